From an optimization exercise on the open Yosys and OpenROAD flow, aimed at small area; shortcuts taken in it are not production practice. Where RTL was checked, it was by simulation tests only, not by an equivalence proof against the original. Order is by start time. A run may have started before the one above it ended, and the first run may already hold edits. Some runs may be left out. An edit can pass the tests and still lose a function that they never use. For runs 3 and 4, only the layout was checked, not whether the RTL still works. Power is estimated from default activity; no workload was simulated.

File: flow/design.v
`timescale 1ns/1ps
module sao_FSM #(
parameter luma_wait_cycle =35, 
parameter chroma_wait_cycle = 30,
parameter luma_BO_collect_cycle = 32,
parameter chroma_BO_collect_cycle = 16,
parameter SHIFT = 24,
parameter num_cycle_luma_st = 870+luma_wait_cycle,		 
parameter num_cycle_luma_dc = 64-SHIFT,		
parameter num_cycle_chroma_st = 210+chroma_wait_cycle,	 
parameter num_cycle_chroma_dc = 60-SHIFT,	   	 
parameter blk_22_X_len = 6,
parameter blk_22_Y_len = 6,
parameter cnt_st_len = 10,
parameter cut_x_len = 9,
parameter cut_y_len = 9,
parameter REFRESH_CYCLE = 22
)
(
	input 	logic				clk,arst_n,rst_n,en_i,en_o,
	input   logic	[2:0]		ctb_size_log2,
	input	logic 	[cut_x_len-1:0]					ctu_x,
	input	logic 	[cut_y_len-1:0]					ctu_y,
	input	logic [4:0] 							X_len,
	input	logic [4:0] 							Y_len,
	input 	logic									isWorking_deci,
	output	logic	[blk_22_X_len-1:0]				X,
	output	logic	[blk_22_Y_len-1:0]				Y,
	output 	logic									isWorking_stat,
	output  logic   								wait_forPre,
	output  logic   								is_bo_pre,
	output 	logic									not_end,
	output	logic   								isToRefresh,
	output	logic									not_end_pre_stage,
	output 	logic	[1:0]							cIdx,
	output	logic									end_of_luma_st,
	output	logic									end_of_chroma_st,
	output	logic									able_to_pass,
	output	logic									end_s,
	output  logic 	[cnt_st_len-1:0]				cnt_st
);
logic	[blk_22_X_len-1:0]					X_;
logic	[blk_22_Y_len-1:0]					Y_;
logic 	[cnt_st_len-1:0]					cnt_st_;
enum logic	{IDLE,WORK}						state_st,n_state_st;
assign	isToRefresh = (isWorking_stat && cnt_st == REFRESH_CYCLE);
assign  wait_forPre = (cIdx && cnt_st<chroma_wait_cycle) || (!cIdx && cnt_st<luma_wait_cycle);			 
assign 	is_bo_pre = (!cIdx && cnt_st<luma_BO_collect_cycle) || (cIdx && cnt_st<chroma_BO_collect_cycle);
logic										not_end_;
assign not_end =  not_end_ ; 
assign isWorking_stat = (state_st == WORK);
logic 								end_of_luma_st_;
assign end_of_luma_st_ = !cIdx && cnt_st == num_cycle_luma_st-1;
assign end_of_chroma_st_ = cIdx>0 && cnt_st < chroma_wait_cycle+12 && cnt_st > chroma_wait_cycle;
logic       n_initial;
assign able_to_pass = ((cnt_st > num_cycle_luma_st-6) || (cIdx && cnt_st> num_cycle_chroma_st-6)) ||  cnt_st<REFRESH_CYCLE-6;
always_ff @(posedge clk or negedge arst_n) 
	if(!arst_n)begin
		 state_st <= IDLE;
		 {cIdx,cnt_st,X,Y,end_s} <=0;
		 not_end_ <= 1;
		 n_initial <= 0;
		 not_end_pre_stage <= 1;
		 end_of_luma_st <= 0;
		 end_of_chroma_st <= 0;
	end
	else if(!rst_n)	begin
		 state_st <= IDLE;
		 {cIdx,cnt_st,X,Y,end_s} <=0;
		 not_end_ <= 1;
		 n_initial <= 0;
		 not_end_pre_stage <= 1;
		 end_of_luma_st <= 0;
		 end_of_chroma_st <= 0;
	end
	else	begin
		if( en_o)	begin
			 state_st <=  n_state_st;
			 cnt_st <= cnt_st_;
			 {X,Y}<={X_,Y_};
			 if(end_of_luma_st_)
				end_of_luma_st <= 1;
			else if(isWorking_deci)
				end_of_luma_st <= 0;
			if(end_of_chroma_st_)
				end_of_chroma_st <= 1;
			else if(isWorking_deci)
				end_of_chroma_st <= 0;
			if(end_of_luma_st_)	begin
				cIdx <= 1;
				end
			else if( cIdx==2'b01 &&  cnt_st == num_cycle_chroma_st-1)
				cIdx <= 2;
			else if( cIdx==2'b10 &&  cnt_st == num_cycle_chroma_st-1)
				cIdx <= 0;
			if(n_initial && cnt_st == 8)
				end_s <= 1;
			else if(isWorking_deci)
				end_s <= 0;
			not_end_ <= ((state_st == IDLE) || (!cIdx? (cnt_st!= num_cycle_luma_st-1) : (cnt_st!= num_cycle_chroma_st-1)));
			not_end_pre_stage <= ((!cIdx? (cnt_st!= luma_BO_collect_cycle-1) : (cnt_st!= chroma_BO_collect_cycle-1)));
			if(cnt_st>50)
				n_initial <= 1;
		end
	end
always_comb	begin
	n_state_st = IDLE;
	cnt_st_ =  cnt_st;
	X_ = X;
	Y_ = Y;
	case ( state_st)
		IDLE:	begin
			if(en_i)
				 n_state_st = WORK;
		end
		WORK:	begin			 
			if((!cIdx &&  cnt_st != num_cycle_luma_st-1) || 
				(|cIdx &&  cnt_st != num_cycle_chroma_st-1)) 
					cnt_st_ =  cnt_st+1;
				else
					cnt_st_ = 0;
			if(X<(X_len) && !wait_forPre)
				X_= X+1;
			else begin
				X_= 0;
				if(Y<(Y_len) && !wait_forPre)
					Y_=Y+1;
				else
					Y_=0; 
			end
			if(en_i)
				 n_state_st = WORK;
		end
		default: begin
		end
	endcase
end
endmodule
`timescale 1ns/1ps
module sao_stat_BO_classify #(
parameter bit_depth = 8
)
(
	input logic [bit_depth-1:0] 	rec,
	output logic  [4:0]	bo_catagory
);
	assign bo_catagory = rec[bit_depth-1:bit_depth-5];
endmodule
`timescale 1ns/1ps
module sao_stat_EO_classify #(
parameter bit_depth = 8
)
(
	input logic signed [1:0] 	sign_l,
	input logic signed [1:0] 	sign_r,
	output logic  [2:0]	eo_catagory
);
	logic [2:0] 	edgeIdx;
	assign edgeIdx=sign_l+sign_r+2;
	always_comb begin
		eo_catagory = 4;
		case (edgeIdx)
			3'd0:eo_catagory = 1;
			3'd1:eo_catagory = 2;
			3'd2:eo_catagory = 0;
			3'd3:eo_catagory = 3;
			default: eo_catagory = 4;
		endcase
	end
endmodule
`timescale 1ns/1ps
module sao_stat_accu #(
	parameter diff_clip_bit = 4,
	parameter num_pix_CTU_log2 = 5,
	parameter num_accu_len = num_pix_CTU_log2*2-1,
	parameter eo_cate_len = 3,
	parameter num_pix = 8,
	parameter num_pix_len = (num_pix>>1),
	parameter size_of_CTU = 64,
	parameter sum_th = (size_of_CTU>>1)*(size_of_CTU>>1)*16-8,
	parameter num_th = (1<<(num_accu_len+1))-4
	)
(
	input logic signed [diff_clip_bit+3:0]			s81,
	input logic signed [diff_clip_bit+3:0]			s71,
	input logic signed [diff_clip_bit+3:0]			s61,
	input logic signed [diff_clip_bit+3:0]			s51,
	input logic signed [diff_clip_bit+2:0]			s41,
	input logic signed [diff_clip_bit+2:0]			s31,
	input logic signed [diff_clip_bit+1:0]			s21,
	input logic signed [diff_clip_bit:0]			s11,
	input logic [num_pix-1:0]						sel,
	input logic   									not_end,		 
	input   logic 									wait_forPre,
	input   logic 									isToRefresh,
	output logic signed [num_accu_len+diff_clip_bit:0]						sum_blk_CTU,
	output logic 	[num_accu_len:0]		num_blk_CTU,
	input  logic  			clk,
	input  logic  			arst_n,
	input  logic  			rst_n,
	input  logic    		en_o
);
logic signed [diff_clip_bit+num_pix_len:0]			sum_blk;
logic signed [diff_clip_bit+num_pix_len:0]			sum_blk_;		 
logic [num_pix_len:0]								num_blk_;
logic [num_pix-1:0]									sel_;
logic 												not_end_;
parameter   num_blk_in_CTB_log2 = 10;
	logic    b_accu;
	logic    b_accu_;
assign b_accu = |sel;
assign num_blk_ = sel_[0]+sel_[1]+sel_[2]+sel_[3]+sel_[4]+sel_[5]+sel_[6]+sel_[7];
always_comb begin
	sum_blk = 0;
	casez(sel)
	8'b1???????: begin sum_blk = s81;	end
	8'b01??????: begin sum_blk = s71;	end
	8'b001?????: begin sum_blk = s61;	end
	8'b0001????: begin sum_blk = s51;	end
	8'b00001???: begin sum_blk = s41;	end
	8'b000001??: begin sum_blk = s31;	end
	8'b0000001?: begin sum_blk = s21;	end
	8'b00000001: begin sum_blk = s11;	end
	default: begin 		end
	endcase
end
always_ff @(posedge clk or negedge arst_n)
	if(!arst_n) begin
		{sum_blk_CTU,num_blk_CTU,sum_blk_,sel_,b_accu_} <= 0;
	end
	else if(!rst_n) begin
		{sum_blk_CTU,num_blk_CTU,sum_blk_,sel_,b_accu_} <= 0;
	end
	else begin
		if(en_o) begin
			b_accu_ <= b_accu && not_end && !wait_forPre;
			not_end_ <= not_end;
			sum_blk_ <= sum_blk;
			sel_ <= sel;
			if(isToRefresh)	begin
				{sum_blk_CTU,num_blk_CTU} <= 0; 
			end
			else  if(b_accu_) begin
				if(num_blk_CTU< num_th)	begin
					sum_blk_CTU <= sum_blk_+sum_blk_CTU;
					num_blk_CTU <= num_blk_ + num_blk_CTU;
				end
			end
		end
	end
endmodule
`timescale 1ns/1ps
module sao_stat_bo_reduce #(
parameter bit_depth = 8,
parameter n_pix = 4
)
(
	input	logic									clk,rst_n,arst_n,wait_forPre,en_o,
	input	logic									not_end_pre_stage,
	input	logic 	[1:0]							cIdx,
	input	logic 	[0:n_pix-1][bit_depth-1:0] 				n_rec_m,
	input	logic									is_bo_pre,
	input	logic									isWorking_stat,
	output 	logic	[0:2][4:0]    						cand_bo
);
logic	[bit_depth:0]				a,b;
logic	[bit_depth:0]				c,d;
logic	[bit_depth-1:0]				avg_22;
logic	[bit_depth+4:0]				sum;
logic	[bit_depth+4:0]				sum_16;
logic	[bit_depth+4:0]				sum_8;
logic								isWorking_stat_r1;
logic								isCollect,isAccu;
logic								isCollect_,isAccu_;
	always_comb begin
		sum_16 = sum+16;
		sum_8 = sum+8;
	end
	always_ff @(posedge clk or negedge arst_n)
		if(!arst_n) begin
			{cand_bo[0],cand_bo[1],cand_bo[2],sum,avg_22,isWorking_stat_r1,isCollect,isAccu} <= 0;
			{a,b}<=0;
			{c,d}<=0;
			{isCollect_,isAccu_}<=0;
		end
		else if (!rst_n) begin
			{cand_bo[0],cand_bo[1],cand_bo[2],sum,avg_22,isWorking_stat_r1,isCollect,isAccu} <= 0;
			{a,b}<=0;
			{c,d}<=0;
			{isCollect_,isAccu_}<=0;
		end
		else begin
			if(en_o)	begin
				isCollect_ <= isWorking_stat && !not_end_pre_stage;
				isAccu_ <= isWorking_stat && is_bo_pre;
				{isCollect,isAccu}<={isCollect_,isAccu_};
				a <= n_rec_m[0]+n_rec_m[1];
				b <= n_rec_m[2]+n_rec_m[3];
				c <= n_rec_m[4]+n_rec_m[5];
				d <= n_rec_m[6]+n_rec_m[7];
				avg_22 <= (a+b +c + d + 4 )>>3;
				if(isAccu)
					sum <= avg_22 + sum;
				else if(isCollect) begin
					sum <= 0;
					if(!cIdx)	begin
						cand_bo[0] <= sum_16>>8;		
					end
					else if(cIdx==1) begin
						cand_bo[1] <= sum_8>>7;
						end
					else begin
						cand_bo[2] <= sum_8>>7;
						end
				end
			end
		end
endmodule
`timescale 1ns/1ps
module sao_stat_boundary #(
	parameter pic_width_len = 13,
	parameter pic_height_len = 13,
	parameter cut_x_len = 9,
	parameter cut_y_len = 9,
	parameter blk_22_X_len = 6,
	parameter blk_22_Y_len = 6
)
(
	input	logic 	[pic_width_len-1:0]				pic_width,	
	input	logic 	[pic_height_len-1:0]			pic_height,
	input	logic 	[cut_x_len-1:0]					ctu_x,
	input	logic 	[cut_y_len-1:0]					ctu_y,
	input	logic	[blk_22_X_len-1:0]				X,
	input	logic	[blk_22_Y_len-1:0]				Y,
	input	logic	[1:0]							cIdx,
	input	logic	[2:0]							ctu_size,
	output	logic 									isAboveAvail,
	output	logic 									isLeftAvail,
	output	logic 									isLeftAboveAvail,
	output	logic									isLeftMergeAvail,
	output	logic									isUpperMergeAvail,
	output	logic [4:0] 							X_len,
	output	logic [4:0] 							Y_len
);
	logic	[5:0]		pic_height_mod_ctu_height;
	logic	[5:0]		pic_width_mod_ctu_width;
	logic	[8:0]		pic_height_div_ctu_height;
	logic	[8:0]		pic_width_div_ctu_width;
	logic   	[5:0]					mod_height;	
	logic   	[5:0]					mod_width;	
	logic       [8:0]					num_cur_ctu_X;	
	logic       [8:0]					num_cur_ctu_Y;	
	logic	b_w,b_h;	
assign pic_height_mod_ctu_height = 	pic_height%(1<<ctu_size);
assign pic_width_mod_ctu_width = 	pic_width%(1<<ctu_size);
assign	pic_height_div_ctu_height =	pic_height>>ctu_size;
assign	pic_width_div_ctu_width =	pic_width>>ctu_size;
logic	isChroma;
assign	isChroma = cIdx? 1:0;
assign mod_height = !cIdx? pic_height_mod_ctu_height: pic_height_mod_ctu_height>>1;
assign mod_width = !cIdx? pic_width_mod_ctu_width: pic_width_mod_ctu_width>>1;
assign num_cur_ctu_X = (ctu_x<<(isChroma))>>(ctu_size-4);
assign num_cur_ctu_Y = (ctu_y<<(isChroma))>>(ctu_size-4);
assign	b_w = !cIdx? mod_width>6 : mod_width>4;
assign	b_h = !cIdx? mod_height>4 : mod_height>2;
always_comb begin
		X_len = !cIdx? 5'd28:5'd13;
		Y_len = !cIdx? 5'd29:5'd14;
end
always_comb
	begin
		 isAboveAvail = 1;
		 isLeftAvail = 1;
		if(X==0 && ctu_x==0)
			 isLeftAvail = 0;
		if(Y==0 && ctu_y==0)
			  isAboveAvail = 0;
		 isLeftAboveAvail =  isLeftAvail &&  isAboveAvail;
		 isLeftMergeAvail =  !ctu_x? 0: 1;
		 isUpperMergeAvail = !ctu_y? 0: 1;
	end
endmodule
`timescale 1ns/1ps
module sao_stat_mask #(
parameter blk_22_X_len = 6,
parameter blk_22_Y_len = 6,
parameter n_pix = 4,
parameter n_eo_type = 4
)
(
	input	logic	[blk_22_X_len-1:0]				X,
	input	logic	[blk_22_Y_len-1:0]				Y,
	input	logic 									isAboveAvail,
	input	logic 									isLeftAvail,
	input	logic 									isLeftAboveAvail,
	output 	logic  	[0:n_eo_type-1][n_pix-1:0]						b_use
);
always_comb begin
	b_use[0] = {8'b11111111};
	b_use[1] = {8'b11111111};
	b_use[2] = {8'b11111111};
	b_use[3] = {8'b11111111};
	if(!isLeftAvail && X==0) begin
		b_use[0][0] = 0;
		b_use[0][2] = 0;
	end
	if(!isAboveAvail && Y==0) begin
		b_use[1][0] = 0;
		b_use[1][1] = 0;
		b_use[1][4] = 0;
		b_use[1][5] = 0;
	end
	if((!isAboveAvail && Y==0) ||(!isLeftAvail && X==0) || (!isLeftAboveAvail && !X && !Y))
		 b_use[2][0] = 0;
	if(! isAboveAvail && Y==0)  begin
		b_use[2][1] = 0;
		b_use[2][4] = 0;
		b_use[2][5] = 0;
	end
	if(!isLeftAvail && X==0) 
		b_use[2][2] = 0;	
	if((!isAboveAvail && Y==0) ||(!isLeftAvail && X==0) || (!isLeftAboveAvail && !X && !Y))
		b_use[3][0] = 0;
	if(! isAboveAvail && Y==0)  begin
		b_use[3][1] = 0;
		b_use[3][4] = 0;
		b_use[3][5] = 0;
	end
	if(!isLeftAvail && X==0) 
		b_use[3][2] = 0;
end		
endmodule 
`timescale 1ns/1ps
module sao_stat_n_add_s11
	#(
		parameter PIX2 = 2,
		parameter diff_clip_bit = 4,
		parameter n_bo_type = 5)
	(
		input 	logic 				[n_bo_type-1:0]								cate_target,		
		input 	logic 				[n_bo_type-1:0]								cate ,	
		input 	logic 	signed		[diff_clip_bit:0]					diff,
		output 	logic 	signed 		[diff_clip_bit:0]					s11
	);
	always_comb begin : proc_
		{s11} = 0;
		s11 = ( cate_target== cate)? diff:0;
	end	
	endmodule  
`timescale 1ns/1ps
module sao_stat_n_add_s21
	#(
		parameter PIX2 = 2,
		parameter diff_clip_bit = 4,
		parameter n_bo_type = 5)
	(
	input 	logic													clk,rst_n,arst_n,		
	input 	logic 				[n_bo_type-1:0]						cate_target,		
	input 	logic 				[0:PIX2-1][n_bo_type-1:0]						cate,	
	input 	logic 	signed		[0:PIX2-1][diff_clip_bit:0]					diff,
	input   logic													isWorking_stat,
	input   logic													en,
	output 	logic 	signed 		[diff_clip_bit+1:0]					s21
	);
		logic signed [diff_clip_bit:0]			c0,d0;
		sao_stat_n_add_s11 #(.n_bo_type(n_bo_type)) s1(
			.cate_target,
			.cate(cate[0]),
			.diff(diff[0]),
			.s11(c0),
			.*);
		sao_stat_n_add_s11 #(.n_bo_type(n_bo_type)) s2(
			.cate_target,
			.cate(cate[1]),
			.diff(diff[1]),
			.s11(d0),
			.*);
assign s21 = d0 +c0;
	endmodule  
`timescale 1ns/1ps
module sao_stat_n_add_s31
	#(
		parameter PIX3 = 3,
		parameter diff_clip_bit = 4,
		parameter n_bo_type = 5)
	(
	input 	logic													clk,rst_n,arst_n,		
	input 	logic 				[n_bo_type-1:0]						cate_target,		
	input 	logic 				[0:PIX3-1][n_bo_type-1:0]						cate,	
	input 	logic 	signed		[0:PIX3-1][diff_clip_bit:0]					diff,
	input   logic													isWorking_stat,
	input   logic													en,
	output 	logic 	signed 		[diff_clip_bit+2:0]					s31
	);
		logic signed [diff_clip_bit:0]				c0,c0_;
		logic signed [diff_clip_bit+1:0]			s2_a,s2_a_;
		sao_stat_n_add_s11 #(.n_bo_type(n_bo_type)) s1(
			.cate_target,
			.cate(cate[0]),
			.diff(diff[0]),
			.s11(c0),
			.*);
		sao_stat_n_add_s21 #(.n_bo_type(n_bo_type)) s21_a(
			.cate_target,
			.cate(cate[1:2]),
			.diff(diff[1:2]),
			.s21(s2_a),
			.*
		);
assign s31 = c0_+s2_a_;
always_ff @(posedge clk or negedge arst_n)
	if(!arst_n) begin
		{c0_,s2_a_} <=0;
	end
	else if(!rst_n) begin
		{c0_,s2_a_} <=0;
	end
	else begin
		if(isWorking_stat & en) begin
			{c0_,s2_a_} <= {c0,s2_a};
		end
	end
endmodule  
`timescale 1ns/1ps
module sao_stat_n_add_s41
	#(
		parameter PIX4 = 4,
		parameter diff_clip_bit = 4,
		parameter n_bo_type = 5)
	(
		input 	logic													clk,rst_n,arst_n,
		input 	logic 				[n_bo_type-1:0]						cate_target,	
		input 	logic 				[0:PIX4-1][n_bo_type-1:0]						cate,	
		input 	logic   signed 		[0:PIX4-1][diff_clip_bit:0]					diff,
		input	logic 													isWorking_stat,en,
		output 	logic 	signed 		[diff_clip_bit+2:0]					s41
	);
	logic signed [diff_clip_bit+1:0]		s2_a,s2_b;
	logic signed [diff_clip_bit+1:0]		s2_a_,s2_b_;
	always_comb begin : proc_
		{s41} = 0;
		s41 = s2_a_ + s2_b_; 
	end
sao_stat_n_add_s21 #(.n_bo_type(n_bo_type)) s21_a(
	.cate_target(cate_target),
	.cate(cate [0:1]),
	.diff(diff[0:1]),
	.s21(s2_a),
	.*
	);
sao_stat_n_add_s21 #(.n_bo_type(n_bo_type)) s21_b(
	.cate_target(cate_target),
	.cate(cate [2:3]),
	.diff(diff[2:3]),
	.s21(s2_b),
	.*
	);
always_ff @(posedge clk or negedge arst_n)
	if(!arst_n) begin
		{s2_a_,s2_b_} <=0;
	end
	else if(!rst_n) begin
		{s2_a_,s2_b_} <=0;
	end
	else begin
		if(isWorking_stat & en) begin
			{s2_a_,s2_b_} <= {s2_a,s2_b};
		end
	end
endmodule  
`timescale 1ns/1ps
module sao_stat_n_add_s51
	#(
		parameter PIX5 = 5,
		parameter diff_clip_bit = 4,
		parameter n_bo_type = 5)
	(
		input 	logic													clk,rst_n,arst_n,
		input 	logic 				[n_bo_type-1:0]								cate_target,		
		input 	logic 				[0:PIX5-1][n_bo_type-1:0]								cate,	
		input 	logic   signed 		[0:PIX5-1][diff_clip_bit:0]					diff,
		input	logic 													isWorking_stat,en,
		output 	logic 	signed 		[diff_clip_bit+3:0]					s51
	);
	logic signed [diff_clip_bit+1:0]		s2_a;
	logic signed [diff_clip_bit+1:0]		s2_a_;
	logic signed [diff_clip_bit+2:0]		s3_a;
	always_comb begin : proc_
		{s51} = 0;
		s51 = s2_a_ + s3_a; 
	end
sao_stat_n_add_s21 #(.n_bo_type(n_bo_type)) s21_a(
	.cate_target,
	.cate(cate[0:1]),
	.diff(diff[0:1]),
	.s21(s2_a),
	.*
	);
sao_stat_n_add_s31  #(.n_bo_type(n_bo_type)) s31_a(
	.cate_target,
	.cate(cate[2:4]),
	.diff(diff[2:4]),
	.s31(s3_a),
	.*
	);
always_ff @(posedge clk or negedge arst_n)
	if(!arst_n) begin
		{s2_a_} <=0;
	end
	else if(!rst_n) begin
		{s2_a_} <=0;
	end
	else begin
		if(isWorking_stat & en) begin
			{s2_a_} <= {s2_a};
		end
	end
endmodule  
`timescale 1ns/1ps
module sao_stat_n_add_s61
	#(
		parameter PIX6 = 6,
		parameter diff_clip_bit = 4,
	parameter n_bo_type = 5)
	(
		input 	logic													clk,rst_n,arst_n,
		input 	logic 				[n_bo_type-1:0]								cate_target,		
		input 	logic 				[0:PIX6-1][n_bo_type-1:0]								cate,	
		input 	logic   signed 		[0:PIX6-1][diff_clip_bit:0]					diff,
		input	logic 													isWorking_stat,en,
		output 	logic 	signed 		[diff_clip_bit+3:0]					s61
	);
	logic signed [diff_clip_bit+2:0]		s3_a;
	logic signed [diff_clip_bit+2:0]		s3_b;
	always_comb begin : proc_
		{s61} = 0;
		s61 = s3_b + s3_a; 
	end
sao_stat_n_add_s31 #(.n_bo_type(n_bo_type)) s31_a(
	.cate_target,
	.cate(cate [0:2]),
	.diff(diff[0:2]),
	.s31(s3_a),
	.*
	);
sao_stat_n_add_s31 #(.n_bo_type(n_bo_type)) s31_b(
	.cate_target,
	.cate(cate [3:5]),
	.diff(diff[3:5]),
	.s31(s3_b),
	.*
	);
endmodule  
`timescale 1ns/1ps
module sao_stat_n_add_s71
	#(
		parameter PIX7 = 7,
		parameter diff_clip_bit = 4,
		parameter n_bo_type = 5)
	(
		input 	logic													clk,rst_n,arst_n,
		input 	logic 				[n_bo_type-1:0]						cate_target,		
		input 	logic 				[0:PIX7-1][n_bo_type-1:0]						cate,	
		input 	logic   signed 		[0:PIX7-1][diff_clip_bit:0]					diff,
		input	logic 													isWorking_stat,en,
		output 	logic 	signed 		[diff_clip_bit+3:0]					s71
	);
	logic signed [diff_clip_bit+2:0]		s3_a;
	logic signed [diff_clip_bit+2:0]		s4_a;
	always_comb begin : proc_
		{s71} = 0;
		s71 = s4_a + s3_a; 
	end
sao_stat_n_add_s31 #(.n_bo_type(n_bo_type)) s31_a(
	.cate_target,
	.cate(cate [0:2]),
	.diff(diff[0:2]),
	.s31(s3_a),
	.*
	);
sao_stat_n_add_s41 #(.n_bo_type(n_bo_type)) s41_a(
	.cate_target,
	.cate(cate [3:6]),
	.diff(diff[3:6]),
	.s41(s4_a),
	.*
	);
endmodule  
`timescale 1ns/1ps
module sao_stat_n_add_s81
	#(
		parameter PIX8 = 8,
		parameter diff_clip_bit = 4,
		parameter n_bo_type = 5)
	(
		input 	logic													clk,rst_n,arst_n,
		input 	logic 				[n_bo_type-1:0]						cate_target,		
		input 	logic 				[0:PIX8-1][n_bo_type-1:0]						cate,	
		input 	logic   signed 		[0:PIX8-1][diff_clip_bit:0]					diff,
		input	logic 													isWorking_stat,en,
		output 	logic 	signed 		[diff_clip_bit+3:0]					s81
	);
	logic signed [diff_clip_bit+2:0]		s4_b;
	logic signed [diff_clip_bit+2:0]		s4_a;
	always_comb begin : proc_
		{s81} = 0;
		s81 = s4_a + s4_b; 
	end
sao_stat_n_add_s41 #(.n_bo_type(n_bo_type)) s41_a(
	.cate_target,
	.cate(cate[0:3]),
	.diff(diff[0:3]),
	.s41(s4_a),
	.*
	);
sao_stat_n_add_s41 #(.n_bo_type(n_bo_type)) s41_b(
	.cate_target,
	.cate(cate [4:7]),
	.diff(diff[4:7]),
	.s41(s4_b),
	.*
	);
endmodule  
`timescale 1ns/1ps																																								
module sao_stat_n_pix
#(
parameter bit_depth = 8, 
parameter diff_clip_bit = 4,
parameter n_pix = 4,
parameter EO_TYPE = 0
)
(
	input logic 	[0:n_pix-1][bit_depth-1:0] 				n_rec_l,
	input logic 	[0:n_pix-1][bit_depth-1:0] 				n_rec_r,
	input logic 	[0:n_pix-1][bit_depth-1:0] 				n_rec_m,
	output logic  	[0:n_pix-1][2:0]							eo_cate
);
logic signed [0:n_pix-1][1:0] 	sign_r;
logic signed [0:n_pix-1][1:0] 	sign_l;
logic signed [0:n_pix-1][1:0] 	sign_r_;
logic signed [0:n_pix-1][1:0] 	sign_l_;
always_comb begin
	case(EO_TYPE)
	2'd0:						 
		begin
			sign_r_[0] = sign_r[0];
			sign_r_[1] = sign_r[1];
			sign_r_[2] = sign_r[2];
			sign_r_[3] = sign_r[3];
			sign_l_[0] = sign_l[0];
			sign_l_[1] = (~sign_r[0]+1); 
			sign_l_[2] = sign_l[2];
			sign_l_[3] = (~sign_r[2]+1); 
		end
	2'd1:		 
		begin
			sign_r_[0] = sign_r[0];
			sign_r_[1] = sign_r[1];
			sign_r_[2] = sign_r[2];
			sign_r_[3] = sign_r[3];
			sign_l_[0] = sign_l[0];
			sign_l_[1] = sign_l[1];
			sign_l_[2] = (~sign_r[0]+1);
			sign_l_[3] = (~sign_r[1]+1);
		end
	2'd2:			 
		begin
			sign_r_[0] = sign_r[0];
			sign_r_[1] = sign_r[1];
			sign_r_[2] = sign_r[2];
			sign_r_[3] = sign_r[3];
			sign_l_[0] = sign_l[0];
			sign_l_[1] = sign_l[1];
			sign_l_[2] = sign_l[2];
			sign_l_[3] = ~sign_r[0]+1;
		end
	default:		 
		begin
			sign_r_[0] = sign_r[0];
			sign_r_[1] = sign_r[1];
			sign_r_[2] = sign_r[2];
			sign_r_[3] = sign_r[3];
			sign_l_[0] = sign_l[0];
			sign_l_[1] = (~sign_r[2]+1);
			sign_l_[2] = sign_l[2];
			sign_l_[3] = sign_l[3];
		end
	endcase
end
generate
for(genvar i=0;i<n_pix;i=i+1) begin:xi	
		sao_stat_one_pixel_cmp  sao_stat_one_pixel_cmp(
			.rec_l( n_rec_l[i]), 
			.rec_r( n_rec_r[i]), 
			.rec_m( n_rec_m[i]), 
			.sign_l(sign_l[i]),
			.sign_r(sign_r[i])
		);
		sao_stat_EO_classify EO_Cat(
			.sign_l(sign_l[i]),
			.sign_r(sign_r[i]),
			.eo_catagory(eo_cate[i])
			);
end
endgenerate
endmodule
`timescale 1ns/1ps
module sao_stat_n_pix_add
#(
parameter diff_clip_bit = 4,
parameter n_pix=8,
parameter EO_CATEGORY_F_V = 0,
parameter EO_CATEGORY_H_V = 1,
parameter EO_CATEGORY_H_P = 2,
parameter EO_CATEGORY_F_P = 3,
parameter n_bo_type = 5
)
(
	input 	logic												clk,rst_n,arst_n,en,
	input 	logic signed 	[0:n_pix-1][diff_clip_bit:0]					n_diff,
	input 	logic 			[0:n_pix-1][n_bo_type-1:0]						cate,
	input	logic 												isWorking_stat,
	input	[n_pix-1:0]											b_use,
	output logic signed 	[diff_clip_bit+2:0]					s41,
	output logic signed 	[diff_clip_bit+2:0]					s31,
	output logic signed 	[diff_clip_bit+1:0]					s21,
	output logic signed 	[diff_clip_bit:0]					s11
	,output logic signed 	[diff_clip_bit+3:0]					s51,
	output logic signed 	[diff_clip_bit+3:0]					s61,
	output logic signed 	[diff_clip_bit+3:0]					s71,
	output logic signed 	[diff_clip_bit+3:0]					s81 
);
logic signed [diff_clip_bit+1:0]		s2_a,s2_b,s2_a_;
logic signed [diff_clip_bit:0]			b0,c0,d0;
logic signed [diff_clip_bit:0]			c1,d1;
logic signed [diff_clip_bit:0]			d2;
logic signed [0:n_pix-1][diff_clip_bit:0]			diff;
logic signed [diff_clip_bit:0]			diff_2,diff_3;
logic signed [diff_clip_bit+1:0]		s21_c;
logic signed [diff_clip_bit:0]			s11_c;
always_comb begin
	diff[0] = b_use[0]? n_diff[0]:0;
	diff[1] = b_use[1]? n_diff[1]:0;
	diff[2] = b_use[2]? n_diff[2]:0;
	diff[3] = b_use[3]? n_diff[3]:0;
end
always_comb begin
	diff[4] = b_use[4]? n_diff[4]:0;
	diff[5] = b_use[5]? n_diff[5]:0;
	diff[6] = b_use[6]? n_diff[6]:0;
	diff[7] = b_use[7]? n_diff[7]:0;
end
always_ff @(posedge clk or negedge arst_n) 
	if(~arst_n) begin
		 {s11,s21}<= 0;
    end else if(~rst_n) begin
		 {s11,s21}<= 0;
	end else begin
		if(isWorking_stat & en)
			{s11,s21}<= {s11_c,s21_c};
	end
sao_stat_n_add_s11 #(.n_bo_type(n_bo_type)) c11(
	.cate_target(cate[7]),
	.cate(cate[7]),
	.diff(diff[7]),
	.s11(s11_c),
	.*);
sao_stat_n_add_s21 #(.n_bo_type(n_bo_type)) c21(
	.cate_target(cate[6]),
	.cate(cate[6:7]),
	.diff(diff[6:7]),
	.s21(s21_c),
	.*);
sao_stat_n_add_s31 #(.n_bo_type(n_bo_type)) c31(
	.cate_target(cate[5]),
	.cate(cate[5:7]),
	.diff(diff[5:7]),
	.*);
sao_stat_n_add_s41 #(.n_bo_type(n_bo_type)) c41(
	.cate_target(cate[4]),
	.cate(cate[4:7]),
	.diff(diff[4:7]),
	.*);
sao_stat_n_add_s51 #(.n_bo_type(n_bo_type)) c51(
	.cate_target(cate[3]),
	.cate(cate[3:7]),
	.diff(diff[3:7]),
	.*);
sao_stat_n_add_s61 #(.n_bo_type(n_bo_type)) c61(
	.cate_target(cate[2]),
	.cate(cate[2:7]),
	.diff(diff[2:7]),
	.*);
sao_stat_n_add_s71 #(.n_bo_type(n_bo_type)) c71(
	.cate_target(cate[1]),
	.cate(cate[1:7]),
	.diff(diff[1:7]),
	.*);
sao_stat_n_add_s81 #(.n_bo_type(n_bo_type)) c81(
	.cate_target(cate[0]),
	.cate(cate[0:7]),
	.diff(diff[0:7]),
	.*);
endmodule
`timescale 1ns/1ps
module sao_stat_n_pix_add_bo
#(
parameter diff_clip_bit = 4,
parameter n_pix=4,
parameter n_bo_type = 5
)
(
	input	logic												clk,rst_n,arst_n,en,
	input 	logic signed 	[0:n_pix-1][diff_clip_bit:0]					n_diff,
	input 	logic 			[0:n_pix-1][n_bo_type-1:0]						bo_cate,
	input	[n_pix-1:0]											b_use,
	input	logic 												isWorking_stat,
	output logic signed 	[diff_clip_bit+2:0]					s41,
	output logic signed 	[diff_clip_bit+2:0]					s31,
	output logic signed 	[diff_clip_bit+1:0]					s21,
	output logic signed 	[diff_clip_bit:0]					s11
);
logic signed [diff_clip_bit+1:0]		s2_a,s2_b,s2_a_;
logic signed [diff_clip_bit+2:0]		s3_a;
logic signed [diff_clip_bit:0]			b0,c0,d0;
logic signed [diff_clip_bit:0]			c1,d1;
logic signed [diff_clip_bit:0]			d2;
logic signed [0:n_pix-1][diff_clip_bit:0]			diff;
logic signed [diff_clip_bit:0]			diff_2,diff_3;
always_comb begin
	diff[0] = b_use[0]? n_diff[0]:0;
	diff[1] = b_use[1]? n_diff[1]:0;
	diff[2] = b_use[2]? n_diff[2]:0;
	diff[3] = b_use[3]? n_diff[3]:0;
	{b0,c0,d0,c1} = 0;
	{s41,s31,s21,s11} = 0;
	if(isWorking_stat)	begin
		b0 = ( bo_cate[0]== bo_cate[1])? diff[1]:0;
		c0 = ( bo_cate[0]== bo_cate[2])? diff[2]:0;
		d0 = ( bo_cate[0]== bo_cate[3])? diff[3]:0;
		c1 = ( bo_cate[1]== bo_cate[2])? diff[2]:0;
		s41 = s2_a_ + s2_a; 
		 s31 = s2_b + d1; 
		s21 = diff_2 + d2;
		 s11 = diff_3;
	 end
end
always_ff @(posedge clk or negedge arst_n)
	if(!arst_n) begin
	{s2_a_,s2_b,s2_a,d1,d2,diff_2,diff_3}<=0;
	end
	else if(!rst_n) begin
	{s2_a_,s2_b,s2_a,d1,d2,diff_2,diff_3}<=0;
	end
	else begin
		if(isWorking_stat & en) begin
			s2_a_ <= d0 + c0; 
			s2_b <= diff[1] + c1 ; 
			s2_a <=diff[0] + b0 ; 
			d1 <= ( bo_cate[1]== bo_cate[3])? diff[3]:0;
			 d2 <= ( bo_cate[2]== bo_cate[3])? diff[3]:0;
			diff_2 <= diff[2]; 
			diff_3 <= diff[3]; 
		end
	end
endmodule
`timescale 1ns/1ps																																								
module sao_stat_n_pix_bo
#(
parameter bit_depth = 8, 
parameter n_pix = 4,
parameter n_bo_type = 5
)
(
	input logic 	[0:n_pix-1][bit_depth-1:0] 				n_rec_m,
	output logic  	[0:n_pix-1][n_bo_type-1:0]					bo_cate
);
generate
for(genvar i=0;i<n_pix;i=i+1) begin:xi	
		sao_stat_BO_classify BO_cate(
			.rec(n_rec_m[i]),
			.bo_catagory(bo_cate[i])
			);
end
endgenerate
endmodule
`timescale 1ns/1ps
module sao_stat_one_pixel_cmp #(
parameter bit_depth = 8 
)
(
	input 	logic [8-1:0] 				rec_l,
	input 	logic [8-1:0] 				rec_r,
	input 	logic [8-1:0] 				rec_m,
	output logic signed [1:0] 	sign_l,
	output logic signed [1:0] 	sign_r
);
	always_comb begin
		sign_l = (rec_m > rec_l)? 1: rec_m == rec_l ? 0 : -1;
		sign_r = (rec_m > rec_r)? 1: rec_m == rec_r ? 0 : -1;
	end
endmodule
`timescale 1ns/1ps
module sao_stat_one_pixel_diff #(
parameter bit_depth = 8,
parameter diff_clip_bit = 4 
)
(
	input 	[bit_depth-1:0] 				rec_m,
	input 	[bit_depth-1:0] 				org_m,
	output logic signed [diff_clip_bit:0]	diff
);
	logic [bit_depth:0] diff_unclip;
    assign diff_unclip = org_m - rec_m;
	always_comb begin
		diff = diff_unclip[diff_clip_bit:0];
		if($signed(diff_unclip) <= ((-1)<<<diff_clip_bit))
			diff = ((-1)<<<diff_clip_bit)+1;
		if ($signed(diff_unclip) >= (1<<diff_clip_bit))
			diff = (1<<diff_clip_bit)-1;
	end
endmodule
`timescale 1ns/1ps
module sao_stat_pip_1to2 #(
parameter diff_clip_bit = 4,
parameter n_pix = 4
)
(
	input 	logic				clk,arst_n,rst_n,en_i,en_o,
	input 	logic				isWorking_stat,
	input   logic 				wait_forPre,
	input	logic				not_end,
	input	logic				not_end_pre_stage,
	input  	logic 	signed 	[0:n_pix-1][diff_clip_bit:0]					n_diff,
	input	logic		[1:0]	cIdx,
	output	logic				not_end_r1,
	output	logic				not_end_pre_stage_r1,
	output  logic 				isWorking_stat_r1,
	output   logic 				wait_forPre_r1,
	output  logic 	signed 	[0:n_pix-1][diff_clip_bit:0]					n_diff_r1,
	output	logic		[1:0]	cIdx_r1
);
always_ff @(posedge clk or negedge arst_n)
	if(!arst_n) begin
		isWorking_stat_r1 <= 0;
		wait_forPre_r1 <=0;
		{n_diff_r1[0],n_diff_r1[1],n_diff_r1[2],n_diff_r1[3]} <=0;
		{n_diff_r1[4],n_diff_r1[5],n_diff_r1[6],n_diff_r1[7]} <=0;
		not_end_r1 <= 0;
		not_end_pre_stage_r1 <= 0;
		cIdx_r1 <= 0 ;
	end
	else if (!rst_n) begin
		isWorking_stat_r1 <= 0;
		wait_forPre_r1 <=0;
		{n_diff_r1[0],n_diff_r1[1],n_diff_r1[2],n_diff_r1[3]} <=0;
		{n_diff_r1[4],n_diff_r1[5],n_diff_r1[6],n_diff_r1[7]} <=0;
		not_end_r1 <= 0;
		not_end_pre_stage_r1 <= 0;
		cIdx_r1 <= 0 ;
	end 
	else begin
		if(en_o)	begin
			isWorking_stat_r1 <= isWorking_stat;
			{n_diff_r1[0],n_diff_r1[1],n_diff_r1[2],n_diff_r1[3]} <= {n_diff[0],n_diff[1],n_diff[2],n_diff[3]};
			{n_diff_r1[4],n_diff_r1[5],n_diff_r1[6],n_diff_r1[7]} <= {n_diff[4],n_diff[5],n_diff[6],n_diff[7]};
			not_end_r1 		<=	not_end;
			wait_forPre_r1 	<=	wait_forPre;
			not_end_pre_stage_r1 <= not_end_pre_stage;
			cIdx_r1 <= cIdx ;
		end
	end
endmodule
`timescale 1ns/1ps
module sao_stat_rec_matching
#(
parameter n_pix=4,
parameter org_window_width = 4,
parameter org_window_height = n_pix/org_window_width,
parameter bit_depth = 8,
parameter EO_TYPE = 0)
(
	input logic 	[0:org_window_height+1][0:org_window_width+1][bit_depth-1:0] 				rec_in,
	output	logic 	[0:n_pix-1][bit_depth-1:0] 				n_rec_l,
	output	logic 	[0:n_pix-1][bit_depth-1:0] 				n_rec_r
);
always_comb begin
	n_rec_l[0]= 0;
	n_rec_l[1]= 0;
	n_rec_l[2]= 0;
	n_rec_l[3]= 0;
	n_rec_r[0]= 0;
	n_rec_r[1]= 0;
	n_rec_r[2]= 0;
	n_rec_r[3]= 0;
	case(EO_TYPE)
	2'd0:		 
		begin
			 n_rec_l[0]= rec_in[1][0];
			 n_rec_l[1]= rec_in[1][1];
			 n_rec_l[2]= rec_in[2][0];
			 n_rec_l[3]= rec_in[2][1];
			 n_rec_r[0]= rec_in[1][2];
			 n_rec_r[1]= rec_in[1][3];
			 n_rec_r[2]= rec_in[2][2];
			 n_rec_r[3]= rec_in[2][3];
			 n_rec_l[4]=rec_in[1][2];
			 n_rec_l[5]=rec_in[1][3];
			 n_rec_l[6]=rec_in[2][2];
			 n_rec_l[7]=rec_in[2][3];
			n_rec_r[4]= rec_in[1][4];
			n_rec_r[5]= rec_in[1][5];
			n_rec_r[6]= rec_in[2][4];
			n_rec_r[7]= rec_in[2][5];
		end
	2'd1:		 
		begin
			 n_rec_l[0]= rec_in[0][1];	 
			 n_rec_l[1]= rec_in[0][2];
			 n_rec_l[2]= rec_in[1][1];
			 n_rec_l[3]= rec_in[1][2];
			 n_rec_r[0]= rec_in[2][1];	 
			 n_rec_r[1]= rec_in[2][2];
			 n_rec_r[2]= rec_in[3][1];
			 n_rec_r[3]= rec_in[3][2];
			 n_rec_l[4]=rec_in[0][3];
			 n_rec_l[5]=rec_in[0][4];
			 n_rec_l[6]=rec_in[1][3];
			 n_rec_l[7]=rec_in[1][4];
			n_rec_r[4]= rec_in[2][3];
			n_rec_r[5]= rec_in[2][4];
			n_rec_r[6]= rec_in[3][3];
			n_rec_r[7]= rec_in[3][4];
		end
	2'd2:		 
		begin
			 n_rec_l[0]= rec_in[0][0];
			 n_rec_l[1]= rec_in[0][1];
			 n_rec_l[2]= rec_in[1][0];
			 n_rec_l[3]= rec_in[1][1];
			 n_rec_r[0]= rec_in[2][2];
			 n_rec_r[1]= rec_in[2][3];
			 n_rec_r[2]= rec_in[3][2];
			 n_rec_r[3]= rec_in[3][3];
			 n_rec_l[4]=rec_in[0][2];
			 n_rec_l[5]=rec_in[0][3];
			 n_rec_l[6]=rec_in[1][2];
			 n_rec_l[7]=rec_in[1][3];
			n_rec_r[4]= rec_in[2][4];
			n_rec_r[5]= rec_in[2][5];
			n_rec_r[6]= rec_in[3][4];
			n_rec_r[7]= rec_in[3][5];
		end
	3'd3: begin    
		 n_rec_l[0]= rec_in[2][0];
		 n_rec_l[1]= rec_in[2][1];
		 n_rec_l[2]= rec_in[3][0];
		 n_rec_l[3]= rec_in[3][1];
		 n_rec_r[0]= rec_in[0][2];
		 n_rec_r[1]= rec_in[0][3];
		 n_rec_r[2]= rec_in[1][2];
		 n_rec_r[3]= rec_in[1][3];
		 n_rec_l[4]=rec_in[2][2];
		 n_rec_l[5]=rec_in[2][3];
		 n_rec_l[6]=rec_in[3][2];
		 n_rec_l[7]=rec_in[3][3];
		n_rec_r[4]= rec_in[0][4];
		n_rec_r[5]= rec_in[0][5];
		n_rec_r[6]= rec_in[1][4];
		n_rec_r[7]= rec_in[1][5];
	end
	default:	
		begin
			 n_rec_l[0]= 0;
			 n_rec_l[1]= 0;
			 n_rec_l[2]= 0;
			 n_rec_l[3]= 0;
			 n_rec_r[0]= 0;
			 n_rec_r[1]= 0;
			 n_rec_r[2]= 0;
			 n_rec_r[3]= 0;
			 n_rec_l[4]= 0;
			 n_rec_l[5]= 0;
			 n_rec_l[6]= 0;
			 n_rec_l[7]= 0;
			 n_rec_r[4]= 0;
			 n_rec_r[5]= 0;
			 n_rec_r[6]= 0;
			 n_rec_r[7]= 0;
		end
	endcase
end
endmodule
`timescale 1ns/1ps
module sao_stat_type #(
parameter EO_TYPE = 0,
parameter bit_depth = 8, 
parameter diff_clip_bit = 4,
parameter n_pix = 4,
parameter org_window_width = 2,
parameter org_window_height = n_pix/org_window_width,
parameter n_category = 4,
parameter cnt_st_len = 10,
parameter num_pix_CTU_log2 = 5,
parameter num_accu_len = num_pix_CTU_log2*2-1
)(
	input	logic  									clk,
	input	logic  									arst_n,
	input	logic  									rst_n,
	input	logic    								en_i,
	input	logic    								en_o,
	input   logic 	[0:org_window_height+1][0:org_window_width+1][bit_depth-1:0] 				rec_in,
	input	logic 	[0:n_pix-1][bit_depth-1:0] 				n_rec_m,
	input 	logic signed 	[0:n_pix-1][diff_clip_bit:0]		n_diff,
	input 	logic									not_end,
	input	[n_pix-1:0]								b_use,			 
	input 	logic 									isWorking_stat,
	input 	logic 									isWorking_stat_r1,
	input   logic 									wait_forPre,
	input	logic									isToRefresh,
	output	logic signed [0:n_category-1][num_accu_len+diff_clip_bit:0]						sum_blk_CTU,
	output 	logic 	[0:n_category-1][num_accu_len:0]		num_blk_CTU
);
logic 			[0:n_category-1][n_pix-1:0]							sel;
logic  			[0:n_pix-1][2:0]								eo_cate;
logic 	[0:n_pix-1][bit_depth-1:0] 							n_rec_l;
logic 	[0:n_pix-1][bit_depth-1:0] 							n_rec_r;
logic signed 	[diff_clip_bit+2:0]					s41;
logic signed 	[diff_clip_bit+2:0]					s31;
logic signed 	[diff_clip_bit+1:0]					s21;
logic signed 	[diff_clip_bit:0]					s11;
logic signed 	[diff_clip_bit+3:0]					s51;
logic signed 	[diff_clip_bit+3:0]					s61;
logic signed 	[diff_clip_bit+3:0]					s71;
logic signed 	[diff_clip_bit+3:0]					s81;
logic 			[n_pix-1:0]							b_use_r1;	
logic  			[0:n_pix-1][2:0]								eo_cate_r1;
logic 			[0:n_category-1][n_pix-1:0]							sel_r1;
logic 			[0:n_category-1][n_pix-1:0]							sel_r2;
logic 												wait_forPre_r1;
logic												not_end_r1;
logic 												isWorking_stat_r2;
always_ff @(posedge clk or negedge arst_n)
	if(!arst_n) begin
		{eo_cate_r1[0],eo_cate_r1[1],eo_cate_r1[2],eo_cate_r1[3],b_use_r1,isWorking_stat_r2,not_end_r1,wait_forPre_r1} <=0;
		{eo_cate_r1[4],eo_cate_r1[5],eo_cate_r1[6],eo_cate_r1[7]} <= 0;
		{sel_r1[0],sel_r1[1],sel_r1[2],sel_r1[3]} <=0;
		{sel_r2[0],sel_r2[1],sel_r2[2],sel_r2[3]} <=0;
	end
	else if (!rst_n) begin
		{eo_cate_r1[0],eo_cate_r1[1],eo_cate_r1[2],eo_cate_r1[3],b_use_r1,isWorking_stat_r2,not_end_r1,wait_forPre_r1} <=0;
		{eo_cate_r1[4],eo_cate_r1[5],eo_cate_r1[6],eo_cate_r1[7]} <= 0;
		{sel_r1[0],sel_r1[1],sel_r1[2],sel_r1[3]} <=0;
		{sel_r2[0],sel_r2[1],sel_r2[2],sel_r2[3]} <=0;
	end
	else begin
		if(en_o)	begin
			{eo_cate_r1[0],eo_cate_r1[1],eo_cate_r1[2],eo_cate_r1[3],b_use_r1} <={eo_cate[0],eo_cate[1],eo_cate[2],eo_cate[3],b_use};
			{eo_cate_r1[4],eo_cate_r1[5],eo_cate_r1[6],eo_cate_r1[7]} <= {eo_cate[4],eo_cate[5],eo_cate[6],eo_cate[7]} ;
			{sel_r1[0],sel_r1[1],sel_r1[2],sel_r1[3]} <={sel[0],sel[1],sel[2],sel[3]};
			{sel_r2[0],sel_r2[1],sel_r2[2],sel_r2[3]} <={sel_r1[0],sel_r1[1],sel_r1[2],sel_r1[3]};
			isWorking_stat_r2 <= isWorking_stat_r1;
			not_end_r1<= not_end;
			wait_forPre_r1<= wait_forPre;
		end
	end
always_comb begin
			if(isWorking_stat)	begin
					sel[0] = {(3'd1) == eo_cate[0],(3'd1) == eo_cate[1],(3'd1) == eo_cate[2],(3'd1) == eo_cate[3],(3'd1) == eo_cate[4],(3'd1) == eo_cate[5],(3'd1) == eo_cate[6],(3'd1) == eo_cate[7]} & {b_use[0],b_use[1],b_use[2],b_use[3],b_use[4],b_use[5],b_use[6],b_use[7]};
					sel[1] = {(3'd2) == eo_cate[0],(3'd2) == eo_cate[1],(3'd2) == eo_cate[2],(3'd2) == eo_cate[3],(3'd2) == eo_cate[4],(3'd2) == eo_cate[5],(3'd2) == eo_cate[6],(3'd2) == eo_cate[7]} & {b_use[0],b_use[1],b_use[2],b_use[3],b_use[4],b_use[5],b_use[6],b_use[7]};
					sel[2] = {(3'd3) == eo_cate[0],(3'd3) == eo_cate[1],(3'd3) == eo_cate[2],(3'd3) == eo_cate[3],(3'd3) == eo_cate[4],(3'd3) == eo_cate[5],(3'd3) == eo_cate[6],(3'd3) == eo_cate[7]} & {b_use[0],b_use[1],b_use[2],b_use[3],b_use[4],b_use[5],b_use[6],b_use[7]};
					sel[3] = {(3'd4) == eo_cate[0],(3'd4) == eo_cate[1],(3'd4) == eo_cate[2],(3'd4) == eo_cate[3],(3'd4) == eo_cate[4],(3'd4) == eo_cate[5],(3'd4) == eo_cate[6],(3'd4) == eo_cate[7]} & {b_use[0],b_use[1],b_use[2],b_use[3],b_use[4],b_use[5],b_use[6],b_use[7]};
			end
			else	begin
				sel[0] = 0;
				sel[1] = 0;
				sel[2] = 0;
				sel[3] = 0;
			end
end
sao_stat_rec_matching #(.EO_TYPE(EO_TYPE), .n_pix(n_pix) ,.org_window_width(org_window_width)) sao_stat_rec_matching
	(.*);
sao_stat_n_pix #(.EO_TYPE(EO_TYPE), .n_pix(n_pix)) sao_stat_n_pix(
	.n_rec_l,
	.n_rec_r,
	.n_rec_m,
	.eo_cate
);
sao_stat_n_pix_add #(.n_pix(n_pix), .n_bo_type(3)) sao_stat_n_pix_add (
	.n_diff,
	.cate(eo_cate_r1),
	.s41(s41),
	.s31(s31),
	.s21(s21),
	.s11(s11),
	.isWorking_stat(isWorking_stat_r1),
	.b_use(b_use_r1),
	.en(en_o),
	.*
	);
generate
	for(genvar i=0;i<n_category;i++) begin:loopi
		sao_stat_accu #(.num_pix(n_pix), .num_pix_CTU_log2(num_pix_CTU_log2),.num_accu_len(num_accu_len)) sao_stat_accu(
		.s41,
		.s31,
		.s21,
		.s11,
		.sel(sel_r2[i]),
		.sum_blk_CTU(sum_blk_CTU[i]),
		.num_blk_CTU(num_blk_CTU[i]),
		.clk,
		.not_end(not_end_r1),
		.wait_forPre(wait_forPre_r1),
		.isToRefresh,
		.*
	);
	end
endgenerate
endmodule
`timescale 1ns/1ps
module sao_stat_type_bo #(
parameter BO_TYPE = 0,
parameter bit_depth = 8, 
parameter diff_clip_bit = 4,
parameter n_pix = 4,
parameter n_category = 8,
parameter cnt_st_len = 10,
parameter num_pix_CTU_log2 = 5,
parameter n_bo_type = 5,
parameter num_accu_len = num_pix_CTU_log2*2-1
)(
	input	logic  									clk,
	input	logic  									arst_n,
	input	logic  									rst_n,
	input	logic    								en_i,
	input	logic    								en_o,
	input	logic 	[0:n_pix-1][bit_depth-1:0] 				n_rec_m,
	input 	logic signed 	[0:n_pix-1][diff_clip_bit:0]		n_diff,
	input 	logic									not_end,
	input	[n_pix-1:0]								b_use,			 
	input   logic 									wait_forPre,
	input	logic	[1:0]							cIdx,
	input	logic  			[0:2][n_bo_type-1:0]			cand_bo_,
	input	logic									isWorking_stat,
	input	logic									isToRefresh,
	output	logic signed [0:n_category-1][num_accu_len+diff_clip_bit:0]						sum_blk_CTU,
	output 	logic 	[0:n_category-1][num_accu_len:0]		num_blk_CTU
);
logic 			[0:n_category-1][n_pix-1:0]							sel;			 
logic  			[0:n_pix-1][n_bo_type-1:0]						bo_cate;
logic  			[0:n_pix-1][n_bo_type-1:0]						bo_cate_r1;
logic signed 	[diff_clip_bit+2:0]					s41;
logic signed 	[diff_clip_bit+2:0]					s31;
logic signed 	[diff_clip_bit+1:0]					s21;
logic signed 	[diff_clip_bit:0]					s11;
logic signed 	[diff_clip_bit+3:0]					s51;
logic signed 	[diff_clip_bit+3:0]					s61;
logic signed 	[diff_clip_bit+3:0]					s71;
logic signed 	[diff_clip_bit+3:0]					s81;
logic	[n_pix-1:0]									b_use_r1;			 
logic			[0:n_pix-1][2:0]								delta;
logic			[0:n_pix-1][2:0]								delta_;
logic  			[n_bo_type-1:0]			cand_bo;
logic			[0:n_pix-1]							isLess;
logic												isWithin[0:n_pix-1];
assign 			cand_bo = cand_bo_[cIdx];
logic 												wait_forPre_r1;
logic												not_end_r1;
generate
	for(genvar bo_category=0;bo_category<n_category;bo_category++) begin:loop_bo_category
		always_ff @(posedge clk or negedge arst_n)
			if(!arst_n) begin
				sel[bo_category] <= 0;
			end
			else if (!rst_n) begin
				sel[bo_category] <= 0;
			end
			else begin
				if(en_o) begin
					if(isWithin[0])
						if(isLess[0])
							sel[bo_category][n_pix-1] <= {bo_category == 3-delta[0]} && b_use_r1[0];
						else
							sel[bo_category][n_pix-1] <= {bo_category == 3+delta_[0]} && b_use_r1[0];
					else
						sel[bo_category][n_pix-1] <= 0;
					if(isWithin[1])
						if(isLess[1])
							sel[bo_category][n_pix-2] <= {bo_category == 3-delta[1]} && b_use_r1[1];
						else
							sel[bo_category][n_pix-2] <= {bo_category == 3+delta_[1]} && b_use_r1[1];
					else
						sel[bo_category][n_pix-2] <= 0;		
					if(isWithin[2])
						if(isLess[2])
							sel[bo_category][n_pix-3] <= {bo_category == 3-delta[2]} && b_use_r1[2];
						else
							sel[bo_category][n_pix-3] <= {bo_category == 3+delta_[2]} && b_use_r1[2];
					else
						sel[bo_category][n_pix-3] <= 0;		
					if(isWithin[3])
						if(isLess[3])
							sel[bo_category][n_pix-4] <= {bo_category == 3-delta[3]} && b_use_r1[3];
						else
							sel[bo_category][n_pix-4] <= {bo_category == 3+delta_[3]} && b_use_r1[3];
					else
						sel[bo_category][n_pix-4] <= 0;
					if(isWithin[4])
						if(isLess[4])
							sel[bo_category][3] <= {bo_category == 3-delta[4]} && b_use_r1[4];
						else
							sel[bo_category][3] <= {bo_category == 3+delta_[4]} && b_use_r1[4];
					else
						sel[bo_category][3] <= 0;
					if(isWithin[5])
						if(isLess[5])
							sel[bo_category][2] <= {bo_category == 3-delta[5]} && b_use_r1[5];
						else
							sel[bo_category][2] <= {bo_category == 3+delta_[5]} && b_use_r1[5];
					else
						sel[bo_category][2] <= 0;		
					if(isWithin[6])
						if(isLess[6])
							sel[bo_category][1] <= {bo_category == 3-delta[6]} && b_use_r1[6];
						else
							sel[bo_category][1] <= {bo_category == 3+delta_[6]} && b_use_r1[6];
					else
						sel[bo_category][1] <= 0;		
					if(isWithin[7])
						if(isLess[7])
							sel[bo_category][0] <= {bo_category == 3-delta[7]} && b_use_r1[7];
						else
							sel[bo_category][0] <= {bo_category == 3+delta_[7]} && b_use_r1[7];
					else
						sel[bo_category][0] <= 0;
				end
		end
		sao_stat_accu #(.num_pix(n_pix),.num_pix_CTU_log2(num_pix_CTU_log2),.num_accu_len(num_accu_len)) sao_stat_accu(
		.s41,
		.s31,
		.s21,
		.s11,
		.sel(sel[bo_category]),
		.sum_blk_CTU(sum_blk_CTU[bo_category]),
		.num_blk_CTU(num_blk_CTU[bo_category]),
		.clk,
		.not_end(not_end_r1),
		.wait_forPre(wait_forPre_r1),
		.isToRefresh,
		.*
	);
	end
endgenerate
always_ff @(posedge clk or negedge arst_n)
	if(!arst_n) begin
		{bo_cate_r1[0],bo_cate_r1[1],bo_cate_r1[2],bo_cate_r1[3]} <=0;
		{bo_cate_r1[4],bo_cate_r1[5],bo_cate_r1[6],bo_cate_r1[7]} <=0;
		b_use_r1 <= 0;
		{wait_forPre_r1,not_end_r1,isLess} <= 0;
		{delta[0],delta[1],delta[2],delta[3],delta_[0],delta_[1],delta_[2],delta_[3]} <=0;
		{delta[4],delta[5],delta[6],delta[7],delta_[4],delta_[5],delta_[6],delta_[7]} <=0;
		{isWithin[0],isWithin[1],isWithin[2],isWithin[3]}<=0;
		{isWithin[4],isWithin[5],isWithin[6],isWithin[7]}<=0;
	end
	else if (!rst_n) begin
		{bo_cate_r1[0],bo_cate_r1[1],bo_cate_r1[2],bo_cate_r1[3]} <=0;
		{bo_cate_r1[4],bo_cate_r1[5],bo_cate_r1[6],bo_cate_r1[7]} <=0;
		b_use_r1 <= 0;
		{wait_forPre_r1,not_end_r1,isLess} <= 0;
		{delta[0],delta[1],delta[2],delta[3],delta_[0],delta_[1],delta_[2],delta_[3]} <=0;
		{delta[4],delta[5],delta[6],delta[7],delta_[4],delta_[5],delta_[6],delta_[7]} <=0;
		{isWithin[0],isWithin[1],isWithin[2],isWithin[3]}<=0;
		{isWithin[4],isWithin[5],isWithin[6],isWithin[7]}<=0;
	end
	else begin
		if(en_o)	begin
			{bo_cate_r1[0],bo_cate_r1[1],bo_cate_r1[2],bo_cate_r1[3]} <={bo_cate[0],bo_cate[1],bo_cate[2],bo_cate[3]};
			{bo_cate_r1[4],bo_cate_r1[5],bo_cate_r1[6],bo_cate_r1[7]} <={bo_cate[4],bo_cate[5],bo_cate[6],bo_cate[7]};
			b_use_r1 <= b_use;
			not_end_r1<= not_end;
			wait_forPre_r1<= wait_forPre;
			delta[0] <=  cand_bo - bo_cate[0];
			delta[1] <=  cand_bo - bo_cate[1];
			delta[2] <=  cand_bo - bo_cate[2];
			delta[3] <=  cand_bo - bo_cate[3];
			delta_[0] <=  bo_cate[0] - cand_bo ;
			delta_[1] <=  bo_cate[1] - cand_bo ;
			delta_[2] <=  bo_cate[2] - cand_bo ;
			delta_[3] <=  bo_cate[3] - cand_bo ;
			delta[4] <=  cand_bo - bo_cate[4];
			delta[5] <=  cand_bo - bo_cate[5];
			delta[6] <=  cand_bo - bo_cate[6];
			delta[7] <=  cand_bo - bo_cate[7];
			delta_[4] <=  bo_cate[4] - cand_bo ;
			delta_[5] <=  bo_cate[5] - cand_bo ;
			delta_[6] <=  bo_cate[6] - cand_bo ;
			delta_[7] <=  bo_cate[7] - cand_bo ;
			isWithin[0]<= (bo_cate[0]<=cand_bo+4 && bo_cate[0]>=cand_bo-3 );
			isWithin[1]<= (bo_cate[1]<=cand_bo+4 && bo_cate[1]>=cand_bo-3 );
			isWithin[2]<= (bo_cate[2]<=cand_bo+4 && bo_cate[2]>=cand_bo-3 );
			isWithin[3]<= (bo_cate[3]<=cand_bo+4 && bo_cate[3]>=cand_bo-3 );
			isWithin[4]<= (bo_cate[4]<=cand_bo+4 && bo_cate[4]>=cand_bo-3 );
			isWithin[5]<= (bo_cate[5]<=cand_bo+4 && bo_cate[5]>=cand_bo-3 );
			isWithin[6]<= (bo_cate[6]<=cand_bo+4 && bo_cate[6]>=cand_bo-3 );
			isWithin[7]<= (bo_cate[7]<=cand_bo+4 && bo_cate[7]>=cand_bo-3 );	
			isLess[4:7] <= {bo_cate[4]<=cand_bo,bo_cate[5]<=cand_bo,bo_cate[6]<=cand_bo,bo_cate[7]<=cand_bo};
			isLess[0:3] <= {bo_cate[0]<=cand_bo,bo_cate[1]<=cand_bo,bo_cate[2]<=cand_bo,bo_cate[3]<=cand_bo};
		end
	end
sao_stat_n_pix_bo #(.n_pix(n_pix)) sao_stat_n_pix_bo(
	.n_rec_m,
	.bo_cate
);
sao_stat_n_pix_add #(.n_pix(n_pix) ,.n_bo_type(n_bo_type)) sao_stat_n_pix_add(
	.n_diff,
	.cate(bo_cate_r1),
	.b_use(b_use_r1),
	.isWorking_stat,
	.s41,
	.s31,
	.s21,
	.s11,
	.en(en_o),
	.*
	);
endmodule
`timescale 1ns/1ps
module sao_top #(
	parameter diff_clip_bit = 4,
	parameter n_category = 4,
	parameter n_category_bo = 8,
	parameter num_pix_CTU_log2 = 5,
	parameter blk_22_X_len = 6,
	parameter blk_22_Y_len = 6,
	parameter n_pix = 4,
	parameter org_window_width = 2,
	parameter org_window_height = n_pix/org_window_width,
	parameter bit_depth = 8,
	parameter pic_width_len = 13,
	parameter pic_height_len = 13,
	parameter cnt_st_len = 10,
	parameter cnt_dc_len = 6,
	parameter isChroma  = 0,
	parameter cut_x_len = 9,
	parameter cut_y_len = 9,
	parameter num_accu_len = num_pix_CTU_log2*2-1,
parameter n_eo_type = 4,
parameter sao_type_len = 3,
parameter offset_len = 4
)(		
	input logic 									clk,arst_n,rst_n,
	input logic 	[pic_width_len-1:0]				pic_width,		
	input logic 	[pic_height_len-1:0]			pic_height,
	input logic 									en_i,en_o,
	input logic 	[cut_x_len-1:0]					ctu_x,
	input logic 	[cut_y_len-1:0]					ctu_y,
	input logic   [2:0]								ctb_size_log2,
	input logic 	[0:n_pix-1][bit_depth-1:0] 				n_org_m,	
	input logic 	[0:org_window_height+1][0:org_window_width+1][bit_depth-1:0] 				rec_in,
	input logic	[2:0]								ctu_size,
	output	logic signed [0:n_eo_type-1][0:n_category-1][num_accu_len+diff_clip_bit:0]						sum_blk_CTU,
	output	logic 	[0:n_eo_type-1][0:n_category-1][num_accu_len:0]											num_blk_CTU,
	output	logic signed [0:n_category_bo-1][num_accu_len+diff_clip_bit:0]						sum_blk_CTU_bo,
	output	logic 	[0:n_category_bo-1][num_accu_len:0]											num_blk_CTU_bo,
	output	logic   								wait_forPre,
	output	logic	[1:0]							cIdx,
	output   logic			[9:0]														cnt_st
	);
	parameter 	EO_0 		= 0;
	parameter 	EO_45 		= 1;
	parameter 	EO_90 		= 2;
	parameter	EO_135 		= 3;
	logic 									en_o_2;
	logic	[blk_22_X_len-1:0]				X;
	logic	[blk_22_Y_len-1:0]				Y;
	logic									not_end;
	logic									not_end_pre_stage;
	logic	[1:0]							cIdx_r1;
	logic 	[0:n_pix-1][bit_depth-1:0] 				n_rec_m;
	logic signed [0:n_pix-1][diff_clip_bit:0]			n_diff;
	logic 									isAboveAvail;
	logic 									isLeftAvail;
	logic 									isLeftAboveAvail;
	logic									isLeftMergeAvail;
	logic									isUpperMergeAvail;
	logic									isLeftMergeAvail_dc;
	logic									isUpperMergeAvail_dc;
	logic  	[0:n_eo_type-1][n_pix-1:0]						b_use;
	logic  	[n_pix-1:0]						b_use_bo;
	logic 									isWorking_deci;
	assign isWorking_deci = 1'b0;
	logic 									isWorking_stat;
	logic 									isWorking_stat_r1;
	logic   								wait_forPre_r1;
	logic									end_of_luma_st;
	logic									end_of_chroma_st;
	logic									is_bo_pre;
	logic									isToRefresh,able_to_pass,end_s;
	logic	[4:0]							cand_bo_r1;
	logic	[0:2][4:0]							cand_bo;
	logic	[0:2][4:0]							cand_bo_;
	logic	[0:2][4:0]							cand_bo_dc;
	logic signed [0:n_eo_type-1][0:n_category-1][num_accu_len+diff_clip_bit:0]						sum_blk_CTU_DCI;
	logic 	[0:n_category-1][0:n_category-1][num_accu_len:0]											num_blk_CTU_DCI;
	logic signed [0:n_category_bo-1][num_accu_len+diff_clip_bit:0]						sum_blk_CTU_bo_DCI;
	logic 	[0:n_category_bo-1][num_accu_len:0]											num_blk_CTU_bo_DCI;
	logic																	not_end_r1;
	logic																	not_end_pre_stage_r1;
	logic 	signed 	[0:n_pix-1][diff_clip_bit:0]										n_diff_r1;
	logic [4:0] 							X_len;
	logic [4:0] 							Y_len;	
	logic 	[cut_x_len-1:0]					ctu_x_dc;
	logic 	[cut_y_len-1:0]					ctu_y_dc;
	assign n_rec_m[0]= rec_in[1][1];
	assign n_rec_m[1]= rec_in[1][2];
	assign n_rec_m[2]= rec_in[2][1];
	assign n_rec_m[3]= rec_in[2][2];
	assign n_rec_m[4]= rec_in[1][3];
	assign n_rec_m[5]= rec_in[1][4];
	assign n_rec_m[6]= rec_in[2][3];
	assign n_rec_m[7]= rec_in[2][4];
	assign b_use_bo =8'b11111111;
generate
	for(genvar i=0; i<n_pix; i=i+1) begin:xi	
		sao_stat_one_pixel_diff #(.diff_clip_bit(4)) sao_stat_one_pixel_diff(
					.rec_m(n_rec_m[i]), 
					.org_m(n_org_m[i]), 
					.diff(n_diff[i]) 
				);
	end
endgenerate	
sao_stat_boundary  sao_stat_boundary(
	.pic_width(pic_width),	
	.pic_height(pic_height),
	.ctu_x(ctu_x),
	.ctu_y(ctu_y),
	.ctu_size(ctu_size),
	.X,
	.Y,
	.isAboveAvail,
	.isLeftAvail,
	.isLeftAboveAvail,
	.cIdx,
	.X_len,
	.Y_len,
	.*
);
sao_FSM	sao_FSM(
	.clk,
	.arst_n,
	.rst_n,
	.en_i(en_i),
	.en_o(en_o),
	.ctb_size_log2(ctb_size_log2-cIdx[1]),
	.ctu_x(ctu_x),
	.ctu_y(ctu_y),
	.X_len,
	.Y_len,
	.isToRefresh,
	.X,
	.Y,
	.not_end,
	.not_end_pre_stage,
	.cIdx,
	.end_of_luma_st,
	.end_of_chroma_st,
	.wait_forPre,
	.isWorking_deci,
	.isWorking_stat,
	.is_bo_pre,
	.able_to_pass,
	.end_s,
	.cnt_st,
	.*
);
sao_stat_bo_reduce #(.n_pix(n_pix)) sao_stat_bo_reduce(
	.clk,
	.rst_n,
	.arst_n,
	.wait_forPre,
	.not_end_pre_stage,
	.cIdx,
	.n_rec_m,
	.cand_bo,
	.en_o(en_o),
	.is_bo_pre,
	.isWorking_stat,
	.*
);
sao_stat_type_bo #(.n_category(n_category_bo),.num_pix_CTU_log2(num_pix_CTU_log2),.num_accu_len(num_accu_len),.n_pix(n_pix) ) sao_stat_type_bo(
	.clk,
	.arst_n,
	.rst_n,
	.en_i(en_i),
	.en_o(en_o),
	.n_rec_m,
	.n_diff(n_diff_r1),
	.not_end(not_end_r1),
	.b_use(b_use_bo),		 
	.sum_blk_CTU(sum_blk_CTU_bo),
	.num_blk_CTU(num_blk_CTU_bo),
	.wait_forPre(wait_forPre_r1),
	.isWorking_stat(isWorking_stat_r1),
	.cIdx(cIdx_r1),
	.cand_bo_(cand_bo),
	.isToRefresh,
	.*
);
sao_stat_pip_1to2 #(.n_pix(n_pix)) sao_stat_pip_1to2(
	.en_i,
	.en_o,
	.cIdx,
	.cIdx_r1,
	.not_end,
	.not_end_pre_stage,
	.not_end_r1,
	.not_end_pre_stage_r1,
	.isWorking_stat_r1,
	.wait_forPre_r1,
	.*
);
sao_stat_mask #(.n_pix(n_pix)) sao_stat_mask(
		.X,
		.Y,
		.isAboveAvail,
		.isLeftAvail,
		.isLeftAboveAvail,
		.b_use(b_use),
		.*
	);
generate
	for(genvar eo_type=0;eo_type<4;eo_type++) begin: type_loop
		sao_stat_type #(.EO_TYPE(eo_type),.num_pix_CTU_log2(num_pix_CTU_log2),.num_accu_len(num_accu_len),.n_pix(n_pix) ,.org_window_width(org_window_width)) sao_stat_type(
		.clk,
		.arst_n,
		.rst_n,
		.en_i(en_i),
		.en_o(en_o),
		.rec_in(rec_in),
		.n_rec_m,
		.n_diff(n_diff_r1),
		.not_end(not_end_r1),
		.b_use(b_use[eo_type]),		 
		.sum_blk_CTU(sum_blk_CTU[eo_type]),
		.num_blk_CTU(num_blk_CTU[eo_type]),
		.isWorking_stat(isWorking_stat),
		.isWorking_stat_r1(isWorking_stat_r1),
		.wait_forPre(wait_forPre_r1),
		.isToRefresh,
		.*
	);
	end
endgenerate
endmodule
`timescale 1ns/1ps
module sao_stat_top (
	input  wire          clk,
	input  wire          arst_n,
	input  wire          rst_n,
	input  wire          en_i,
	input  wire          en_o,
	input  wire [8:0]    ctu_x,
	input  wire [8:0]    ctu_y,
	input  wire [63:0]   n_org_m,
	input  wire [191:0]  rec_in,
	output wire [223:0]  sum_eo,
	output wire [159:0]  num_eo,
	output wire [111:0]  sum_bo,
	output wire [79:0]   num_bo,
	output wire          wait_forPre,
	output wire [1:0]    cIdx,
	output wire [9:0]    cnt_st
);
	logic [0:7][7:0]          org_a;
	logic [0:3][0:5][7:0]     rec_a;
	logic signed [0:3][0:3][13:0] sum_a;
	logic [0:3][0:3][9:0]     num_a;
	logic signed [0:7][13:0]  sum_bo_a;
	logic [0:7][9:0]          num_bo_a;
	genvar i, j;
	generate
		for (i = 0; i < 8; i = i + 1) begin : g_org
			assign org_a[i] = n_org_m[8*i +: 8];
			assign sum_bo[14*i +: 14] = sum_bo_a[i];
			assign num_bo[10*i +: 10] = num_bo_a[i];
		end
		for (i = 0; i < 4; i = i + 1) begin : g_r
			for (j = 0; j < 6; j = j + 1) begin : g_c
				assign rec_a[i][j] = rec_in[8*(i*6+j) +: 8];
			end
			for (j = 0; j < 4; j = j + 1) begin : g_k
				assign sum_eo[14*(i*4+j) +: 14] = sum_a[i][j];
				assign num_eo[10*(i*4+j) +: 10] = num_a[i][j];
			end
		end
	endgenerate
	sao_top #(
		.num_pix_CTU_log2(5),
		.num_accu_len(9),
		.n_pix(8),
		.org_window_width(4)
	) u_sao (
		.clk(clk),
		.arst_n(arst_n),
		.rst_n(rst_n),
		.pic_width(13'd0),
		.pic_height(13'd0),
		.en_i(en_i),
		.en_o(en_o),
		.ctu_x(ctu_x),
		.ctu_y(ctu_y),
		.ctb_size_log2(3'd6),
		.n_org_m(org_a),
		.rec_in(rec_a),
		.ctu_size(3'd6),
		.sum_blk_CTU(sum_a),
		.num_blk_CTU(num_a),
		.sum_blk_CTU_bo(sum_bo_a),
		.num_blk_CTU_bo(num_bo_a),
		.wait_forPre(wait_forPre),
		.cIdx(cIdx),
		.cnt_st(cnt_st)
	);
endmodule
File: flow/run.sh
#!/bin/bash
# synth_recipe.tcl (not shown) runs the flow's synth.tcl, then flattens the netlist and writes it again
# the make line also repeats each setting of config.mk as NAME=value (left out here)
make -C /OpenROAD-flow-scripts/flow DESIGN_CONFIG=/design/flow/config.mk WORK_HOME=/design/flow/orfs CLKGATE_MAP_FILE= SYNTH_SCRIPT=/design/flow/synth_recipe.tcl finish
File: flow/config.mk
export PLATFORM = sky130hd
export DESIGN_NAME = sao_stat_top
export DESIGN_NICKNAME = sao_stat_top
export VERILOG_FILES = /design/flow/design.v
export SDC_FILE = /design/flow/constraint.sdc
export NUM_CORES = 4
export LEC_CHECK = 0
export CAP_MARGIN = 20
export CORE_MARGIN = 2
export CORE_UTILIZATION = 40
export SLEW_MARGIN = 20
File: flow/constraint.sdc
create_clock -name core_clock -period 6.5 [get_ports {clk}]
set_input_delay 1.3000 -clock core_clock [delete_from_list [all_inputs] [get_ports {clk}]]
set_output_delay 1.3000 -clock core_clock [all_outputs]
set_load 0.01 [all_outputs]
==> results_dict.tcl, run 1 <==
set metrics [dict create \
    outcome "timing/DRC/antenna clean" \
    cts-hold-fix-buffers 0 \
    drtIter0Drc 16400 \
    dpl_cell_area_mm2 0.183 \
    finalCritPeriodShare 0.751 \
    seq_area_frac_synth 0.327 \
    crit_path_start_kind "register" \
    clock_skew_ns 0.0390 \
    maxSlewViolCount 0 \
    wl_met3_um 71300 \
    yosysWarnings 41 \
    grt_max_degree 164 \
    setup_violations 0 \
    grt_first_pass_wirelength_um 951000 \
    clk_pin_slew_ns 0.06 \
    fmax_mhz 205 \
    synthDistinctLibCells 96 \
    power_leakage_nw 92.3 \
    fin_util 0.462 \
    io_pins 868 \
    synth_edf_count 0 \
    fill_cells 39900 \
    rows 237 \
    htree_num_levels 5 \
    grt_usage 0.303 \
    synth.avg_cell_area_um2 9.11 \
    start_util 0.401 \
    portBuffers 867 \
    max_slew_margin 0.0662 \
    p_per_area_mw_per_mm2 190 \
    via_count 143000 \
    drt-met1-wl_um 300000 \
    ir_worst_vdd_mv 0.188 \
    synth_nets 20900 \
    grt_pass1_vias 135000 \
    cap_violations 0 \
    die_x_um 650 \
    ys_ff_latch 2185 \
    rsz0062_at_grt "no" \
    synthArstFlopShare 1.00 \
    clk_latency_ns 0.96 \
    die_h_um 650 \
    critical_path_class "register to register" \
    post-cts-setup-buffers 0 \
    drc_errors 0 \
    place_congestion 1.01 \
    layout_min_cycle_time_ns 4.88 \
    clock_path_buffers 4 \
    fin_worst_hold_slack_ns 0.261 \
    cts_tree "done" \
    hold_class "input pin to asynchronous set/reset pin" \
    numClockSinks 2185 \
    cts_buffers 274 \
    cts_resized 0 \
    layout-drive-gt1-share 0.0492 \
    synth_area_mm2 0.167 \
    tightest_slew_ns 1.39 \
    clock_tree.root_cell "clkbuf_16" \
    hold_viol 0 \
    cp.required_ns 7.33 \
    setup_ws_ns 1.62 \
    mostFrequentLayoutCells "dfrtp_1, nor2_1, ha_1, inv_1, nand2_1" \
    top_layer "met5" \
    grt_remaining_overflow 0 \
    antenna_found_initial 30 \
    wl_per_cell_um 26.6 \
    dieArea_mm2 0.423 \
    mostFrequentLayoutCell "dfrtp_1" \
    synth_cells 18300 \
    crit_arrival_ns 5.71 \
    place_hpwl_um 507000 \
    core-area_mm2 0.416 \
    final_nets 21600 \
    fin_area_mm2 0.192 \
    avgViaCountPerCell 5.78 \
    place_ws_ns 0.956 \
    path_max_fanout 19 \
    area_growth_pct 15.1 \
    ant_nets 0 \
    wl_met2_um 256000 \
    setup_tns_ns 0 \
    wl_um 657000 \
    dr.pass1.iters 9 \
    synth-main-ff-cell "dfrtp_1" \
    crit_path_end_kind "register" \
]
stage by stage:
stage	instances	power (W)
global route	24800	0.0378
CTS	24700	0.0367
floorplan	18300	0.0177
global placement	24300	0.0202
detailed placement	24300	0.0203
finish	24800	0.0366
report_power, final:
part / switching, W / internal [W] / leakage, nW
sequential: 0.000549 / 0.0138 / 30.3
clock: 0.00666 / 0.00970 / 4.63
combinational: 0.00391 / 0.00196 / 57.3
cells by family after synthesis:
group,after synthesis,share of synthesized area
AND/OR/NAND/NOR,4958,0.135
adder cells (fa/ha/maj),2332,0.197
multiplexers,511,0.0309
AO/OA/AOI/OAI,4510,0.179
XOR/XNOR,1445,0.0759
buffers and inverters,2382,0.0539
flip-flops,2185,0.327
cell usage after synthesis, types with 66 or more instances:
library cell | n | area, µm²
or2_2 | 78 | 488
a22oi_1 | 147 | 1100
a21o_1 | 568 | 4260
mux2i_1 | 493 | 4930
nor2_1 | 1836 | 6890
and2_1 | 106 | 663
a22o_1 | 447 | 3920
nand3_1 | 350 | 1750
nand2_1 | 1354 | 5080
and3_1 | 95 | 594
o221ai_1 | 66 | 578
a221oi_1 | 177 | 1550
dfrtp_1 | 2183 | 54600
xor2_1 | 658 | 5760
a21oi_1 | 887 | 4440
o21ai_0 | 1232 | 6170
nor3_1 | 275 | 1380
buf_1 | 104 | 390
clkbuf_1 | 644 | 2420
a211oi_1 | 164 | 1230
xnor2_1 | 786 | 6880
o21a_1 | 124 | 931
nand4_1 | 111 | 694
a32o_1 | 104 | 1040
a31oi_1 | 74 | 463
nand2b_1 | 214 | 1340
ha_1 | 1818 | 22700
inv_1 | 1620 | 6080
fa_1 | 506 | 10100
nor2b_1 | 293 | 1830
final timing paths:
kind | startpoint | depth (start not counted) | slack, ns | to
setup / recovery | u_sao.sao_stat_pip_1to2.cIdx_r1[0]$_DFFE_PN0N_ | 13 | 1.62 | u_sao.sao_stat_type_bo.isWithin[7]$_DFFE_PN0N_
hold / removal | arst_n | 1 | 0.26 | u_sao.sao_stat_bo_reduce.sum[2]$_DFFE_PN0P_
setup reg to reg | u_sao.sao_stat_pip_1to2.cIdx_r1[0]$_DFFE_PN0N_ | 13 | 1.62 | u_sao.sao_stat_type_bo.isWithin[7]$_DFFE_PN0N_
hold reg to reg | register | 2 | 0.48 | register
max in group asynchronous | arst_n | 3 | 4.47 | asynchronous set/reset pin
min in group core_clock | register | 2 | 0.48 | register
final cells by class:
cell class	instances	area, µm²	area share
repair buffers	1198	11500	0.0599
inverters	1622	6100	0.0317
multi-input cells	13800	104000	0.539
flip-flops and latches	2185	54700	0.285
clock inverters	102	1460	0.00760
clock buffers	390	7960	0.0414
well taps	5497	6880	0.0358
diodes	13	32.5	0.000169
worst max-delay path: stages (launching register included):
cell and delay, ns:
dfrtp_1 0.63, ha_1 0.54, or2b_2 0.39, mux4_2 0.46, or3_4 0.50, inv_1 0.43, ha_1 0.32, inv_1 0.27
ha_1 0.30, a21o_1 0.16, a21o_1 0.18, maj3_2 0.30, a21oi_1 0.21, o21ai_1 0.08
routing by layer:
layer,global-route usage,vias to the layer above
li1,-,65300
met1,0.448,70300
met2,0.414,6445
met3,0.0821,1160
met4,0.114,12
met5,0,-
==> run 2: changes to the inputs <==
==> flow/design.v (replaced) <==
`timescale 1ns/1ps
module sao_stat_top (
	input  wire          clk,
	input  wire          arst_n,
	input  wire          rst_n,
	input  wire          en_i,
	input  wire          en_o,
	input  wire [8:0]    ctu_x,
	input  wire [8:0]    ctu_y,
	input  wire [63:0]   n_org_m,
	input  wire [191:0]  rec_in,
	output wire [223:0]  sum_eo,
	output wire [159:0]  num_eo,
	output wire [111:0]  sum_bo,
	output wire [79:0]   num_bo,
	output wire          wait_forPre,
	output wire [1:0]    cIdx,
	output wire [9:0]    cnt_st
);
	genvar i, j, t, c;
	reg        st;           
	reg [1:0]  cidx;
	reg [9:0]  cnt;
	reg [4:0]  xc, yc;
	reg        not_end;
	reg        ne_pre;
	wire luma     = (cidx == 2'd0);
	wire wfp      = luma ? (cnt < 10'd35) : (cnt < 10'd30);
	wire bo_pre   = luma ? (cnt < 10'd32) : (cnt < 10'd16);
	wire cnt_last = luma ? (cnt == 10'd904) : (cnt == 10'd239);
	wire refresh  = st && (cnt == 10'd22);
	wire [4:0] xlen = luma ? 5'd28 : 5'd13;
	wire [4:0] ylen = luma ? 5'd29 : 5'd14;
	assign wait_forPre = wfp;
	assign cIdx = cidx;
	assign cnt_st = cnt;
	always @(posedge clk or negedge arst_n)
		if (!arst_n) begin
			st <= 1'b0; cidx <= 2'd0; cnt <= 10'd0; xc <= 5'd0; yc <= 5'd0;
			not_end <= 1'b1; ne_pre <= 1'b1;
		end else if (!rst_n) begin
			st <= 1'b0; cidx <= 2'd0; cnt <= 10'd0; xc <= 5'd0; yc <= 5'd0;
			not_end <= 1'b1; ne_pre <= 1'b1;
		end else if (en_o) begin
			st <= en_i;
			if (st) begin
				cnt <= cnt_last ? 10'd0 : cnt + 10'd1;
				if (xc < xlen && !wfp)
					xc <= xc + 5'd1;
				else begin
					xc <= 5'd0;
					yc <= (yc < ylen && !wfp) ? yc + 5'd1 : 5'd0;
				end
			end
			if (luma && cnt == 10'd904)
				cidx <= 2'd1;
			else if (cidx == 2'd1 && cnt == 10'd239)
				cidx <= 2'd2;
			else if (cidx == 2'd2 && cnt == 10'd239)
				cidx <= 2'd0;
			not_end <= !st || !cnt_last;
			ne_pre <= luma ? (cnt != 10'd31) : (cnt != 10'd15);
		end
	function [7:0] px;
		input [191:0] w;
		input integer r, cc;
		px = w[8*(r*6+cc) +: 8];
	endfunction
	wire [7:0] rec [0:7];
	wire [4:0] dif [0:7];
	generate
		for (i = 0; i < 8; i = i + 1) begin : g_px
			assign rec[i] = px(rec_in, 1 + ((i >> 1) & 1), 1 + (i & 1) + 2 * ((i >> 2) & 1));
			wire [8:0] du = {1'b0, n_org_m[8*i +: 8]} - {1'b0, rec[i]};
			assign dif[i] = ($signed(du) <= -9'sd16) ? 5'b10001 :
			                ($signed(du) >=  9'sd16) ? 5'b01111 : du[4:0];
		end
	endgenerate
	function [1:0] sgn;
		input [7:0] a, b;
		sgn = (a > b) ? 2'b01 : (a == b) ? 2'b00 : 2'b11;
	endfunction
	function [2:0] ecat;
		input [1:0] sl, sr;
		reg signed [2:0] s;
		begin
			s = $signed({sl[1], sl}) + $signed({sr[1], sr});
			case (s)
				-3'sd2: ecat = 3'd1;
				-3'sd1: ecat = 3'd2;
				 3'sd1: ecat = 3'd3;
				 3'sd2: ecat = 3'd4;
				default: ecat = 3'd0;
			endcase
		end
	endfunction
	wire [1:0] h [0:3][0:4];
	wire [1:0] v [0:2][0:5];
	wire [1:0] dg [0:2][0:4];
	wire [1:0] ad [0:2][0:4];
	generate
		for (i = 0; i < 4; i = i + 1) begin : g_cr
			for (j = 0; j < 6; j = j + 1) begin : g_cc
				if (i >= 1 && i <= 2 && j <= 4) begin : g_h
					assign h[i][j] = sgn(px(rec_in, i, j), px(rec_in, i, j + 1));
				end
				if (i <= 2 && j >= 1 && j <= 4) begin : g_v
					assign v[i][j] = sgn(px(rec_in, i, j), px(rec_in, i + 1, j));
				end
				if (i <= 2 && j <= 4) begin : g_d
					assign dg[i][j] = sgn(px(rec_in, i, j), px(rec_in, i + 1, j + 1));
					assign ad[i][j] = sgn(px(rec_in, i, j + 1), px(rec_in, i + 1, j));
				end
			end
		end
	endgenerate
	function [1:0] neg;
		input [1:0] s;
		neg = ~s + 2'd1;
	endfunction
	wire lft = (xc == 5'd0) && (ctu_x == 9'd0);
	wire abv = (yc == 5'd0) && (ctu_y == 9'd0);
	wire [2:0] e0 [0:3][0:7];
	generate
		for (i = 0; i < 8; i = i + 1) begin : g_ec
			localparam integer R = 1 + ((i >> 1) & 1);
			localparam integer C = 1 + (i & 1) + 2 * ((i >> 2) & 1);
			wire [2:0] c0 = ecat(neg(h[R][C-1]), h[R][C]);
			wire [2:0] c1 = ecat(neg(v[R-1][C]), v[R][C]);
			wire [2:0] c2 = ecat(neg(dg[R-1][C-1]), dg[R][C]);
			wire [2:0] c3 = ecat(ad[R][C-1], neg(ad[R-1][C]));
			wire m0 = lft && (i == 0 || i == 2);
			wire m1 = abv && (i == 0 || i == 1 || i == 4 || i == 5);
			wire m2 = (lft && (i == 0 || i == 2)) || (abv && (i == 0 || i == 1 || i == 4 || i == 5));
			assign e0[0][i] = m0 ? 3'd0 : c0;
			assign e0[1][i] = m1 ? 3'd0 : c1;
			assign e0[2][i] = m2 ? 3'd0 : c2;
			assign e0[3][i] = m2 ? 3'd0 : c3;
		end
	endgenerate
	reg        iscol_, isacc_, iscol, isacc;
	reg [7:0]  avg1, avg2;
	reg [12:0] bsum;
	reg [4:0]  cand0, cand1, cand2;
	reg [1:0]  cir;
	wire [10:0] psum = ((rec[0] + rec[1]) + (rec[2] + rec[3])) + ((rec[4] + rec[5]) + (rec[6] + rec[7]));
	wire [10:0] psum4 = psum + 11'd4;
	wire [12:0] bsum16 = bsum + 13'd16;
	wire [12:0] bsum8 = bsum + 13'd8;
	wire [4:0] cand = (cir == 2'd0) ? cand0 : (cir == 2'd1) ? cand1 : cand2;
	always @(posedge clk)
		if (en_o) begin
			avg1 <= psum4[10:3];
			avg2 <= avg1;
		end
	always @(posedge clk or negedge arst_n)
		if (!arst_n) begin
			{iscol_, isacc_, iscol, isacc} <= 4'd0;
			bsum <= 13'd0; cand0 <= 5'd0; cand1 <= 5'd0; cand2 <= 5'd0; cir <= 2'd0;
		end else if (!rst_n) begin
			{iscol_, isacc_, iscol, isacc} <= 4'd0;
			bsum <= 13'd0; cand0 <= 5'd0; cand1 <= 5'd0; cand2 <= 5'd0; cir <= 2'd0;
		end else if (en_o) begin
			iscol_ <= st && !ne_pre;
			isacc_ <= st && bo_pre;
			iscol <= iscol_;
			isacc <= isacc_;
			cir <= cidx;
			if (isacc)
				bsum <= bsum + {5'd0, avg2};
			else if (iscol) begin
				bsum <= 13'd0;
				if (cidx == 2'd0)
					cand0 <= bsum16[12:8];
				else if (cidx == 2'd1)
					cand1 <= bsum8[11:7];
				else
					cand2 <= bsum8[11:7];
			end
		end
	reg c1, c2, c3, w1, w2, w3;
	always @(posedge clk or negedge arst_n)
		if (!arst_n)
			{c1, c2, c3, w1, w2, w3} <= 6'd0;
		else if (!rst_n)
			{c1, c2, c3, w1, w2, w3} <= 6'd0;
		else if (en_o) begin
			c1 <= not_end && !wfp;
			w1 <= st;
			c2 <= c1; w2 <= w1;
			c3 <= c2; w3 <= w2;
		end
	reg [4:0] d1 [0:7];
	reg [4:0] d2 [0:7];
	reg [4:0] d3 [0:7];
	reg [2:0] e1 [0:3][0:7];
	reg [2:0] e2 [0:3][0:7];
	reg [2:0] e3 [0:3][0:7];
	reg [4:0] b1 [0:7];
	reg [4:0] b2 [0:7];
	reg [4:0] k1, k2;
	reg       z3 [0:7];      
	reg [2:0] s3 [0:7];      
	generate
		for (i = 0; i < 8; i = i + 1) begin : g_pipe
			wire [6:0] rel = {2'd0, b2[i]} + 7'd3 - {2'd0, k2};
			always @(posedge clk)
				if (en_o) begin
					d1[i] <= dif[i];
					d2[i] <= d1[i];
					d3[i] <= d2[i];
					b1[i] <= rec[i][7:3];
					b2[i] <= b1[i];
					z3[i] <= (k2 >= 5'd3) && (rel[6:3] == 4'd0);
					s3[i] <= rel[2:0];
				end
			for (t = 0; t < 4; t = t + 1) begin : g_pt
				always @(posedge clk)
					if (en_o) begin
						e1[t][i] <= e0[t][i];
						e2[t][i] <= e1[t][i];
						e3[t][i] <= e2[t][i];
					end
			end
		end
	endgenerate
	always @(posedge clk)
		if (en_o) begin
			k1 <= cand;
			k2 <= k1;
		end
	reg  signed [7:0] tsum [0:7];
	wire signed [7:0] tnew [0:7];
	generate
		for (i = 0; i < 8; i = i + 1) begin : g_t
			wire signed [7:0] term [0:7];
			for (j = 0; j < 8; j = j + 1) begin : g_tt
				if (j < i) begin : g_z
					assign term[j] = 8'sd0;
				end else if (j == i) begin : g_s
					assign term[j] = {{3{d2[j][4]}}, d2[j]};
				end else begin : g_o
					assign term[j] = (b2[j] == b2[i]) ? {{3{d2[j][4]}}, d2[j]} : 8'sd0;
				end
			end
			assign tnew[i] = ((term[0] + term[1]) + (term[2] + term[3])) + ((term[4] + term[5]) + (term[6] + term[7]));
			always @(posedge clk)
				if (en_o && w2)
					tsum[i] <= tnew[i];
		end
	endgenerate
	wire clr = !rst_n || (en_o && refresh);
	wire ge = en_o && c3 && w3;
	wire gb = en_o && c3;
	generate
		for (t = 0; t < 4; t = t + 1) begin : g_eo
			for (c = 0; c < 4; c = c + 1) begin : g_cat
				wire [7:0] m [0:7];
				wire [3:0] hit [0:7];
				for (i = 0; i < 8; i = i + 1) begin : g_m
					wire on = (e3[t][i] == c + 1);
					assign m[i] = on ? {{3{d3[i][4]}}, d3[i]} : 8'd0;
					assign hit[i] = {3'd0, on};
				end
				wire [7:0] s = ((m[0] + m[1]) + (m[2] + m[3])) + ((m[4] + m[5]) + (m[6] + m[7]));
				wire [3:0] n = ((hit[0] + hit[1]) + (hit[2] + hit[3])) + ((hit[4] + hit[5]) + (hit[6] + hit[7]));
				reg [13:0] acc_s;
				reg [9:0]  acc_n;
				wire g = ge && (acc_n[9:2] != 8'hff);
				always @(posedge clk or negedge arst_n)
					if (!arst_n) begin
						acc_s <= 14'd0; acc_n <= 10'd0;
					end else if (clr) begin
						acc_s <= 14'd0; acc_n <= 10'd0;
					end else begin
						acc_s <= acc_s + (g ? {{6{s[7]}}, s} : 14'd0);
						acc_n <= acc_n + (g ? {6'd0, n} : 10'd0);
					end
				assign sum_eo[14*(t*4+c) +: 14] = acc_s;
				assign num_eo[10*(t*4+c) +: 10] = acc_n;
			end
		end
		for (c = 0; c < 8; c = c + 1) begin : g_bo
			wire [7:0] hit;
			wire [7:0] first;
			wire [3:0] hn [0:7];
			wire [7:0] sel [0:7];
			for (i = 0; i < 8; i = i + 1) begin : g_h
				assign hit[i] = z3[i] && (s3[i] == c);
				if (i == 0) begin : g_f0
					assign first[i] = hit[i];
				end else begin : g_fi
					assign first[i] = hit[i] && !(|hit[i-1:0]);
				end
				assign hn[i] = {3'd0, hit[i]};
				assign sel[i] = first[i] ? tsum[i] : 8'd0;
			end
			wire [7:0] s = (sel[0] | sel[1] | sel[2] | sel[3]) | (sel[4] | sel[5] | sel[6] | sel[7]);
			wire [3:0] n = ((hn[0] + hn[1]) + (hn[2] + hn[3])) + ((hn[4] + hn[5]) + (hn[6] + hn[7]));
			reg [13:0] acc_s;
			reg [9:0]  acc_n;
			wire g = gb && (acc_n[9:2] != 8'hff);
			always @(posedge clk or negedge arst_n)
				if (!arst_n) begin
					acc_s <= 14'd0; acc_n <= 10'd0;
				end else if (clr) begin
					acc_s <= 14'd0; acc_n <= 10'd0;
				end else begin
					acc_s <= acc_s + (g ? {{6{s[7]}}, s} : 14'd0);
					acc_n <= acc_n + (g ? {6'd0, n} : 10'd0);
				end
			assign sum_bo[14*c +: 14] = acc_s;
			assign num_bo[10*c +: 10] = acc_n;
		end
	endgenerate
endmodule
==> run 2 against run 1 <==
Still clean on timing, DRC and antenna. Worst setup slack worse by 1.4 ns. Clock power is 46% lower. Total power is 33% lower. Critical path depth is 12 higher. Maximum frequency is 22% lower. Synthesized cell count is 39% lower. Utilization is 1.6 points higher. Cell area is 31% lower. Final cell count is 35% lower. Sequential power is 35% lower. Wire length is 41% lower. Highest routed layer unchanged.
==> results_dict.tcl, run 2 <==
set metrics [dict create \
    ir_worst_vdd_mv 0.200 \
    dr.pass1.iters 10 \
    clk_latency_ns 0.88 \
    power_leakage_nw 61.0 \
    comb_power_share 0.260 \
    cts-hold-fix-buffers 0 \
    fill_cells 25700 \
    synth_cells 11200 \
    place_hpwl_um 307000 \
    critical_path_class "register to register" \
    switching_power_w 0.00793 \
    crit_path_start_kind "register" \
    reg2reg_slack_ns 0.21 \
    tightest_slew_ns 1.10 \
    ys_ff_latch 1248 \
    place_congestion 0.960 \
    hold_class "register to register" \
    path_max_fanout 4 \
    final_cells 16100 \
    synthArstFlopShare 0.514 \
    crit_arrival_ns 7.05 \
    dp_cells 15800 \
    finalCritPeriodShare 0.968 \
    grt_first_pass_wirelength_um 576000 \
    rr_endpoint "g_eo[0].g_cat[2].acc_s[12]$_DFF_PN0_" \
    dpl_cell_area_mm2 0.126 \
    hold_path_depth 0 \
    seq_power_share 0.379 \
    p_per_area_mw_per_mm2 185 \
    core-area_mm2 0.277 \
    grt_pass1_vias 89800 \
    grt_max_degree 160 \
    clock_tree.root_cell "clkbuf_16" \
    final_nets 14600 \
    cp.required_ns 7.26 \
    cts_tree "done" \
    via_count 88200 \
    worstHoldStart "e2[20][1]$_DFFE_PP_" \
    synth_nets 13600 \
    r2r-start "e3[3][1]$_DFFE_PP_" \
    synth-main-ff-cell "dfrtp_1" \
    outcome "timing/DRC/antenna clean" \
    synth_top_cell_area_share 0.163 \
    fin_util 0.478 \
    p_int_w 0.0166 \
    seq_area_frac_synth 0.307 \
    clk_pin_slew_ns 0.07 \
    synth.avg_cell_area_um2 9.95 \
    cap_violations 0 \
    synth_top_cell_by_area "edfxtp_1" \
    dieArea_mm2 0.283 \
    clock_skew_ns 0.0595 \
    setup_violations 0 \
    start_util 0.403 \
    largest_register "g_eo.g_cat.acc_s" \
    grt_usage 0.269 \
    worstRegToRegCells 25 \
    numClockSinks 1248 \
    p_sw_frac 0.323 \
    htree_num_levels 4 \
    fin_worst_hold_slack_ns 0.389 \
    cts_buffers 155 \
    die_h_um 532 \
    yosys-top-cells-area "edfxtp_1, fa_1, dfrtp_1" \
    layout-drive-gt1-share 0.0706 \
    holdPathEnd "e3[20][1]$_DFFE_PP_" \
    synth_area_mm2 0.112 \
    grt_remaining_overflow 0 \
    synthDistinctLibCells 97 \
    die_x_um 532 \
    multiInputGateArea_mm2 0.0714 \
    largest_reg_flops 224 \
    mostFrequentLayoutCell "inv_1" \
    wl_per_cell_um 24.0 \
    ys_top_cells_by_count "inv_1, ha_1, fa_1" \
    mostFrequentLayoutCells "inv_1, ha_1, fa_1, clkdlybuf4s50_1, nor2_1" \
    drc_errors 0 \
    wl_um 388000 \
    layout_min_cycle_time_ns 6.29 \
    yosysMostFrequentCell "inv_1" \
    io_pins 868 \
    fmax_mhz 159 \
    ant_nets 0 \
    crit_path_end_kind "register" \
    portBuffers 867 \
    synth_edf_count 607 \
    reg.largest.list "g_eo.g_cat.acc_s: 224 flops, g_eo.g_cat.acc_n: 160 flops, g_bo.acc_s: 112 flops" \
    hold_viol 0 \
    maxSlewViolCount 0 \
    fin_area_mm2 0.132 \
    drtIter0Drc 7148 \
    p_clk_frac 0.360 \
    rows 193 \
    register_area_mm2 0.0343 \
    clock_path_buffers 4 \
    yosysWarnings 12 \
    avgViaCountPerCell 5.47 \
    antenna_found_initial 73 \
    max_slew_margin 0.261 \
    area_growth_pct 18.5 \
]
-- run 2: repair_timing --
item	CTS	global route
setup endpoints to repair	2	61
gates resized for setup	2	144
setup buffers	0	22
hold endpoints to repair	0	0
pin swaps	0	15
-- run 2: per-layer routing --
layer | wire, µm | track usage
met5 | 140 | 0
met4 | 17400 | 0.114
met3 | 27900 | 0.0421
met2 | 171000 | 0.415
met1 | 171000 | 0.374
-- run 2: critical path, stage by stage, from the launching register on --
cell      delay (ns)
edfxtp_1        0.41
buf_4           0.16
and3b_2         0.24
and2_1          0.18
fa_1            0.48
fa_1            0.54
fa_1            0.55
inv_1           0.06
fa_1            0.53
inv_1           0.04
ha_2            0.20
inv_1           0.08
fa_2            0.22
inv_1           0.05
a21o_1          0.18
a21oi_2         0.15
xor2_1          0.16
nor2_1          0.08
ha_2            0.20
or3_4           0.41
a21oi_4         0.12
nor2_1          0.08
or4_4           0.43
a22o_1          0.27
a21oi_2         0.15
mux2i_1         0.21
-- run 2: power groups by stage --
stage | logic (W) | registers [W] | clock network [W]
2_1_floorplan | 0.00413 | 0.00916 | 0
3_3_place_gp | 0.00611 | 0.00944 | 0
3_5_place_dp | 0.00627 | 0.00945 | 0
4_1_cts | 0.00632 | 0.00930 | 0.00907
5_1_grt | 0.00715 | 0.00934 | 0.00936
6_report | 0.00639 | 0.00931 | 0.00884
-- run 2: layout make-up --
class	count	share of cell area
inverters	1372	0.0389
diodes	39	0.000737
clock inverters	68	0.00608
flip-flops and latches	1248	0.259
repair buffers	1222	0.0883
well taps	3705	0.0350
multi-input cells	8278	0.540
clock buffers	200	0.0324
-- run 2: worst max-delay path by stage --
stage / cells past startpoint / to / startpoint
final: 25 / g_eo[0].g_cat[2].acc_s[12]$_DFF_PN0_ / e3[3][1]$_DFFE_PP_
after CTS: 22 / g_eo[0].g_cat[2].acc_s[12]$_DFF_PN0_ / e3[0][2]$_DFFE_PP_
after global routing: 25 / g_eo[0].g_cat[2].acc_s[12]$_DFF_PN0_ / e3[3][1]$_DFFE_PP_
after floorplan: 24 / g_eo[0].g_cat[3].acc_s[12]$_DFF_PN0_ / e3[4][1]$_DFFE_PP_
after global placement: 26 / g_eo[0].g_cat[1].acc_s[13]$_DFF_PN0_ / e3[1][0]$_DFFE_PP_
after detailed placement: 26 / g_eo[0].g_cat[1].acc_s[13]$_DFF_PN0_ / e3[1][0]$_DFFE_PP_
-- run 2: cell families (layout without fill, tap and decap cells) --
logic type	after synthesis	count (layout)	share of synthesized area
other	0	39	0
and+or+nand+nor	3380	3380	0.158
xor gates and xnor gates	785	785	0.0616
muxes	78	78	0.00742
buffers and inverters	1690	2862	0.0582
adders and majority gates	2080	2080	0.293
DFF	1248	1248	0.307
AOI/OAI and AO/OA	1955	1955	0.115
-- run 2: per-stage QoR --
step                      setup TNS [ns]  worst slack, ns  power, W
after floorplan                        0            0.466    0.0133
after global placement                 0            0.115    0.0156
after detailed placement               0           0.0141    0.0157
after CTS                              0           0.0169    0.0247
after global routing              -0.132          -0.0408    0.0259
final                                  0            0.209    0.0245
==> run 3: changes to the inputs <==
==> flow/design.v (replaced) <==
`timescale 1ns/1ps
module sao_stat_top (
	input  wire          clk,
	input  wire          arst_n,
	input  wire          rst_n,
	input  wire          en_i,
	input  wire          en_o,
	input  wire [8:0]    ctu_x,
	input  wire [8:0]    ctu_y,
	input  wire [63:0]   n_org_m,
	input  wire [191:0]  rec_in,
	output wire [223:0]  sum_eo,
	output wire [159:0]  num_eo,
	output wire [111:0]  sum_bo,
	output wire [79:0]   num_bo,
	output wire          wait_forPre,
	output wire [1:0]    cIdx,
	output wire [9:0]    cnt_st
);
	genvar i, t, c;
	reg        st;           
	reg [1:0]  cidx;
	reg [9:0]  cnt;
	reg [4:0]  xc, yc;
	reg        not_end;
	reg        ne_pre;
	wire luma     = (cidx == 2'd0);
	wire wfp      = luma ? (cnt < 10'd35) : (cnt < 10'd30);
	wire bo_pre   = luma ? (cnt < 10'd32) : (cnt < 10'd16);
	wire cnt_last = luma ? (cnt == 10'd904) : (cnt == 10'd239);
	wire refresh  = st && (cnt == 10'd22);
	wire [4:0] xlen = luma ? 5'd28 : 5'd13;
	wire [4:0] ylen = luma ? 5'd29 : 5'd14;
	assign wait_forPre = wfp;
	assign cIdx = cidx;
	assign cnt_st = cnt;
	always @(posedge clk or negedge arst_n)
		if (!arst_n) begin
			st <= 1'b0; cidx <= 2'd0; cnt <= 10'd0; xc <= 5'd0; yc <= 5'd0;
			not_end <= 1'b1; ne_pre <= 1'b1;
		end else if (!rst_n) begin
			st <= 1'b0; cidx <= 2'd0; cnt <= 10'd0; xc <= 5'd0; yc <= 5'd0;
			not_end <= 1'b1; ne_pre <= 1'b1;
		end else if (en_o) begin
			st <= en_i;
			if (st) begin
				cnt <= cnt_last ? 10'd0 : cnt + 10'd1;
				if (xc < xlen && !wfp)
					xc <= xc + 5'd1;
				else begin
					xc <= 5'd0;
					yc <= (yc < ylen && !wfp) ? yc + 5'd1 : 5'd0;
				end
			end
			if (luma && cnt == 10'd904)
				cidx <= 2'd1;
			else if (cidx == 2'd1 && cnt == 10'd239)
				cidx <= 2'd2;
			else if (cidx == 2'd2 && cnt == 10'd239)
				cidx <= 2'd0;
			not_end <= !st || !cnt_last;
			ne_pre <= luma ? (cnt != 10'd31) : (cnt != 10'd15);
		end
	wire lft = (xc == 5'd0) && (ctu_x == 9'd0);
	wire abv = (yc == 5'd0) && (ctu_y == 9'd0);
	wire [39:0] dif0;
	wire [95:0] eo0;
	wire [39:0] bnd0;
	wire [63:0] recm;
	sao_front u_front (.rec_in(rec_in), .n_org_m(n_org_m), .lft(lft), .abv(abv),
		.dif(dif0), .eo(eo0), .bnd(bnd0), .recm(recm));
	reg        iscol_, isacc_, iscol, isacc;
	reg [7:0]  avg1, avg2;
	reg [12:0] bsum;
	reg [4:0]  cand0, cand1, cand2;
	reg [1:0]  cir;
	wire [10:0] psum;
	sao_avg8 u_avg (.p(recm), .s(psum));
	wire [12:0] bsum16 = bsum + 13'd16;
	wire [12:0] bsum8 = bsum + 13'd8;
	wire [4:0] cand = (cir == 2'd0) ? cand0 : (cir == 2'd1) ? cand1 : cand2;
	always @(posedge clk)
		if (en_o) begin
			avg1 <= psum[10:3];
			avg2 <= avg1;
		end
	always @(posedge clk or negedge arst_n)
		if (!arst_n) begin
			{iscol_, isacc_, iscol, isacc} <= 4'd0;
			bsum <= 13'd0; cand0 <= 5'd0; cand1 <= 5'd0; cand2 <= 5'd0; cir <= 2'd0;
		end else if (!rst_n) begin
			{iscol_, isacc_, iscol, isacc} <= 4'd0;
			bsum <= 13'd0; cand0 <= 5'd0; cand1 <= 5'd0; cand2 <= 5'd0; cir <= 2'd0;
		end else if (en_o) begin
			iscol_ <= st && !ne_pre;
			isacc_ <= st && bo_pre;
			iscol <= iscol_;
			isacc <= isacc_;
			cir <= cidx;
			if (isacc)
				bsum <= bsum + {5'd0, avg2};
			else if (iscol) begin
				bsum <= 13'd0;
				if (cidx == 2'd0)
					cand0 <= bsum16[12:8];
				else if (cidx == 2'd1)
					cand1 <= bsum8[11:7];
				else
					cand2 <= bsum8[11:7];
			end
		end
	reg c1, c2, c3, w1, w2, w3;
	always @(posedge clk or negedge arst_n)
		if (!arst_n)
			{c1, c2, c3, w1, w2, w3} <= 6'd0;
		else if (!rst_n)
			{c1, c2, c3, w1, w2, w3} <= 6'd0;
		else if (en_o) begin
			c1 <= not_end && !wfp;
			w1 <= st;
			c2 <= c1; w2 <= w1;
			c3 <= c2; w3 <= w2;
		end
	reg [39:0] d1, d2;           
	reg [95:0] e1, e2;           
	reg [39:0] b1, b2;           
	reg [4:0]  k1, k2;           
	reg [7:0]  z3;               
	reg [23:0] s3;               
	wire [7:0]  zn;
	wire [23:0] sn;
	generate
		for (i = 0; i < 8; i = i + 1) begin : g_slot
			wire [6:0] rel = {2'd0, b2[5*i +: 5]} + 7'd3 - {2'd0, k2};
			assign zn[i] = (k2 >= 5'd3) && (rel[6:3] == 4'd0);
			assign sn[3*i +: 3] = rel[2:0];
		end
	endgenerate
	always @(posedge clk)
		if (en_o) begin
			d1 <= dif0; d2 <= d1;
			e1 <= eo0; e2 <= e1;
			b1 <= bnd0; b2 <= b1;
			k1 <= cand; k2 <= k1;
			z3 <= zn; s3 <= sn;
		end
	reg  [56:0] tsum;
	wire [56:0] tnew;
	sao_tsum u_tsum (.b(b2), .d(d2), .t(tnew));
	always @(posedge clk)
		if (en_o && w2)
			tsum <= tnew;
	wire clr = !rst_n || (en_o && refresh);
	wire ge = en_o && c3 && w3;
	wire gb = en_o && c3;
	wire [23:0] pr;
	generate
		for (i = 0; i < 4; i = i + 1) begin : g_pair
			assign pr[6*i +: 6] = {d2[10*i+4], d2[10*i +: 5]} + {d2[10*i+9], d2[10*i+5 +: 5]};
		end
		for (t = 0; t < 4; t = t + 1) begin : g_eo
			for (c = 0; c < 4; c = c + 1) begin : g_cat
				wire [7:0] sn;
				wire [3:0] nn;
				reg  [7:0] s3e;
				reg  [3:0] n3e;
				sao_eo_csum #(.CAT(c + 1)) u_sum (.codes(e2[24*t +: 24]), .d(d2), .p(pr), .s(sn), .n(nn));
				always @(posedge clk)
					if (en_o) begin
						s3e <= sn;
						n3e <= nn;
					end
				sao_acc u_acc (
					.clk(clk), .arst_n(arst_n), .clr(clr), .g_in(ge), .s(s3e), .n(n3e),
					.acc_s(sum_eo[14*(t*4+c) +: 14]), .acc_n(num_eo[10*(t*4+c) +: 10]));
			end
		end
		for (c = 0; c < 8; c = c + 1) begin : g_bo
			wire [7:0] sb;
			wire [3:0] nb;
			sao_bo_ssum #(.SLOT(c)) u_sum (.z(z3), .slots(s3), .t(tsum), .s(sb), .n(nb));
			sao_acc u_acc (
				.clk(clk), .arst_n(arst_n), .clr(clr), .g_in(gb), .s(sb), .n(nb),
				.acc_s(sum_bo[14*c +: 14]), .acc_n(num_bo[10*c +: 10]));
		end
	endgenerate
endmodule
module sao_front (
	input  wire [191:0] rec_in,
	input  wire [63:0]  n_org_m,
	input  wire         lft,
	input  wire         abv,
	output wire [39:0]  dif,
	output wire [95:0]  eo,
	output wire [39:0]  bnd,
	output wire [63:0]  recm
);
	genvar i, j;
	function [7:0] px;
		input [191:0] w;
		input integer r, cc;
		px = w[8*(r*6+cc) +: 8];
	endfunction
	function [1:0] sgn;
		input [7:0] a, b;
		integer k;
		reg g, l;
		begin
			g = 1'b0; l = 1'b0;
			for (k = 0; k < 8; k = k + 1) begin
				g = (a[k] & ~b[k]) | ((a[k] | ~b[k]) & g);
				l = (~a[k] & b[k]) | ((~a[k] | b[k]) & l);
			end
			sgn = {l, g | l};
		end
	endfunction
	function [1:0] neg;
		input [1:0] s;
		neg = ~s + 2'd1;
	endfunction
	function [2:0] ecat;
		input [1:0] sl, sr;
		reg signed [2:0] s;
		begin
			s = $signed({sl[1], sl}) + $signed({sr[1], sr});
			case (s)
				-3'sd2: ecat = 3'd1;
				-3'sd1: ecat = 3'd2;
				 3'sd1: ecat = 3'd3;
				 3'sd2: ecat = 3'd4;
				default: ecat = 3'd0;
			endcase
		end
	endfunction
	generate
		for (i = 0; i < 8; i = i + 1) begin : g_px
			wire [7:0] r = px(rec_in, 1 + ((i >> 1) & 1), 1 + (i & 1) + 2 * ((i >> 2) & 1));
			wire [8:0] du = {1'b0, n_org_m[8*i +: 8]} - {1'b0, r};
			wire hi = !du[8] && (du[7:4] != 4'b0000);
			wire lo = du[8] && !(du[7:4] == 4'b1111 && du[3:0] != 4'b0000);
			assign dif[5*i +: 5] = lo ? 5'b10001 : hi ? 5'b01111 : du[4:0];
			assign bnd[5*i +: 5] = r[7:3];
			assign recm[8*i +: 8] = r;
		end
	endgenerate
	wire [1:0] h [0:3][0:4];
	wire [1:0] v [0:2][0:5];
	wire [1:0] dg [0:2][0:4];
	wire [1:0] ad [0:2][0:4];
	generate
		for (i = 0; i < 4; i = i + 1) begin : g_cr
			for (j = 0; j < 6; j = j + 1) begin : g_cc
				if (i >= 1 && i <= 2 && j <= 4) begin : g_h
					assign h[i][j] = sgn(px(rec_in, i, j), px(rec_in, i, j + 1));
				end
				if (i <= 2 && j >= 1 && j <= 4) begin : g_v
					assign v[i][j] = sgn(px(rec_in, i, j), px(rec_in, i + 1, j));
				end
				if (i <= 2 && j <= 4) begin : g_d
					assign dg[i][j] = sgn(px(rec_in, i, j), px(rec_in, i + 1, j + 1));
					assign ad[i][j] = sgn(px(rec_in, i, j + 1), px(rec_in, i + 1, j));
				end
			end
		end
	endgenerate
	generate
		for (i = 0; i < 8; i = i + 1) begin : g_ec
			localparam integer R = 1 + ((i >> 1) & 1);
			localparam integer C = 1 + (i & 1) + 2 * ((i >> 2) & 1);
			wire [2:0] c0 = ecat(neg(h[R][C-1]), h[R][C]);
			wire [2:0] c1 = ecat(neg(v[R-1][C]), v[R][C]);
			wire [2:0] c2 = ecat(neg(dg[R-1][C-1]), dg[R][C]);
			wire [2:0] c3 = ecat(ad[R][C-1], neg(ad[R-1][C]));
			wire m0 = lft && (i == 0 || i == 2);
			wire m1 = abv && (i == 0 || i == 1 || i == 4 || i == 5);
			wire m2 = m0 || m1;
			assign eo[3*i +: 3]      = m0 ? 3'd0 : c0;
			assign eo[24 + 3*i +: 3] = m1 ? 3'd0 : c1;
			assign eo[48 + 3*i +: 3] = m2 ? 3'd0 : c2;
			assign eo[72 + 3*i +: 3] = m2 ? 3'd0 : c3;
		end
	endgenerate
endmodule
module sao_avg8 (
	input  wire [63:0] p,
	output wire [10:0] s
);
	assign s = ((p[7:0] + p[15:8]) + (p[23:16] + p[31:24])) +
	           ((p[39:32] + p[47:40]) + (p[55:48] + p[63:56])) + 11'd4;
endmodule
module sao_tsum (
	input  wire [39:0] b,
	input  wire [39:0] d,
	output wire [56:0] t
);
	genvar i, j;
	wire [7:0] tt [0:7];
	generate
		for (i = 0; i < 8; i = i + 1) begin : g_t
			localparam integer HI = (i < 4) ? 3 : 7;
			wire [6:0] term [0:3];
			for (j = 0; j < 4; j = j + 1) begin : g_tt
				localparam integer J = (HI - 3) + j;
				if (J < i) begin : g_z
					assign term[j] = 7'd0;
				end else if (J == i) begin : g_s
					assign term[j] = {{2{d[5*J+4]}}, d[5*J +: 5]};
				end else begin : g_o
					assign term[j] = (b[5*J +: 5] == b[5*i +: 5]) ? {{2{d[5*J+4]}}, d[5*J +: 5]} : 7'd0;
				end
			end
			wire [6:0] in_grp = (term[0] + term[1]) + (term[2] + term[3]);
			if (i >= 4) begin : g_hi
				assign tt[i] = {in_grp[6], in_grp};
			end else begin : g_lo
				wire [7:0] up = (b[5*i +: 5] == b[20 +: 5]) ? tt[4] :
				                (b[5*i +: 5] == b[25 +: 5]) ? tt[5] :
				                (b[5*i +: 5] == b[30 +: 5]) ? tt[6] :
				                (b[5*i +: 5] == b[35 +: 5]) ? tt[7] : 8'd0;
				assign tt[i] = {in_grp[6], in_grp} + up;
			end
		end
	endgenerate
	assign t = {tt[7][4:0], tt[6][5:0], tt[5][6:0], tt[4][6:0], tt[3], tt[2], tt[1], tt[0]};
endmodule
module sao_eo_csum #(parameter CAT = 1) (
	input  wire [23:0] codes,
	input  wire [39:0] d,
	input  wire [23:0] p,
	output wire [7:0]  s,
	output wire [3:0]  n
);
	function [6:0] add6s;
		input [5:0] x, y;
		integer k;
		reg c;
		reg [6:0] xx, yy;
		begin
			xx = {x[5], x}; yy = {y[5], y}; c = 1'b0;
			for (k = 0; k < 7; k = k + 1) begin
				add6s[k] = xx[k] ^ yy[k] ^ c;
				c = (xx[k] & yy[k]) | (xx[k] & c) | (yy[k] & c);
			end
		end
	endfunction
	function [7:0] add7s;
		input [6:0] x, y;
		integer k;
		reg c;
		reg [7:0] xx, yy;
		begin
			xx = {x[6], x}; yy = {y[6], y}; c = 1'b0;
			for (k = 0; k < 8; k = k + 1) begin
				add7s[k] = xx[k] ^ yy[k] ^ c;
				c = (xx[k] & yy[k]) | (xx[k] & c) | (yy[k] & c);
			end
		end
	endfunction
	genvar i;
	wire [7:0] on;
	wire [5:0] r [0:3];
	generate
		for (i = 0; i < 8; i = i + 1) begin : g_on
			assign on[i] = (codes[3*i +: 3] == CAT);
		end
		for (i = 0; i < 4; i = i + 1) begin : g_pr
			wire a = on[2*i];
			wire b = on[2*i+1];
			wire [5:0] da = {d[10*i+4], d[10*i +: 5]};
			wire [5:0] db = {d[10*i+9], d[10*i+5 +: 5]};
			assign r[i] = ({6{a & b}} & p[6*i +: 6]) | ({6{a & ~b}} & da) | ({6{~a & b}} & db);
		end
	endgenerate
	assign s = add7s(add6s(r[0], r[1]), add6s(r[2], r[3]));
	assign n = ((on[0] + on[1]) + (on[2] + on[3])) + ((on[4] + on[5]) + (on[6] + on[7]));
endmodule
module sao_acc (
	input  wire        clk,
	input  wire        arst_n,
	input  wire        clr,
	input  wire        g_in,
	input  wire [7:0]  s,
	input  wire [3:0]  n,
	output reg  [13:0] acc_s,
	output reg  [9:0]  acc_n
);
	function [8:0] rca8;
		input [7:0] x, y;
		integer k;
		reg c;
		begin
			c = 1'b0;
			for (k = 0; k < 8; k = k + 1) begin
				rca8[k] = x[k] ^ y[k] ^ c;
				c = (x[k] & y[k]) | (x[k] & c) | (y[k] & c);
			end
			rca8[8] = c;
		end
	endfunction
	function [4:0] rca4;
		input [3:0] x, y;
		integer k;
		reg c;
		begin
			c = 1'b0;
			for (k = 0; k < 4; k = k + 1) begin
				rca4[k] = x[k] ^ y[k] ^ c;
				c = (x[k] & y[k]) | (x[k] & c) | (y[k] & c);
			end
			rca4[4] = c;
		end
	endfunction
	wire g = g_in && (acc_n[9:2] != 8'hff);
	wire [7:0] sg = g ? s : 8'd0;
	wire [3:0] ng = g ? n : 4'd0;
	wire [8:0] lo_s = rca8(acc_s[7:0], sg);
	wire inc = lo_s[8] & ~sg[7];
	wire dec = ~lo_s[8] & sg[7];
	wire [5:0] all1, all0;
	assign all1[0] = 1'b1;
	assign all0[0] = 1'b1;
	genvar b;
	generate
		for (b = 1; b < 6; b = b + 1) begin : g_ch
			assign all1[b] = all1[b-1] & acc_s[7+b];
			assign all0[b] = all0[b-1] & ~acc_s[7+b];
		end
	endgenerate
	wire [5:0] hi_s = acc_s[13:8] ^ (({6{inc}} & all1) | ({6{dec}} & all0));
	wire [4:0] lo_n = rca4(acc_n[3:0], ng);
	wire [5:0] hn_p = acc_n[9:4] + 6'd1;
	wire [5:0] hi_n = lo_n[4] ? hn_p : acc_n[9:4];
	always @(posedge clk or negedge arst_n)
		if (!arst_n) begin
			acc_s <= 14'd0; acc_n <= 10'd0;
		end else if (clr) begin
			acc_s <= 14'd0; acc_n <= 10'd0;
		end else begin
			acc_s <= {hi_s, lo_s[7:0]};
			acc_n <= {hi_n, lo_n[3:0]};
		end
endmodule
module sao_bo_ssum #(parameter SLOT = 0) (
	input  wire [7:0]  z,
	input  wire [23:0] slots,
	input  wire [56:0] t,
	output wire [7:0]  s,
	output wire [3:0]  n
);
	wire [7:0] tv [0:7];
	assign tv[0] = t[7:0];
	assign tv[1] = t[15:8];
	assign tv[2] = t[23:16];
	assign tv[3] = t[31:24];
	assign tv[4] = {t[38], t[38:32]};
	assign tv[5] = {t[45], t[45:39]};
	assign tv[6] = {{2{t[51]}}, t[51:46]};
	assign tv[7] = {{3{t[56]}}, t[56:52]};
	genvar i;
	wire [7:0] hit;
	wire [7:0] first;
	wire [3:0] hn [0:7];
	wire [7:0] sel [0:7];
	generate
		for (i = 0; i < 8; i = i + 1) begin : g_h
			assign hit[i] = z[i] && (slots[3*i +: 3] == SLOT);
			if (i == 0) begin : g_f0
				assign first[i] = hit[i];
			end else begin : g_fi
				assign first[i] = hit[i] && !(|hit[i-1:0]);
			end
			assign hn[i] = {3'd0, hit[i]};
			assign sel[i] = first[i] ? tv[i] : 8'd0;
		end
	endgenerate
	assign s = (sel[0] | sel[1] | sel[2] | sel[3]) | (sel[4] | sel[5] | sel[6] | sel[7]);
	assign n = ((hn[0] + hn[1]) + (hn[2] + hn[3])) + ((hn[4] + hn[5]) + (hn[6] + hn[7]));
endmodule
==> run 3 against run 2 <==
Total power up 8.8%. Clock skew rose by 0.0018 ns. Critical path depth is 3 lower. Combinational power increased by 21%. First-iteration DRC count rose by 59%. Sequential power increased by 9.6%. Register-to-register slack improved by 0.19 ns. Largest cell class unchanged. Highest routed layer unchanged.
==> results_dict.tcl, run 3 <==
set metrics [dict create \
    synth_area_mm2 0.102 \
    htree_num_levels 4 \
    cts_tree "done" \
    fill_cells 23100 \
    worstRegToRegCells 22 \
    clock_tree.root_cell "clkbuf_16" \
    die_h_um 510 \
    crit_chain "nor2b_1 -> nand2_1 -> ha_1 -> nand3_1 -> nor4_1 -> a222oi_1 -> a31oi_1 -> ha_1 -> fa_1 -> fa_1 -> inv_1 -> fa_1 -> fa_1 -> fa_1 -> fa_1 -> fa_1 -> inv_1 -> ha_1 -> nand4_1 -> o21ai_0 -> xnor2_1 -> nor2_1" \
    outcome "timing/DRC/antenna clean" \
    synthArstFlopShare 0.493 \
    synth_edf_count 659 \
    yosysWarnings 16 \
    fmax_mhz 164 \
    rr_endpoint "g_bo[1].u_acc.acc_s[13]$_DFF_PN0_" \
    reg2reg_slack_ns 0.40 \
    fin_worst_hold_slack_ns 0.397 \
    finalCritPeriodShare 0.938 \
    setup_violations 0 \
    clock_skew_ns 0.0613 \
    synth.avg_cell_area_um2 10.2 \
    startpoint "z3[4]$_DFFE_PP_" \
    grt_pass1_vias 81700 \
    clock_path_buffers 3 \
    synth-main-ff-cell "edfxtp_1" \
    mostFrequentLayoutCell "inv_1" \
    grt_max_degree 159 \
    r2r-start "z3[4]$_DFFE_PP_" \
    rows 185 \
    register_area_mm2 0.0358 \
    drtIter0Drc 11400 \
    antenna_found_initial 37 \
    core-area_mm2 0.254 \
    layout-drive-gt1-share 0.0650 \
    dp_cells 14200 \
    crit_arrival_ns 6.78 \
    synth_cells 10000 \
    tightest_slew_ns 1.28 \
    grt_usage 0.295 \
    crit_path_start_kind "register" \
    yosysMostFrequentCell "inv_1" \
    largest_reg_flops 224 \
    drc_errors 0 \
    cp.required_ns 7.18 \
    rsz0062_at_grt "no" \
    ys_ff_latch 1300 \
    io_pins 868 \
    dr.pass1.iters 14 \
    max_slew_margin 0.141 \
    critPathMaxStageDelay_ns 0.59 \
    portBuffers 867 \
    area_growth_pct 19.0 \
    crit_path_end_kind "register" \
    place_congestion 0.994 \
    maxSlewViolCount 0 \
    multiInputGateArea_mm2 0.0602 \
    clk_pin_slew_ns 0.06 \
    synth_nets 11900 \
    cp-endpoint "g_bo[1].u_acc.acc_s[13]$_DFF_PN0_" \
    yosys-top-cells-area "edfxtp_1, dfrtp_1, fa_1" \
    slowest_stage "nor4_1" \
    grt_remaining_overflow 0 \
    ys_top_cells_by_count "inv_1, ha_1, nor2_1" \
    numClockSinks 1300 \
    synth_top_cell_area_share 0.193 \
    via_count 83100 \
    path_max_fanout 5 \
    place_hpwl_um 303000 \
    seq_area_frac_synth 0.350 \
    p_per_area_mw_per_mm2 219 \
    wl_per_cell_um 27.0 \
    grt_first_pass_wirelength_um 561000 \
    synth_top_cell_by_area "edfxtp_1" \
    start_util 0.403 \
    avgViaCountPerCell 5.74 \
    clk_latency_ns 0.83 \
    die_x_um 510 \
    setup_tns_ns 0 \
    hold_class "input pin to asynchronous set/reset pin" \
    dieArea_mm2 0.260 \
    final_nets 12900 \
    ir_worst_vdd_mv 0.222 \
    ant_nets 0 \
    cap_violations 0 \
    synthDistinctLibCells 88 \
    fin_util 0.479 \
    layout_min_cycle_time_ns 6.10 \
    reg.largest.list "g_eo.g_cat.u_acc.acc_s: 224 flops, g_eo.g_cat.u_acc.acc_n: 160 flops, g_eo.g_cat.s3e: 128 flops" \
    final_cells 14500 \
    fin_area_mm2 0.122 \
    power_leakage_nw 53.0 \
    largest_register "g_eo.g_cat.u_acc.acc_s" \
    cpMostUsedCell "fa_1" \
    mostFrequentLayoutCells "inv_1, clkdlybuf4s50_1, ha_1, nor2_1, fa_1" \
    dpl_cell_area_mm2 0.117 \
    critical_path_class "register to register" \
    wl_um 391000 \
    hold_viol 0 \
    cts-hold-fix-buffers 0 \
    cts_buffers 152 \
]
run 3: cell types whose count changed after synthesis, sizes merged, moves of 105 or more:
cell    before  now
a21o       313   52
a21oi      534  411
a222oi      57  364
and2       644  345
clkbuf     178  283
fa         894  736
ha        1186  857
maj3         0  125
nand2      691  567
nor3b      162   27
o21ai      388  277
xnor2      452  321
run 3: timing repair:
item,in CTS,in global routing
setup endpoints to repair,0,1
setup buffers,0,0
resized for setup,0,1
run 3: per-layer routing:
metal	vias up	global-route usage	wire (µm)
li1	36600	-	-
met1	41300	0.410	167000
met2	4351	0.442	168000
met3	848	0.0688	38800
met4	26	0.118	17600
met5	-	0	176
run 3: worst min-delay path by stage:
stage	endpoint	cells after the start
4_1_cts	g_bo[5].u_acc.acc_s[3]$_DFF_PN0_	1
6_report	g_bo[5].u_acc.acc_s[3]$_DFF_PN0_	1
2_1_floorplan	avg2[0]$_DFFE_PP_	0
3_5_place_dp	b2[11]$_DFFE_PP_	0
3_3_place_gp	d2[19]$_DFFE_PP_	0
5_1_grt	g_bo[5].u_acc.acc_s[3]$_DFF_PN0_	1
run 3: final cells by class:
cell class / count / area share
Antenna cell: 16 / 0.000329
Timing Repair Buffer: 1211 / 0.0936
Multi-Input combinational cell: 6991 / 0.494
Inverter: 1324 / 0.0408
Clock buffer: 190 / 0.0339
Sequential cell: 1300 / 0.294
Clock inverter: 88 / 0.00870
Tap cell: 3366 / 0.0346
run 3: cells by family (layout without fill, tap and decap cells):
family	Yosys count	count (layout)	share of synthesized area
xor+xnor	619	619	0.0529
simple gates	2740	2740	0.133
compound gates	1765	1765	0.124
other cells	0	16	0
flops	1300	1300	0.350
mux	149	149	0.0149
buf+inv	1741	2813	0.0644
fa+ha+maj	1718	1718	0.261
run 3: power breakdown:
group          switching [W]  internal, W  total (W)
registers           0.000449      0.00976     0.0102
clock network        0.00366      0.00513    0.00879
logic                0.00488      0.00282    0.00770
run 3: per-stage QoR:
step,total power (W),worst slack (ns)
final,0.0267,0.400
after global routing,0.0279,0.0183
after CTS,0.0268,0.368
after detailed placement,0.0179,0.0227
after global placement,0.0177,0.113
after floorplan,0.0145,0.0890
run 3: critical path: cells and delay by family (launching register included):
family | cells | cell delay, ns
compound gates | 3 | 0.70
buf+inv | 2 | 0.13
xor+xnor | 1 | 0.15
simple gates | 6 | 1.33
flops | 1 | 0.45
fa+ha+maj | 10 | 3.19
==> run 4: changes to the inputs <==
--- a/flow/design.v
+++ b/flow/design.v
@@ -1,4 +1,289 @@
 `timescale 1ns/1ps
+module sao_avg8 (
+	input  wire [63:0] p,
+	output wire [10:0] s
+);
+	wire s1;
+	wire c2;
+	assign s1 = p[0] ^ p[8] ^ p[16];
+	assign c2 = (p[0] & p[8]) | (p[0] & p[16]) | (p[8] & p[16]);
+	wire s3;
+	wire c4;
+	assign s3 = p[1] ^ p[9] ^ p[17];
+	assign c4 = (p[1] & p[9]) | (p[1] & p[17]) | (p[9] & p[17]);
+	wire s5;
+	wire c6;
+	assign s5 = p[25] ^ p[33];
+	assign c6 = p[25] & p[33];
+	wire s7;
+	wire c8;
+	assign s7 = p[2] ^ p[10] ^ p[18];
+	assign c8 = (p[2] & p[10]) | (p[2] & p[18]) | (p[10] & p[18]);
+	wire s9;
+	wire c10;
+	assign s9 = p[26] ^ p[34] ^ p[42];
+	assign c10 = (p[26] & p[34]) | (p[26] & p[42]) | (p[34] & p[42]);
+	wire s11;
+	wire c12;
+	assign s11 = p[50] ^ p[58];
+	assign c12 = p[50] & p[58];
+	wire s13;
+	wire c14;
+	assign s13 = p[3] ^ p[11] ^ p[19];
+	assign c14 = (p[3] & p[11]) | (p[3] & p[19]) | (p[11] & p[19]);
+	wire s15;
+	wire c16;
+	assign s15 = p[27] ^ p[35] ^ p[43];
+	assign c16 = (p[27] & p[35]) | (p[27] & p[43]) | (p[35] & p[43]);
+	wire s17;
+	wire c18;
+	assign s17 = p[51] ^ p[59];
+	assign c18 = p[51] & p[59];
+	wire s19;
+	wire c20;
+	assign s19 = p[4] ^ p[12] ^ p[20];
+	assign c20 = (p[4] & p[12]) | (p[4] & p[20]) | (p[12] & p[20]);
+	wire s21;
+	wire c22;
+	assign s21 = p[28] ^ p[36] ^ p[44];
+	assign c22 = (p[28] & p[36]) | (p[28] & p[44]) | (p[36] & p[44]);
+	wire s23;
+	wire c24;
+	assign s23 = p[52] ^ p[60];
+	assign c24 = p[52] & p[60];
+	wire s25;
+	wire c26;
+	assign s25 = p[5] ^ p[13] ^ p[21];
+	assign c26 = (p[5] & p[13]) | (p[5] & p[21]) | (p[13] & p[21]);
+	wire s27;
+	wire c28;
+	assign s27 = p[29] ^ p[37] ^ p[45];
+	assign c28 = (p[29] & p[37]) | (p[29] & p[45]) | (p[37] & p[45]);
+	wire s29;
+	wire c30;
+	assign s29 = p[53] ^ p[61];
+	assign c30 = p[53] & p[61];
+	wire s31;
+	wire c32;
+	assign s31 = p[6] ^ p[14] ^ p[22];
+	assign c32 = (p[6] & p[14]) | (p[6] & p[22]) | (p[14] & p[22]);
+	wire s33;
+	wire c34;
+	assign s33 = p[30] ^ p[38] ^ p[46];
+	assign c34 = (p[30] & p[38]) | (p[30] & p[46]) | (p[38] & p[46]);
+	wire s35;
+	wire c36;
+	assign s35 = p[54] ^ p[62];
+	assign c36 = p[54] & p[62];
+	wire s37;
+	wire c38;
+	assign s37 = p[7] ^ p[15] ^ p[23];
+	assign c38 = (p[7] & p[15]) | (p[7] & p[23]) | (p[15] & p[23]);
+	wire s39;
+	wire c40;
+	assign s39 = p[31] ^ p[39] ^ p[47];
+	assign c40 = (p[31] & p[39]) | (p[31] & p[47]) | (p[39] & p[47]);
+	wire s41;
+	wire c42;
+	assign s41 = p[55] ^ p[63];
+	assign c42 = p[55] & p[63];
+	wire s43;
+	wire c44;
+	assign s43 = p[24] ^ p[32] ^ p[40];
+	assign c44 = (p[24] & p[32]) | (p[24] & p[40]) | (p[32] & p[40]);
+	wire s45;
+	wire c46;
+	assign s45 = p[41] ^ p[49] ^ p[57];
+	assign c46 = (p[41] & p[49]) | (p[41] & p[57]) | (p[49] & p[57]);
+	wire s47;
+	wire c48;
+	assign s47 = c2 ^ s3;
+	assign c48 = c2 & s3;
+	wire s49;
+	wire c50;
+	assign s49 = 1'b1 ^ c4 ^ c6;
+	assign c50 = (1'b1 & c4) | (1'b1 & c6) | (c4 & c6);
+	wire s51;
+	wire c52;
+	assign s51 = s7 ^ s9 ^ s11;
+	assign c52 = (s7 & s9) | (s7 & s11) | (s9 & s11);
+	wire s53;
+	wire c54;
+	assign s53 = c8 ^ c10 ^ c12;
+	assign c54 = (c8 & c10) | (c8 & c12) | (c10 & c12);
+	wire s55;
+	wire c56;
+	assign s55 = s13 ^ s15 ^ s17;
+	assign c56 = (s13 & s15) | (s13 & s17) | (s15 & s17);
+	wire s57;
+	wire c58;
+	assign s57 = c14 ^ c16 ^ c18;
+	assign c58 = (c14 & c16) | (c14 & c18) | (c16 & c18);
+	wire s59;
+	wire c60;
+	assign s59 = s19 ^ s21 ^ s23;
+	assign c60 = (s19 & s21) | (s19 & s23) | (s21 & s23);
+	wire s61;
+	wire c62;
+	assign s61 = c20 ^ c22 ^ c24;
+	assign c62 = (c20 & c22) | (c20 & c24) | (c22 & c24);
+	wire s63;
+	wire c64;
+	assign s63 = s25 ^ s27 ^ s29;
+	assign c64 = (s25 & s27) | (s25 & s29) | (s27 & s29);
+	wire s65;
+	wire c66;
+	assign s65 = c26 ^ c28 ^ c30;
+	assign c66 = (c26 & c28) | (c26 & c30) | (c28 & c30);
+	wire s67;
+	wire c68;
+	assign s67 = s31 ^ s33 ^ s35;
+	assign c68 = (s31 & s33) | (s31 & s35) | (s33 & s35);
+	wire s69;
+	wire c70;
+	assign s69 = c32 ^ c34 ^ c36;
+	assign c70 = (c32 & c34) | (c32 & c36) | (c34 & c36);
+	wire s71;
+	wire c72;
+	assign s71 = s37 ^ s39 ^ s41;
+	assign c72 = (s37 & s39) | (s37 & s41) | (s39 & s41);
+	wire s73;
+	wire c74;
+	assign s73 = c38 ^ c40;
+	assign c74 = c38 & c40;
+	wire s75;
+	wire c76;
+	assign s75 = p[48] ^ p[56];
+	assign c76 = p[48] & p[56];
+	wire s77;
+	wire c78;
+	assign s77 = s5 ^ c44 ^ s45;
+	assign c78 = (s5 & c44) | (s5 & s45) | (c44 & s45);
+	wire s79;
+	wire c80;
+	assign s79 = c46 ^ c48 ^ s49;
+	assign c80 = (c46 & c48) | (c46 & s49) | (c48 & s49);
+	wire s81;
+	wire c82;
+	assign s81 = c50 ^ c52 ^ s53;
+	assign c82 = (c50 & c52) | (c50 & s53) | (c52 & s53);
+	wire s83;
+	wire c84;
+	assign s83 = c54 ^ c56 ^ s57;
+	assign c84 = (c54 & c56) | (c54 & s57) | (c56 & s57);
+	wire s85;
+	wire c86;
+	assign s85 = c58 ^ c60 ^ s61;
+	assign c86 = (c58 & c60) | (c58 & s61) | (c60 & s61);
+	wire s87;
+	wire c88;
+	assign s87 = c62 ^ c64 ^ s65;
+	assign c88 = (c62 & c64) | (c62 & s65) | (c64 & s65);
+	wire s89;
+	wire c90;
+	assign s89 = c66 ^ c68 ^ s69;
+	assign c90 = (c66 & c68) | (c66 & s69) | (c68 & s69);
+	wire s91;
+	wire c92;
+	assign s91 = c42 ^ c70 ^ c72;
+	assign c92 = (c42 & c70) | (c42 & c72) | (c70 & c72);
+	wire s93;
+	wire c94;
+	assign s93 = s1 ^ s43;
+	assign c94 = s1 & s43;
+	wire s95;
+	wire c96;
+	assign s95 = s47 ^ c76 ^ s77;
+	assign c96 = (s47 & c76) | (s47 & s77) | (c76 & s77);
+	wire s97;
+	wire c98;
+	assign s97 = s51 ^ c78 ^ s79;
+	assign c98 = (s51 & c78) | (s51 & s79) | (c78 & s79);
+	wire s99;
+	wire c100;
+	assign s99 = s55 ^ c80 ^ s81;
+	assign c100 = (s55 & c80) | (s55 & s81) | (c80 & s81);
+	wire s101;
+	wire c102;
+	assign s101 = s59 ^ c82 ^ s83;
+	assign c102 = (s59 & c82) | (s59 & s83) | (c82 & s83);
+	wire s103;
+	wire c104;
+	assign s103 = s63 ^ c84 ^ s85;
+	assign c104 = (s63 & c84) | (s63 & s85) | (c84 & s85);
+	wire s105;
+	wire c106;
+	assign s105 = s67 ^ c86 ^ s87;
+	assign c106 = (s67 & c86) | (s67 & s87) | (c86 & s87);
+	wire s107;
+	wire c108;
+	assign s107 = s71 ^ c88 ^ s89;
+	assign c108 = (s71 & c88) | (s71 & s89) | (c88 & s89);
+	wire s109;
+	wire c110;
+	assign s109 = s73 ^ c90 ^ s91;
+	assign c110 = (s73 & c90) | (s73 & s91) | (c90 & s91);
+	wire s111;
+	wire c112;
+	assign s111 = c74 ^ c92;
+	assign c112 = c74 & c92;
+	wire s113;
+	wire c114;
+	assign s113 = s75 ^ s93;
+	assign c114 = s75 & s93;
+	assign s[0] = s113;
+	wire s115;
+	wire c116;
+	assign s115 = c94 ^ s95 ^ c114;
+	assign c116 = (c94 & s95) | (c94 & c114) | (s95 & c114);
+	assign s[1] = s115;
+	wire s117;
+	wire c118;
+	assign s117 = c96 ^ s97 ^ c116;
+	assign c118 = (c96 & s97) | (c96 & c116) | (s97 & c116);
+	assign s[2] = s117;
+	wire s119;
+	wire c120;
+	assign s119 = c98 ^ s99 ^ c118;
+	assign c120 = (c98 & s99) | (c98 & c118) | (s99 & c118);
+	assign s[3] = s119;
+	wire s121;
+	wire c122;
+	assign s121 = c100 ^ s101 ^ c120;
+	assign c122 = (c100 & s101) | (c100 & c120) | (s101 & c120);
+	assign s[4] = s121;
+	wire s123;
+	wire c124;
+	assign s123 = c102 ^ s103 ^ c122;
+	assign c124 = (c102 & s103) | (c102 & c122) | (s103 & c122);
+	assign s[5] = s123;
+	wire s125;
+	wire c126;
+	assign s125 = c104 ^ s105 ^ c124;
+	assign c126 = (c104 & s105) | (c104 & c124) | (s105 & c124);
+	assign s[6] = s125;
+	wire s127;
+	wire c128;
+	assign s127 = c106 ^ s107 ^ c126;
+	assign c128 = (c106 & s107) | (c106 & c126) | (s107 & c126);
+	assign s[7] = s127;
+	wire s129;
+	wire c130;
+	assign s129 = c108 ^ s109 ^ c128;
+	assign c130 = (c108 & s109) | (c108 & c128) | (s109 & c128);
+	assign s[8] = s129;
+	wire s131;
+	wire c132;
+	assign s131 = c110 ^ s111 ^ c130;
+	assign c132 = (c110 & s111) | (c110 & c130) | (s111 & c130);
+	assign s[9] = s131;
+	wire s133;
+	wire c134;
+	assign s133 = c112 ^ c132;
+	assign c134 = c112 & c132;
+	assign s[10] = s133;
+endmodule
+`timescale 1ns/1ps
 module sao_stat_top (
 	input  wire          clk,
 	input  wire          arst_n,
@@ -281,13 +566,6 @@
 		end
 	endgenerate
 endmodule
-module sao_avg8 (
-	input  wire [63:0] p,
-	output wire [10:0] s
-);
-	assign s = ((p[7:0] + p[15:8]) + (p[23:16] + p[31:24])) +
-	           ((p[39:32] + p[47:40]) + (p[55:48] + p[63:56])) + 11'd4;
-endmodule
 module sao_tsum (
 	input  wire [39:0] b,
 	input  wire [39:0] d,
--- a/flow/config.mk
+++ b/flow/config.mk
@@ -8,4 +8,5 @@
 export CAP_MARGIN = 20
 export CORE_MARGIN = 2
 export CORE_UTILIZATION = 40
+export CTS_BUF_LIST = sky130_fd_sc_hd__clkbuf_4 sky130_fd_sc_hd__clkbuf_8
 export SLEW_MARGIN = 20
==> run 4 against run 3 <==
First-iteration DRC count down 4.3%. Critical path type is now input pin to register. Final cell count up 0.35%. Clock power fell by 11%. Combinational power decreased by 3.4%. Sequential cell count did not move. Still clean.
==> results_dict.tcl, run 4 <==
set metrics [dict create \
    maxSlewViolCount 0 \
    cap_violations 0 \
    p_total_w 0.0256 \
    yosysWarnings 16 \
    drtIter0Drc 10900 \
    yosysMostFrequentCell "inv_1" \
    dieArea_mm2 0.260 \
    synth_nets 11800 \
    synthXorXnorAreaFrac 0.0492 \
    ys_ff_latch 1300 \
    place_congestion 0.980 \
    die_x_um 509 \
    fill_cells 23600 \
    die_h_um 509 \
    clk_pin_slew_ns 0.06 \
    ir_worst_vdd_mv 0.150 \
    clock_tree.root_cell "clkbuf_8" \
    clock_path_buffers 3 \
    crit_arrival_ns 7.05 \
    core-area_mm2 0.254 \
    synth_area_mm2 0.102 \
    grt_first_pass_wirelength_um 566000 \
    dr.pass1.iters 17 \
    power_leakage_nw 52.5 \
    path_max_fanout 2 \
    rows 185 \
    setup_violations 0 \
    clock_skew_ns 0.0893 \
    ant_nets 0 \
    seq_area_frac_synth 0.351 \
    hold_viol 0 \
    cts_buffers 223 \
    layout_min_cycle_time_ns 6.27 \
    clk_latency_ns 1.05 \
    ys_top_cells_by_count "inv_1, nor2_1, ha_1" \
    tightest_slew_ns 1.18 \
    max_slew_margin 0.210 \
    final_nets 12800 \
    crit_path_start_kind "input pin" \
    portBuffers 867 \
    mostFrequentLayoutCell "inv_1" \
    worstRegToRegCells 23 \
    hold_class "input pin to asynchronous set/reset pin" \
    synthDistinctLibCells 91 \
    place_hpwl_um 302000 \
    grt_usage 0.298 \
    area_growth_pct 18.4 \
    crit_path_end_kind "register" \
    cts_tree "done" \
    avgViaCountPerCell 5.69 \
    register_area_mm2 0.0358 \
    synth.avg_cell_area_um2 10.3 \
    cp.required_ns 7.28 \
    htree_num_levels 4 \
    synth-main-ff-cell "edfxtp_1" \
    wl_per_cell_um 27.2 \
    rsz0062_at_grt "no" \
    largest_register "g_eo.g_cat.u_acc.acc_s" \
    synthArstFlopShare 0.493 \
    fmax_mhz 159 \
    outcome "timing/DRC/antenna clean" \
    drc_errors 0 \
    reg.largest.list "g_eo.g_cat.u_acc.acc_s: 224 flops, g_eo.g_cat.u_acc.acc_n: 160 flops, g_eo.g_cat.s3e: 128 flops" \
    reg2reg_slack_ns 0.39 \
    critical_path_class "input pin to register" \
    post-cts-setup-buffers 0 \
    grt_pass1_vias 81100 \
    synth_cells 9970 \
    synth_edf_count 659 \
    finalCritPeriodShare 0.965 \
    numClockSinks 1300 \
    layout-drive-gt1-share 0.0753 \
    synthMuxAreaShare 0.0147 \
    antenna_found_initial 43 \
    cts_resized 0 \
    p_per_area_mw_per_mm2 211 \
    setup_tns_ns 0 \
    largest_reg_flops 224 \
    rr_endpoint "g_bo[1].u_acc.acc_s[13]$_DFF_PN0_" \
    fin_area_mm2 0.121 \
    synth_top_cell_area_share 0.194 \
    grt_remaining_overflow 0 \
    mostFrequentLayoutCells "inv_1, clkdlybuf4s50_1, nor2_1, ha_1, fa_1" \
    synth_compound_area_frac 0.120 \
    synthSimpleGateAreaFrac 0.134 \
    dpl_cell_area_mm2 0.116 \
    r2r-start "s3[1]$_DFFE_PP_" \
    cts-hold-fix-buffers 0 \
    start_util 0.402 \
    synth_top_cell_by_area "edfxtp_1" \
    synth_fa_ha_area_frac 0.266 \
    synth_top_family_by_area "adder cells" \
    via_count 82700 \
    wl_um 395000 \
    multiInputGateArea_mm2 0.0599 \
    io_pins 868 \
    yosys-top-cells-area "edfxtp_1, dfrtp_1, fa_1" \
    grt_max_degree 163 \
]
## run 4: cell types whose count changed after synthesis, sizes merged, moves of 20 or more
cell and delta:
clkbuf +20, xnor2 -24, maj3 +44, a21oi -48
ha -50, fa +31, xor2 -21
## run 4: how the worst max path moves through the flow
stage                          start                           endpoint  cells past startpoint
finish                    rec_in[81]                  avg1[7]$_DFFE_PP_                     15
CTS                 s3[17]$_DFFE_PP_  g_bo[3].u_acc.acc_s[13]$_DFF_PN0_                     21
detailed placement        rec_in[81]                  avg1[7]$_DFFE_PP_                     15
global route         s3[1]$_DFFE_PP_  g_bo[1].u_acc.acc_s[13]$_DFF_PN0_                     23
floorplan                 rec_in[57]                  avg1[7]$_DFFE_PP_                     16
global placement          rec_in[81]                  avg1[7]$_DFFE_PP_                     15
## run 4: cell type report
cell class              count  share of cell area
multi-input cells        6904               0.495
flip-flops and latches   1300               0.296
repair buffers           1191              0.0929
inverters                1342              0.0417
well taps                3366              0.0348
clock buffers             285              0.0302
clock inverters           132             0.00885
diodes                     17            0.000352
## run 4: kinds of logic after synthesis
| logic type | Yosys count |
|---|---|
| xor gates and xnor gates | 574 |
| DFF | 1300 |
| and+or+nand+nor | 2747 |
| buffers and inverters | 1766 |
| adders and majority gates | 1743 |
| AOI/OAI and AO/OA | 1693 |
| muxes | 147 |
## run 4: routing by layer
metal | global-route usage | wire (µm) | vias to the layer above
met1 | 0.425 | 172000 | 40900
met2 | 0.436 | 164000 | 4361
met5 | 0 | 228 | -
li1 | - | - | 36400
met4 | 0.122 | 18400 | 34
met3 | 0.0699 | 40100 | 901
## run 4: power breakdown
group	switching (W)	leakage, nW	internal [W]
sequential	0.000486	15.4	0.00977
combinational	0.00479	34.7	0.00266
clock	0.00364	2.48	0.00421
total	0.00891	52.5	0.0166
## run 4: stage by stage
step                hold WS, ns  utilization  instances  setup slack [ns]
floorplan                 0.400            -       9970           -0.0415
global placement          0.401        0.457      14100            -0.760
global route              0.175        0.476      14500            0.0398
CTS                       0.131        0.476      14500             0.333
detailed placement        0.405        0.457      14100            -0.795
finish                    0.178        0.476      14500             0.225
## run 4: critical path, stage by stage
cell and delay [ns]:
clkdlybuf4s50_1 0.40, buf_4 0.16, fa_1 0.52, fa_1 0.55, fa_1 0.42, maj3_1 0.36, maj3_1 0.38, fa_1 0.41
fa_1 0.41, fa_1 0.46, fa_2 0.37, fa_2 0.36, fa_2 0.35, fa_1 0.40, xor2_1 0.18
==> run 5: changes to the inputs <==
--- a/flow/design.v
+++ b/flow/design.v
@@ -496,31 +496,41 @@
 				g = (a[k] & ~b[k]) | ((a[k] | ~b[k]) & g);
 				l = (~a[k] & b[k]) | ((~a[k] | b[k]) & l);
 			end
-			sgn = {l, g | l};
+			sgn = {l, g};
+		end
+	endfunction
+	function [8:0] sub9;
+		input [7:0] a, b;
+		integer k;
+		reg c;
+		begin
+			c = 1'b1;
+			for (k = 0; k < 8; k = k + 1) begin
+				sub9[k] = a[k] ^ ~b[k] ^ c;
+				c = (a[k] & ~b[k]) | (a[k] & c) | (~b[k] & c);
+			end
+			sub9[8] = ~c;
 		end
 	endfunction
 	function [1:0] neg;
 		input [1:0] s;
-		neg = ~s + 2'd1;
+		neg = {s[0], s[1]};
 	endfunction
 	function [2:0] ecat;
 		input [1:0] sl, sr;
-		reg signed [2:0] s;
+		reg gl, ll, gr, lr, el, er;
 		begin
-			s = $signed({sl[1], sl}) + $signed({sr[1], sr});
-			case (s)
-				-3'sd2: ecat = 3'd1;
-				-3'sd1: ecat = 3'd2;
-				 3'sd1: ecat = 3'd3;
-				 3'sd2: ecat = 3'd4;
-				default: ecat = 3'd0;
-			endcase
+			gl = sl[0]; ll = sl[1]; gr = sr[0]; lr = sr[1];
+			el = ~gl & ~ll; er = ~gr & ~lr;
+			ecat[0] = ~((el & er) | (gl & lr) | (ll & gr));
+			ecat[1] = (ll & lr) | (gl & gr);
+			ecat[2] = (gl & ~lr) | (el & gr);
 		end
 	endfunction
 	generate
 		for (i = 0; i < 8; i = i + 1) begin : g_px
 			wire [7:0] r = px(rec_in, 1 + ((i >> 1) & 1), 1 + (i & 1) + 2 * ((i >> 2) & 1));
-			wire [8:0] du = {1'b0, n_org_m[8*i +: 8]} - {1'b0, r};
+			wire [8:0] du = sub9(n_org_m[8*i +: 8], r);
 			wire hi = !du[8] && (du[7:4] != 4'b0000);
 			wire lo = du[8] && !(du[7:4] == 4'b1111 && du[3:0] != 4'b0000);
 			assign dif[5*i +: 5] = lo ? 5'b10001 : hi ? 5'b01111 : du[4:0];
@@ -559,10 +569,10 @@
 			wire m0 = lft && (i == 0 || i == 2);
 			wire m1 = abv && (i == 0 || i == 1 || i == 4 || i == 5);
 			wire m2 = m0 || m1;
-			assign eo[3*i +: 3]      = m0 ? 3'd0 : c0;
-			assign eo[24 + 3*i +: 3] = m1 ? 3'd0 : c1;
-			assign eo[48 + 3*i +: 3] = m2 ? 3'd0 : c2;
-			assign eo[72 + 3*i +: 3] = m2 ? 3'd0 : c3;
+			assign eo[3*i +: 3]      = {c0[2:1], c0[0] & ~m0};
+			assign eo[24 + 3*i +: 3] = {c1[2:1], c1[0] & ~m1};
+			assign eo[48 + 3*i +: 3] = {c2[2:1], c2[0] & ~m2};
+			assign eo[72 + 3*i +: 3] = {c3[2:1], c3[0] & ~m2};
 		end
 	endgenerate
 endmodule
@@ -639,7 +649,7 @@
 	wire [5:0] r [0:3];
 	generate
 		for (i = 0; i < 8; i = i + 1) begin : g_on
-			assign on[i] = (codes[3*i +: 3] == CAT);
+			assign on[i] = codes[3*i] && (codes[3*i+2] == (CAT >= 3)) && (codes[3*i+1] == (CAT == 1 || CAT == 4));
 		end
 		for (i = 0; i < 4; i = i + 1) begin : g_pr
 			wire a = on[2*i];
==> run 5 against run 4 <==
Register-to-register slack worse by 0.10 ns. Worst setup slack worse by 0.12 ns. Sequential cell count stayed put.
==> results_dict.tcl, run 5 <==
set metrics [dict create \
    outcome "timing/DRC/antenna clean" \
    drc_errors 0 \
    final_nets 12300 \
    synth-main-ff-cell "edfxtp_1" \
    slowest_stage "fa_1" \
    fin_area_mm2 0.118 \
    crit_buf_inv 1 \
    yosysWarnings 16 \
    dpl_cell_area_mm2 0.113 \
    io_pins 868 \
    synth_cells 9582 \
    place_congestion 0.997 \
    startpoint "rec_in[81]" \
    post-cts-setup-buffers 0 \
    synth.avg_cell_area_um2 10.3 \
    mostFrequentLayoutCell "inv_1" \
    cts-hold-fix-buffers 0 \
    portBuffers 867 \
    clk_pin_slew_ns 0.06 \
    grt_remaining_overflow 0 \
    cts_tree "done" \
    layout_min_cycle_time_ns 6.39 \
    grt_first_pass_wirelength_um 551000 \
    htree_num_levels 4 \
    comb_power_share 0.263 \
    wl_um 387000 \
    layout-drive-gt1-share 0.0819 \
    dieArea_mm2 0.252 \
    clock_path_buffers 3 \
    synth_nets 11300 \
    numClockSinks 1300 \
    hold_class "input pin to asynchronous set/reset pin" \
    largest_reg_flops 224 \
    clock_tree.root_cell "clkbuf_8" \
    synth_area_mm2 0.0991 \
    p_per_area_mw_per_mm2 210 \
    seq_power_share 0.406 \
    clock_skew_ns 0.0803 \
    clk_latency_ns 1.02 \
    ys_top_cells_by_count "inv_1, nor2_1, fa_1" \
    fmax_mhz 156 \
    grt_pass1_vias 78600 \
    hold_viol 0 \
    setup_violations 0 \
    cpMostUsedCell "fa_1" \
    crit_path_start_kind "input pin" \
    seq_area_frac_synth 0.361 \
    setup_ws_ns 0.110 \
    p_total_w 0.0248 \
    p_sw_frac 0.334 \
    ys_ff_latch 1300 \
    wl_per_cell_um 27.4 \
    path_delay_family "adder cells" \
    avgViaCountPerCell 5.69 \
    drtIter0Drc 10800 \
    area_growth_pct 19.0 \
    cts_buffers 221 \
    crit_arrival_ns 7.15 \
    cp.required_ns 7.26 \
    ant_nets 0 \
    power_leakage_nw 51.2 \
    cts_resized 0 \
    finalCritPeriodShare 0.983 \
    synth_top_cell_area_share 0.200 \
    ir_worst_vdd_mv 0.224 \
    rows 182 \
    critical_path_class "input pin to register" \
    max_slew_margin 0.196 \
    critPathMaxStageDelay_ns 0.65 \
    synth_top_cell_by_area "edfxtp_1" \
    mostFrequentLayoutCells "inv_1, clkdlybuf4s50_1, nor2_1, fa_1, ha_1" \
    die_h_um 502 \
    antenna_found_initial 23 \
    switching_power_w 0.00826 \
    synthDistinctLibCells 103 \
    grt_max_degree 147 \
    place_ws_ns -0.920 \
    synthArstFlopShare 0.493 \
    tightest_slew_ns 1.21 \
    via_count 80300 \
    yosysMostFrequentCell "inv_1" \
    dr.pass1.iters 15 \
    r2r-start "s3[8]$_DFFE_PP_" \
    cap_violations 0 \
    path_max_fanout 2 \
    reg.largest.list "g_eo.g_cat.u_acc.acc_s: 224 flops, g_eo.g_cat.u_acc.acc_n: 160 flops, g_eo.g_cat.s3e: 128 flops" \
    maxSlewViolCount 0 \
    start_util 0.403 \
    p_clk_frac 0.331 \
    p_int_w 0.0165 \
    place_hpwl_um 299000 \
    grt_usage 0.301 \
    core-area_mm2 0.246 \
    yosys-top-cells-area "edfxtp_1, dfrtp_1, fa_1" \
    crit_path_end_kind "register" \
    die_x_um 502 \
    largest_register "g_eo.g_cat.u_acc.acc_s" \
    crit_chain "clkdlybuf4s50_1 -> fa_1 -> fa_1 -> fa_1 -> maj3_1 -> maj3_1 -> fa_1 -> fa_1 -> fa_1 -> fa_1 -> fa_1 -> fa_2 -> fa_1 -> xor2_1" \
    synth_edf_count 659 \
    rsz0062_at_grt "no" \
]
[run 5: stage by stage]
| stage | util | setup TNS (ns) | cells | hold slack (ns) |
|---|---|---|---|---|
| 3_5_place_dp | 0.459 | -3.93 | 13700 | 0.405 |
| 6_report | 0.479 | 0 | 14100 | 0.389 |
| 5_1_grt | 0.479 | 0 | 14100 | 0.359 |
| 3_3_place_gp | 0.459 | -2.47 | 13700 | 0.400 |
| 2_1_floorplan | - | 0 | 9582 | 0.400 |
| 4_1_cts | 0.479 | 0 | 14100 | 0.285 |
[run 5: power groups by stage]
stage | Combinational (W) | Sequential (W) | Clock [W]
4_1_cts | 0.00639 | 0.0100 | 0.00845
2_1_floorplan | 0.00348 | 0.00995 | 0
6_report | 0.00651 | 0.0100 | 0.00820
3_5_place_dp | 0.00636 | 0.0102 | 0
3_3_place_gp | 0.00625 | 0.0102 | 0
5_1_grt | 0.00700 | 0.0101 | 0.00879
[run 5: routing by layer]
| metal | up-vias | global-route usage | part of all wire |
|---|---|---|---|
| met5 | - | 0 | 0.00035 |
| met2 | 4183 | 0.441 | 0.42 |
| met3 | 833 | 0.0691 | 0.10 |
| met1 | 39900 | 0.425 | 0.43 |
| li1 | 35400 | - | - |
| met4 | 22 | 0.126 | 0.047 |
[run 5: layout make-up]
cell class                 instances  area, µm²
inverter                        1279       4810
timing repair buffer            1209      11400
clock buffer                     317       3960
fill                           22600     128000
multi-input combinational       6579      56800
tap                             3312       4140
sequential                      1300      35800
antenna                           14       35.0
clock inverter                   100       1020
[run 5: kinds of logic after synthesis]
group                      synth area share
xor gates and xnor gates             0.0439
buffers and inverters                0.0661
muxes                                0.0133
DFF                                   0.361
and+or+nand+nor                       0.132
AOI/OAI and AO/OA                     0.125
adders and majority gates             0.258
[run 5: path summary, 6_finish.rpt]
| kind | to | slack, ns | depth (start not counted) |
|---|---|---|---|
| hold / removal | g_eo[1].g_cat[2].u_acc.acc_s[0]$_DFF_PN0_ | 0.39 | 1 |
| setup reg to reg | g_bo[6].u_acc.acc_s[13]$_DFF_PN0_ | 0.29 | 23 |
| hold reg to reg | d2[13]$_DFFE_PP_ | 0.40 | 0 |
| setup / recovery | avg1[7]$_DFFE_PP_ | 0.11 | 14 |
| max in group asynchronous | g_bo[3].u_acc.acc_s[8]$_DFF_PN0_ | 4.61 | 3 |
| min in group core_clock | d2[13]$_DFFE_PP_ | 0.40 | 0 |
==> run 6: changes to the inputs <==
==> flow/flow/run.sh (new file) <==
#!/bin/bash
# The standard layout, with a plain buf_1 as each port's buffer.
set -euo pipefail
export BUFFER_PORTS_ARGS="-buffer_cell sky130_fd_sc_hd__buf_1"
bash standard.sh finish > standard_flow.log 2>&1
==> flow/standard.sh (new file) <==
#!/bin/bash
# synth_recipe.tcl (not shown) runs the flow's synth.tcl, then flattens the netlist and writes it again
# the make line also repeats each setting of config.mk as NAME=value (left out here)
make -C /OpenROAD-flow-scripts/flow DESIGN_CONFIG=/design/flow/config.mk WORK_HOME=/design/flow/orfs CLKGATE_MAP_FILE= SYNTH_SCRIPT=/design/flow/synth_recipe.tcl "${@:-finish}"
removed: flow/run.sh
==> run 6 against run 5 <==
Combinational power is 3% lower. Utilization decreased by 2.4 points. Die area unchanged. Hold slack improved by 0.013 ns. First-iteration DRC count grew 5.3%. Synthesized cell count did not move. Non-clock buffer count fell by 28. Critical path depth increased by 9. Sequential cell count stayed put.
==> results_dict.tcl, run 6 <==
set metrics [dict create \
    largest_reg_flops 224 \
    largest_register "g_eo.g_cat.u_acc.acc_s" \
    htree_num_levels 4 \
    outcome "timing/DRC/antenna clean" \
    hold_viol 0 \
    drc_errors 0 \
    wl_per_cell_um 27.0 \
    crit_path_start_kind "register" \
    numClockSinks 1300 \
    seq_power_share 0.416 \
    synth_top_cell_by_area "edfxtp_1" \
    crit_chain "nand2b_1 -> nor2_1 -> inv_1 -> ha_1 -> nand2_1 -> nor2_1 -> a222oi_1 -> a31oi_1 -> ha_1 -> fa_1 -> fa_1 -> inv_1 -> fa_1 -> fa_1 -> fa_1 -> fa_1 -> fa_1 -> inv_1 -> ha_1 -> nand4_1 -> o21ai_0 -> xnor2_1 -> nor2_1" \
    antenna_found_initial 59 \
    yosysMostFrequentCell "inv_1" \
    crit_buf_inv 3 \
    fill_cells 23400 \
    grt_max_degree 188 \
    wl_um 381000 \
    cpMostUsedCell "fa_1" \
    finalCritPeriodShare 0.940 \
    place_congestion 1.00 \
    avgViaCountPerCell 5.73 \
    seq_area_frac_synth 0.361 \
    yosys-top-cells-area "edfxtp_1, dfrtp_1, fa_1" \
    place_hpwl_um 290000 \
    mostFrequentLayoutCell "inv_1" \
    crit_path_end_kind "register" \
    synth_cells 9582 \
    tightest_slew_ns 1.26 \
    cp.required_ns 7.34 \
    start_util 0.403 \
    max_slew_margin 0.162 \
    post-cts-setup-buffers 0 \
    path_delay_family "adder cells" \
    dr.pass1.iters 13 \
    power_leakage_nw 48.9 \
    synth_top_cell_area_share 0.200 \
    p_per_area_mw_per_mm2 216 \
    layout-drive-gt1-share 0.0786 \
    ir_worst_vdd_mv 0.207 \
    reg.largest.list "g_eo.g_cat.u_acc.acc_s: 224 flops, g_eo.g_cat.u_acc.acc_n: 160 flops, g_eo.g_cat.s3e: 128 flops" \
    synth.avg_cell_area_um2 10.3 \
    slowest_stage "edfxtp_1" \
    rsz0062_at_grt "no" \
    path_max_fanout 9 \
    synth-main-ff-cell "edfxtp_1" \
    setup_violations 0 \
    p_sw_frac 0.340 \
    core-area_mm2 0.246 \
    grt_pass1_vias 78700 \
    io_pins 868 \
    drtIter0Drc 11400 \
    clk_latency_ns 1.02 \
    yosysWarnings 16 \
    clock_path_buffers 3 \
    synthArstFlopShare 0.493 \
    die_x_um 502 \
    p_int_w 0.0160 \
    hold_class "register to register" \
    critPathMaxStageDelay_ns 0.54 \
    synth_area_mm2 0.0991 \
    portBuffers 867 \
    p_total_w 0.0242 \
    fmax_mhz 164 \
    ant_nets 0 \
    clk_pin_slew_ns 0.08 \
    synth_edf_count 659 \
    comb_power_share 0.262 \
    final_nets 12300 \
    die_h_um 502 \
    critical_path_class "register to register" \
    multiInputGateArea_mm2 0.0568 \
    mostFrequentLayoutCells "inv_1, buf_1, nor2_1, fa_1, ha_1" \
    maxSlewViolCount 0 \
    grt_first_pass_wirelength_um 545000 \
    clock_tree.root_cell "clkbuf_8" \
    rows 182 \
    register_area_mm2 0.0358 \
    p_clk_frac 0.321 \
    cap_violations 0 \
    synthDistinctLibCells 103 \
    cts_buffers 221 \
    clock_skew_ns 0.0627 \
    cts_tree "done" \
    crit_arrival_ns 6.95 \
    dieArea_mm2 0.252 \
    ys_top_cells_by_count "inv_1, nor2_1, fa_1" \
    via_count 80700 \
    grt_remaining_overflow 0 \
    switching_power_w 0.00823 \
    ys_ff_latch 1300 \
    grt_usage 0.296 \
    setup_tns_ns 0 \
    layout_min_cycle_time_ns 6.11 \
    area_growth_pct 13.1 \
    synth_nets 11300 \
]
run 6: area by class of cell:
| class | count | area share |
|---|---|---|
| Multi-Input combinational cell | 6579 | 0.507 |
| Sequential cell | 1300 | 0.320 |
| Timing Repair Buffer | 1181 | 0.0513 |
| Inverter | 1279 | 0.0429 |
| Tap cell | 3312 | 0.0370 |
| Clock buffer | 306 | 0.0344 |
| Clock inverter | 108 | 0.00749 |
| Antenna cell | 15 | 0.000335 |
run 6: metrics by stage:
| stage | util | area [µm²] | cells | worst slack (ns) | hold WS, ns |
|---|---|---|---|---|---|
| 3_5_place_dp | 0.436 | 107000 | 13600 | -0.568 | 0.405 |
| 6_report | 0.455 | 112000 | 14100 | 0.391 | 0.402 |
| 2_1_floorplan | - | 99100 | 9582 | 0.00629 | 0.400 |
| 3_3_place_gp | 0.436 | 107000 | 13600 | -0.497 | 0.402 |
| 5_1_grt | 0.455 | 112000 | 14100 | 0.0557 | 0.386 |
| 4_1_cts | 0.455 | 112000 | 14100 | 0.229 | 0.306 |
run 6: layer usage:
metal	track usage	vias up	wire (µm)
met5	0	-	356
met4	0.118	56	17000
met3	0.0791	879	41600
met2	0.431	4459	159000
met1	0.416	40100	163000
li1	-	35300	-
run 6: power groups by stage:
stage / Combinational, W / Sequential (W) / Clock, W
6_report: 0.00634 / 0.0101 / 0.00778
5_1_grt: 0.00684 / 0.0101 / 0.00836
4_1_cts: 0.00623 / 0.0101 / 0.00800
3_5_place_dp: 0.00619 / 0.0102 / 0
3_3_place_gp: 0.00607 / 0.0102 / 0
2_1_floorplan: 0.00348 / 0.00995 / 0
run 6: worst paths after layout:
kind	startpoint	end	slack (ns)	depth (start not counted)
worst max-delay path	s3[8]$_DFFE_PP_	g_bo[3].u_acc.acc_s[13]$_DFF_PN0_	0.39	23
worst min-delay path	e1[92]$_DFFE_PP_	e2[92]$_DFFE_PP_	0.40	0
worst max register to register	s3[8]$_DFFE_PP_	g_bo[3].u_acc.acc_s[13]$_DFF_PN0_	0.39	23
worst min register to register	e1[92]$_DFFE_PP_	e2[92]$_DFFE_PP_	0.40	0
max in group asynchronous	arst_n	g_eo[2].g_cat[1].u_acc.acc_n[1]$_DFF_PN0_	4.64	2
min in group asynchronous	arst_n	g_bo[7].u_acc.acc_n[1]$_DFF_PN0_	0.42	1
run 6: timing repair:
action                                  4_1_cts  5_1_grt
hold endpoints to repair                      0        0
hold buffers                                  0        0
endpoints found under the setup margin        0        9
resized for setup                             0        6
run 6: worst register-to-register path, cell delays in order (launching register included):
cell      delay, ns
edfxtp_1       0.54
nand2b_1       0.18
nor2_1         0.14
inv_1          0.11
ha_1           0.17
nand2_1        0.09
nor2_1         0.45
a222oi_1       0.22
a31oi_1        0.26
ha_1           0.20
fa_1           0.21
fa_1           0.18
inv_1          0.06
fa_1           0.43
fa_1           0.45
fa_1           0.44
fa_1           0.45
fa_1           0.47
inv_1          0.09
ha_1           0.20
nand4_1        0.17
o21ai_0        0.28
xnor2_1        0.15
nor2_1         0.05
run 6: cells by family after synthesis:
logic type | Yosys count | share of synthesized area
simple gates | 2656 | 0.132
xor+xnor | 497 | 0.0439
buf+inv | 1703 | 0.0661
compound gates | 1686 | 0.125
fa+ha+maj | 1613 | 0.258
mux | 127 | 0.0133
flops | 1300 | 0.361
==> run 7: changes to the inputs <==
--- a/flow/design.v
+++ b/flow/design.v
@@ -303,6 +303,57 @@
 	output wire [9:0]    cnt_st
 );
 	genvar i, t, c;
+	function [12:0] add13;
+		input [12:0] x, y;
+		integer k;
+		reg cy;
+		begin
+			cy = 1'b0;
+			for (k = 0; k < 13; k = k + 1) begin
+				add13[k] = x[k] ^ y[k] ^ cy;
+				cy = (x[k] & y[k]) | (x[k] & cy) | (y[k] & cy);
+			end
+		end
+	endfunction
+	function [9:0] inc9;      
+		input [8:0] x;
+		integer k;
+		reg cy;
+		begin
+			cy = 1'b1;
+			for (k = 0; k < 9; k = k + 1) begin
+				inc9[k] = x[k] ^ cy;
+				cy = x[k] & cy;
+			end
+			inc9[9] = cy;
+		end
+	endfunction
+	function [5:0] sub5;      
+		input [4:0] x, y;
+		integer k;
+		reg cy;
+		begin
+			cy = 1'b1;
+			for (k = 0; k < 5; k = k + 1) begin
+				sub5[k] = x[k] ^ ~y[k] ^ cy;
+				cy = (x[k] & ~y[k]) | (x[k] & cy) | (~y[k] & cy);
+			end
+			sub5[5] = ~cy;
+		end
+	endfunction
+	function [5:0] add5s;     
+		input [4:0] x, y;
+		integer k;
+		reg cy;
+		reg [5:0] xx, yy;
+		begin
+			xx = {x[4], x}; yy = {y[4], y}; cy = 1'b0;
+			for (k = 0; k < 6; k = k + 1) begin
+				add5s[k] = xx[k] ^ yy[k] ^ cy;
+				cy = (xx[k] & yy[k]) | (xx[k] & cy) | (yy[k] & cy);
+			end
+		end
+	endfunction
 	reg        st;           
 	reg [1:0]  cidx;
 	reg [9:0]  cnt;
@@ -361,8 +412,8 @@
 	reg [1:0]  cir;
 	wire [10:0] psum;
 	sao_avg8 u_avg (.p(recm), .s(psum));
-	wire [12:0] bsum16 = bsum + 13'd16;
-	wire [12:0] bsum8 = bsum + 13'd8;
+	wire [9:0] b16 = inc9(bsum[12:4]);
+	wire [9:0] b8 = inc9(bsum[11:3]);
 	wire [4:0] cand = (cir == 2'd0) ? cand0 : (cir == 2'd1) ? cand1 : cand2;
 	always @(posedge clk)
 		if (en_o) begin
@@ -383,15 +434,15 @@
 			isacc <= isacc_;
 			cir <= cidx;
 			if (isacc)
-				bsum <= bsum + {5'd0, avg2};
+				bsum <= add13(bsum, {5'd0, avg2});
 			else if (iscol) begin
 				bsum <= 13'd0;
 				if (cidx == 2'd0)
-					cand0 <= bsum16[12:8];
+					cand0 <= b16[8:4];
 				else if (cidx == 2'd1)
-					cand1 <= bsum8[11:7];
+					cand1 <= b8[8:4];
 				else
-					cand2 <= bsum8[11:7];
+					cand2 <= b8[8:4];
 			end
 		end
 	reg c1, c2, c3, w1, w2, w3;
@@ -412,12 +463,14 @@
 	reg [4:0]  k1, k2;           
 	reg [7:0]  z3;               
 	reg [23:0] s3;               
+	wire [4:0]  k2m3 = k2 - 5'd3;
+	wire        k2ok = (k2 >= 5'd3);
 	wire [7:0]  zn;
 	wire [23:0] sn;
 	generate
 		for (i = 0; i < 8; i = i + 1) begin : g_slot
-			wire [6:0] rel = {2'd0, b2[5*i +: 5]} + 7'd3 - {2'd0, k2};
-			assign zn[i] = (k2 >= 5'd3) && (rel[6:3] == 4'd0);
+			wire [5:0] rel = sub5(b2[5*i +: 5], k2m3);
+			assign zn[i] = k2ok && (rel[5:3] == 3'd0);
 			assign sn[3*i +: 3] = rel[2:0];
 		end
 	endgenerate
@@ -441,7 +494,7 @@
 	wire [23:0] pr;
 	generate
 		for (i = 0; i < 4; i = i + 1) begin : g_pair
-			assign pr[6*i +: 6] = {d2[10*i+4], d2[10*i +: 5]} + {d2[10*i+9], d2[10*i+5 +: 5]};
+			assign pr[6*i +: 6] = add5s(d2[10*i +: 5], d2[10*i+5 +: 5]);
 		end
 		for (t = 0; t < 4; t = t + 1) begin : g_eo
 			for (c = 0; c < 4; c = c + 1) begin : g_cat
@@ -581,31 +634,57 @@
 	input  wire [39:0] d,
 	output wire [56:0] t
 );
-	genvar i, j;
+	function eqb;
+		input [39:0] bb;
+		input integer x, y;
+		eqb = (bb[5*x +: 5] == bb[5*y +: 5]);
+	endfunction
+	function [6:0] add7;
+		input [6:0] x, y;
+		integer k;
+		reg c;
+		begin
+			c = 1'b0;
+			for (k = 0; k < 7; k = k + 1) begin
+				add7[k] = x[k] ^ y[k] ^ c;
+				c = (x[k] & y[k]) | (x[k] & c) | (y[k] & c);
+			end
+		end
+	endfunction
+	function [7:0] add8;
+		input [7:0] x, y;
+		integer k;
+		reg c;
+		begin
+			c = 1'b0;
+			for (k = 0; k < 8; k = k + 1) begin
+				add8[k] = x[k] ^ y[k] ^ c;
+				c = (x[k] & y[k]) | (x[k] & c) | (y[k] & c);
+			end
+		end
+	endfunction
+	wire [6:0] gs [0:7];     
 	wire [7:0] tt [0:7];
+	genvar g, k;
 	generate
-		for (i = 0; i < 8; i = i + 1) begin : g_t
-			localparam integer HI = (i < 4) ? 3 : 7;
-			wire [6:0] term [0:3];
-			for (j = 0; j < 4; j = j + 1) begin : g_tt
-				localparam integer J = (HI - 3) + j;
-				if (J < i) begin : g_z
-					assign term[j] = 7'd0;
-				end else if (J == i) begin : g_s
-					assign term[j] = {{2{d[5*J+4]}}, d[5*J +: 5]};
-				end else begin : g_o
-					assign term[j] = (b[5*J +: 5] == b[5*i +: 5]) ? {{2{d[5*J+4]}}, d[5*J +: 5]} : 7'd0;
-				end
-			end
-			wire [6:0] in_grp = (term[0] + term[1]) + (term[2] + term[3]);
-			if (i >= 4) begin : g_hi
-				assign tt[i] = {in_grp[6], in_grp};
+		for (g = 0; g < 2; g = g + 1) begin : g_grp
+			localparam integer B = 4 * g;
+			wire [6:0] x [0:3];
+			for (k = 0; k < 4; k = k + 1) begin : g_x
+				assign x[k] = {{2{d[5*(B+k)+4]}}, d[5*(B+k) +: 5]};
+			end
+			assign gs[B+3] = x[3];
+			assign gs[B+2] = add7(x[2], eqb(b, B+2, B+3) ? gs[B+3] : 7'd0);
+			assign gs[B+1] = add7(x[1], eqb(b, B+1, B+2) ? gs[B+2] : eqb(b, B+1, B+3) ? gs[B+3] : 7'd0);
+			assign gs[B]   = add7(add7(x[0], eqb(b, B, B+1) ? x[1] : 7'd0),
+			                      add7(eqb(b, B, B+2) ? x[2] : 7'd0, eqb(b, B, B+3) ? x[3] : 7'd0));
+		end
+		for (k = 0; k < 8; k = k + 1) begin : g_k
+			if (k >= 4) begin : g_hi
+				assign tt[k] = {gs[k][6], gs[k]};
 			end else begin : g_lo
-				wire [7:0] up = (b[5*i +: 5] == b[20 +: 5]) ? tt[4] :
-				                (b[5*i +: 5] == b[25 +: 5]) ? tt[5] :
-				                (b[5*i +: 5] == b[30 +: 5]) ? tt[6] :
-				                (b[5*i +: 5] == b[35 +: 5]) ? tt[7] : 8'd0;
-				assign tt[i] = {in_grp[6], in_grp} + up;
+				wire [7:0] up = eqb(b, k, 4) ? tt[4] : eqb(b, k, 5) ? tt[5] : eqb(b, k, 6) ? tt[6] : eqb(b, k, 7) ? tt[7] : 8'd0;
+				assign tt[k] = add8({gs[k][6], gs[k]}, up);
 			end
 		end
 	endgenerate
@@ -744,10 +823,22 @@
 	assign tv[5] = {t[45], t[45:39]};
 	assign tv[6] = {{2{t[51]}}, t[51:46]};
 	assign tv[7] = {{3{t[56]}}, t[56:52]};
+	function [3:0] pop8;
+		input [7:0] v;
+		reg s1, c1, s2, c2, s3, c3, b0, c4, s5, c5, b1, c6;
+		begin
+			s1 = v[0] ^ v[1] ^ v[2]; c1 = (v[0] & v[1]) | (v[0] & v[2]) | (v[1] & v[2]);
+			s2 = v[3] ^ v[4] ^ v[5]; c2 = (v[3] & v[4]) | (v[3] & v[5]) | (v[4] & v[5]);
+			s3 = v[6] ^ v[7]; c3 = v[6] & v[7];
+			b0 = s1 ^ s2 ^ s3; c4 = (s1 & s2) | (s1 & s3) | (s2 & s3);
+			s5 = c1 ^ c2 ^ c3; c5 = (c1 & c2) | (c1 & c3) | (c2 & c3);
+			b1 = s5 ^ c4; c6 = s5 & c4;
+			pop8 = {c5 & c6, c5 ^ c6, b1, b0};
+		end
+	endfunction
 	genvar i;
 	wire [7:0] hit;
 	wire [7:0] first;
-	wire [3:0] hn [0:7];
 	wire [7:0] sel [0:7];
 	generate
 		for (i = 0; i < 8; i = i + 1) begin : g_h
@@ -757,10 +848,9 @@
 			end else begin : g_fi
 				assign first[i] = hit[i] && !(|hit[i-1:0]);
 			end
-			assign hn[i] = {3'd0, hit[i]};
 			assign sel[i] = first[i] ? tv[i] : 8'd0;
 		end
 	endgenerate
 	assign s = (sel[0] | sel[1] | sel[2] | sel[3]) | (sel[4] | sel[5] | sel[6] | sel[7]);
-	assign n = ((hn[0] + hn[1]) + (hn[2] + hn[3])) + ((hn[4] + hn[5]) + (hn[6] + hn[7]));
+	assign n = pop8(hit);
 endmodule
--- a/flow/config.mk
+++ b/flow/config.mk
@@ -7,6 +7,8 @@
 export LEC_CHECK = 0
 export CAP_MARGIN = 20
 export CORE_MARGIN = 2
-export CORE_UTILIZATION = 40
+export CORE_UTILIZATION = 55
 export CTS_BUF_LIST = sky130_fd_sc_hd__clkbuf_4 sky130_fd_sc_hd__clkbuf_8
+export CTS_CLUSTER_DIAMETER = 90
+export CTS_CLUSTER_SIZE = 14
 export SLEW_MARGIN = 20
==> run 7 against run 6 <==
Worst setup slack worse by 0.14 ns. Synthesized area down 2.2%. Clock skew down 0.013 ns. Non-clock buffer count up 45. Synthesized cell count down 2.4%. Cell area down 5.1%. Sequential power about the same. Total power down 14%. Still clean. Largest power group unchanged. Combinational power down 3.6%. Clock power down 39%. Global-route usage up 9.2 points. Hold slack better by 0.0011 ns.
==> results_dict.tcl, run 7 <==
set metrics [dict create \
    outcome "timing/DRC/antenna clean" \
    dieArea_mm2 0.180 \
    synth_top_cell_by_area "edfxtp_1" \
    antenna_found_initial 26 \
    largest_register "g_eo.g_cat.u_acc.acc_s" \
    synth_area_mm2 0.0970 \
    mostFrequentLayoutCell "inv_1" \
    ant_nets 0 \
    cp.required_ns 7.13 \
    clock_tree.root_cell "clkbuf_8" \
    reg2reg_slack_ns 0.25 \
    place_ws_ns -0.426 \
    setup_violations 0 \
    synth-main-ff-cell "edfxtp_1" \
    layout_min_cycle_time_ns 6.25 \
    use_met2 0.568 \
    area_growth_pct 9.74 \
    grt_usage 0.388 \
    place_hpwl_um 272000 \
    numClockSinks 1300 \
    crit_path_end_kind "register" \
    max_slew_margin 0.164 \
    grt-busiest-layer "met2" \
    mostFrequentLayoutCells "inv_1, buf_1, fa_1, nor2_1, nand2_1" \
    synth_cells 9356 \
    finalCritPeriodShare 0.962 \
    fmax_mhz 160 \
    ys_ff_latch 1300 \
    setup_ws_ns 0.246 \
    synthArstFlopShare 0.493 \
    hold_viol 0 \
    path_max_fanout 5 \
    tightest_slew_ns 1.25 \
    fin_worst_hold_slack_ns 0.403 \
    avgViaCountPerCell 6.16 \
    final_nets 11900 \
    clk_pin_slew_ns 0.09 \
    grt_pass1_vias 75300 \
    hold_class "register to register" \
    yosysMostFrequentCell "inv_1" \
    yosysWarnings 16 \
    seq_area_frac_synth 0.369 \
    ys_top_cells_by_count "inv_1, fa_1, nor2_1" \
    crit_arrival_ns 6.88 \
    p_total_w 0.0209 \
    clock_path_buffers 3 \
    power_leakage_nw 46.4 \
    critical_path_class "register to register" \
    met3_usage 0.0952 \
    fin_util 0.606 \
    reg.largest.list "g_eo.g_cat.u_acc.acc_s: 224 flops, g_eo.g_cat.u_acc.acc_n: 160 flops, g_eo.g_cat.s3e: 128 flops" \
    drtIter0Drc 11600 \
    wl_per_cell_um 27.9 \
    synthDistinctLibCells 93 \
    cts_buffers 108 \
    place_congestion 1.04 \
    grt_max_degree 191 \
    io_pins 868 \
    p_per_area_mw_per_mm2 196 \
    die_h_um 424 \
    clock_skew_ns 0.0498 \
    cts_tree "done" \
    wl_um 353000 \
    start_util 0.552 \
    core-area_mm2 0.176 \
    rsz0062_at_grt "no" \
    portBuffers 867 \
    largest_reg_flops 224 \
    maxSlewViolCount 0 \
    final_cells 12700 \
    ir_worst_vdd_mv 0.310 \
    clk_latency_ns 0.92 \
    layout-drive-gt1-share 0.0663 \
    dr.pass1.iters 15 \
    grt_first_pass_wirelength_um 509000 \
    grt_remaining_overflow 0 \
    via_count 78000 \
    drc_errors 0 \
    rows 154 \
    synth_edf_count 659 \
    dp_cells 12500 \
    synth_nets 11000 \
    synth.avg_cell_area_um2 10.4 \
    synth_top_cell_area_share 0.204 \
    yosys-top-cells-area "edfxtp_1, fa_1, dfrtp_1" \
    cap_violations 0 \
    die_x_um 424 \
    gr-usage-met1 0.535 \
    htree_num_levels 3 \
    crit_path_start_kind "register" \
]
## run 7: what timing repair did
| item | in CTS | in global routing |
|---|---|---|
| hold buffers | 0 | 0 |
| gates resized for setup | 0 | 12 |
| buffers inserted | 0 | 4 |
| endpoints found under the hold margin | 0 | 0 |
| endpoints found under the setup margin | 0 | 10 |
## run 7: metrics by stage
stage / setup TNS (ns) / instance area, µm²
2_1_floorplan: 0 / 97000
3_3_place_gp: -0.598 / 104000
3_5_place_dp: -1.22 / 104000
4_1_cts: 0 / 106000
5_1_grt: 0 / 106000
6_report: 0 / 106000
## run 7: final cells by class
class | count | area (µm²)
fillers | 15000 | 69300
multi-input cells | 6296 | 54500
flip-flops and latches | 1300 | 35800
repair buffers | 1226 | 6100
inverters | 1323 | 4970
well taps | 2340 | 2930
clock buffers | 146 | 1790
clock inverters | 17 | 216
diodes | 18 | 45.0
## run 7: worst max-delay path, stage by stage (launching register included)
cell and delay [ns]:
edfxtp_1 0.46, xnor2_1 0.19, nand3_1 0.19, nor3_1 0.26, buf_4 0.19, and2_1 0.14
ha_1 0.17, fa_1 0.45, a22o_1 0.24, fa_1 0.40, fa_1 0.39, fa_1 0.44
fa_1 0.41, fa_1 0.55, or2_2 0.33, a31o_2 0.24, fa_1 0.40, fa_1 0.49
## run 7: cell families after synthesis
group	Yosys count	synth area share
XOR/XNOR	429	0.0387
flip-flops	1300	0.369
multiplexers	110	0.0116
AND/OR/NAND/NOR	2631	0.131
adder cells (fa/ha/maj)	1539	0.259
buffers and inverters	1760	0.0690
AO/OA/AOI/OAI	1587	0.121
## run 7: worst paths after layout
| kind | endpoint | startpoint | depth (start not counted) |
|---|---|---|---|
| max | tsum[6]$_DFFE_PP_ | b2[38]$_DFFE_PP_ | 17 |
| min | e2[66]$_DFFE_PP_ | e1[66]$_DFFE_PP_ | 0 |
| max reg2reg | tsum[6]$_DFFE_PP_ | b2[38]$_DFFE_PP_ | 17 |
| min reg2reg | e2[66]$_DFFE_PP_ | e1[66]$_DFFE_PP_ | 0 |
| max in group asynchronous | g_eo[1].g_cat[3].u_acc.acc_s[8]$_DFF_PN0_ | arst_n | 2 |
| min in group asynchronous | g_bo[1].u_acc.acc_n[4]$_DFFE_PN0P_ | arst_n | 1 |
## run 7: report_power, final
part,switching (W),leakage (nW),internal (W)
Clock,0.00281,1.05,0.00191
Sequential,0.000404,15.4,0.00963
Combinational,0.00407,29.9,0.00204
Total,0.00728,46.4,0.0136
## run 7: layer usage
metal	part of all wire	up-vias
li1	-	33900
met2	0.42	4703
met1	0.40	38500
met5	0.00033	-
met4	0.061	18
met3	0.12	962
==> run 8: changes to the inputs <==
--- a/flow/config.mk
+++ b/flow/config.mk
@@ -7,8 +7,9 @@
 export LEC_CHECK = 0
 export CAP_MARGIN = 20
 export CORE_MARGIN = 2
-export CORE_UTILIZATION = 55
+export CORE_UTILIZATION = 68
 export CTS_BUF_LIST = sky130_fd_sc_hd__clkbuf_4 sky130_fd_sc_hd__clkbuf_8
 export CTS_CLUSTER_DIAMETER = 90
 export CTS_CLUSTER_SIZE = 14
+export PLACE_DENSITY = 0.78
 export SLEW_MARGIN = 20
==> run 8 against run 7 <==
Sequential power about the same. Hold slack got worse by 0.017 ns. Synthesized cell count unchanged. Utilization increased by 14 points. Critical path type unchanged. Clock power increased by 2%. Critical path depth increased by 5. Cell area decreased by 0.39%. Combinational power about the same. First-iteration DRC count increased by 21%. Via count increased by 3.9%. Non-clock buffer count increased by 4. Clock skew increased by 0.029 ns.
==> results_dict.tcl, run 8 <==
set metrics [dict create \
    cts_tree "done" \
    fmax_mhz 159 \
    fin_area_mm2 0.106 \
    dp_cells 12000 \
    yosysWarnings 16 \
    portBuffers 867 \
    mostFrequentLayoutCells "inv_1, buf_1, fa_1, nor2_1, nand2_1" \
    finalCritPeriodShare 0.968 \
    synth_nets 11000 \
    htree_num_levels 3 \
    max_slew_margin 0.170 \
    holdPathEnd "e2[93]$_DFFE_PP_" \
    area_growth_pct 9.31 \
    synth_area_mm2 0.0970 \
    post-cts-setup-buffers 0 \
    slowest_stage "nor2_1" \
    tightest_slew_ns 1.25 \
    path_max_fanout 11 \
    ys_ff_latch 1300 \
    critPathMaxStageDelay_ns 0.79 \
    place_hpwl_um 263000 \
    grt_usage 0.462 \
    place_congestion 1.07 \
    p_per_area_mw_per_mm2 198 \
    synth_edf_count 659 \
    grt_first_pass_wirelength_um 497000 \
    dpl_cell_area_mm2 0.104 \
    layout_min_cycle_time_ns 6.29 \
    hold_path_depth 0 \
    startpoint "s3[10]$_DFFE_PP_" \
    yosysMostFrequentCell "inv_1" \
    path_delay_family "adder cells" \
    dr.pass1.iters 17 \
    reg2reg_slack_ns 0.21 \
    synthDistinctLibCells 93 \
    largest_register "g_eo.g_cat.u_acc.acc_s" \
    critical_path_class "register to register" \
    r2r-start "s3[10]$_DFFE_PP_" \
    clock_path_buffers 3 \
    die_h_um 382 \
    crit_chain "nand2b_1 -> nor2_1 -> a22oi_1 -> o21ai_0 -> a221oi_1 -> a21oi_1 -> ha_1 -> fa_1 -> fa_1 -> inv_1 -> fa_1 -> fa_1 -> fa_1 -> fa_1 -> fa_1 -> inv_1 -> ha_1 -> and3_1 -> nand4_1 -> o41ai_1 -> xnor2_1 -> nor2_1" \
    grt_pass1_vias 79300 \
    grt_remaining_overflow 0 \
    layout-drive-gt1-share 0.0672 \
    cpMostUsedCell "fa_1" \
    synth_cells 9356 \
    final_nets 11900 \
    crit_arrival_ns 7.06 \
    clk_pin_slew_ns 0.11 \
    hold_viol 0 \
    yosys-top-cells-area "edfxtp_1, fa_1, dfrtp_1" \
    die_x_um 382 \
    clock_skew_ns 0.0792 \
    synth_top_cell_area_share 0.204 \
    maxSlewViolCount 0 \
    cap_violations 0 \
    core-area_mm2 0.142 \
    numClockSinks 1300 \
    crit_path_end_kind "register" \
    worstHoldStart "e1[93]$_DFFE_PP_" \
    start_util 0.685 \
    seq_area_frac_synth 0.369 \
    hold_class "register to register" \
    setup_violations 0 \
    ys_top_cells_by_count "inv_1, fa_1, nor2_1" \
    synth_top_cell_by_area "edfxtp_1" \
    dieArea_mm2 0.146 \
    antenna_found_initial 24 \
    mostFrequentLayoutCell "inv_1" \
    outcome "timing/DRC/antenna clean" \
    drc_errors 0 \
    avgViaCountPerCell 6.63 \
    via_count 81100 \
    cp.required_ns 7.27 \
    synthArstFlopShare 0.493 \
    power_leakage_nw 46.5 \
    clock_tree.root_cell "clkbuf_8" \
    synth.avg_cell_area_um2 10.4 \
    wl_per_cell_um 27.8 \
    wl_um 341000 \
    io_pins 868 \
    crit_buf_inv 2 \
    grt_max_degree 185 \
    fin_worst_hold_slack_ns 0.386 \
    clk_latency_ns 0.93 \
    rows 138 \
    ir_worst_vdd_mv 0.257 \
    cts_buffers 106 \
    rr_endpoint "g_bo[5].u_acc.acc_s[13]$_DFF_PN0_" \
    largest_reg_flops 224 \
    reg.largest.list "g_eo.g_cat.u_acc.acc_s: 224 flops, g_eo.g_cat.u_acc.acc_n: 160 flops, g_eo.g_cat.s3e: 128 flops" \
    crit_path_start_kind "register" \
    fill_cells 9590 \
    ant_nets 0 \
    final_cells 12200 \
    drtIter0Drc 14000 \
    worstRegToRegCells 22 \
    fin_util 0.749 \
    synth-main-ff-cell "edfxtp_1" \
]
==> run 8: cell counts after synthesis <==
No cell type changed its count.
==> run 8: per-stage QoR <==
step | power [W] | setup TNS, ns | worst slack, ns
2_1_floorplan | 0.0133 | 0 | 0.00701
3_3_place_gp | 0.0158 | -0.828 | -0.472
3_5_place_dp | 0.0160 | -1.17 | -0.488
4_1_cts | 0.0207 | 0 | 0.294
5_1_grt | 0.0217 | -0.00265 | -0.00265
6_report | 0.0210 | 0 | 0.210
==> run 8: worst max path at each step <==
stage	to	slack, ns	cells past startpoint
after detailed placement	avg1[7]$_DFFE_PP_	-0.49	15
after global placement	avg1[7]$_DFFE_PP_	-0.47	15
final	g_bo[5].u_acc.acc_s[13]$_DFF_PN0_	0.21	22
after floorplan	avg1[7]$_DFFE_PP_	0.007	16
after global routing	g_bo[5].u_acc.acc_s[13]$_DFF_PN0_	-0.003	26
after CTS	g_bo[5].u_acc.acc_s[13]$_DFF_PN0_	0.29	26
==> run 8: layout make-up <==
cell class | instances | area (µm²) | area share
Multi-Input combinational cell | 6296 | 54500 | 0.514
Sequential cell | 1300 | 35800 | 0.338
Timing Repair Buffer | 1230 | 6160 | 0.0581
Inverter | 1323 | 4970 | 0.0468
Tap cell | 1890 | 2360 | 0.0223
Clock buffer | 164 | 1910 | 0.0180
Clock inverter | 14 | 211 | 0.00199
Antenna cell | 16 | 40.0 | 0.000378
==> run 8: timing repair <==
item / in CTS / in global routing
setup endpoints to repair: 0 / 8
gates resized for setup: 0 / 6
hold buffers: 0 / 0
hold endpoints to repair: 0 / 0
==> run 8: where the power goes <==
part	internal [W]	leakage [nW]	switching [W]
Clock	0.00197	1.13	0.00283
Sequential	0.00963	15.4	0.000415
Combinational	0.00205	30.0	0.00407
Total	0.0137	46.5	0.00732
==> run 8: kinds of logic after synthesis <==
group	after synthesis	synth area share
AND/OR/NAND/NOR	2631	0.131
buffers and inverters	1760	0.0690
AO/OA/AOI/OAI	1587	0.121
adder cells (fa/ha/maj)	1539	0.259
flip-flops	1300	0.369
XOR/XNOR	429	0.0387
multiplexers	110	0.0116
==> run 8: per-layer routing <==
| layer | part of all wire | wire length (µm) | track usage | up-vias |
|---|---|---|---|---|
| met1 | 0.35 | 120000 | 0.605 | 39200 |
| met2 | 0.43 | 146000 | 0.689 | 6329 |
| met3 | 0.14 | 47500 | 0.133 | 1570 |
| li1 | - | - | - | 33900 |
| met4 | 0.078 | 26700 | 0.269 | 19 |
| met5 | 0.00053 | 180 | 0.00331 | - |

## afterwards: timing with drivers on the ports
The flow's constraints put no driver on any port. The routed layouts listed below were extracted and timed again, unchanged, in two steps.
Step 1 assumes that a clkbuf_16 drives the clock port and a buf_2 every other input.
Step 2 moves the port delays by t, midway between the first and last clock arrival at a register: inputs arrive t later, outputs are due t later. That takes back most of the time a late clock gives input paths.
a / b / c = no drivers / after step 1 / after step 2; a / b = the first two.
| run | t (ns) | setup slack, ns | pins driven straight from the clock port |
|---|---|---|---|
| run 1 | 1.049 | 1.618 / 1.618 / 0.819 | 1 |
| run 2 | 0.947 | 0.209 / 0.209 / 0.209 | 1 |
| run 3 | 0.896 | 0.400 / 0.400 / 0.031 | 1 |
| run 4 | 1.085 | 0.225 / 0.288 / -0.796 | 1 |
| run 5 | 1.072 | 0.110 / 0.181 / -0.891 | 1 |
| run 6 | 1.076 | 0.391 / 0.391 / -0.545 | 1 |
| run 7 | 0.997 | 0.246 / 0.246 / -0.362 | 1 |
| run 8 | 0.976 | 0.210 / 0.210 / -0.498 | 1 |
With both steps, setup timing fails in 5 of these runs, where it was met with ideal ports. For run 4, which loses most, drivers alone change the setup slack by +0.063 ns; drivers and shift together by -1.021 ns.
